Background: an optimization exercise with open tools, aiming at small area and a short achievable clock period. Do not read the settings as production practice.
At most, simulation tests tie the RTL to the original design; equivalence was not proved.
Runs are listed by start time; runs that overlapped did not see each other's results, and the first one shown may already differ from the original design.
The series may have gaps, and a smaller design here may also do less where the tests do not look.
No functional check of the RTL was part of run 5.

<file path="flow/config.mk">
export PLATFORM = sky130hd
export DESIGN_NAME = awgn_top
export DESIGN_NICKNAME = awgn_top
export VERILOG_FILES = /design/flow/design.v
export SDC_FILE = /design/flow/constraint.sdc
export NUM_CORES = 4
export LEC_CHECK = 0
export CAP_MARGIN = 20
export CORE_MARGIN = 2
export CORE_UTILIZATION = 40
export SLEW_MARGIN = 20
export SYNTH_MEMORY_MAX_BITS = 16384
</file>
<file path="flow/constraint.sdc">
create_clock -name core_clock -period 23.0 [get_ports {clk}]
set_input_delay 4.6000 -clock core_clock [delete_from_list [all_inputs] [get_ports {clk}]]
set_output_delay 4.6000 -clock core_clock [all_outputs]
set_load 0.01 [all_outputs]
</file>
<file path="flow/design.v">
`timescale 1ns / 1ps
`timescale 1ns / 1ps
module lshift1(
input [47:0] a, input s, output reg [47:0] out
    );
integer i;
always @ (*)
begin
if (s==1)
begin
for (i=0;i<47;i=i+1)
     out[i+1]=a[i];
out[0]=1'b0;
end
else 
out=a;
end
endmodule
module lshift2(
input [47:0] a, input s, output reg [47:0] out
    );
integer i;
always @ (*)
begin
if (s==1)
begin
for (i=0;i<46;i=i+1)
     out[i+2]=a[i];
out[1:0]=2'b0;
end
else 
out=a;
end
endmodule
module lshift4(
input [47:0] a, input s, output reg [47:0] out
    );
integer i;
always @ (*)
begin
if (s==1)
begin
for (i=0;i<44;i=i+1)
     out[i+4]=a[i];
out[3:0]=4'b0;
end
else 
out=a;
end
endmodule
module lshift8(
input [47:0] a, input s, output reg [47:0] out
    );
integer i;
always @ (*)
begin
if (s==1)
begin
for (i=0;i<40;i=i+1)
     out[i+8]=a[i];
out[7:0]=8'b0;
end
else 
out=a;
end
endmodule
module lshift16(
input [47:0] a, input s, output reg [47:0] out
    );
integer i;
always @ (*)
begin
if (s==1)
begin
for (i=0;i<32;i=i+1)
     out[i+16]=a[i];
out[15:0]=16'b0;
end
else 
out=a;
end
endmodule
module lshift32(
input [47:0] a, input s, output reg [47:0] out
    );
integer i;
always @ (*)
begin
if (s==1)
begin
for (i=0;i<16;i=i+1)
     out[i+32]=a[i];
out[31:0]=32'b0;
end
else 
out=a;
end
endmodule
module lshift_48(input [47:0] a, input [5:0] s, output [47:0] out);
wire [47:0] o1,o2,o3,o4,o5,o6;
lshift1 s1(a,s[0],o1);
lshift2 s2(o1,s[1],o2);
lshift4 s3(o2,s[2],o3);
lshift8 s4(o3,s[3],o4);
lshift16 s5(o4,s[4],o5);
lshift32 s6(o5,s[5],out);
endmodule
module lzd2(a,p,v);
input [1:0]a;
output reg p,v;
always @ (*)
begin
v= a[0] | a[1];
p= ~a[1] & a[0];
end
endmodule
module lzd4(a,p,v);
input [3:0]a;
output reg [1:0]p;
output reg v;
wire p1,p2,v1,v2;
lzd2 l1 (a[1:0],p1,v1);
lzd2 l2 (a[3:2],p2,v2);
always @ (*)
begin
v = v1 | v2;
p[1]=~v2;
if (v2==1)
p[0]= p2;
else
p[0]= p1;
end
endmodule
module lzd8(a,p,v);
input [7:0]a;
output reg [2:0]p;
output reg v;
wire [1:0] p1,p2;
wire v1,v2;
lzd4 l3 (a[3:0],p1,v1);
lzd4 l4 (a[7:4],p2,v2);
always @ (*)
begin
v = v1 | v2;
p[2]=~v2;
if (v2==0)
begin p[1]= p1[1];
p[0]= p1[0]; end
else
begin p[1]= p2[1];
p[0]= p2[0]; end
end
endmodule
module lzd16(a,p,v);
input [15:0]a;
output reg [3:0]p;
output reg v;
wire [2:0] p1,p2;
wire v1,v2;
lzd8 l5 (a[7:0],p1,v1);
lzd8 l6 (a[15:8],p2,v2);
always @ (*)
begin
v = v1 | v2;
p[3]=~v2;
if (v2==0)
begin p[2] = p1[2];
p[1]= p1[1];
p[0]= p1[0]; end
else
begin p[2] = p2[2];
p[1]= p2[1];
p[0]= p2[0]; end
end
endmodule
module lzd32(a,p,v);
input [31:0]a;
output reg [4:0]p;
output reg v;
wire [3:0] p1,p2;
wire v1,v2;
lzd16 l7 (a[15:0],p1,v1);
lzd16 l8 (a[31:16],p2,v2);
always @ (*)
begin
v = v1 | v2;
p[4]=~v2;
if (v2==0)
begin p[3] = p1[3];
p[2] = p1[2];
p[1]= p1[1];
p[0]= p1[0]; end
else
begin p[3] = p2[3];
p[2] = p2[2];
p[1]= p2[1];
p[0]= p2[0]; end
end
endmodule
module lzd48(a,p,v);
input [47:0]a;
output reg [5:0]p;
output reg v;
wire [4:0] p1,p2;
wire v1,v2;
lzd32 l9 ({a[15:0],16'b0},p1,v1);
lzd32 l10 (a[47:16],p2,v2);
always @ (*)
begin
v = v1 | v2;
p[5]=~v2;
if (v2==0)
begin p[4] = p1[4];
p[3] = p1[3];
p[2] = p1[2];
p[1]= p1[1];
p[0]= p1[0]; end
else
begin p[4] = p2[4];
p[3] = p2[3];
p[2] = p2[2];
p[1]= p2[1];
p[0]= p2[0]; end
end
endmodule
`timescale 1ns / 1ps
module mem_128x52(
    input clk,
    input [51:0] wdata,
    input we,
    input [6:0] addr,
    output [51:0] rdata
    );
reg [51:0]mem[0:127];
reg [51:0] data_out;
initial begin
$readmemb("mem_coeff_log.mem",mem);
end
assign rdata = data_out;
always @ (posedge clk)
begin
   data_out <= mem[addr];
end
endmodule
`timescale 1ns / 1ps
module mem_64x19(
    input clk,
    input [18:0] wdata,
    input we,
    input [5:0] addr,
    output [18:0] rdata
    );
reg [18:0]mem[0:63];
reg [18:0] data_out;
initial begin
$readmemb("mem_coeff_sqrt.mem",mem);
end
assign rdata = data_out;
always @ (posedge clk)
begin
   data_out <= mem[addr];
end
endmodule
`timescale 1ns / 1ps
module mem_128x19(
    input clk,
    input [18:0] wdata,
    input we_0,
    input we_1,
    input [6:0] addr_0,
    input [6:0] addr_1,
    output [18:0] rdata_0,
    output [18:0] rdata_1
    );
reg [18:0]mem[0:127];
reg [18:0] data_out_0,data_out_1;
initial begin
$readmemb("mem_coeff_cos.mem",mem);
end
assign rdata_0 = data_out_0;
assign rdata_1 = data_out_1;
always @ (posedge clk)
begin
   data_out_0 <= mem[addr_0];
   data_out_1 <= mem[addr_1];
end
endmodule
`timescale 1ns / 1ps
module tausworthe(clk,reset,s0,s1,s2,r
    );
input clk, reset;
input [31:0] s0,s1,s2;
output reg[31:0] r;
wire [31:0] b1,b2,b0,d0,d1,d2,w0,w1,w2;
wire [31:0] y0,y1,y2,x0,x1,x2,c0,c1,c2;
wire [31:0] r_temp;
reg [31:0] p2,p1,p0;
reg flag;
assign w0=p0 << 13;
assign y0= w0 ^ p0;
assign b0= y0 >> 19;
assign c0 = p0 & 32'hfffffffe;
assign d0= c0 << 12;
assign w1= p1 << 2;
assign y1= w1 ^ p1;
assign b1= y1 >> 25;
assign c1 = p1 & 32'hfffffff8;
assign d1=c1<<4;
assign w2=p2<<3;
assign y2= w2 ^ p2;
assign b2=y2>>11;
assign c2 = p2 & 32'hfffffff0;
assign d2=c2<<17;
assign r_temp = x0 ^ x1 ^ x2;
assign x0= b0 ^ d0;
assign x1= b1 ^ d1;
assign x2= b2 ^ d2;
always @ (posedge clk)
begin
if (reset) flag<=1'b0;
else begin
if (~flag)
   begin {p2,p1,p0}<={s2,s1,s0};
	flag <=1'b1; end
else
  {p2,p1,p0}<={x2,x1,x0};
end
r<=r_temp;
end
endmodule
`timescale 1ns / 1ps
module taus_wrapper(clk,reset,s0,s1,s2,s3,s4,s5,u0,u1
    );
input clk,reset;
input [31:0] s0,s1,s2,s3,s4,s5;
output [47:0] u0;
output [15:0] u1;
wire [31:0] w0,w1;
tausworthe taus1(clk,reset,s0,s1,s2,w0);
tausworthe taus2(clk,reset,s3,s4,s5,w1);
assign u0= {w0,w1[31:16]};
assign u1=w1[15:0];
endmodule
`timescale 1ns / 1ps
module log_block(clk,u0,e
    );
input clk;
input [47:0] u0;
output reg [30:0] e;
wire [47:0] x_e;
wire [7:0] x_a;
wire [39:0] x_b;
wire [5:0] lzd_op,exp_e;
wire lzd_v;
wire [52:0] m1;
wire [21:0]m4,m5;
wire [22:0]m2;
wire [61:0]m3;
wire [26:0]y_e;
wire [30:0]y_e_add,y_e_sub;
wire [31:0] e_bar,y_e_new,e_temp;
wire [32:0] e_final;
wire [51:0]rdata,wdata;
reg we;
reg [5:0] exp_e_reg;
reg [47:0]x_e_reg;
wire [21:0]c1_log_reg;
wire [29:0]c0_log_reg;
reg [12:0]c2_log_reg;
mem_128x52 mem (
		.clk(clk), 
		.rdata(rdata), 
		.wdata(wdata),
		.we(we), 
		.addr(x_e[46:40])
	);
lzd48 lzd_log1(u0,lzd_op,lzd_v);
assign exp_e= lzd_op + 1'b1;
lshift_48 lshift_log1(u0,lzd_op,x_e);
wire x_comb;
assign x_a = x_e_reg[47:40];
assign x_b = x_e_reg[39:0];
assign x_comb= x_e_reg[46] | x_e_reg[45] | x_e_reg[44] |x_e_reg[43] |x_e_reg[42] |x_e_reg[41] |x_e_reg[40]; 
assign c0_log_reg = x_comb ? rdata[51:22]:30'b000000011001101000110101111001;
assign c1_log_reg = x_comb ?rdata[21:0]: 22'b1110101001101110000100;
assign m1 =  x_b  * c2_log_reg;
assign m2 =  c1_log_reg - m1[52:40];
assign m4 = ~m2[21:0] + 1'b1;
assign m5 = m2[22] ? m2[21:0]: m4;
assign m3 = m5 * x_b;
assign y_e_add= c0_log_reg + m3[61:39];
assign y_e_sub = c0_log_reg - m3[61:39];
assign y_e = m2[22]? y_e_add[30:4]:y_e_sub[30:4];
assign e_bar =  exp_e_reg * 26'b10110001011100100001100000;
assign y_e_new = y_e;
assign e_temp = e_bar - y_e_new;
assign e_final = e_temp <<1;
always @ (posedge clk)
begin
we <=1'b0;
exp_e_reg <=exp_e;
x_e_reg <=x_e;
c2_log_reg <= 13'b0111011110010;
e <= e_final[32:2]  ;
end
endmodule
`timescale 1ns / 1ps
module sqrt(clk,in,out
    );
input clk;
input [30:0] in;
output reg[16:0] out;
wire [5:0]exp_f,exp_fbar,exp_f1;
wire [36:0]x12,x24;
wire [19:0]y12,y24;
wire [45:0]y_ans_temp,y_1;
wire [14:0]y_ans;
wire [4:0] w1;
wire [47:0] x_bar;
wire [30:0]x_fbar,x_fbar_temp,x_f;
wire [18:0] rdata,c0;
wire wdata;
wire v1;
wire [1:0]flag;
reg [11:0]c1_12,c1_24;
reg y_f_final;
reg we;
reg [30:0]in_reg;
reg [30:0]x_f_reg;
reg [5:0]exp_fbar_reg,exp_f_reg;
mem_64x19 mem (
		.clk(clk), 
		.rdata(c0), 
		.wdata(wdata),
		.we(we), 
		.addr(x_f[30:25])
	);
lzd32 lzd_sqrt1({in,1'b0},w1,v1);
assign exp_f = 5'b00101 - w1;
assign exp_f1 = exp_f[5]?(~exp_f + 1'b1) : exp_f;
lshift_48 l_sqrt1({in,17'b0},{1'b0,w1},x_bar);
assign x_fbar = x_bar[47:17];
assign x_f = exp_f[0]?(x_fbar>>1):x_fbar;
assign flag={exp_f[0],exp_f[5]};
assign exp_fbar = (flag==2'b11)?(exp_f1 - 1'b1)>>1 : (flag==2'b10)?(exp_f1 + 1'b1)>>1 :exp_f1 >>1;
assign x24 = c1_24 * x_f_reg[24:0];
assign x12 = c1_12 * x_f_reg[24:0];
assign y24 = x24[36:24] + c0;
assign y12 = x12[36:24] + c0;
assign y_ans = x_f_reg[30]? y24[19:5] : y12[19:5];
assign y_ans_temp = {5'b0,y_ans,26'b0};
assign y_1 = exp_f_reg[5]?(y_ans_temp >>exp_fbar_reg):(y_ans_temp <<exp_fbar_reg);
wire [45:0]y_f,y_f_temp;
wire [5:0]ls_val;
assign y_f_temp = exp_f_reg[5]?{2'b0,y_1[40:0],3'b0}:{y_1[45:0]};
assign ls_val = 6'b000101-exp_fbar_reg;
assign y_f=exp_f_reg[5]?y_f_temp : (y_f_temp << ls_val);
always @ (posedge clk)
begin
in_reg <=in;
we<=1'b0;
c1_24 <=12'b100101010001;
c1_12 <=12'b110100101101;
x_f_reg <=x_f;
exp_f_reg <=exp_f;
exp_fbar_reg <=exp_fbar;
out <=y_f[45:29];
end
endmodule
`timescale 1ns / 1ps
module sincos_block(clk,reset,u1,g0,g1
    );
input clk,reset;
input [15:0] u1;
output reg [15:0] g0,g1;
wire wdata;
reg [1:0]quad;
reg we;
reg [11:0] c1_sincos;
reg [13:0] x_g_a_reg,x_g_b_reg;
reg [19:0]y_g_a_reg,y_g_b_reg;  
reg quad_reg;
reg [15:0]g0_temp1,g1_temp1;  
wire [13:0] x_g_a,x_g_b;
wire [6:0] x_g_a_B,x_g_b_B;
wire [19:0] m1a,m1b,m4a,m4b;
wire [18:0] c0_a,c0_b;
wire [20:0] m2a,m2b;
wire [19:0]y_g_a,y_g_b;
wire [15:0]g0_temp,g1_temp;
wire [18:0] rdata_0,rdata_1;
mem_128x19 mem (
		.clk(clk), 
		.rdata_0(rdata_0), 
		.rdata_1(rdata_1), 
		.wdata(wdata),
		.we_0(we), 
		.we_1(we),
		.addr_0(x_g_a[13:7]),
		.addr_1(x_g_b[13:7])	
	);
assign x_g_a=u1[13:0];
assign x_g_b=14'h3fff-u1[13:0];
assign x_g_a_B = x_g_a_reg[6:0];
assign x_g_b_B = x_g_b_reg[6:0];
assign x_comb_0= x_g_a_reg[13] | x_g_a_reg[12] | x_g_a_reg[11] | |x_g_a_reg[10] |x_g_a_reg[9] |x_g_a_reg[8] | x_g_a_reg[7]; 
assign x_comb_1= x_g_b_reg[13] | x_g_b_reg[12] | x_g_b_reg[11] | |x_g_b_reg[10] |x_g_b_reg[9] |x_g_b_reg[8] | x_g_b_reg[7]; 
assign c0_a = x_comb_0 ? rdata_0: 19'b1001010001001000101;
assign c0_b = x_comb_1 ? rdata_1: 19'b1001010001001000101;
assign m1a = c1_sincos * x_g_a_B;
assign m1b = c1_sincos * x_g_b_B;
assign m2a= {c0_a,1'b0} - {1'b0,m1a};
assign m2b= {c0_b,1'b0} - {1'b0,m1b};
assign m4a = ~m2a[19:0] + 1'b1;
assign m4b = ~m2b[19:0] + 1'b1;
assign y_g_a = m2a[20] ? m2a[19:0] : m4a;
assign y_g_b = m2b[20] ? m2b[19:0] : m4b;
assign g0_temp[15] = (quad==2'b00)?1'b0:(quad==2'b01)?1'b0: (quad==2'b10)?1'b1:(quad==2'b11)?1'b1:1'b0 ;
assign g1_temp[15] = (quad==2'b00)?1'b0:(quad==2'b01)?1'b1: (quad==2'b10)?1'b1:(quad==2'b11)?1'b0:1'b0 ;
assign g0_temp[14:0] = (quad==2'b00)?y_g_b[19:5]:(quad==2'b01)?y_g_a[19:5]: (quad==2'b10)?y_g_b[19:5]:(quad==2'b11)?y_g_a[19:5]: 15'b0 ;
assign g1_temp[14:0] = (quad==2'b00)?y_g_a[19:5]:(quad==2'b01)?y_g_b[19:5]: (quad==2'b10)?y_g_a[19:5]:(quad==2'b11)?y_g_b[19:5]: 15'b0 ;
always @ (posedge clk)
begin
we <=1'b0;
c1_sincos<=12'b100001011001;
quad <= u1[15:14];
quad_reg <=quad;
y_g_a_reg <=y_g_a;
y_g_b_reg <=y_g_b;
x_g_a_reg <=x_g_a;
x_g_b_reg <=x_g_b;
g0_temp1 <=g0_temp;
g1_temp1 <=g1_temp;  
g0<=g0_temp1;
g1<=g1_temp1;
end
endmodule
`timescale 1ns / 1ps
module awgn_top(clk,reset,s0,s1,s2,s3,s4,s5,x0,x1,valid
    );
input clk,reset;
input [31:0] s0,s1,s2,s3,s4,s5;
output [16:0] x0,x1;
output valid;
wire [47:0] u0;
wire [15:0] u1;
wire [30:0]e;
wire [16:0]f;
wire [31:0] y0,y1;
wire [15:0]g0,g1;
taus_wrapper t1 (.clk(clk),
                  .reset(reset),
						.s0(s0),
						.s1(s1),
						.s2(s2),
						.s3(s3),
						.s4(s4),
						.s5(s5),
						.u0(u0),
						.u1(u1));
log_block l1 (.clk(clk),
               .u0(u0),
					 .e(e));
sqrt sq1 (.clk(clk),
                .in(e),
					.out(f));
sincos_block sc1 (.clk(clk),
                  .reset(reset),
						.u1(u1),
						.g0(g0),
						.g1(g1));
assign y0= f * g0[14:0];
assign y1 = f * g1[14:0];
assign x0={g0[15],y0[31:16]};
assign x1={g1[15],y1[31:16]};
reg [2:0] vcnt;
always @ (posedge clk)
begin
if (reset) vcnt <= 3'd0;
else if (vcnt != 3'd6) vcnt <= vcnt + 3'd1;
end
assign valid = (vcnt == 3'd6);
endmodule
</file>
<file path="flow/mem_coeff_cos.mem">
1001010001001000101
1001001100111101100
1001001000110010010
1001000100100111001
1001000000011011111
1000111100010000110
1000111000000101100
1000110011111010011
1000101111101111001
1000101011100100000
1000100111011000110
1000100011001101101
1000011111000010011
1000011010110111010
1000010110101100000
1000010010100000111
1000001110010101101
1000001010001010100
1000000101111111010
1000000001110100001
0111111101101000111
0111111001011101110
0111110101010010100
0111110001000111011
0111101100111100001
0111101000110001000
0111100100100101110
0111100000011010101
0111011100001111011
0111011000000100010
0111010011111001000
0111001111101101111
0111001011100010101
0111000111010111100
0111000011001100010
0110111111000001001
0110111010110101111
0110110110101010110
0110110010011111100
0110101110010100011
0110101010001001001
0110100101111110000
0110100001110010111
0110011101100111101
0110011001011100100
0110010101010001010
0110010001000110001
0110001100111010111
0110001000101111110
0110000100100100100
0110000000011001011
0101111100001110001
0101111000000011000
0101110011110111110
0101101111101100101
0101101011100001011
0101100111010110010
0101100011001011000
0101011110111111111
0101011010110100101
0101010110101001100
0101010010011110010
0101001110010011001
0101001010000111111
0101000101111100110
0101000001110001100
0100111101100110011
0100111001011011001
0100110101010000000
0100110001000100110
0100101100111001101
0100101000101110011
0100100100100011010
0100100000011000000
0100011100001100111
0100011000000001101
0100010011110110100
0100001111101011010
0100001011100000001
0100000111010100111
0100000011001001110
0011111110111110100
0011111010110011011
0011110110101000001
0011110010011101000
0011101110010001110
0011101010000110101
0011100101111011011
0011100001110000010
0011011101100101000
0011011001011001111
0011010101001110101
0011010001000011100
0011001100111000010
0011001000101101001
0011000100100001111
0011000000010110110
0010111100001011100
0010111000000000011
0010110011110101010
0010101111101010000
0010101011011110111
0010100111010011101
0010100011001000100
0010011110111101010
0010011010110010001
0010010110100110111
0010010010011011110
0010001110010000100
0010001010000101011
0010000101111010001
0010000001101111000
0001111101100011110
0001111001011000101
0001110101001101011
0001110001000010010
0001101100110111000
0001101000101011111
0001100100100000101
0001100000010101100
0001011100001010010
0001010111111111001
0001010011110011111
0001001111101000110
0001001011011101100
0001000111010010011
0001000011000111001
0000111110111100000
</file>
<file path="flow/mem_coeff_log.mem">
0000000110011010001101011110011110101001101110000100
0000001101101110001000101110101110100101111110111101
0000010101000000001100011011001110100010001111110110
0000011100010000011000100100001110011110100000101111
0000100011011110101101001001101110011010110001100111
0000101010101011001010001011011110010111000010100000
0000110001110101101111101001101110010011010011011001
0000111000111110011101100100001110001111100100010010
0001000000000101010011111011011110001011110101001011
0001000111001010010010101111001110001000000110000100
0001001110001101011001111110111110000100010110111100
0001010101001110101001101011001110000000100111110101
0001011100001110000001110100001101111100111000101110
0001100011001011100010011001001101111001001001100111
0001101010000111001011011010111101110101011010100000
0001110001000000111100111000101101110001101011011001
0001110111111000110110110011001101101101111100010001
0001111110101110111001001010001101101010001101001010
0010000101100011000011111101011101100110011110000011
0010001100010101010111001101001101100010101110111100
0010010011000101110010111001011101011110111111110101
0010011001110100010111000001101101011011010000101110
0010100000100001000011100110101101010111100001100111
0010100111001011111000100111111101010011110010011111
0010101101110100110110000101111101010000000011011000
0010110100011011111100000000001101001100010100010001
0010111011000001001010010110101101001000100101001010
0011000001100100100001001001101101000100110110000011
0011001000000110000000011001011101000001000110111100
0011001110100101101000000101001100111101010111110100
0011010101000011011000001101011100111001101000101101
0011011011011111010000110001111100110101111001100110
0011100001111001010001110011001100110010001010011111
0011101000010001011011010000111100101110011011011000
0011101110100111101101001010101100101010101100010001
0011110100111100000111100001001100100110111101001001
0011111011001110101010010100001100100011001110000010
0100000001011111010101100011001100011111011110111011
0100000111101110001001001110111100011011101111110100
0100001101111011000101010110111100011000000000101101
0100010100000110001001111011011100010100010001100110
0100011010001111010110111100011100010000100010011110
0100100000010110101100011001101100001100110011010111
0100100110011100001010010011011100001001000100010000
0100101100011111110000101001101100000101010101001001
0100110010100001011111011100001100000001100110000010
0100111000100001010110101011001011111101110110111011
0100111110011111010110010110011011111010000111110011
0101000100011011011110011110011011110110011000101100
0101001010010101101111000010101011110010101001100101
0101010000001110001000000011001011101110111010011110
0101010110000100101001100000011011101011001011010111
0101011011111001010011011001111011100111011100010000
0101100001101100000101101111101011100011101101001000
0101100111011101000000100010001011011111111110000001
0101101101001100000011110000101011011100001110111010
0101110010111001001111011011111011011000011111110011
0101111000100100100011100011101011010100110000101100
0101111110001110000000000111101011010001000001100101
0110000011110101100101001000001011001101010010011101
0110001001011011010010100100111011001001100011010110
0110001110111111001000011110001011000101110100001111
0110010100100001000110110011111011000010000101001000
0110011010000001001101100101111010111110010110000001
0110011111011111011100110100011010111010100110111010
0110100100111011110100011111011010110110110111110010
0110101010010110010100100110101010110011001000101011
0110101111101110111101001010101010101111011001100100
0110110101000101101110001010111010101011101010011101
0110111010011010100111100111011010100111111011010110
0110111111101101101001100000011010100100001100001111
0111000100111110110011110101101010100000011101001000
0111001010001110000110100111101010011100101110000000
0111001111011011100001110110001010011000111110111001
0111010100100111000101100000101010010101001111110010
0111011001110000110001100111111010010001100000101011
0111011110111000100110001011011010001101110001100100
0111100011111110100011001011011010001010000010011101
0111101001000010101000100111111010000110010011010101
0111101110000100110110100000011010000010100100001110
0111110011000101001100110101101001111110110101000111
0111111000000011101011100111011001111011000110000000
0111111101000000010010110101011001110111010110111001
1000000001111011000010011111111001110011100111110010
1000000110110011111010100110111001101111111000101010
1000001011101010111011001010001001101100001001100011
1000010000100000000100001001111001101000011010011100
1000010101010011010101100101111001100100101011010101
1000011010000100101111011110101001100000111100001110
1000011110110100010001110011101001011101001101000111
1000100011100001111100100100111001011001011101111111
1000101000001101101111110010101001010101101110111000
1000101100110111101011011101001001010001111111110001
1000110001011111101111100011101001001110010000101010
1000110110000101111100000110101001001010100001100011
1000111010101010010001000110001001000110110010011100
1000111111001100101110100010001001000011000011010100
1001000011101101010100011010101000111111010100001101
1001001000001100000010101111001000111011100101000110
1001001100101000111001100000011000110111110101111111
1001010001000011111000101110001000110100000110111000
1001010101011101000000010111111000110000010111110001
1001011001110100010000011110011000101100101000101001
1001011110001001101001000001001000101000111001100010
1001100010011101001010000000011000100101001010011011
1001100110101110110011011100001000100001011011010100
1001101010111110100101010100001000011101101100001101
1001101111001100011111101000101000011001111101000110
1001110011011000100010011001111000010110001101111110
1001110111100010101101100110111000010010011110110111
1001111011101011000001010000111000001110101111110000
1001111111110001011101010110111000001011000000101001
1010000011110110000001111001101000000111010001100010
1010000111111000101110111000101000000011100010011011
1010001011111001100100010011110111111111110011010011
1010001111111000100010001011110111111100000100001100
1010010011110101101000100000010111111000010101000101
1010010111110000110111010000110111110100100101111110
1010011011101010001110011110000111110000110110110111
1010011111100001101110000111010111101101000111110000
1010100011010111010110001101010111101001011000101001
1010100111001011000110101111110111100101101001100001
1010101010111100111111101110100111100001111010011010
1010101110101101000001001001110111011110001011010011
1010110010011011001011000001100111011010011100001100
1010110110000111011101010101010111010110101101000101
1010111001110001111000000110000111010010111101111110
1010111101011010011011010010100111001111001110110110
</file>
<file path="flow/mem_coeff_sqrt.mem">
0100110011110111000
0101000001000010010
0101001110001101101
0101011011011000111
0101101000100100010
0101110101101111100
0110000010111010111
0110010000000110001
0110011101010001100
0110101010011100111
0110110111101000001
0111000100110011100
0111010001111110110
0111011111001010001
0111101100010101011
0111111001100000110
1000000110101100000
1000010011110111011
1000100001000010101
1000101110001110000
1000111011011001010
1001001000100100101
1001010101101111111
1001100010111011010
1001110000000110100
1001111101010001111
1010001010011101010
1010010111101000100
1010100100110011111
1010110001111111001
1010111111001010100
1011001100010101110
1011011101100010010
1011100110110110101
1011110000001010111
1011111001011111010
1100000010110011100
1100001100000111111
1100010101011100001
1100011110110000100
1100101000000100110
1100110001011001001
1100111010101101011
1101000100000001110
1101001101010110000
1101010110101010011
1101011111111110101
1101101001010011000
1101110010100111010
1101111011111011101
1110000101010000000
1110001110100100010
1110010111111000101
1110100001001100111
1110101010100001010
1110110011110101100
1110111101001001111
1111000110011110001
1111001111110010100
1111011001000110110
1111100010011011001
1111101011101111011
1111110101000011110
1111111110011000000
</file>
<file path="flow/run.sh">
#!/bin/bash
# synth_recipe.tcl (not shown) runs the flow's synth.tcl, then flattens the netlist and writes it again
# the make line also repeats each setting of config.mk as NAME=value (left out here)
make -C /OpenROAD-flow-scripts/flow DESIGN_CONFIG=/design/flow/config.mk WORK_HOME=/design/flow/orfs CLKGATE_MAP_FILE= SYNTH_SCRIPT=/design/flow/synth_recipe.tcl finish
</file>
==> flow_summary.ini, run 1 <==
[worst_setup_path]
r2r_start = l1.x_e_reg[11]$_SDFF_PP0_
endpoint_kind = flip-flop
crit_path_max_fanout = 8
crit_path_frequent_cell = fa_1
required_ns = 23.62
timing_worst_setup_path_type = reg2reg
arrival_ns = 22.51
cpPeakStageDelay_ns = 0.59
ff2ff_setup_slack_ns = 1.12
reg2regPathDepth = 91
startpoint_type = flip-flop
crit_slowest_cell = fa_1
r2r_end = l1.e[30]$_DFF_P_

[synthesis]
syn_inst = 12800
muxShareOfSynthArea_pct = 4.34
ys_async_sr_fraction_pct = 0
synth-xor-area-share_pct = 4.19
post_synth_fa_ha_maj_area_fraction_pct = 40.9
netlist_area_um2 = 109000
ys_ff_latch = 579
synth_edf_count = 176
yosysSeqAreaShare_pct = 12.2
synth-simple-area-share_pct = 15.0
synth_compound_area_share_pct = 13.5
synth_top_family_by_area = adder cells
synth_ff_type = dfxtp_1
yosys_warnings = 24
synth_cell_type_count = 110
synth_nets = 15600
avgSynthCellArea_um2 = 8.55

[finish]
layout-drive-gt1-share_pct = 5.79
final_cell_mix = inv_1 (2,019), nand2_1 (1,596), fa_1 (1,553)
final_common_cell = inv_1
regArea_um2 = 13400
final_nets = 15400
largest_reg_flops = 52
postLayoutCoreUtil_pct = 43.5
nFillCells = 27000
multi_input_area_um2 = 85800
area_growth_pct = 8.13

[timing]
holdWs_ns = 0.322
worstMarginPinSlew_ns = 1.09
finClkSkew_ns = 0.0423
max_slew_margin_pct = 25.6
fmax_mhz = 45.7
finalMaxSlewViolations = 0
setup_viol = 0
period_share_pct = 95.1
finalHoldViolCount = 0
setup_ws_ns = 1.12
fin_crit_ns = 21.88

[place]
hpwl_mm = 261
gp_congestion = 0.983
io_buffers = 212
dp_slack_ns = -0.272

[routing]
vias = 90300
routedWlPerCell_um = 21.2
wl_mm = 343
ant_nets = 0
drt_iter0_markers = 8546
viasPerCell = 5.57
drc_errors = 0
firstDrtPassIters = 7

[die]
rows = 191
design.core.area_um2 = 271000
start_util_pct = 40.3
num_io_pins = 229
die_height_um = 526
die_w_um = 526
die-area_um2 = 277000

[global_routing]
gr-total-overflow = 0
grt_pass1_wl_mm = 537
grt_pass1_vias = 91200
grt_max_degree = 203
antenna_found_initial = 12
grt_usage_pct = 24.5

[clock_tree]
clk_path_buf_depth = 3
cts_root_buffer = clkbuf_16
cts_tree = built
h-tree-depth = 3
clkSinkCount = 579
path_clk_slew_ns = 0.06
numCtsBuffers = 72
clk-insertion-delay-late_ns = 0.72

[job]
drv_cap = 0

[worst_hold_path]
hold_path_end = sc1.g0[1]$_DFF_P_
hp-class = reg2reg
hold_depth = 0
worstHoldStart = sc1.g0_temp1[1]$_DFF_P_

[status]
outcome = finished clean
-- how the worst max path moves through the flow --
stage | slack (ns) | startpoint | cells past startpoint | to
2_1_floorplan | 2.22 | l1.x_e_reg[11]$_SDFF_PP0_ | 94 | l1.e[30]$_DFF_P_
3_3_place_gp | -0.20 | l1.x_e_reg[13]$_SDFF_PP0_ | 87 | l1.e[28]$_DFF_P_
3_5_place_dp | -0.27 | l1.x_e_reg[13]$_SDFF_PP0_ | 87 | l1.e[28]$_DFF_P_
4_1_cts | 0.06 | l1.x_e_reg[13]$_SDFF_PP0_ | 92 | l1.e[30]$_DFF_P_
5_1_grt | -0.09 | l1.x_e_reg[11]$_SDFF_PP0_ | 89 | l1.e[30]$_DFF_P_
6_report | 1.12 | l1.x_e_reg[11]$_SDFF_PP0_ | 91 | l1.e[30]$_DFF_P_
-- cell type report --
type	instances	area share [%]
inverter	2038	6.49
tap	3570	3.79
antenna	4	0.00848
sequential	579	11.3
timing repair buffer	445	3.54
clock buffer	88	1.67
clock inverter	45	0.485
multi-input combinational	9438	72.7
-- repair_timing --
action                                  4_1_cts  5_1_grt
hold buffers                                  0        0
gates resized for setup                       5       51
pin swaps                                     1       15
endpoints found under the setup margin        4       15
buffers inserted                              1       23
gates cloned                                  0        6
-- synthesized netlist by cell type (206+ instances only) --
| library cell | n | area, um^2 |
|---|---|---|
| a21oi_1 | 604 | 3020 |
| dfxtp_1 | 403 | 8070 |
| nand2_1 | 1597 | 5990 |
| o21ai_0 | 453 | 2270 |
| nand3_1 | 206 | 1030 |
| ha_1 | 1084 | 13600 |
| and2_1 | 444 | 2780 |
| fa_1 | 1553 | 31100 |
| xnor2_1 | 397 | 3480 |
| clkbuf_1 | 520 | 1950 |
| inv_1 | 2020 | 7580 |
| mux2i_1 | 221 | 2210 |
| nor2_1 | 676 | 2540 |
-- worst max-delay path: cells and delay by family, from the launching register on --
| kind | cells | cell delay [ns] |
|---|---|---|
| simple gates | 19 | 3.30 |
| compound gates | 39 | 8.08 |
| xor+xnor | 6 | 1.13 |
| buf+inv | 8 | 0.75 |
| fa+ha+maj | 19 | 8.12 |
| flops | 1 | 0.38 |
-- per-stage QoR --
step | TNS [ns] | area [um^2] | std cells
after global placement | -0.316 | 115000 | 16000
after global routing | -0.164 | 118000 | 16200
after floorplan | 0 | 109000 | 12800
final | 0 | 118000 | 16200
after CTS | 0 | 117000 | 16200
after detailed placement | -0.500 | 115000 | 16000
-- cell families (layout without fill, tap and decap cells) --
family	Yosys count	in the layout
other	0	4
and+or+nand+nor	3586	3586
muxes	421	421
AOI/OAI and AO/OA	2272	2272
xor gates and xnor gates	521	522
buffers and inverters	2746	2616
DFF	579	579
adders and majority gates	2637	2637
-- layer usage --
layer | vias to the layer above | share of wire (%) | global-route usage (%)
met5 | - | 0.021 | 0
met3 | 820 | 7.4 | 3.97
met4 | 10 | 4.2 | 8.70
met1 | 44400 | 43 | 33.6
met2 | 3513 | 45 | 39.2
li1 | 41500 | - | -
Power of run 1 is left out: the tool's default activity adds up to more than one toggle a clock period on the data nets, which glitch-free logic cannot reach.
==> run 2: too many edits to list; what changed since run 1 <==
flow/design.v: 583 -> 7208 lines; modules unchanged: 0
  awgn_taus: new, 58 lines
  awgn_ln1: new, 75 lines
  awgn_ln2: new, 1064 lines, not shown
  awgn_ln3: new, 2952 lines, shown in part
  awgn_sq1: new, 38 lines
  awgn_sq2: new, 856 lines, not shown
  awgn_ang: new, 580 lines, not shown
  awgn_out: new, 1537 lines, not shown
  awgn_top: edited, 45 -> 48 lines
  removed: lshift1, lshift2, lshift4, lshift8, lshift16, lshift32, lshift_48, lzd2, lzd4, lzd8, lzd16, lzd32, lzd48, mem_128x52, mem_64x19, mem_128x19, tausworthe, taus_wrapper, log_block, sqrt, sincos_block
  code outside the modules changed too, not shown
==> module awgn_taus as of run 2 <==
module awgn_taus(clk, reset, s0, s1, s2, s3, s4, s5, u0, u1);
input clk;
input reset;
input [31:0] s0;
input [31:0] s1;
input [31:0] s2;
input [31:0] s3;
input [31:0] s4;
input [31:0] s5;
output [47:0] u0;
output [15:0] u1;
reg rq;
reg [31:1] t1p0;
reg [31:3] t1p1;
reg [31:4] t1p2;
wire [31:0] tv1;
wire [31:0] tv2;
wire [31:0] tv3;
wire [31:0] tx4;
wire [31:0] tx5;
wire [31:0] tx6;
wire [31:0] tu7;
reg [31:1] t2p0;
reg [31:3] t2p1;
reg [31:4] t2p2;
wire [31:0] tv8;
wire [31:0] tv9;
wire [31:0] tv10;
wire [31:0] tx11;
wire [31:0] tx12;
wire [31:0] tx13;
wire [31:0] tu14;
assign tv1 = {t1p0, 1'b0};
assign tv2 = {t1p1, 3'b0};
assign tv3 = {t1p2, 4'b0};
assign tx4 = (((tv1 << 13) ^ tv1) >> 19) ^ (tv1 << 12);
assign tx5 = (((tv2 << 2) ^ tv2) >> 25) ^ (tv2 << 4);
assign tx6 = (((tv3 << 3) ^ tv3) >> 11) ^ (tv3 << 17);
assign tu7 = tx4 ^ tx5 ^ tx6;
assign tv8 = {t2p0, 1'b0};
assign tv9 = {t2p1, 3'b0};
assign tv10 = {t2p2, 4'b0};
assign tx11 = (((tv8 << 13) ^ tv8) >> 19) ^ (tv8 << 12);
assign tx12 = (((tv9 << 2) ^ tv9) >> 25) ^ (tv9 << 4);
assign tx13 = (((tv10 << 3) ^ tv10) >> 11) ^ (tv10 << 17);
assign tu14 = tx11 ^ tx12 ^ tx13;
assign u0 = {tu7, tu14[31:16]};
assign u1 = tu14[15:0];
always @(posedge clk) begin
  rq <= reset;
  t1p0 <= rq ? s0[31:1] : tx4[31:1];
  t1p1 <= rq ? s1[31:3] : tx5[31:3];
  t1p2 <= rq ? s2[31:4] : tx6[31:4];
  t2p0 <= rq ? s3[31:1] : tx11[31:1];
  t2p1 <= rq ? s4[31:3] : tx12[31:3];
  t2p2 <= rq ? s5[31:4] : tx13[31:4];
end
endmodule
==> module awgn_ln1 as of run 2 <==
module awgn_ln1(clk, u0, xe1, ex1);
input clk;
input [47:0] u0;
output [46:0] xe1;
output [5:0] ex1;
reg [5:0] lz;
wire [47:0] xe;
reg [46:0] xe1;
reg [5:0] ex1;
always @(*) begin
  if (u0[47:16] != 32'd0) begin
    lz = 6'd31;
    casez (u0[47:16])
      32'b1???????????????????????????????: lz = 6'd0;
      32'b01??????????????????????????????: lz = 6'd1;
      32'b001?????????????????????????????: lz = 6'd2;
      32'b0001????????????????????????????: lz = 6'd3;
      32'b00001???????????????????????????: lz = 6'd4;
      32'b000001??????????????????????????: lz = 6'd5;
      32'b0000001?????????????????????????: lz = 6'd6;
      32'b00000001????????????????????????: lz = 6'd7;
      32'b000000001???????????????????????: lz = 6'd8;
      32'b0000000001??????????????????????: lz = 6'd9;
      32'b00000000001?????????????????????: lz = 6'd10;
      32'b000000000001????????????????????: lz = 6'd11;
      32'b0000000000001???????????????????: lz = 6'd12;
      32'b00000000000001??????????????????: lz = 6'd13;
      32'b000000000000001?????????????????: lz = 6'd14;
      32'b0000000000000001????????????????: lz = 6'd15;
      32'b00000000000000001???????????????: lz = 6'd16;
      32'b000000000000000001??????????????: lz = 6'd17;
      32'b0000000000000000001?????????????: lz = 6'd18;
      32'b00000000000000000001????????????: lz = 6'd19;
      32'b000000000000000000001???????????: lz = 6'd20;
      32'b0000000000000000000001??????????: lz = 6'd21;
      32'b00000000000000000000001?????????: lz = 6'd22;
      32'b000000000000000000000001????????: lz = 6'd23;
      32'b0000000000000000000000001???????: lz = 6'd24;
      32'b00000000000000000000000001??????: lz = 6'd25;
      32'b000000000000000000000000001?????: lz = 6'd26;
      32'b0000000000000000000000000001????: lz = 6'd27;
      32'b00000000000000000000000000001???: lz = 6'd28;
      32'b000000000000000000000000000001??: lz = 6'd29;
      32'b0000000000000000000000000000001?: lz = 6'd30;
      32'b00000000000000000000000000000001: lz = 6'd31;
      default: lz = 6'd31;
    endcase
  end else if (u0[15:0] != 16'd0) begin
    casez (u0[15:0])
      16'b1???????????????: lz = 6'd32;
      16'b01??????????????: lz = 6'd33;
      16'b001?????????????: lz = 6'd34;
      16'b0001????????????: lz = 6'd35;
      16'b00001???????????: lz = 6'd36;
      16'b000001??????????: lz = 6'd37;
      16'b0000001?????????: lz = 6'd38;
      16'b00000001????????: lz = 6'd39;
      16'b000000001???????: lz = 6'd40;
      16'b0000000001??????: lz = 6'd41;
      16'b00000000001?????: lz = 6'd42;
      16'b000000000001????: lz = 6'd43;
      16'b0000000000001???: lz = 6'd44;
      16'b00000000000001??: lz = 6'd45;
      16'b000000000000001?: lz = 6'd46;
      16'b0000000000000001: lz = 6'd47;
      default: lz = 6'd47;
    endcase
  end else lz = 6'd62;
end
assign xe = u0 << lz;
always @(posedge clk) begin
  xe1 <= xe[46:0];
  ex1 <= lz + 6'd1;
end
endmodule
==> module awgn_ln3 as of run 2, first 143 of 2952 lines <==
module awgn_ln3(clk, m5r, xb2, w2, za, zb);
input clk;
input [21:0] m5r;
input [39:0] xb2;
input [35:0] w2;
output [74:0] za;
output [74:0] zb;
wire bzo403;
wire bzt404;
wire bzn405;
wire bz406;
wire bz407;
wire bz408;
wire bz409;
wire bz410;
wire bz411;
wire bz412;
wire bz413;
wire bz414;
wire bz415;
wire bz416;
wire bz417;
wire bz418;
wire bz419;
wire bz420;
wire bz421;
wire bz422;
wire bz423;
wire bz424;
wire bz425;
wire bz426;
wire bz427;
wire bz428;
wire bz429;
wire bz430;
wire bz431;
wire bz432;
wire bz433;
wire bz434;
wire bz435;
wire bz436;
wire bz437;
wire bz438;
wire bz439;
wire bz440;
wire bz441;
wire bz442;
wire bz443;
wire bz444;
wire bz445;
wire bz446;
wire bznn447;
wire bzo448;
wire bzt449;
wire bzn450;
wire bz451;
wire bz452;
wire bz453;
wire bz454;
wire bz455;
wire bz456;
wire bz457;
wire bz458;
wire bz459;
wire bz460;
wire bz461;
wire bz462;
wire bz463;
wire bz464;
wire bz465;
wire bz466;
wire bz467;
wire bz468;
wire bz469;
wire bz470;
wire bz471;
wire bz472;
wire bz473;
wire bz474;
wire bz475;
wire bz476;
wire bz477;
wire bz478;
wire bz479;
wire bz480;
wire bz481;
wire bz482;
wire bz483;
wire bz484;
wire bz485;
wire bz486;
wire bz487;
wire bz488;
wire bz489;
wire bz490;
wire bz491;
wire bznn492;
wire bzo493;
wire bzt494;
wire bzn495;
wire bz496;
wire bz497;
wire bz498;
wire bz499;
wire bz500;
wire bz501;
wire bz502;
wire bz503;
wire bz504;
wire bz505;
wire bz506;
wire bz507;
wire bz508;
wire bz509;
wire bz510;
wire bz511;
wire bz512;
wire bz513;
wire bz514;
wire bz515;
wire bz516;
wire bz517;
wire bz518;
wire bz519;
wire bz520;
wire bz521;
wire bz522;
wire bz523;
wire bz524;
wire bz525;
wire bz526;
wire bz527;
wire bz528;
wire bz529;
wire bz530;
wire bz531;
wire bz532;
wire bz533;
wire bz534;
wire bz535;
wire bz536;
wire bznn537;
wire bzo538;
==> module awgn_sq1 as of run 2 <==
module awgn_sq1(clk, za, zb, xf4, w14);
input clk;
input [74:0] za;
input [74:0] zb;
output [29:0] xf4;
output [3:0] w14;
wire [74:0] zs;
wire [30:0] e;
reg [3:0] w1;
wire [30:0] un;
reg [29:0] xf4;
reg [3:0] w14;
assign zs = za + zb;
assign e = zs[74:44];
always @(*) begin
  casez (e[30:18])
    13'b1????????????: w1 = 4'd0;
    13'b01???????????: w1 = 4'd1;
    13'b001??????????: w1 = 4'd2;
    13'b0001?????????: w1 = 4'd3;
    13'b00001????????: w1 = 4'd4;
    13'b000001???????: w1 = 4'd5;
    13'b0000001??????: w1 = 4'd6;
    13'b00000001?????: w1 = 4'd7;
    13'b000000001????: w1 = 4'd8;
    13'b0000000001???: w1 = 4'd9;
    13'b00000000001??: w1 = 4'd10;
    13'b000000000001?: w1 = 4'd11;
    13'b0000000000001: w1 = 4'd12;
    default: w1 = 4'd12;
  endcase
end
assign un = e << w1;
always @(posedge clk) begin
  xf4 <= w1[0] ? un[29:0] : un[30:1];
  w14 <= w1;
end
endmodule
==> module awgn_top as of run 2 <==
module awgn_top(clk, reset, s0, s1, s2, s3, s4, s5, x0, x1, valid);
input clk;
input reset;
input [31:0] s0;
input [31:0] s1;
input [31:0] s2;
input [31:0] s3;
input [31:0] s4;
input [31:0] s5;
output [16:0] x0;
output [16:0] x1;
output valid;
wire [47:0] u0;
wire [15:0] u1;
wire [46:0] xe1;
wire [5:0] ex1;
wire [21:0] m5r;
wire [39:0] xb2;
wire [35:0] w2;
wire [74:0] za;
wire [74:0] zb;
wire [29:0] xf4;
wire [3:0] w14;
wire [14:0] fr;
wire pr;
wire [14:0] g0r;
wire [14:0] g1r;
wire sg0;
wire sg1;
wire [16:0] x0r;
wire [16:0] x1r;
reg [2:0] vcnt;
awgn_taus tg(.clk(clk), .reset(reset), .s0(s0), .s1(s1), .s2(s2), .s3(s3), .s4(s4), .s5(s5), .u0(u0), .u1(u1));
awgn_ln1 l1(.clk(clk), .u0(u0), .xe1(xe1), .ex1(ex1));
awgn_ln2 l2(.clk(clk), .xe1(xe1), .ex1(ex1), .m5r(m5r), .xb2(xb2), .w2(w2));
awgn_ln3 l3(.clk(clk), .m5r(m5r), .xb2(xb2), .w2(w2), .za(za), .zb(zb));
awgn_sq1 q1(.clk(clk), .za(za), .zb(zb), .xf4(xf4), .w14(w14));
awgn_sq2 q2(.clk(clk), .xf4(xf4), .w14(w14), .fr(fr), .pr(pr));
awgn_ang an(.clk(clk), .u1(u1), .g0r(g0r), .g1r(g1r), .sg0(sg0), .sg1(sg1));
awgn_out om(.clk(clk), .fr(fr), .pr(pr), .g0r(g0r), .g1r(g1r), .sg0(sg0), .sg1(sg1), .x0r(x0r), .x1r(x1r));
always @(posedge clk) begin
  if (reset) vcnt <= 3'd0;
  else if (vcnt != 3'd7) vcnt <= vcnt + 3'd1;
end
assign valid = (vcnt == 3'd7);
assign x0 = x0r;
assign x1 = x1r;
endmodule
removed: flow/mem_coeff_cos.mem
removed: flow/mem_coeff_log.mem
removed: flow/mem_coeff_sqrt.mem
==> run 2 against run 1 <==
  * Still clean
  * Sequential share of layout area grew 2.5 points
  * Synthesized cell count is 5.9% higher
  * Die area fell by 6.5%
  * Critical endpoint is now l2.romc[15]$_DFF_P_
  * Critical path depth is 65 lower
  * Critical path type unchanged
==> flow_summary.ini, run 2 <==
[place]
dp_slack_ns = 13.88
hpwl_mm = 271
io_buffers = 212
gp_congestion = 0.965

[die]
die_w_um = 509
start_util_pct = 40.2
die_height_um = 509
die-area_um2 = 259000
design.core.area_um2 = 254000
rows = 185
num_io_pins = 229

[synthesis]
synth_nets = 15100
yosys-top-cells-count = nor2_1 (1,311), a21oi_1 (1,298), nand2_1 (1,262), inv_1 (1,090), o21ai_0 (1,029)
netlist_area_um2 = 102000
yosysMostFrequentCell = nor2_1
ys_ff_latch = 742
yosysTopAreaCellShare_pct = 16.1
ys_async_sr_fraction_pct = 0
syn_inst = 13500
synth_cell_type_count = 120
yosys_warnings = 9
yosysSeqAreaShare_pct = 14.6
synth_area_leaders = fa_1 (16%), dfxtp_1 (15%), ha_1 (7.5%)
synth_ff_type = dfxtp_1
synth_top_area_cell = fa_1
synth_edf_count = 0
avgSynthCellArea_um2 = 7.54

[clock_tree]
clkSinkCount = 742
h-tree-depth = 3
cts_tree = built
post_cts_resized = 0
cts-hold-fix-buffers = 0
clk-insertion-delay-late_ns = 0.76
cts_setup_buffers = 0
path_clk_slew_ns = 0.06
clk_path_buf_depth = 3
cts_root_buffer = clkbuf_16
numCtsBuffers = 87

[job]
drv_cap = 0

[finish]
top_register = l3.za
layout-drive-gt1-share_pct = 6.49
final_cell_mix = nor2_1 (1,300), a21oi_1 (1,298), nand2_1 (1,261)
postLayoutCoreUtil_pct = 42.7
final_nets = 14400
area_growth_pct = 6.36
final_common_cell = nor2_1
nFillCells = 26000
largest_reg_flops = 75

[status]
outcome = finished clean

[timing]
finalHoldViolCount = 0
setup_viol = 0
period_share_pct = 42.0
setup_ws_ns = 13.34
finClkSkew_ns = 0.0885
fin_crit_ns = 9.66
fmax_mhz = 104
worstMarginPinSlew_ns = 1.13
rsz0062_at_grt = false
tns_ns = 0
max_slew_margin_pct = 24.5
holdWs_ns = 0.319
finalMaxSlewViolations = 0

[routing]
routedWlPerCell_um = 23.2
drc_errors = 0
drt_iter0_markers = 11900
firstDrtPassIters = 6
viasPerCell = 6.11
vias = 99100
ant_nets = 0
wl_mm = 376

[global_routing]
gr-total-overflow = 0
grt_pass1_wl_mm = 575
grt_pass1_vias = 92500
antenna_found_initial = 18
grt_usage_pct = 28.2
grt_max_degree = 134

[worst_setup_path]
timing_worst_setup_path_type = reg2reg
crit_start = tg.t1p0[14]$_DFF_P_
crit_path_max_fanout = 34
ff2ff_setup_slack_ns = 13.34
r2r_end = l2.romc[15]$_DFF_P_
endpoint_kind = flip-flop
required_ns = 23.54
reg2regPathDepth = 26
arrival_ns = 10.19
r2r_start = tg.t1p0[14]$_DFF_P_
startpoint_type = flip-flop
crit_path_end = l2.romc[15]$_DFF_P_

[worst_hold_path]
hold_depth = 0
hp-class = reg2reg
run 2: routing by layer:
metal  global-route usage [%]  wire length, um  vias to the layer above
met5                        0               92                        -
met4                     10.9            15800                       14
met3                     4.89            33700                      836
met2                     43.2           164000                     5118
met1                     39.3           162000                    47200
li1                         -                -                    45900
run 2: critical path: stages, from the launching register on:
cell       delay, ns
dfxtp_1         0.58
xor3_1          0.53
xnor2_2         0.34
nand3_1         0.18
nor3_1          0.50
nand2_1         0.49
nor3_1          0.57
a21o_1          0.55
buf_4           0.43
inv_6           0.21
mux2i_1         0.44
mux2i_1         0.18
mux2i_1         0.34
nor2_1          0.09
o31a_1          0.29
buf_4           0.25
inv_2           0.07
buf_4           0.44
ha_1            0.47
buf_4           0.38
nor2_1          0.09
buf_4           0.19
nor3_1          0.50
a21oi_1         0.09
o2111ai_1       0.22
a21oi_1         0.06
a31oi_1         0.83
run 2: cell type report:
class                      instances  area, um^2  area share (%)
timing repair buffer             462        4010            3.70
clock buffer                     105        2360            2.17
multi-input combinational      10400       78000            71.9
tap                             3366        4210            3.88
clock inverter                    56         718           0.662
antenna                            8        20.0          0.0185
inverter                        1106        4170            3.84
sequential                       742       15000            13.8
run 2: cell families (layout without fill, tap and decap cells):
logic type,Yosys count,after routing,share of synthesized area [%]
AOI/OAI and AO/OA,4470,4470,27.6
and+or+nand+nor,3433,3433,14.5
buffers and inverters,2402,1729,9.08
adders and majority gates,1548,1548,24.7
DFF,742,742,14.6
muxes,461,461,4.99
xor gates and xnor gates,457,457,4.59
other,1,9,0.00368
run 2: through the flow:
step,cells,instance area (um^2)
after floorplan,13500,102000
after CTS,16200,108000
after detailed placement,16000,105000
after global placement,16000,105000
final,16200,108000
after global routing,16200,108000
run 2: how the worst min path moves through the flow:
stage / from / endpoint
after floorplan: an.ua[0]$_DFF_P_ / an.ub[0]$_DFF_P_
after global placement: an.ua[13]$_DFF_P_ / an.ub[13]$_DFF_P_
after detailed placement: an.ua[10]$_DFF_P_ / an.ub[10]$_DFF_P_
after CTS: an.ub[6]$_DFF_P_ / an.uc[6]$_DFF_P_
after global routing: an.ua[7]$_DFF_P_ / an.ub[7]$_DFF_P_
final: an.ub[6]$_DFF_P_ / an.uc[6]$_DFF_P_
Power of run 2 is left out for the same reason.
## Run 3: large edit since run 2, in outline
flow/design.v: 7208 -> 6554 lines; modules unchanged: 1
  awgn_taus: edited, 58 -> 58 lines
  awgn_ln1: edited, 75 -> 80 lines
  awgn_ln2: edited, 1064 -> 802 lines, not shown
  awgn_sq1: edited, 38 -> 36 lines
  awgn_sq2: edited, 856 -> 25 lines
  awgn_sq3: new, 760 lines, not shown
  awgn_sq4: new, 65 lines
  awgn_ang: edited, 580 -> 272 lines, not shown
  awgn_out: edited, 1537 -> 1443 lines, shown in part
  awgn_top: edited, 48 -> 61 lines
==> module awgn_taus as of run 3 <==
module awgn_taus(clk, reset, s0, s1, s2, s3, s4, s5, u0, u1);
input clk;
input reset;
input [31:0] s0;
input [31:0] s1;
input [31:0] s2;
input [31:0] s3;
input [31:0] s4;
input [31:0] s5;
output [47:0] u0;
output [15:0] u1;
reg rq;
reg [31:1] t1p0;
reg [31:3] t1p1;
reg [31:4] t1p2;
wire [31:0] tv1;
wire [31:0] tv2;
wire [31:0] tv3;
wire [31:0] tx4;
wire [31:0] tx5;
wire [31:0] tx6;
wire [31:0] tu7;
reg [31:0] t2p0;
reg [31:0] t2p1;
reg [31:0] t2p2;
wire [31:0] tv8;
wire [31:0] tv9;
wire [31:0] tv10;
wire [31:0] tx11;
wire [31:0] tx12;
wire [31:0] tx13;
wire [31:0] tu14;
assign tv1 = {t1p0, 1'b0};
assign tv2 = {t1p1, 3'b0};
assign tv3 = {t1p2, 4'b0};
assign tx4 = (((tv1 << 13) ^ tv1) >> 19) ^ (tv1 << 12);
assign tx5 = (((tv2 << 2) ^ tv2) >> 25) ^ (tv2 << 4);
assign tx6 = (((tv3 << 3) ^ tv3) >> 11) ^ (tv3 << 17);
assign tu7 = tx4 ^ tx5 ^ tx6;
assign tv8 = {t2p0[31:1], 1'b0};
assign tv9 = {t2p1[31:3], 3'b0};
assign tv10 = {t2p2[31:4], 4'b0};
assign tx11 = (((tv8 << 13) ^ tv8) >> 19) ^ (tv8 << 12);
assign tx12 = (((tv9 << 2) ^ tv9) >> 25) ^ (tv9 << 4);
assign tx13 = (((tv10 << 3) ^ tv10) >> 11) ^ (tv10 << 17);
assign tu14 = tx11 ^ tx12 ^ tx13;
assign u0 = {tu7, tu14[31:16]};
assign u1 = t2p0[15:0] ^ t2p1[15:0] ^ t2p2[15:0];
always @(posedge clk) begin
  rq <= reset;
  t1p0 <= rq ? s0[31:1] : tx4[31:1];
  t1p1 <= rq ? s1[31:3] : tx5[31:3];
  t1p2 <= rq ? s2[31:4] : tx6[31:4];
  t2p0 <= rq ? s3[31:0] : tx11[31:0];
  t2p1 <= rq ? s4[31:0] : tx12[31:0];
  t2p2 <= rq ? s5[31:0] : tx13[31:0];
end
endmodule
==> module awgn_ln1 as of run 3 <==
module awgn_ln1(clk, u0, xe1, ex1);
input clk;
input [47:0] u0;
output [46:0] xe1;
output [5:0] ex1;
reg [4:0] lzh;
reg [3:0] lzl;
wire hz;
wire lzz;
wire [5:0] lz;
wire [47:0] xe;
reg [46:0] xe1;
reg [5:0] ex1;
always @(*) begin
  casez (u0[47:16])
    32'b1???????????????????????????????: lzh = 5'd0;
    32'b01??????????????????????????????: lzh = 5'd1;
    32'b001?????????????????????????????: lzh = 5'd2;
    32'b0001????????????????????????????: lzh = 5'd3;
    32'b00001???????????????????????????: lzh = 5'd4;
    32'b000001??????????????????????????: lzh = 5'd5;
    32'b0000001?????????????????????????: lzh = 5'd6;
    32'b00000001????????????????????????: lzh = 5'd7;
    32'b000000001???????????????????????: lzh = 5'd8;
    32'b0000000001??????????????????????: lzh = 5'd9;
    32'b00000000001?????????????????????: lzh = 5'd10;
    32'b000000000001????????????????????: lzh = 5'd11;
    32'b0000000000001???????????????????: lzh = 5'd12;
    32'b00000000000001??????????????????: lzh = 5'd13;
    32'b000000000000001?????????????????: lzh = 5'd14;
    32'b0000000000000001????????????????: lzh = 5'd15;
    32'b00000000000000001???????????????: lzh = 5'd16;
    32'b000000000000000001??????????????: lzh = 5'd17;
    32'b0000000000000000001?????????????: lzh = 5'd18;
    32'b00000000000000000001????????????: lzh = 5'd19;
    32'b000000000000000000001???????????: lzh = 5'd20;
    32'b0000000000000000000001??????????: lzh = 5'd21;
    32'b00000000000000000000001?????????: lzh = 5'd22;
    32'b000000000000000000000001????????: lzh = 5'd23;
    32'b0000000000000000000000001???????: lzh = 5'd24;
    32'b00000000000000000000000001??????: lzh = 5'd25;
    32'b000000000000000000000000001?????: lzh = 5'd26;
    32'b0000000000000000000000000001????: lzh = 5'd27;
    32'b00000000000000000000000000001???: lzh = 5'd28;
    32'b000000000000000000000000000001??: lzh = 5'd29;
    32'b0000000000000000000000000000001?: lzh = 5'd30;
    32'b00000000000000000000000000000001: lzh = 5'd31;
    default: lzh = 5'd31;
  endcase
end
always @(*) begin
  casez (u0[15:0])
    16'b1???????????????: lzl = 4'd0;
    16'b01??????????????: lzl = 4'd1;
    16'b001?????????????: lzl = 4'd2;
    16'b0001????????????: lzl = 4'd3;
    16'b00001???????????: lzl = 4'd4;
    16'b000001??????????: lzl = 4'd5;
    16'b0000001?????????: lzl = 4'd6;
    16'b00000001????????: lzl = 4'd7;
    16'b000000001???????: lzl = 4'd8;
    16'b0000000001??????: lzl = 4'd9;
    16'b00000000001?????: lzl = 4'd10;
    16'b000000000001????: lzl = 4'd11;
    16'b0000000000001???: lzl = 4'd12;
    16'b00000000000001??: lzl = 4'd13;
    16'b000000000000001?: lzl = 4'd14;
    16'b0000000000000001: lzl = 4'd15;
    default: lzl = 4'd15;
  endcase
end
assign hz = u0[47:16] == 32'd0;
assign lzz = u0[15:0] == 16'd0;
assign lz = hz ? (lzz ? 6'd62 : {2'b10, lzl}) : {1'b0, lzh};
assign xe = u0 << lz;
always @(posedge clk) begin
  xe1 <= xe[46:0];
  ex1 <= lz + 6'd1;
end
endmodule
==> module awgn_sq1, changes in run 3 <==
@@ -1,14 +1,13 @@
-module awgn_sq1(clk, za, zb, xf4, w14);
+module awgn_sq1(clk, za, zb, e4, w14);
 input clk;
 input [74:0] za;
 input [74:0] zb;
-output [29:0] xf4;
+output [30:0] e4;
 output [3:0] w14;
 wire [74:0] zs;
 wire [30:0] e;
 reg [3:0] w1;
-wire [30:0] un;
-reg [29:0] xf4;
+reg [30:0] e4;
 reg [3:0] w14;
 assign zs = za + zb;
 assign e = zs[74:44];
@@ -30,9 +29,8 @@
     default: w1 = 4'd12;
   endcase
 end
-assign un = e << w1;
 always @(posedge clk) begin
-  xf4 <= w1[0] ? un[29:0] : un[30:1];
+  e4 <= e;
   w14 <= w1;
 end
 endmodule
==> module awgn_sq2 as of run 3 <==
module awgn_sq2(clk, e4, w14, xf5, rs5, w15);
input clk;
input [30:0] e4;
input [3:0] w14;
output [24:0] xf5;
output [18:0] rs5;
output [3:0] w15;
wire [30:0] un;
wire [29:0] xf;
wire [5:0] sadr;
wire [18:0] roms;
localparam [1215:0] roms_T = 1216'hff981fa87bebbdfc4d9f646de7e53c678f7a4fecf59d542ba133f2fc5e3a45c2a037beeee53ada531affd756a9e9ab0d101d9d5af3164e5026c7b098ab870c1fe059cbe5f57815ee6dadbb12b315d5f952b1fcd499fa5e89453aa7d47ce03498bb52adfe4892c76ca8b8e11085613ddc0d607e60cf62addf28ba3f671338dbd05aa73b3a8c64062c175d75be2d12256d8ea71b54109267b8;
reg [24:0] xf5;
reg [18:0] rs5;
reg [3:0] w15;
assign un = e4 << w14;
assign xf = w14[0] ? un[29:0] : un[30:1];
assign sadr = {w14[0], xf[29:25]};
assign roms = roms_T[sadr*19 +: 19];
always @(posedge clk) begin
  xf5 <= xf[24:0];
  rs5 <= roms;
  w15 <= w14;
end
endmodule
==> module awgn_sq4 as of run 3 <==
module awgn_sq4(clk, ya6, w16, bo, bt, bn, pr);
input clk;
input [14:0] ya6;
input [3:0] w16;
output [7:0] bo;
output [7:0] bt;
output [6:0] bn;
output pr;
wire pos;
reg [1:0] fbv;
wire [14:0] f;
wire [16:0] fx;
reg [7:0] bo, bt;
reg [6:0] bn;
reg pr;
assign pos = w16 <= 4'd5;
always @(*) begin
  case (w16)
    4'd0: fbv = 2'd0;
    4'd1: fbv = 2'd0;
    4'd2: fbv = 2'd0;
    4'd3: fbv = 2'd0;
    4'd4: fbv = 2'd0;
    4'd5: fbv = 2'd0;
    4'd6: fbv = 2'd0;
    4'd7: fbv = 2'd1;
    4'd8: fbv = 2'd1;
    4'd9: fbv = 2'd2;
    4'd10: fbv = 2'd2;
    4'd11: fbv = 2'd3;
    4'd12: fbv = 2'd3;
    4'd13: fbv = 2'd0;
    4'd14: fbv = 2'd0;
    4'd15: fbv = 2'd0;
  endcase
end
assign f = pos ? ya6 : (ya6 >> fbv);
assign fx = {1'b0, f, 1'b0};
always @(posedge clk) begin
  bo[0] <= fx[1] ^ fx[0];
  bt[0] <= (fx[2] & ~fx[1] & ~fx[0]) | (~fx[2] & fx[1] & fx[0]);
  bn[0] <= fx[2];
  bo[1] <= fx[3] ^ fx[2];
  bt[1] <= (fx[4] & ~fx[3] & ~fx[2]) | (~fx[4] & fx[3] & fx[2]);
  bn[1] <= fx[4];
  bo[2] <= fx[5] ^ fx[4];
  bt[2] <= (fx[6] & ~fx[5] & ~fx[4]) | (~fx[6] & fx[5] & fx[4]);
  bn[2] <= fx[6];
  bo[3] <= fx[7] ^ fx[6];
  bt[3] <= (fx[8] & ~fx[7] & ~fx[6]) | (~fx[8] & fx[7] & fx[6]);
  bn[3] <= fx[8];
  bo[4] <= fx[9] ^ fx[8];
  bt[4] <= (fx[10] & ~fx[9] & ~fx[8]) | (~fx[10] & fx[9] & fx[8]);
  bn[4] <= fx[10];
  bo[5] <= fx[11] ^ fx[10];
  bt[5] <= (fx[12] & ~fx[11] & ~fx[10]) | (~fx[12] & fx[11] & fx[10]);
  bn[5] <= fx[12];
  bo[6] <= fx[13] ^ fx[12];
  bt[6] <= (fx[14] & ~fx[13] & ~fx[12]) | (~fx[14] & fx[13] & fx[12]);
  bn[6] <= fx[14];
  bo[7] <= fx[15] ^ fx[14];
  bt[7] <= (fx[16] & ~fx[15] & ~fx[14]) | (~fx[16] & fx[15] & fx[14]);
  pr <= pos;
end
endmodule
==> module awgn_out, changes in run 3, first 110 of 2400 lines <==
@@ -1,6 +1,8 @@
-module awgn_out(clk, fr, pr, g0r, g1r, sg0, sg1, x0r, x1r);
+module awgn_out(clk, bo, bt, bn, pr, g0r, g1r, sg0, sg1, x0r, x1r);
 input clk;
-input [14:0] fr;
+input [7:0] bo;
+input [7:0] bt;
+input [6:0] bn;
 input pr;
 input [14:0] g0r;
 input [14:0] g1r;
@@ -8,253 +10,141 @@
 input sg1;
 output [16:0] x0r;
 output [16:0] x1r;
-wire bp0o2243;
-wire bp0t2244;
-wire bp0n2245;
-wire bp02246;
-wire bp02247;
-wire bp02248;
-wire bp02249;
-wire bp02250;
-wire bp02251;
-wire bp02252;
-wire bp02253;
-wire bp02254;
-wire bp02255;
-wire bp02256;
-wire bp02257;
-wire bp02258;
-wire bp02259;
-wire bp02260;
-wire bp02261;
-wire bp0nn2262;
-wire bp0o2263;
-wire bp0t2264;
-wire bp0n2265;
-wire bp02266;
-wire bp02267;
-wire bp02268;
-wire bp02269;
-wire bp02270;
-wire bp02271;
-wire bp02272;
-wire bp02273;
-wire bp02274;
-wire bp02275;
-wire bp02276;
-wire bp02277;
-wire bp02278;
-wire bp02279;
-wire bp02280;
-wire bp02281;
-wire bp0nn2282;
-wire bp0o2283;
-wire bp0t2284;
-wire bp0n2285;
-wire bp02286;
-wire bp02287;
-wire bp02288;
-wire bp02289;
-wire bp02290;
-wire bp02291;
-wire bp02292;
-wire bp02293;
-wire bp02294;
-wire bp02295;
-wire bp02296;
-wire bp02297;
-wire bp02298;
-wire bp02299;
-wire bp02300;
-wire bp02301;
-wire bp0nn2302;
-wire bp0o2303;
-wire bp0t2304;
-wire bp0n2305;
-wire bp02306;
-wire bp02307;
-wire bp02308;
-wire bp02309;
-wire bp02310;
-wire bp02311;
-wire bp02312;
-wire bp02313;
-wire bp02314;
-wire bp02315;
-wire bp02316;
-wire bp02317;
-wire bp02318;
-wire bp02319;
-wire bp02320;
-wire bp02321;
-wire bp0nn2322;
-wire bp0o2323;
-wire bp0t2324;
-wire bp0n2325;
-wire bp02326;
-wire bp02327;
-wire bp02328;
-wire bp02329;
-wire bp02330;
-wire bp02331;
-wire bp02332;
-wire bp02333;
-wire bp02334;
-wire bp02335;
-wire bp02336;
-wire bp02337;
==> module awgn_top as of run 3 <==
module awgn_top(clk, reset, s0, s1, s2, s3, s4, s5, x0, x1, valid);
input clk;
input reset;
input [31:0] s0;
input [31:0] s1;
input [31:0] s2;
input [31:0] s3;
input [31:0] s4;
input [31:0] s5;
output [16:0] x0;
output [16:0] x1;
output valid;
wire [47:0] u0;
wire [15:0] u1;
wire [46:0] xe1;
wire [5:0] ex1;
wire [21:0] m5r;
wire [39:0] xb2;
wire [35:0] w2;
wire [74:0] za;
wire [74:0] zb;
wire [30:0] e4;
wire [3:0] w14;
wire [24:0] xf5;
wire [18:0] rs5;
wire [3:0] w15;
wire [14:0] ya6;
wire [3:0] w16;
wire [7:0] bo;
wire [7:0] bt;
wire [6:0] bn;
wire pr;
wire [14:0] g0r;
wire [14:0] g1r;
wire sg0;
wire sg1;
wire [16:0] x0r;
wire [16:0] x1r;
reg [3:0] vcnt;
reg vr;
awgn_taus tg(.clk(clk), .reset(reset), .s0(s0), .s1(s1), .s2(s2), .s3(s3), .s4(s4), .s5(s5), .u0(u0), .u1(u1));
awgn_ln1 l1(.clk(clk), .u0(u0), .xe1(xe1), .ex1(ex1));
awgn_ln2 l2(.clk(clk), .xe1(xe1), .ex1(ex1), .m5r(m5r), .xb2(xb2), .w2(w2));
awgn_ln3 l3(.clk(clk), .m5r(m5r), .xb2(xb2), .w2(w2), .za(za), .zb(zb));
awgn_sq1 q1(.clk(clk), .za(za), .zb(zb), .e4(e4), .w14(w14));
awgn_sq2 q2(.clk(clk), .e4(e4), .w14(w14), .xf5(xf5), .rs5(rs5), .w15(w15));
awgn_sq3 q3(.clk(clk), .xf5(xf5), .rs5(rs5), .w15(w15), .ya6(ya6), .w16(w16));
awgn_sq4 q4(.clk(clk), .ya6(ya6), .w16(w16), .bo(bo), .bt(bt), .bn(bn), .pr(pr));
awgn_ang an(.clk(clk), .u1(u1), .g0r(g0r), .g1r(g1r), .sg0(sg0), .sg1(sg1));
awgn_out om(.clk(clk), .bo(bo), .bt(bt), .bn(bn), .pr(pr), .g0r(g0r), .g1r(g1r), .sg0(sg0), .sg1(sg1), .x0r(x0r), .x1r(x1r));
always @(posedge clk) begin
  if (reset) vcnt <= 4'd0;
  else if (vcnt != 4'd8) vcnt <= vcnt + 4'd1;
end
assign valid = vr;
assign x0 = x0r;
assign x1 = x1r;
always @(posedge clk) begin
  vr <= ~reset & (vcnt == 4'd8);
end
endmodule
==> run 3 against run 2 <==
  * Still clean
  * Clock skew about the same
  * Via count decreased by 13%
  * Non-clock buffer count decreased by 51
  * Sequential cell count up 33
  * Global-route usage fell by 1.8 points
  * Routed wire length shrank 15%
  * First-iteration DRC count is 27% lower
  * Utilization grew 0.36 points
  * Final cell count is 11% lower
  * Register-to-register slack gained 1.6 ns
  * Count of clock-buffer cells in the layout up 10
  * Largest cell class unchanged
==> flow_summary.ini, run 3 <==
[status]
outcome = finished clean

[finish]
nFillCells = 23000
top_register = l3.za
final_common_cell = nor2_1
layout-drive-gt1-share_pct = 6.27
final_cell_mix = nor2_1 (1,137), nand2_1 (1,104), inv_1 (1,092)
final_nets = 12900
area_growth_pct = 7.27
largest_reg_flops = 75

[routing]
wl_mm = 319
ant_nets = 0
drt_iter0_markers = 8629
drc_errors = 0
routedWlPerCell_um = 22.0
vias = 85800
firstDrtPassIters = 9
viasPerCell = 5.92

[clock_tree]
path_clk_slew_ns = 0.07
h-tree-depth = 3
cts_setup_buffers = 0
clk_path_buf_depth = 3
clk-insertion-delay-late_ns = 0.79
cts_tree = built
post_cts_resized = 0
cts_root_buffer = clkbuf_16
cts-hold-fix-buffers = 0
clkSinkCount = 775
numCtsBuffers = 91

[timing]
rsz0062_at_grt = false
fmax_mhz = 124
finalHoldViolCount = 0
fin_crit_ns = 8.07
tns_ns = 0
finalMaxSlewViolations = 0
setup_viol = 0
worstMarginPinSlew_ns = 1.18
max_slew_margin_pct = 20.7
finClkSkew_ns = 0.0886
period_share_pct = 35.1

[synthesis]
avgSynthCellArea_um2 = 7.81
yosys-top-cells-count = nor2_1 (1,146), nand2_1 (1,104), inv_1 (1,094), a21oi_1 (1,045), o21ai_0 (955)
yosys_warnings = 11
synth_edf_count = 0
synth_area_leaders = fa_1 (18%), dfxtp_1 (17%), ha_1 (6.9%)
ys_ff_latch = 775
synth_ff_type = dfxtp_1
yosysSeqAreaShare_pct = 16.6
netlist_area_um2 = 93300
synth_top_area_cell = fa_1
ys_async_sr_fraction_pct = 0
synth_nets = 13500
yosysTopAreaCellShare_pct = 18.0
yosysMostFrequentCell = nor2_1
synth_cell_type_count = 106
syn_inst = 12000

[global_routing]
met1_usage_pct = 35.8
gr-total-overflow = 0
grt_pass1_wl_mm = 496
antenna_found_initial = 11
grt_pass1_vias = 83300
grt_usage_pct = 26.3
use_met3_pct = 3.35
grt_max_degree = 121
top_usage_layer = met2
use_met2_pct = 42.0

[die]
start_util_pct = 40.2
die_w_um = 487
design.core.area_um2 = 232000
die_height_um = 487
num_io_pins = 229
rows = 177
die-area_um2 = 237000

[worst_setup_path]
required_ns = 23.65
timing_worst_setup_path_type = reg2reg
crit_path_max_fanout = 24
arrival_ns = 8.72
startpoint_type = flip-flop
endpoint_kind = flip-flop

[place]
hpwl_mm = 231
gp_congestion = 0.953
io_buffers = 220

[worst_hold_path]
hp-class = reg2reg

[job]
drv_cap = 0
==> run 3: cells by family after synthesis <==
group	Yosys count	share of synthesized area (%)
flops	775	16.6
compound gates	3557	23.4
mux	435	5.38
fa+ha+maj	1434	25.8
buf+inv	2184	8.88
xor+xnor	670	6.81
other cells	1	0.00402
simple gates	2894	13.1
==> run 3: path summary, 6_finish.rpt <==
path                                    startpoint            endpoint  cells past startpoint  slack [ns]
worst min register to register   an.ub[12]$_DFF_P_   an.uc[12]$_DFF_P_                      0        0.32
worst max-delay path            l1.xe1[41]$_DFF_P_  l2.m5r[19]$_DFF_P_                     22       14.93
worst max register to register  l1.xe1[41]$_DFF_P_  l2.m5r[19]$_DFF_P_                     22       14.93
worst min-delay path             an.ub[12]$_DFF_P_   an.uc[12]$_DFF_P_                      0        0.32
==> run 3: critical path: stages, from the launching register on <==
cell	delay, ns
dfxtp_1	0.30
buf_4	0.38
clkinv_1	0.83
ha_1	0.94
nor2b_1	0.19
buf_4	0.24
a21oi_1	0.16
and2_0	0.46
o311ai_0	0.66
nand2_1	0.12
nand2_1	0.09
o221ai_1	0.19
fa_1	0.61
inv_1	0.05
ha_1	0.22
a2111o_1	0.29
o21ai_0	0.41
o21ai_0	0.35
o41ai_1	0.63
o21ai_0	0.30
nor3b_1	0.23
a31oi_1	0.19
a21oi_1	0.07
==> run 3: stage by stage <==
| step | hold WS, ns | cell area [um^2] | setup slack (ns) | util, % | cells |
|---|---|---|---|---|---|
| 5_1_grt | 0.327 | 100000 | 14.75 | 43.1 | 14500 |
| 4_1_cts | 0.320 | 100000 | 15.21 | 43.1 | 14500 |
| 6_report | 0.320 | 100000 | 14.93 | 43.1 | 14500 |
| 2_1_floorplan | 0.310 | 93300 | 16.92 | - | 12000 |
| 3_3_place_gp | 0.311 | 96900 | 15.24 | 41.7 | 14300 |
| 3_5_place_dp | 0.312 | 96900 | 15.26 | 41.7 | 14300 |
==> run 3: final cells by class <==
cell class	instances	area [um^2]	area share [%]
Tap cell	3043	3810	3.80
Clock buffer	115	2510	2.51
Antenna cell	10	25.0	0.0250
Sequential cell	775	15700	15.6
Multi-Input combinational cell	8991	69600	69.5
Clock inverter	53	703	0.702
Inverter	1105	4150	4.14
Timing Repair Buffer	411	3640	3.63
==> run 3: layer usage <==
| metal | vias to the layer above | routed length [um] |
|---|---|---|
| met5 | - | 48 |
| met4 | 8 | 14700 |
| met3 | 706 | 23900 |
| met2 | 3893 | 144000 |
| met1 | 41500 | 137000 |
| li1 | 39700 | - |
Power of run 3 is left out for the same reason.
==> run 4: changes to the inputs <==
--- a/flow/config.mk
+++ b/flow/config.mk
@@ -7,6 +7,6 @@
 export LEC_CHECK = 0
 export CAP_MARGIN = 20
 export CORE_MARGIN = 2
-export CORE_UTILIZATION = 40
+export CORE_UTILIZATION = 60
 export SLEW_MARGIN = 20
 export SYNTH_MEMORY_MAX_BITS = 16384
==> run 4 against run 3 <==
  * Non-clock buffer count down 19
  * Count of clock-buffer cells in the layout down 3
  * Area after synthesis unchanged
  * Clock skew up 0.0019 ns
  * Final cell count down 7.1%
  * Setup slack better by 0.83 ns
  * Global-route usage up 12 points
  * Maximum frequency up 11%
  * Worst hold slack worse by 0.033 ns
  * Critical path depth unchanged
==> flow_summary.ini, run 4 <==
[synthesis]
avgSynthCellArea_um2 = 7.81
synth_edf_count = 0
ys_ff_latch = 775
syn_inst = 12000
yosysSeqAreaShare_pct = 16.6
yosysTopAreaCellShare_pct = 18.0
yosysMostFrequentCell = nor2_1
yosys-top-cells-count = nor2_1 (1,146), nand2_1 (1,104), inv_1 (1,094), a21oi_1 (1,045), o21ai_0 (955)
synth_area_leaders = fa_1 (18%), dfxtp_1 (17%), ha_1 (6.9%)
synth_ff_type = dfxtp_1
netlist_area_um2 = 93300
synth_top_area_cell = fa_1
yosys_warnings = 11
synth_cell_type_count = 106
ys_async_sr_fraction_pct = 0
synth_nets = 13500

[global_routing]
grt_pass1_vias = 83900
grt_max_degree = 126
antenna_found_initial = 5
grt_usage_pct = 38.2
grt_pass1_wl_mm = 480
gr-total-overflow = 0

[finish]
layoutNonFillerInstCount = 13500
stdcell_area_um2 = 98800
final_cell_mix = nor2_1 (1,136), nand2_1 (1,103), inv_1 (1,091)
final_common_cell = nor2_1
final_nets = 12900
top_register = l3.za
area_growth_pct = 5.87
layout-drive-gt1-share_pct = 6.16
largest_reg_flops = 75
nFillCells = 13300

[timing]
finalMaxSlewViolations = 0
fin_crit_ns = 7.24
holdWs_ns = 0.287
tns_ns = 0
rsz0062_at_grt = false
worstMarginPinSlew_ns = 1.22
period_share_pct = 31.5
max_slew_margin_pct = 18.9
fmax_mhz = 138
finalHoldViolCount = 0
finClkSkew_ns = 0.0905
setup_viol = 0

[die]
die-area_um2 = 159000
start_util_pct = 60.5
die_height_um = 398
rows = 144
num_io_pins = 229
die_w_um = 398
design.core.area_um2 = 154000

[job]
drv_cap = 0

[routing]
viasPerCell = 6.45
drt_iter0_markers = 9783
routedWlPerCell_um = 22.9
firstDrtPassIters = 9
ant_nets = 0
wl_mm = 309
drc_errors = 0
vias = 87000

[worst_setup_path]
cp.depth = 22
r2r_start = l1.xe1[41]$_DFF_P_
cp_num_buf_inv = 3
ff2ff_setup_slack_ns = 15.76
crit_path_frequent_cell = o21ai_0
crit_path_max_fanout = 24
arrival_ns = 7.91
crit_path_end = l2.w2[32]$_DFF_P_
cpPeakStageDelay_ns = 0.81
reg2regPathDepth = 22
crit_start = l1.xe1[41]$_DFF_P_
required_ns = 23.67
path_cells = buf_4 -> clkinv_1 -> buf_4 -> ha_1 -> nand2_1 -> and3_1 -> o21ai_0 -> a41oi_1 -> fa_1 -> ha_1 -> or2_2 -> o31ai_1 -> a211oi_1 -> o311ai_0 -> o21ai_0 -> nor2_1 -> o2111ai_1 -> a31oi_1 -> nor2b_1 -> o21ai_0 -> nor2b_1 -> xnor2_1
r2r_end = l2.w2[32]$_DFF_P_
startpoint_type = flip-flop
crit_slowest_cell = ha_1
cpLargestDelayFamily = compound AO/OA/AOI/OAI gates
timing_worst_setup_path_type = reg2reg
endpoint_kind = flip-flop

[clock_tree]
cts_root_buffer = clkbuf_16
numCtsBuffers = 91
cts_setup_buffers = 0
post_cts_resized = 0
cts_tree = built
cts-hold-fix-buffers = 0
path_clk_slew_ns = 0.06
h-tree-depth = 3
clkSinkCount = 775
clk-insertion-delay-late_ns = 0.81
clk_path_buf_depth = 3

[place]
io_buffers = 220
hpwl_mm = 221
gp_congestion = 1.01
placed_area_um2 = 95500
dp.cells = 13300

[status]
outcome = finished clean

[worst_hold_path]
hold_depth = 0
hp-class = reg2reg
==> run 4: cell counts after synthesis <==
Identical to the previous run, type by type.
==> run 4: logic make-up (layout without fill, tap and decap cells) <==
group                    count (synthesis)  in the layout  share of synthesized area (%)
buffers and inverters                 2184           1668                           8.88
XOR/XNOR                               670            670                           6.81
multiplexers                           435            435                           5.38
flip-flops                             775            775                           16.6
AO/OA/AOI/OAI                         3557           3557                           23.4
other                                    1              3                        0.00402
AND/OR/NAND/NOR                       2894           2894                           13.1
adder cells (fa/ha/maj)               1434           1434                           25.8
==> run 4: area by class of cell <==
class | count | area (um^2) | share of cell area (%)
antenna | 2 | 5.00 | 0.00506
timing repair buffer | 392 | 3510 | 3.55
clock buffer | 112 | 2450 | 2.48
sequential | 775 | 15700 | 15.8
tap | 2044 | 2560 | 2.59
multi-input combinational | 8991 | 69700 | 70.5
clock inverter | 59 | 843 | 0.853
inverter | 1105 | 4150 | 4.20
==> run 4: how the worst min path moves through the flow <==
stage,from,to
floorplan,an.uc[14]$_DFF_P_,an.qd[0]$_DFF_P_
global placement,an.ub[10]$_DFF_P_,an.uc[10]$_DFF_P_
detailed placement,an.ub[13]$_DFF_P_,an.uc[13]$_DFF_P_
CTS,an.uc[14]$_DFF_P_,an.qd[0]$_DFF_P_
global route,an.uc[14]$_DFF_P_,an.qd[0]$_DFF_P_
finish,an.uc[14]$_DFF_P_,an.qd[0]$_DFF_P_
==> run 4: per-stage QoR <==
| stage | utilization (%) | setup WS, ns |
|---|---|---|
| floorplan | - | 16.92 |
| global placement | 61.9 | 16.06 |
| detailed placement | 61.9 | 16.07 |
| CTS | 64.1 | 16.00 |
| global route | 64.1 | 15.35 |
| finish | 64.1 | 15.76 |
==> run 4: metal layers <==
layer | share of wire, % | routed length (um) | global-route usage, %
met2 | 46 | 141000 | 61.9
met4 | 5.4 | 16700 | 18.9
met5 | 0.021 | 66 | 0
met3 | 9.1 | 28200 | 5.96
met1 | 40 | 123000 | 49.6
==> run 4: worst reg2reg max path, stage by stage (launching register included) <==
cell       delay (ns)
dfxtp_1          0.30
buf_4            0.25
clkinv_1         0.09
buf_4            0.31
ha_1             0.82
nand2_1          0.59
and3_1           0.42
o21ai_0          0.54
a41oi_1          0.33
fa_1             0.53
ha_1             0.36
or2_2            0.33
o31ai_1          0.10
a211oi_1         0.15
o311ai_0         0.55
o21ai_0          0.22
nor2_1           0.17
o2111ai_1        0.15
a31oi_1          0.30
nor2b_1          0.08
o21ai_0          0.24
nor2b_1          0.20
xnor2_1          0.12
Power of run 4 is left out for the same reason.
==> run 5: too many edits to list; what changed since run 4 <==
flow/design.v: 6554 -> 6449 lines; modules unchanged: 5
  awgn_ln2: edited, 802 -> 615 lines, not shown
  awgn_ln3: edited, 2952 -> 3033 lines, shown in part
  awgn_sq3: edited, 760 -> 760 lines, not shown
  awgn_ang: edited, 272 -> 272 lines, not shown
  awgn_out: edited, 1443 -> 1443 lines, not shown
  awgn_top: edited, 61 -> 62 lines
==> module awgn_ln3, changes in run 5, first 127 of 3558 lines <==
@@ -1,13 +1,108 @@
-module awgn_ln3(clk, m5r, xb2, w2, za, zb);
+module awgn_ln3(clk, m5r, xb2, eb2, rc2, za, zb);
 input clk;
 input [21:0] m5r;
 input [39:0] xb2;
-input [35:0] w2;
+input [26:0] eb2;
+input [29:0] rc2;
 output [74:0] za;
 output [74:0] zb;
-wire bzo403;
-wire bzt404;
-wire bzn405;
+wire bzo309;
+wire bzt310;
+wire bzn311;
+wire bz312;
+wire bz313;
+wire bz314;
+wire bz315;
+wire bz316;
+wire bz317;
+wire bz318;
+wire bz319;
+wire bz320;
+wire bz321;
+wire bz322;
+wire bz323;
+wire bz324;
+wire bz325;
+wire bz326;
+wire bz327;
+wire bz328;
+wire bz329;
+wire bz330;
+wire bz331;
+wire bz332;
+wire bz333;
+wire bz334;
+wire bz335;
+wire bz336;
+wire bz337;
+wire bz338;
+wire bz339;
+wire bz340;
+wire bz341;
+wire bz342;
+wire bz343;
+wire bz344;
+wire bz345;
+wire bz346;
+wire bz347;
+wire bz348;
+wire bz349;
+wire bz350;
+wire bz351;
+wire bz352;
+wire bznn353;
+wire bzo354;
+wire bzt355;
+wire bzn356;
+wire bz357;
+wire bz358;
+wire bz359;
+wire bz360;
+wire bz361;
+wire bz362;
+wire bz363;
+wire bz364;
+wire bz365;
+wire bz366;
+wire bz367;
+wire bz368;
+wire bz369;
+wire bz370;
+wire bz371;
+wire bz372;
+wire bz373;
+wire bz374;
+wire bz375;
+wire bz376;
+wire bz377;
+wire bz378;
+wire bz379;
+wire bz380;
+wire bz381;
+wire bz382;
+wire bz383;
+wire bz384;
+wire bz385;
+wire bz386;
+wire bz387;
+wire bz388;
+wire bz389;
+wire bz390;
+wire bz391;
+wire bz392;
+wire bz393;
+wire bz394;
+wire bz395;
+wire bz396;
+wire bz397;
+wire bznn398;
+wire bzo399;
+wire bzt400;
+wire bzn401;
+wire bz402;
+wire bz403;
+wire bz404;
+wire bz405;
 wire bz406;
 wire bz407;
 wire bz408;
@@ -45,14 +140,14 @@
 wire bz440;
 wire bz441;
 wire bz442;
-wire bz443;
-wire bz444;
-wire bz445;
-wire bz446;
-wire bznn447;
-wire bzo448;
-wire bzt449;
-wire bzn450;
+wire bznn443;
==> module awgn_top, changes in run 5 <==
@@ -16,7 +16,8 @@
 wire [5:0] ex1;
 wire [21:0] m5r;
 wire [39:0] xb2;
-wire [35:0] w2;
+wire [26:0] eb2;
+wire [29:0] rc2;
 wire [74:0] za;
 wire [74:0] zb;
 wire [30:0] e4;
@@ -40,8 +41,8 @@
 reg vr;
 awgn_taus tg(.clk(clk), .reset(reset), .s0(s0), .s1(s1), .s2(s2), .s3(s3), .s4(s4), .s5(s5), .u0(u0), .u1(u1));
 awgn_ln1 l1(.clk(clk), .u0(u0), .xe1(xe1), .ex1(ex1));
-awgn_ln2 l2(.clk(clk), .xe1(xe1), .ex1(ex1), .m5r(m5r), .xb2(xb2), .w2(w2));
-awgn_ln3 l3(.clk(clk), .m5r(m5r), .xb2(xb2), .w2(w2), .za(za), .zb(zb));
+awgn_ln2 l2(.clk(clk), .xe1(xe1), .ex1(ex1), .m5r(m5r), .xb2(xb2), .eb2(eb2), .rc2(rc2));
+awgn_ln3 l3(.clk(clk), .m5r(m5r), .xb2(xb2), .eb2(eb2), .rc2(rc2), .za(za), .zb(zb));
 awgn_sq1 q1(.clk(clk), .za(za), .zb(zb), .e4(e4), .w14(w14));
 awgn_sq2 q2(.clk(clk), .e4(e4), .w14(w14), .xf5(xf5), .rs5(rs5), .w15(w15));
 awgn_sq3 q3(.clk(clk), .xf5(xf5), .rs5(rs5), .w15(w15), .ya6(ya6), .w16(w16));
removed: flow/run.sh
==> flow/flow/run.sh (new file) <==
#!/bin/bash
# Standard layout (standard synthesis, same SDC), with timing repair asked to keep
# extra setup slack so that the resizer works on paths well below the 23 ns period.
set -euo pipefail
bash standard.sh SETUP_SLACK_MARGIN=16 finish > flow_make.log 2>&1
==> flow/standard.sh (new file) <==
#!/bin/bash
# synth_recipe.tcl (not shown) runs the flow's synth.tcl, then flattens the netlist and writes it again
# the make line also repeats each setting of config.mk as NAME=value (left out here)
make -C /OpenROAD-flow-scripts/flow DESIGN_CONFIG=/design/flow/config.mk WORK_HOME=/design/flow/orfs CLKGATE_MAP_FILE= SYNTH_SCRIPT=/design/flow/synth_recipe.tcl "${@:-finish}"
--- a/flow/config.mk
+++ b/flow/config.mk
@@ -7,6 +7,6 @@
 export LEC_CHECK = 0
 export CAP_MARGIN = 20
 export CORE_MARGIN = 2
-export CORE_UTILIZATION = 60
+export CORE_UTILIZATION = 40
 export SLEW_MARGIN = 20
 export SYNTH_MEMORY_MAX_BITS = 16384
==> run 5 against run 4 <==
  * Still clean on timing, DRC and antenna
  * Register-to-register slack gained 0.65 ns
  * Routed wire length grew 10%
  * Maximum frequency grew 9.9%
  * Via count grew 0.93%
  * Area after synthesis grew 1.2%
  * Critical path depth grew 6
  * First-iteration DRC count grew 2.1%
  * Setup slack gained 0.65 ns
  * Highest routed layer unchanged
==> flow_summary.ini, run 5 <==
[clock_tree]
cts_root_buffer = clkbuf_16
cts_setup_buffers = 0
h-tree-depth = 3
clk_path_buf_depth = 3
cts_tree = built
clk-insertion-delay-late_ns = 0.80
path_clk_slew_ns = 0.08
clkSinkCount = 796
numCtsBuffers = 94

[timing]
max_slew_margin_pct = 21.3
tns_ns = 0
finalMaxSlewViolations = 0
setup_viol = 0
setup_ws_ns = 16.41
period_share_pct = 28.6
worstMarginPinSlew_ns = 1.17
fin_crit_ns = 6.59
finClkSkew_ns = 0.0859
rsz0062_at_grt = true
finalHoldViolCount = 0
fmax_mhz = 152

[worst_setup_path]
startpoint_type = flip-flop
r2r_end = l2.m5r[15]$_DFF_P_
crit_path_max_fanout = 5
arrival_ns = 7.17
r2r_start = l1.xe1[5]$_SDFF_PP0_
crit_slowest_cell = a2111oi_1
required_ns = 23.58
cpPeakStageDelay_ns = 0.63
crit_path_frequent_cell = o21ai_0
reg2regPathDepth = 28
ff2ff_setup_slack_ns = 16.41
endpoint_kind = flip-flop
timing_worst_setup_path_type = reg2reg
crit_start = l1.xe1[5]$_SDFF_PP0_

[die]
die_w_um = 490
num_io_pins = 229
rows = 178
die-area_um2 = 240000
start_util_pct = 40.2
die_height_um = 490
design.core.area_um2 = 235000

[routing]
drc_errors = 0
routedWlPerCell_um = 23.3
ant_nets = 0
wl_mm = 339
vias = 87800
drt_iter0_markers = 9993
viasPerCell = 6.02
firstDrtPassIters = 7

[synthesis]
ys_ff_latch = 796
yosysSeqAreaShare_pct = 16.9
netlist_area_um2 = 94500
synth_nets = 13400
synth_edf_count = 0
yosysMostFrequentCell = inv_1
syn_inst = 11900
yosys_warnings = 11
yosysTopAreaCellShare_pct = 17.4
yosys-top-cells-count = inv_1 (1,086), nand2_1 (1,064), a21oi_1 (1,000), nor2_1 (940), clkbuf_1 (872)
synth_area_leaders = fa_1 (17%), dfxtp_1 (17%), ha_1 (6.8%)
ys_async_sr_fraction_pct = 0
avgSynthCellArea_um2 = 7.94
synth_ff_type = dfxtp_1
synth_top_area_cell = fa_1
synth_cell_type_count = 93

[place]
io_buffers = 220
dp_slack_ns = 15.76
gp_congestion = 0.980
hpwl_mm = 243
placed_area_um2 = 98400

[worst_hold_path]
hp-class = reg2reg
hold_path_end = an.uc[12]$_DFF_P_
worstHoldStart = an.ub[12]$_DFF_P_
hold_depth = 0

[finish]
final_common_cell = inv_1
top_register = l3.za
final_nets = 12900
largest_reg_flops = 75
final_cell_mix = inv_1 (1,085), nand2_1 (1,064), a21oi_1 (999)
stdcell_area_um2 = 102000
area_growth_pct = 7.76
layout-drive-gt1-share_pct = 6.74

[global_routing]
grt_usage_pct = 27.2
grt_max_degree = 123
antenna_found_initial = 18
grt_pass1_vias = 85100
gr-total-overflow = 0
grt_pass1_wl_mm = 518

[job]
drv_cap = 0

[status]
outcome = finished clean
[run 5: cell count changes in the layout (fill, tap and decap cells not counted), sizes merged, moves of 45 or more]
cell	previous run	this run
o311a	41	106
a211oi	152	204
nor2	1146	940
o21ai	978	795
o22ai	190	303
o211ai	241	170
buf	172	217
a21oi	1047	1000
[run 5: how the worst max path moves through the flow]
stage,cells after the start,end,slack (ns)
after floorplan,31,l2.m5r[20]$_DFF_P_,17.01
after global placement,29,l2.m5r[20]$_DFF_P_,15.78
after detailed placement,29,l2.m5r[20]$_DFF_P_,15.76
after CTS,29,l2.m5r[20]$_DFF_P_,16.02
after global routing,28,l2.m5r[15]$_DFF_P_,15.98
final,28,l2.m5r[15]$_DFF_P_,16.41
[run 5: final cells by class]
class	count	area, um^2
diodes	12	30.0
multi-input cells	8901	70400
inverters	1106	4150
fillers	23300	133000
well taps	3150	3940
flip-flops and latches	796	16100
clock inverters	55	716
repair buffers	437	3870
clock buffers	121	2640
[run 5: timing repair]
item                                    4_1_cts  5_1_grt
resized for setup                             4       17
endpoints found under the hold margin         0        0
endpoints found under the setup margin        7       13
pin swaps                                     0        2
hold buffers                                  0        0
[run 5: metrics by stage]
| step | instances | utilization (%) | hold WS (ns) |
|---|---|---|---|
| after detailed placement | 14400 | 41.9 | 0.312 |
| after global routing | 14600 | 43.3 | 0.319 |
| after floorplan | 11900 | - | 0.310 |
| final | 14600 | 43.3 | 0.314 |
| after CTS | 14600 | 43.3 | 0.319 |
| after global placement | 14400 | 41.9 | 0.311 |
[run 5: routing by layer]
metal	global-route usage (%)	routed length, um	vias up
met5	0	108	-
met4	10.1	13400	16
met3	4.65	29700	788
met2	43.3	152000	4319
met1	37.0	144000	42600
li1	-	-	40100
[run 5: cells by family (layout without fill, tap and decap cells)]
group,after synthesis,after routing,synth area share [%]
DFF,796,796,16.9
buffers and inverters,2204,1719,8.78
adders and majority gates,1442,1442,25.4
and+or+nand+nor,2703,2703,12.4
AOI/OAI and AO/OA,3604,3604,24.2
muxes,455,455,5.58
other,1,13,0.00397
xor gates and xnor gates,696,696,6.87
[run 5: worst max-delay path, delay by kind of cell, from the launching register on]
kind,cells,cell delay (ns)
compound gates,14,2.89
xor+xnor,2,0.32
fa+ha+maj,4,1.62
buf+inv,2,0.15
flops,1,0.51
simple gates,6,0.95
Power of run 5 is left out for the same reason.
==> run 6: too many edits to list; what changed since run 5 <==
flow/design.v: 6449 -> 6386 lines; modules unchanged: 3
  awgn_ln2: edited, 615 -> 652 lines
  awgn_ln3: edited, 3033 -> 2848 lines, shown in part
  awgn_sq1: edited, 36 -> 36 lines
  awgn_sq3: edited, 760 -> 760 lines, not shown
  awgn_sq4: edited, 65 -> 41 lines
  awgn_ang: edited, 272 -> 322 lines, not shown
  awgn_out: edited, 1443 -> 1502 lines, not shown
  awgn_top: edited, 62 -> 62 lines
==> module awgn_ln2, changes in run 6 <==
@@ -1,8 +1,9 @@
-module awgn_ln2(clk, xe1, ex1, m5r, xb2, eb2, rc2);
+module awgn_ln2(clk, xe1, ex1, m5s, x32, xb2, eb2, rc2);
 input clk;
 input [46:0] xe1;
 input [5:0] ex1;
-output [21:0] m5r;
+output [32:0] m5s;
+output [41:0] x32;
 output [39:0] xb2;
 output [26:0] eb2;
 output [29:0] rc2;
@@ -267,8 +268,10 @@
 wire s269;
 wire c270;
 wire [51:0] m1s;
-reg [21:0] m5r;
+wire [21:0] m5;
+reg [32:0] m5s;
 reg [39:0] xb2;
+reg [41:0] x32;
 wire s271;
 wire c272;
 wire s273;
@@ -568,6 +571,7 @@
 assign s269 = ~xe1[39];
 assign c270 = xe1[39];
 assign m1s = {c268, c266, c264, c262, c260, c258, c256, c254, c252, c250, c248, c246, c244, c242, c240, c238, c236, c234, c232, c230, c228, c226, c224, c222, c220, c218, c216, c214, c212, c210, c208, c206, c204, c202, c200, c198, c196, c194, c192, c190, c188, c186, c184, c182, c180, c178, c176, 1'b1, xe1[2], xe1[1], xe1[0], 1'b0} + {s269, s267, s265, s263, s261, s259, s257, s255, s253, s251, s249, s247, s245, s243, s241, s239, s237, s235, s233, s231, s229, s227, s225, s223, s221, s219, s217, s215, s213, s211, s209, s207, s205, s203, s201, s199, s197, s195, s193, s191, s189, s187, s185, s183, s181, s179, s177, s175, 1'b0, 1'b0, 1'b0, 1'b0};
+assign m5 = romk + {10'd0, m1s[51:40]};
 assign s271 = ex1[0] ^ ex1[1];
 assign c272 = ex1[0] & ex1[1];
 assign s273 = ex1[1] ^ ex1[2];
@@ -607,9 +611,42 @@
 assign s307 = ex1[3] ^ ex1[5];
 assign c308 = ex1[3] & ex1[5];
 always @(posedge clk) begin
-  m5r <= romk + {10'd0, m1s[51:40]};
+  m5s[0] <= ~m5[1] & m5[0];
+  m5s[1] <= m5[1] & ~m5[0];
+  m5s[2] <= m5[1] & m5[0];
+  m5s[3] <= ~m5[3] & m5[2];
+  m5s[4] <= m5[3] & ~m5[2];
+  m5s[5] <= m5[3] & m5[2];
+  m5s[6] <= ~m5[5] & m5[4];
+  m5s[7] <= m5[5] & ~m5[4];
+  m5s[8] <= m5[5] & m5[4];
+  m5s[9] <= ~m5[7] & m5[6];
+  m5s[10] <= m5[7] & ~m5[6];
+  m5s[11] <= m5[7] & m5[6];
+  m5s[12] <= ~m5[9] & m5[8];
+  m5s[13] <= m5[9] & ~m5[8];
+  m5s[14] <= m5[9] & m5[8];
+  m5s[15] <= ~m5[11] & m5[10];
+  m5s[16] <= m5[11] & ~m5[10];
+  m5s[17] <= m5[11] & m5[10];
+  m5s[18] <= ~m5[13] & m5[12];
+  m5s[19] <= m5[13] & ~m5[12];
+  m5s[20] <= m5[13] & m5[12];
+  m5s[21] <= ~m5[15] & m5[14];
+  m5s[22] <= m5[15] & ~m5[14];
+  m5s[23] <= m5[15] & m5[14];
+  m5s[24] <= ~m5[17] & m5[16];
+  m5s[25] <= m5[17] & ~m5[16];
+  m5s[26] <= m5[17] & m5[16];
+  m5s[27] <= ~m5[19] & m5[18];
+  m5s[28] <= m5[19] & ~m5[18];
+  m5s[29] <= m5[19] & m5[18];
+  m5s[30] <= ~m5[21] & m5[20];
+  m5s[31] <= m5[21] & ~m5[20];
+  m5s[32] <= m5[21] & m5[20];
   xb2 <= xe1[39:0];
-  eb2 <= {1'b0, ex1[5], ex1[4], c306, c304, c302, c300, c298, c296, c294, c292, c290, c288, c286, c284, c282, ex1[4], ex1[0], ex1[2], ex1[1], ex1[0], ex1[4], ex1[3], ex1[2], ex1[1], ex1[0], ex1[0]} + {1'b0, 1'b0, c308, s307, s305, s303, s301, s299, s297, s295, s293, s291, s289, s287, s285, s283, s281, ex1[3], 1'b0, 1'b0, ex1[5], ex1[5], ex1[4], ex1[3], ex1[2], ex1[1], 1'b0};
-  rc2 <= romc;
+  x32 <= {2'b0, xe1[39:0]} + {1'b0, xe1[39:0], 1'b0};
+  eb2 <= ~({1'b0, ex1[5], ex1[4], c306, c304, c302, c300, c298, c296, c294, c292, c290, c288, c286, c284, c282, ex1[4], ex1[0], ex1[2], ex1[1], ex1[0], ex1[4], ex1[3], ex1[2], ex1[1], ex1[0], ex1[0]} + {1'b0, 1'b0, c308, s307, s305, s303, s301, s299, s297, s295, s293, s291, s289, s287, s285, s283, s281, ex1[3], 1'b0, 1'b0, ex1[5], ex1[5], ex1[4], ex1[3], ex1[2], ex1[1], 1'b0});
+  rc2 <= ~romc;
 end
 endmodule
==> module awgn_ln3 as of run 6, first 142 of 2848 lines <==
module awgn_ln3(clk, m5s, xb2, x32, eb2, rc2, za, zb);
input clk;
input [32:0] m5s;
input [39:0] xb2;
input [41:0] x32;
input [26:0] eb2;
input [29:0] rc2;
output [74:0] za;
output [74:0] zb;
wire rp309;
wire rp310;
wire rp311;
wire rp312;
wire rp313;
wire rp314;
wire rp315;
wire rp316;
wire rp317;
wire rp318;
wire rp319;
wire rp320;
wire rp321;
wire rp322;
wire rp323;
wire rp324;
wire rp325;
wire rp326;
wire rp327;
wire rp328;
wire rp329;
wire rp330;
wire rp331;
wire rp332;
wire rp333;
wire rp334;
wire rp335;
wire rp336;
wire rp337;
wire rp338;
wire rp339;
wire rp340;
wire rp341;
wire rp342;
wire rp343;
wire rp344;
wire rp345;
wire rp346;
wire rp347;
wire rp348;
wire rp349;
wire rp350;
wire rp351;
wire rp352;
wire rp353;
wire rp354;
wire rp355;
wire rp356;
wire rp357;
wire rp358;
wire rp359;
wire rp360;
wire rp361;
wire rp362;
wire rp363;
wire rp364;
wire rp365;
wire rp366;
wire rp367;
wire rp368;
wire rp369;
wire rp370;
wire rp371;
wire rp372;
wire rp373;
wire rp374;
wire rp375;
wire rp376;
wire rp377;
wire rp378;
wire rp379;
wire rp380;
wire rp381;
wire rp382;
wire rp383;
wire rp384;
wire rp385;
wire rp386;
wire rp387;
wire rp388;
wire rp389;
wire rp390;
wire rp391;
wire rp392;
wire rp393;
wire rp394;
wire rp395;
wire rp396;
wire rp397;
wire rp398;
wire rp399;
wire rp400;
wire rp401;
wire rp402;
wire rp403;
wire rp404;
wire rp405;
wire rp406;
wire rp407;
wire rp408;
wire rp409;
wire rp410;
wire rp411;
wire rp412;
wire rp413;
wire rp414;
wire rp415;
wire rp416;
wire rp417;
wire rp418;
wire rp419;
wire rp420;
wire rp421;
wire rp422;
wire rp423;
wire rp424;
wire rp425;
wire rp426;
wire rp427;
wire rp428;
wire rp429;
wire rp430;
wire rp431;
wire rp432;
wire rp433;
wire rp434;
wire rp435;
wire rp436;
wire rp437;
wire rp438;
wire rp439;
wire rp440;
wire rp441;
==> module awgn_sq1, changes in run 6 <==
@@ -10,7 +10,7 @@
 reg [30:0] e4;
 reg [3:0] w14;
 assign zs = za + zb;
-assign e = zs[74:44];
+assign e = ~zs[74:44];
 always @(*) begin
   casez (e[30:18])
     13'b1????????????: w1 = 4'd0;
==> module awgn_sq4 as of run 6 <==
module awgn_sq4(clk, ya6, w16, fr, f3r, pr);
input clk;
input [14:0] ya6;
input [3:0] w16;
output [14:0] fr;
output [16:0] f3r;
output pr;
wire pos;
reg [1:0] fbv;
wire [14:0] f;
reg [14:0] fr;
reg [16:0] f3r;
reg pr;
assign pos = w16 <= 4'd5;
always @(*) begin
  case (w16)
    4'd0: fbv = 2'd0;
    4'd1: fbv = 2'd0;
    4'd2: fbv = 2'd0;
    4'd3: fbv = 2'd0;
    4'd4: fbv = 2'd0;
    4'd5: fbv = 2'd0;
    4'd6: fbv = 2'd0;
    4'd7: fbv = 2'd1;
    4'd8: fbv = 2'd1;
    4'd9: fbv = 2'd2;
    4'd10: fbv = 2'd2;
    4'd11: fbv = 2'd3;
    4'd12: fbv = 2'd3;
    4'd13: fbv = 2'd0;
    4'd14: fbv = 2'd0;
    4'd15: fbv = 2'd0;
  endcase
end
assign f = pos ? ya6 : (ya6 >> fbv);
always @(posedge clk) begin
  fr <= f;
  f3r <= {2'b0, f} + {1'b0, f, 1'b0};
  pr <= pos;
end
endmodule
==> module awgn_top as of run 6 <==
module awgn_top(clk, reset, s0, s1, s2, s3, s4, s5, x0, x1, valid);
input clk;
input reset;
input [31:0] s0;
input [31:0] s1;
input [31:0] s2;
input [31:0] s3;
input [31:0] s4;
input [31:0] s5;
output [16:0] x0;
output [16:0] x1;
output valid;
wire [47:0] u0;
wire [15:0] u1;
wire [46:0] xe1;
wire [5:0] ex1;
wire [32:0] m5s;
wire [41:0] x32;
wire [39:0] xb2;
wire [26:0] eb2;
wire [29:0] rc2;
wire [74:0] za;
wire [74:0] zb;
wire [30:0] e4;
wire [3:0] w14;
wire [24:0] xf5;
wire [18:0] rs5;
wire [3:0] w15;
wire [14:0] ya6;
wire [3:0] w16;
wire [14:0] fr;
wire [16:0] f3r;
wire pr;
wire [23:0] g0s;
wire [23:0] g1s;
wire sg0;
wire sg1;
wire [16:0] x0r;
wire [16:0] x1r;
reg [3:0] vcnt;
reg vr;
awgn_taus tg(.clk(clk), .reset(reset), .s0(s0), .s1(s1), .s2(s2), .s3(s3), .s4(s4), .s5(s5), .u0(u0), .u1(u1));
awgn_ln1 l1(.clk(clk), .u0(u0), .xe1(xe1), .ex1(ex1));
awgn_ln2 l2(.clk(clk), .xe1(xe1), .ex1(ex1), .m5s(m5s), .x32(x32), .xb2(xb2), .eb2(eb2), .rc2(rc2));
awgn_ln3 l3(.clk(clk), .m5s(m5s), .xb2(xb2), .x32(x32), .eb2(eb2), .rc2(rc2), .za(za), .zb(zb));
awgn_sq1 q1(.clk(clk), .za(za), .zb(zb), .e4(e4), .w14(w14));
awgn_sq2 q2(.clk(clk), .e4(e4), .w14(w14), .xf5(xf5), .rs5(rs5), .w15(w15));
awgn_sq3 q3(.clk(clk), .xf5(xf5), .rs5(rs5), .w15(w15), .ya6(ya6), .w16(w16));
awgn_sq4 q4(.clk(clk), .ya6(ya6), .w16(w16), .fr(fr), .f3r(f3r), .pr(pr));
awgn_ang an(.clk(clk), .u1(u1), .g0s(g0s), .g1s(g1s), .sg0(sg0), .sg1(sg1));
awgn_out om(.clk(clk), .fr(fr), .f3r(f3r), .pr(pr), .g0s(g0s), .g1s(g1s), .sg0(sg0), .sg1(sg1), .x0r(x0r), .x1r(x1r));
always @(posedge clk) begin
  if (reset) vcnt <= 4'd0;
  else if (vcnt != 4'd8) vcnt <= vcnt + 4'd1;
end
assign valid = vr;
assign x0 = x0r;
assign x1 = x1r;
always @(posedge clk) begin
  vr <= ~reset & (vcnt == 4'd8);
end
endmodule
==> flow/flow/run.sh (replaced) <==
#!/bin/bash
# Standard layout (standard synthesis, same SDC and constraints), with the timing repair
# asked to keep extra setup slack so that it also works on paths well below the 23 ns period.
set -euo pipefail
bash standard.sh SETUP_SLACK_MARGIN=16.5 finish > flow_make.log 2>&1
--- a/flow/config.mk
+++ b/flow/config.mk
@@ -7,6 +7,6 @@
 export LEC_CHECK = 0
 export CAP_MARGIN = 20
 export CORE_MARGIN = 2
-export CORE_UTILIZATION = 40
+export CORE_UTILIZATION = 60
 export SLEW_MARGIN = 20
 export SYNTH_MEMORY_MAX_BITS = 16384
==> run 6 against run 5 <==
  * Still clean on timing, DRC and antenna
  * Die area is 41% lower
  * Routed wire length is 19% lower
  * Clock skew is 0.033 ns lower
  * Worst hold slack better by 0.0098 ns
  * Final cell count is 23% lower
  * Critical path depth is 1 lower
  * Setup slack better by 0.25 ns
  * Synthesized cell count is 20% lower
  * Sequential cell count is 70 higher
  * Critical path type unchanged
  * Largest cell class unchanged
==> flow_summary.ini, run 6 <==
[place]
hpwl_mm = 198
gp_congestion = 1.03
io_buffers = 220
dp.cells = 11000

[finish]
final_cell_mix = inv_1 (1,301), dfxtp_1 (813), fa_1 (771)
largest_reg_flops = 73
layout-drive-gt1-share_pct = 6.89
top_register = l3.zb
final_nets = 10800
layoutNonFillerInstCount = 11200
area_growth_pct = 7.51
final_common_cell = inv_1

[synthesis]
synth_edf_count = 0
yosys_warnings = 11
yosys-top-cells-count = inv_1 (1,302), dfxtp_1 (866), fa_1 (771), nand2_1 (692), a222oi_1 (625)
yosysSeqAreaShare_pct = 20.7
ys_ff_latch = 866
yosysMostFrequentCell = inv_1
synth_top_area_cell = dfxtp_1
avgSynthCellArea_um2 = 8.76
netlist_area_um2 = 83700
synth_nets = 11100
synth_cell_type_count = 95
synth_area_leaders = dfxtp_1 (21%), fa_1 (18%), ha_1 (9.3%)
ys_async_sr_fraction_pct = 0
syn_inst = 9548
yosysTopAreaCellShare_pct = 20.7
synth_ff_type = dfxtp_1

[timing]
finalMaxSlewViolations = 0
finClkSkew_ns = 0.0531
tns_ns = 0
fin_crit_ns = 6.33
finalHoldViolCount = 0
rsz0062_at_grt = true
fmax_mhz = 158
worstMarginPinSlew_ns = 1.13
period_share_pct = 27.5
setup_viol = 0
holdWs_ns = 0.324
max_slew_margin_pct = 24.2

[routing]
drt_iter0_markers = 13700
vias = 74400
top_layer = met5
wl_met1_mm = 108
wl_mm = 274
routedWlPerCell_um = 24.5
firstDrtPassIters = 22
drc_errors = 0
ant_nets = 0
viasPerCell = 6.64
wl_met3_mm = 30.7
wl_met2_mm = 120

[worst_hold_path]
hold_path_end = an.uc[12]$_DFF_P_
worstHoldStart = an.ub[12]$_DFF_P_
hp-class = reg2reg
hold_depth = 0

[job]
drv_cap = 0

[worst_setup_path]
endpoint_kind = flip-flop
startpoint_type = flip-flop
reg2regPathDepth = 27
r2r_start = l1.xe1[41]$_DFF_P_
required_ns = 23.60
timing_worst_setup_path_type = reg2reg
crit_path_max_fanout = 28
arrival_ns = 6.94
cpPeakStageDelay_ns = 0.67
crit_slowest_cell = a211oi_1
ff2ff_setup_slack_ns = 16.67
r2r_end = l2.m5s[31]$_DFF_P_

[clock_tree]
clk_path_buf_depth = 3
h-tree-depth = 3
cts_root_buffer = clkbuf_16
path_clk_slew_ns = 0.06
cts_tree = built
cts-hold-fix-buffers = 0
clkSinkCount = 866
clk-insertion-delay-late_ns = 0.76
numCtsBuffers = 95

[die]
num_io_pins = 229
die-area_um2 = 142000
rows = 137
design.core.area_um2 = 139000
die_w_um = 377
die_height_um = 377
start_util_pct = 60.2

[status]
outcome = finished clean

[global_routing]
grt_pass1_wl_mm = 427
grt_pass1_vias = 73000
antenna_found_initial = 10
gr-total-overflow = 0
grt_max_degree = 98
grt_usage_pct = 38.0
run 6: final cells by class:
cell class                      instances  area [um^2]
Fill cell                           11700        49100
Multi-Input combinational cell       6615        58700
Antenna cell                            5         12.5
Timing Repair Buffer                  349         3180
Tap cell                             1876         2350
Inverter                             1316         4940
Timing Repair inverter                  1         7.51
Clock buffer                          119         2590
Sequential cell                       866        17400
Clock inverter                         60          769
run 6: worst max path at each step:
stage,startpoint,endpoint,slack [ns],cells after the start
global placement,l1.xe1[12]$_SDFF_PP0_,l2.m5s[31]$_DFF_P_,16.22,25
finish,l1.xe1[41]$_DFF_P_,l2.m5s[31]$_DFF_P_,16.67,27
global route,l1.xe1[6]$_SDFF_PP0_,l2.m5s[31]$_DFF_P_,16.37,27
detailed placement,l1.xe1[12]$_SDFF_PP0_,l2.m5s[31]$_DFF_P_,16.09,25
floorplan,l1.xe1[20]$_SDFF_PP0_,l2.m5s[31]$_DFF_P_,17.29,27
CTS,l1.xe1[10]$_SDFF_PP0_,l2.m5s[31]$_DFF_P_,16.43,27
run 6: per-stage QoR:
stage                     setup slack [ns]  util, %  cell area (um^2)
final                                16.67     64.7             90000
after global placement               16.22     62.1             86400
after CTS                            16.43     64.6             89800
after global routing                 16.37     64.7             90000
after floorplan                      17.29        -             83700
after detailed placement             16.09     62.1             86400
run 6: timing repair:
item                                    in CTS  in global routing
endpoints found under the setup margin      25                 46
hold endpoints to repair                     0                  0
cloned                                       1                  0
setup buffers                                1                  7
pin swaps                                    1                 11
gates resized for setup                     23                 48
run 6: metal layers:
layer | GRT usage, % | vias up
met5 | 0.137 | -
met4 | 17.7 | 14
met3 | 8.36 | 960
met2 | 58.7 | 4835
met1 | 50.9 | 35500
li1 | - | 33100
run 6: cells by family (layout without fill, tap and decap cells):
kind of cell / after synthesis / in the layout / share of synthesized area [%]
AOI/OAI and AO/OA: 2516 / 2516 / 21.6
xor gates and xnor gates: 452 / 452 / 5.06
adders and majority gates: 1394 / 1394 / 27.8
buffers and inverters: 2067 / 1845 / 9.34
DFF: 866 / 866 / 20.7
muxes: 386 / 386 / 5.49
other: 1 / 6 / 0.00448
and+or+nand+nor: 1866 / 1866 / 10.1
run 6: critical path: cells and delay by family (launching register included):
kind / cells / cell delay (ns)
AOI/OAI and AO/OA: 13 / 2.46
buffers and inverters: 5 / 1.20
adders and majority gates: 3 / 1.04
and+or+nand+nor: 5 / 0.99
DFF: 1 / 0.31
muxes: 1 / 0.19
Power of run 6 is left out for the same reason.
## Run 7: large edit since run 6, in outline
flow/design.v: 6386 -> 6842 lines; modules unchanged: 3
  awgn_ln1: edited, 80 -> 83 lines
  awgn_ln2: edited, 652 -> 809 lines, not shown
  awgn_ln3: edited, 2848 -> 2853 lines, shown in part
  awgn_sq1: edited, 36 -> 37 lines
  awgn_sq3: edited, 760 -> 760 lines, not shown
  awgn_ang: edited, 322 -> 610 lines, not shown
  awgn_out: edited, 1502 -> 1502 lines, not shown
  awgn_top: edited, 62 -> 64 lines
==> module awgn_ln1, changes in run 7 <==
@@ -1,8 +1,9 @@
-module awgn_ln1(clk, u0, xe1, ex1);
+module awgn_ln1(clk, u0, xe1, ex1, xa1n);
 input clk;
 input [47:0] u0;
 output [46:0] xe1;
 output [5:0] ex1;
+output [6:0] xa1n;
 reg [4:0] lzh;
 reg [3:0] lzl;
 wire hz;
@@ -11,6 +12,7 @@
 wire [47:0] xe;
 reg [46:0] xe1;
 reg [5:0] ex1;
+reg [6:0] xa1n;
 always @(*) begin
   casez (u0[47:16])
     32'b1???????????????????????????????: lzh = 5'd0;
@@ -76,5 +78,6 @@
 always @(posedge clk) begin
   xe1 <= xe[46:0];
   ex1 <= lz + 6'd1;
+  xa1n <= ~xe[46:40];
 end
 endmodule
==> module awgn_ln3, changes in run 7, first 128 of 4930 lines <==
@@ -1,89 +1,13 @@
-module awgn_ln3(clk, m5s, xb2, x32, eb2, rc2, za, zb);
+module awgn_ln3(clk, m5s, xb2, x32, eb2, rc2, za, zb, zc);
 input clk;
 input [32:0] m5s;
 input [39:0] xb2;
 input [41:0] x32;
 input [26:0] eb2;
 input [29:0] rc2;
-output [74:0] za;
-output [74:0] zb;
-wire rp309;
-wire rp310;
-wire rp311;
-wire rp312;
-wire rp313;
-wire rp314;
-wire rp315;
-wire rp316;
-wire rp317;
-wire rp318;
-wire rp319;
-wire rp320;
-wire rp321;
-wire rp322;
-wire rp323;
-wire rp324;
-wire rp325;
-wire rp326;
-wire rp327;
-wire rp328;
-wire rp329;
-wire rp330;
-wire rp331;
-wire rp332;
-wire rp333;
-wire rp334;
-wire rp335;
-wire rp336;
-wire rp337;
-wire rp338;
-wire rp339;
-wire rp340;
-wire rp341;
-wire rp342;
-wire rp343;
-wire rp344;
-wire rp345;
-wire rp346;
-wire rp347;
-wire rp348;
-wire rp349;
-wire rp350;
-wire rp351;
-wire rp352;
-wire rp353;
-wire rp354;
-wire rp355;
-wire rp356;
-wire rp357;
-wire rp358;
-wire rp359;
-wire rp360;
-wire rp361;
-wire rp362;
-wire rp363;
-wire rp364;
-wire rp365;
-wire rp366;
-wire rp367;
-wire rp368;
-wire rp369;
-wire rp370;
-wire rp371;
-wire rp372;
-wire rp373;
-wire rp374;
-wire rp375;
-wire rp376;
-wire rp377;
-wire rp378;
-wire rp379;
-wire rp380;
-wire rp381;
-wire rp382;
-wire rp383;
-wire rp384;
-wire rp385;
+output [30:0] za;
+output [30:0] zb;
+output zc;
 wire rp386;
 wire rp387;
 wire rp388;
@@ -469,2380 +393,2461 @@
 wire rp768;
 wire rp769;
 wire rp770;
-wire s771;
-wire c772;
-wire s773;
-wire c774;
-wire s775;
-wire c776;
-wire s777;
-wire c778;
-wire s779;
-wire c780;
-wire s781;
-wire c782;
-wire s783;
-wire c784;
-wire s785;
-wire c786;
-wire s787;
-wire c788;
-wire s789;
-wire c790;
-wire s791;
-wire c792;
-wire s793;
-wire c794;
-wire s795;
-wire c796;
-wire s797;
-wire c798;
-wire s799;
-wire c800;
==> module awgn_sq1, changes in run 7 <==
@@ -1,16 +1,17 @@
-module awgn_sq1(clk, za, zb, e4, w14);
+module awgn_sq1(clk, za, zb, zc, e4, w14);
 input clk;
-input [74:0] za;
-input [74:0] zb;
+input [30:0] za;
+input [30:0] zb;
+input zc;
 output [30:0] e4;
 output [3:0] w14;
-wire [74:0] zs;
+wire [30:0] zs;
 wire [30:0] e;
 reg [3:0] w1;
 reg [30:0] e4;
 reg [3:0] w14;
-assign zs = za + zb;
-assign e = ~zs[74:44];
+assign zs = za + zb + {30'd0, zc};
+assign e = ~zs;
 always @(*) begin
   casez (e[30:18])
     13'b1????????????: w1 = 4'd0;
==> module awgn_top as of run 7 <==
module awgn_top(clk, reset, s0, s1, s2, s3, s4, s5, x0, x1, valid);
input clk;
input reset;
input [31:0] s0;
input [31:0] s1;
input [31:0] s2;
input [31:0] s3;
input [31:0] s4;
input [31:0] s5;
output [16:0] x0;
output [16:0] x1;
output valid;
wire [47:0] u0;
wire [15:0] u1;
wire [46:0] xe1;
wire [5:0] ex1;
wire [6:0] xa1n;
wire [32:0] m5s;
wire [41:0] x32;
wire [39:0] xb2;
wire [26:0] eb2;
wire [29:0] rc2;
wire [30:0] za;
wire [30:0] zb;
wire zc;
wire [30:0] e4;
wire [3:0] w14;
wire [24:0] xf5;
wire [18:0] rs5;
wire [3:0] w15;
wire [14:0] ya6;
wire [3:0] w16;
wire [14:0] fr;
wire [16:0] f3r;
wire pr;
wire [23:0] g0s;
wire [23:0] g1s;
wire sg0;
wire sg1;
wire [16:0] x0r;
wire [16:0] x1r;
reg [3:0] vcnt;
reg vr;
awgn_taus tg(.clk(clk), .reset(reset), .s0(s0), .s1(s1), .s2(s2), .s3(s3), .s4(s4), .s5(s5), .u0(u0), .u1(u1));
awgn_ln1 l1(.clk(clk), .u0(u0), .xe1(xe1), .ex1(ex1), .xa1n(xa1n));
awgn_ln2 l2(.clk(clk), .xe1(xe1), .ex1(ex1), .xa1n(xa1n), .m5s(m5s), .x32(x32), .xb2(xb2), .eb2(eb2), .rc2(rc2));
awgn_ln3 l3(.clk(clk), .m5s(m5s), .xb2(xb2), .x32(x32), .eb2(eb2), .rc2(rc2), .za(za), .zb(zb), .zc(zc));
awgn_sq1 q1(.clk(clk), .za(za), .zb(zb), .zc(zc), .e4(e4), .w14(w14));
awgn_sq2 q2(.clk(clk), .e4(e4), .w14(w14), .xf5(xf5), .rs5(rs5), .w15(w15));
awgn_sq3 q3(.clk(clk), .xf5(xf5), .rs5(rs5), .w15(w15), .ya6(ya6), .w16(w16));
awgn_sq4 q4(.clk(clk), .ya6(ya6), .w16(w16), .fr(fr), .f3r(f3r), .pr(pr));
awgn_ang an(.clk(clk), .u1(u1), .g0s(g0s), .g1s(g1s), .sg0(sg0), .sg1(sg1));
awgn_out om(.clk(clk), .fr(fr), .f3r(f3r), .pr(pr), .g0s(g0s), .g1s(g1s), .sg0(sg0), .sg1(sg1), .x0r(x0r), .x1r(x1r));
always @(posedge clk) begin
  if (reset) vcnt <= 4'd0;
  else if (vcnt != 4'd8) vcnt <= vcnt + 4'd1;
end
assign valid = vr;
assign x0 = x0r;
assign x1 = x1r;
always @(posedge clk) begin
  vr <= ~reset & (vcnt == 4'd8);
end
endmodule
==> flow/flow/run.sh (replaced) <==
#!/bin/bash
# Standard layout (standard synthesis, same SDC and constraints), with the timing repair
# asked to keep extra setup slack so that it also works on paths well below the 23 ns period.
set -euo pipefail
bash standard.sh SETUP_SLACK_MARGIN=16.8 finish > flow_make.log 2>&1
==> run 7 against run 6 <==
  * Largest cell class unchanged
  * Register-to-register slack better by 0.33 ns
  * Sequential cell count down 75
  * Utilization up 0.23 points
  * Count of clock-buffer cells in the layout down 6
  * Setup slack better by 0.19 ns
==> flow_summary.ini, run 7 <==
[status]
outcome = finished clean

[global_routing]
gr-total-overflow = 0
grt_usage_pct = 35.3
grt_max_degree = 89
grt_pass1_vias = 69000
antenna_found_initial = 10
grt_pass1_wl_mm = 385

[worst_hold_path]
hold_depth = 0
worstHoldStart = an.ub[11]$_DFF_P_
hp-class = reg2reg

[clock_tree]
numCtsBuffers = 88
clk-insertion-delay-late_ns = 0.76
h-tree-depth = 3
cts_root_buffer = clkbuf_16
clk_path_buf_depth = 3
cts_tree = built
cts-hold-fix-buffers = 0
clkSinkCount = 791
path_clk_slew_ns = 0.06

[worst_setup_path]
r2r_start = tg.t1p2[12]$_DFF_P_
startpoint_type = flip-flop
cp.depth = 1
crit_start = om.x1r[12]$_DFF_P_
reg2regPathDepth = 14
timing_worst_setup_path_type = reg2out
path_cells = clkdlybuf4s50_1
arrival_ns = 1.54
endpoint_kind = output port
cp_num_buf_inv = 1
crit_path_max_fanout = 1
crit_slowest_cell = clkdlybuf4s50_1
cpPeakStageDelay_ns = 0.52
required_ns = 18.40
cpLargestDelayFamily = buffers and inverters

[synthesis]
avgSynthCellArea_um2 = 8.96
ys_ff_latch = 791
netlist_area_um2 = 80600
yosys-top-cells-count = inv_1 (1,591), fa_1 (837), dfxtp_1 (791), ha_1 (623), a222oi_1 (622)
synth_top_area_cell = fa_1
yosysSeqAreaShare_pct = 19.6
yosysTopAreaCellShare_pct = 20.8
yosys_warnings = 11
synth_nets = 10700
synth_cell_type_count = 96
synth_edf_count = 0
synth_ff_type = dfxtp_1
syn_inst = 9000
yosysMostFrequentCell = inv_1
synth_area_leaders = fa_1 (21%), dfxtp_1 (20%), ha_1 (9.7%)
ys_async_sr_fraction_pct = 0

[place]
io_buffers = 220
placed_area_um2 = 83400
gp_congestion = 0.971
hpwl_mm = 180

[timing]
worstMarginPinSlew_ns = 1.08
fmax_mhz = 163
period_share_pct = 26.7
setup_viol = 0
fin_crit_ns = 6.14
tns_ns = 0
holdWs_ns = 0.325
max_slew_margin_pct = 28.0
finClkSkew_ns = 0.0716
rsz0062_at_grt = false
finalMaxSlewViolations = 0
finalHoldViolCount = 0

[die]
num_io_pins = 229
die_w_um = 371
design.core.area_um2 = 133000
rows = 134
start_util_pct = 60.4
die_height_um = 371
die-area_um2 = 137000

[routing]
routedWlPerCell_um = 23.1
vias = 68800
drt_iter0_markers = 12100
drc_errors = 0
firstDrtPassIters = 23
wl_mm = 246
ant_nets = 0
viasPerCell = 6.47

[finish]
final_nets = 10400
top_register = l1.xe1
area_growth_pct = 7.47
layout-drive-gt1-share_pct = 6.70
final_cell_mix = inv_1 (1,586), fa_1 (837), dfxtp_1 (760)
largest_reg_flops = 47
nFillCells = 11200
multi_input_area_um2 = 56400
final_common_cell = inv_1
stdcell_area_um2 = 86700
regArea_um2 = 15900

[job]
drv_cap = 0
[run 7: cell count changes in the layout (fill, tap and decap cells not counted), moves of 23 or more]
| cell | before | now |
|---|---|---|
| inv_1 | 1301 | 1586 |
| a21oi_1 | 536 | 394 |
| nand2_1 | 691 | 558 |
| nor2_1 | 544 | 421 |
| o21ai_0 | 488 | 388 |
| fa_1 | 771 | 837 |
| dfxtp_1 | 813 | 760 |
| xnor2_1 | 316 | 270 |
| a211oi_1 | 93 | 54 |
| o22ai_1 | 63 | 28 |
| a31oi_1 | 97 | 68 |
| clkdlybuf4s50_1 | 220 | 196 |
| dlygate4sd2_1 | 0 | 23 |
[run 7: layout make-up]
type / count / share of cell area, %
Tap cell: 1768 / 2.55
Clock inverter: 47 / 0.739
Antenna cell: 10 / 0.0289
Multi-Input combinational cell: 5964 / 65.1
Timing Repair inverter: 1 / 0.00577
Clock buffer: 113 / 2.80
Inverter: 1602 / 6.96
Sequential cell: 791 / 18.3
Timing Repair Buffer: 335 / 3.52
[run 7: per-stage QoR]
| stage | utilization [%] | cells | setup WS, ns |
|---|---|---|---|
| floorplan | - | 9000 | 17.57 |
| global placement | 62.5 | 10500 | 16.57 |
| detailed placement | 62.5 | 10500 | 16.50 |
| CTS | 64.8 | 10600 | 16.80 |
| global route | 64.9 | 10600 | 16.80 |
| finish | 64.9 | 10600 | 16.86 |
[run 7: cell families after synthesis]
group                    Yosys count  synth area share [%]
adder cells (fa/ha/maj)         1460                  30.4
buffers and inverters           2245                  10.6
multiplexers                     402                  5.87
AND/OR/NAND/NOR                 1565                  8.85
other                              2               0.00931
XOR/XNOR                         415                  5.09
flip-flops                       791                  19.6
AO/OA/AOI/OAI                   2120                  19.5
[run 7: worst paths after layout]
check	to	slack, ns
setup / recovery	x1[12]	16.86
hold / removal	an.uc[11]$_DFF_P_	0.33
setup reg to reg	l1.xa1n[3]$_DFF_P_	17.00
hold reg to reg	an.uc[11]$_DFF_P_	0.33
[run 7: per-layer routing]
| metal | GRT usage (%) | share of wire, % | vias to the layer above |
|---|---|---|---|
| met5 | 0.0699 | 0.0041 | - |
| met3 | 6.94 | 10 | 871 |
| met4 | 16.0 | 4.8 | 2 |
| met2 | 56.5 | 45 | 4148 |
| li1 | - | - | 30800 |
| met1 | 46.2 | 40 | 32900 |
[run 7: timing repair]
action / CTS / global route
setup buffers: 1 / 4
resized for setup: 38 / 30
pin swaps: 0 / 0
setup endpoints to repair: 31 / 25
cloned: 0 / 1
endpoints found under the hold margin: 0 / 0
Power of run 7 is left out for the same reason.
--- run 8: outline of the changes from run 7 ---
flow/design.v: 6842 -> 6837 lines; modules unchanged: 3
  awgn_ln2: edited, 809 -> 733 lines
  awgn_ln3: edited, 2853 -> 2949 lines, shown in part
  awgn_sq1: edited, 37 -> 39 lines
  awgn_sq3: edited, 760 -> 764 lines, not shown
  awgn_ang: edited, 610 -> 608 lines, not shown
  awgn_out: edited, 1502 -> 1502 lines, not shown
  awgn_top: edited, 64 -> 60 lines
  removed: awgn_sq2
==> module awgn_ln2, changes in run 8 <==
@@ -1,4 +1,4 @@
-module awgn_ln2(clk, xe1, ex1, xa1n, m5s, x32, xb2, eb2, rc2);
+module awgn_ln2(clk, xe1, ex1, xa1n, m5s, x32, xb2, ex2n, rc2);
 input clk;
 input [46:0] xe1;
 input [5:0] ex1;
@@ -6,7 +6,7 @@
 output [32:0] m5s;
 output [41:0] x32;
 output [39:0] xb2;
-output [26:0] eb2;
+output [5:0] ex2n;
 output [29:0] rc2;
 wire [4:0] rkr;
 localparam [639:0] rkr_T = 640'had294a52939ce739ce5294a528c6318c610842107bdef7bdce739ce6b5ad6b58c6318c5ad6b5ad6a5294a525294a5284210841ce739ce6318c6314a5294a42108420c6318c6310842108210842100000;
@@ -351,45 +351,7 @@
 reg [32:0] m5s;
 reg [39:0] xb2;
 reg [41:0] x32;
-wire s348;
-wire c349;
-wire s350;
-wire c351;
-wire s352;
-wire c353;
-wire s354;
-wire c355;
-wire s356;
-wire c357;
-wire s358;
-wire c359;
-wire s360;
-wire c361;
-wire s362;
-wire c363;
-wire s364;
-wire c365;
-wire s366;
-wire c367;
-wire s368;
-wire c369;
-wire s370;
-wire c371;
-wire s372;
-wire c373;
-wire s374;
-wire c375;
-wire s376;
-wire c377;
-wire s378;
-wire c379;
-wire s380;
-wire c381;
-wire s382;
-wire c383;
-wire s384;
-wire c385;
-reg [26:0] eb2;
+reg [5:0] ex2n;
 reg [29:0] rc2;
 assign rkr = rkr_T[xe1[46:40]*5 +: 5];
 assign xa2 = ~xa1n;
@@ -729,44 +691,6 @@
 assign c347 = xe1[43];
 assign m1s = {1'b0, xe1[46], xe1[45], xe1[44], c345, c343, c341, 1'b1, na18, c337, c335, c333, c331, c329, c327, c325, c323, c321, c319, c317, c315, c313, c311, c309, c307, c305, c303, c301, c299, c297, c295, c293, c291, c289, c287, c285, c283, c281, c279, c277, c275, c273, c271, c269, c267, c265, c263, c261, c259, c257, c255, c253, c251, c249, c247, c245, c243, 1'b1, xe1[2], xe1[1], xe1[0], 1'b0} + {1'b0, 1'b0, 1'b0, c347, s346, s344, s342, s340, c339, s338, s336, s334, s332, s330, s328, s326, s324, s322, s320, s318, s316, s314, s312, s310, s308, s306, s304, s302, s300, s298, s296, s294, s292, s290, s288, s286, s284, s282, s280, s278, s276, s274, s272, s270, s268, s266, s264, s262, s260, s258, s256, s254, s252, s250, s248, s246, s244, s242, 1'b0, 1'b0, 1'b0, 1'b0};
 assign m5 = m1s[61:40];
-assign s348 = ex1[0] ^ ex1[1];
-assign c349 = ex1[0] & ex1[1];
-assign s350 = ex1[1] ^ ex1[2];
-assign c351 = ex1[1] & ex1[2];
-assign s352 = ex1[0] ^ ex1[2] ^ ex1[3];
-assign c353 = (ex1[0] & ex1[2]) | (ex1[3] & (ex1[0] ^ ex1[2]));
-assign s354 = ex1[1] ^ ex1[3] ^ ex1[4];
-assign c355 = (ex1[1] & ex1[3]) | (ex1[4] & (ex1[1] ^ ex1[3]));
-assign s356 = ex1[2] ^ ex1[4];
-assign c357 = ex1[2] & ex1[4];
-assign s358 = ex1[0] ^ ex1[1];
-assign c359 = ex1[0] & ex1[1];
-assign s360 = ex1[2] ^ ex1[5] ^ s348;
-assign c361 = (ex1[2] & ex1[5]) | (s348 & (ex1[2] ^ ex1[5]));
-assign s362 = ex1[3] ^ c349 ^ s350;
-assign c363 = (ex1[3] & c349) | (s350 & (ex1[3] ^ c349));
-assign s364 = ex1[4] ^ c351 ^ s352;
-assign c365 = (ex1[4] & c351) | (s352 & (ex1[4] ^ c351));
-assign s366 = ex1[5] ^ c353 ^ s354;
-assign c367 = (ex1[5] & c353) | (s354 & (ex1[5] ^ c353));
-assign s368 = ex1[5] ^ c355 ^ s356;
-assign c369 = (ex1[5] & c355) | (s356 & (ex1[5] ^ c355));
-assign s370 = ex1[3] ^ ex1[5] ^ c357;
-assign c371 = (ex1[3] & ex1[5]) | (c357 & (ex1[3] ^ ex1[5]));
-assign s372 = ex1[0] ^ ex1[4];
-assign c373 = ex1[0] & ex1[4];
-assign s374 = ex1[0] ^ ex1[1] ^ ex1[5];
-assign c375 = (ex1[0] & ex1[1]) | (ex1[5] & (ex1[0] ^ ex1[1]));
-assign s376 = ex1[1] ^ ex1[2];
-assign c377 = ex1[1] & ex1[2];
-assign s378 = ex1[0] ^ ex1[2] ^ ex1[3];
-assign c379 = (ex1[0] & ex1[2]) | (ex1[3] & (ex1[0] ^ ex1[2]));
-assign s380 = ex1[1] ^ ex1[3] ^ ex1[4];
-assign c381 = (ex1[1] & ex1[3]) | (ex1[4] & (ex1[1] ^ ex1[3]));
-assign s382 = ex1[2] ^ ex1[4] ^ ex1[5];
-assign c383 = (ex1[2] & ex1[4]) | (ex1[5] & (ex1[2] ^ ex1[4]));
-assign s384 = ex1[3] ^ ex1[5];
-assign c385 = ex1[3] & ex1[5];
 always @(posedge clk) begin
   m5s[0] <= ~m5[1] & m5[0];
   m5s[1] <= m5[1] & ~m5[0];
@@ -803,7 +727,7 @@
   m5s[32] <= m5[21] & m5[20];
   xb2 <= xe1[39:0];
   x32 <= {2'b0, xe1[39:0]} + {1'b0, xe1[39:0], 1'b0};
-  eb2 <= ~({1'b0, ex1[5], ex1[4], c383, c381, c379, c377, c375, c373, c371, c369, c367, c365, c363, c361, c359, ex1[4], ex1[0], ex1[2], ex1[1], ex1[0], ex1[4], ex1[3], ex1[2], ex1[1], ex1[0], ex1[0]} + {1'b0, 1'b0, c385, s384, s382, s380, s378, s376, s374, s372, s370, s368, s366, s364, s362, s360, s358, ex1[3], 1'b0, 1'b0, ex1[5], ex1[5], ex1[4], ex1[3], ex1[2], ex1[1], 1'b0});
+  ex2n <= ~ex1;
   rc2 <= ~romc;
 end
 endmodule
==> module awgn_ln3, changes in run 8, first 129 of 3043 lines <==
@@ -1,13 +1,51 @@
-module awgn_ln3(clk, m5s, xb2, x32, eb2, rc2, za, zb, zc);
+module awgn_ln3(clk, m5s, xb2, x32, ex2n, rc2, za, zb, zc);
 input clk;
 input [32:0] m5s;
 input [39:0] xb2;
 input [41:0] x32;
-input [26:0] eb2;
+input [5:0] ex2n;
 input [29:0] rc2;
 output [30:0] za;
 output [30:0] zb;
 output zc;
+wire rp348;
+wire rp349;
+wire rp350;
+wire rp351;
+wire rp352;
+wire rp353;
+wire rp354;
+wire rp355;
+wire rp356;
+wire rp357;
+wire rp358;
+wire rp359;
+wire rp360;
+wire rp361;
+wire rp362;
+wire rp363;
+wire rp364;
+wire rp365;
+wire rp366;
+wire rp367;
+wire rp368;
+wire rp369;
+wire rp370;
+wire rp371;
+wire rp372;
+wire rp373;
+wire rp374;
+wire rp375;
+wire rp376;
+wire rp377;
+wire rp378;
+wire rp379;
+wire rp380;
+wire rp381;
+wire rp382;
+wire rp383;
+wire rp384;
+wire rp385;
 wire rp386;
 wire rp387;
 wire rp388;
@@ -432,44 +470,44 @@
 wire rp807;
 wire rp808;
 wire rp809;
-wire rp810;
-wire rp811;
-wire rp812;
-wire rp813;
-wire rp814;
-wire rp815;
-wire rp816;
-wire rp817;
-wire rp818;
-wire rp819;
-wire rp820;
-wire rp821;
-wire rp822;
-wire rp823;
-wire rp824;
-wire rp825;
-wire rp826;
-wire rp827;
-wire rp828;
-wire rp829;
-wire rp830;
-wire rp831;
-wire rp832;
-wire rp833;
-wire rp834;
-wire rp835;
-wire rp836;
-wire rp837;
-wire rp838;
-wire rp839;
-wire rp840;
-wire rp841;
-wire rp842;
-wire rp843;
-wire rp844;
-wire rp845;
-wire rp846;
-wire rp847;
+wire s810;
+wire c811;
+wire s812;
+wire c813;
+wire s814;
+wire c815;
+wire s816;
+wire c817;
+wire s818;
+wire c819;
+wire s820;
+wire c821;
+wire s822;
+wire c823;
+wire s824;
+wire c825;
+wire s826;
+wire c827;
+wire s828;
+wire c829;
+wire s830;
+wire c831;
+wire s832;
+wire c833;
+wire s834;
+wire c835;
+wire s836;
+wire c837;
+wire s838;
+wire c839;
+wire s840;
+wire c841;
+wire s842;
==> module awgn_sq1 as of run 8 <==
module awgn_sq1(clk, za, zb, zc, xf5, w15);
input clk;
input [30:0] za;
input [30:0] zb;
input zc;
output [29:0] xf5;
output [3:0] w15;
wire [30:0] zs;
wire [30:0] e;
reg [3:0] w1;
wire [30:0] un;
reg [29:0] xf5;
reg [3:0] w15;
assign zs = za + zb + {30'd0, zc};
assign e = ~zs;
always @(*) begin
  casez (e[30:18])
    13'b1????????????: w1 = 4'd0;
    13'b01???????????: w1 = 4'd1;
    13'b001??????????: w1 = 4'd2;
    13'b0001?????????: w1 = 4'd3;
    13'b00001????????: w1 = 4'd4;
    13'b000001???????: w1 = 4'd5;
    13'b0000001??????: w1 = 4'd6;
    13'b00000001?????: w1 = 4'd7;
    13'b000000001????: w1 = 4'd8;
    13'b0000000001???: w1 = 4'd9;
    13'b00000000001??: w1 = 4'd10;
    13'b000000000001?: w1 = 4'd11;
    13'b0000000000001: w1 = 4'd12;
    default: w1 = 4'd12;
  endcase
end
assign un = e << w1;
always @(posedge clk) begin
  xf5 <= w1[0] ? un[29:0] : un[30:1];
  w15 <= w1;
end
endmodule
==> module awgn_top as of run 8 <==
module awgn_top(clk, reset, s0, s1, s2, s3, s4, s5, x0, x1, valid);
input clk;
input reset;
input [31:0] s0;
input [31:0] s1;
input [31:0] s2;
input [31:0] s3;
input [31:0] s4;
input [31:0] s5;
output [16:0] x0;
output [16:0] x1;
output valid;
wire [47:0] u0;
wire [15:0] u1;
wire [46:0] xe1;
wire [5:0] ex1;
wire [6:0] xa1n;
wire [32:0] m5s;
wire [41:0] x32;
wire [39:0] xb2;
wire [5:0] ex2n;
wire [29:0] rc2;
wire [30:0] za;
wire [30:0] zb;
wire zc;
wire [29:0] xf5;
wire [3:0] w15;
wire [14:0] ya6;
wire [3:0] w16;
wire [14:0] fr;
wire [16:0] f3r;
wire pr;
wire [23:0] g0s;
wire [23:0] g1s;
wire sg0;
wire sg1;
wire [16:0] x0r;
wire [16:0] x1r;
reg [3:0] vcnt;
reg vr;
awgn_taus tg(.clk(clk), .reset(reset), .s0(s0), .s1(s1), .s2(s2), .s3(s3), .s4(s4), .s5(s5), .u0(u0), .u1(u1));
awgn_ln1 l1(.clk(clk), .u0(u0), .xe1(xe1), .ex1(ex1), .xa1n(xa1n));
awgn_ln2 l2(.clk(clk), .xe1(xe1), .ex1(ex1), .xa1n(xa1n), .m5s(m5s), .x32(x32), .xb2(xb2), .ex2n(ex2n), .rc2(rc2));
awgn_ln3 l3(.clk(clk), .m5s(m5s), .xb2(xb2), .x32(x32), .ex2n(ex2n), .rc2(rc2), .za(za), .zb(zb), .zc(zc));
awgn_sq1 q1(.clk(clk), .za(za), .zb(zb), .zc(zc), .xf5(xf5), .w15(w15));
awgn_sq3 q3(.clk(clk), .xf5(xf5), .w15(w15), .ya6(ya6), .w16(w16));
awgn_sq4 q4(.clk(clk), .ya6(ya6), .w16(w16), .fr(fr), .f3r(f3r), .pr(pr));
awgn_ang an(.clk(clk), .u1(u1), .g0s(g0s), .g1s(g1s), .sg0(sg0), .sg1(sg1));
awgn_out om(.clk(clk), .fr(fr), .f3r(f3r), .pr(pr), .g0s(g0s), .g1s(g1s), .sg0(sg0), .sg1(sg1), .x0r(x0r), .x1r(x1r));
always @(posedge clk) begin
  if (reset) vcnt <= 4'd0;
  else if (vcnt != 4'd7) vcnt <= vcnt + 4'd1;
end
assign valid = vr;
assign x0 = x0r;
assign x1 = x1r;
always @(posedge clk) begin
  vr <= ~reset & (vcnt == 4'd7);
end
endmodule
==> flow/flow/run.sh (replaced) <==
#!/bin/bash
# Standard layout (standard synthesis, same SDC and constraints). The timing repair is asked to
# keep extra setup slack, so that it also works on paths well below the 23 ns period, and the
# port buffers are buf_2 cells.
set -euo pipefail
bash standard.sh SETUP_SLACK_MARGIN=17.2 "BUFFER_PORTS_ARGS=-buffer_cell sky130_fd_sc_hd__buf_2" finish > flow_make.log 2>&1
--- a/flow/config.mk
+++ b/flow/config.mk
@@ -7,6 +7,6 @@
 export LEC_CHECK = 0
 export CAP_MARGIN = 20
 export CORE_MARGIN = 2
-export CORE_UTILIZATION = 60
+export CORE_UTILIZATION = 55
 export SLEW_MARGIN = 20
 export SYNTH_MEMORY_MAX_BITS = 16384
==> run 8 against run 7 <==
  * Design area is 1.6% lower
  * Non-clock buffer count is 88 higher
  * Final cell count is 0.57% higher
  * First-iteration DRC count is 6.6% lower
  * Register-to-register slack better by 0.17 ns
  * Critical path type is now reg2reg
==> flow_summary.ini, run 8 <==
[status]
outcome = finished clean

[global_routing]
grt_usage_pct = 35.2
antenna_found_initial = 13
use_met3_pct = 6.62
grt_pass1_vias = 69700
grt_max_degree = 107
top_usage_layer = met2
met1_usage_pct = 45.0
use_met2_pct = 57.6
gr-total-overflow = 0
grt_pass1_wl_mm = 404

[routing]
wl_mm = 259
drt_iter0_markers = 11300
vias = 68800
drc_errors = 0
ant_nets = 0
viasPerCell = 6.44
firstDrtPassIters = 22
routedWlPerCell_um = 24.2

[synthesis]
netlist_area_um2 = 78000
synth_edf_count = 0
yosysTopAreaCellShare_pct = 22.0
synth_top_family_by_area = adder cells
synth_compound_area_share_pct = 20.7
ys_ff_latch = 704
synth_cell_type_count = 95
ys_async_sr_fraction_pct = 0
muxShareOfSynthArea_pct = 4.96
yosys_warnings = 10
synth_ff_type = dfxtp_1
avgSynthCellArea_um2 = 8.80
synth-simple-area-share_pct = 8.71
syn_inst = 8863
synth-xor-area-share_pct = 5.28
yosysMostFrequentCell = inv_1
yosys-top-cells-count = inv_1 (1,552), fa_1 (856), dfxtp_1 (704), a222oi_1 (624), ha_1 (592)
yosysSeqAreaShare_pct = 18.1
post_synth_fa_ha_maj_area_fraction_pct = 31.5
synth_area_leaders = fa_1 (22%), dfxtp_1 (18%), ha_1 (9.5%)
synth_nets = 10500
synth_top_area_cell = fa_1

[clock_tree]
cts_root_buffer = clkbuf_16
cts_tree = built
path_clk_slew_ns = 0.06
clk_path_buf_depth = 3
clkSinkCount = 704
numCtsBuffers = 83
h-tree-depth = 3
cts-hold-fix-buffers = 0
clk-insertion-delay-late_ns = 0.72

[timing]
finalHoldViolCount = 0
worstMarginPinSlew_ns = 1.27
fin_crit_ns = 5.83
period_share_pct = 25.3
setup_viol = 0
rsz0062_at_grt = true
finalMaxSlewViolations = 0
max_slew_margin_pct = 14.9
tns_ns = 0
finClkSkew_ns = 0.0387
fmax_mhz = 172

[die]
die-area_um2 = 145000
rows = 138
num_io_pins = 229
start_util_pct = 55.2
die_w_um = 381
die_height_um = 381
design.core.area_um2 = 141000

[worst_setup_path]
path_cells = buf_12 -> a222oi_1 -> inv_1 -> fa_1 -> inv_1 -> fa_1 -> fa_1 -> fa_1 -> fa_1 -> ha_1 -> o21ai_1 -> nand2b_1 -> a21oi_2 -> nor2b_1 -> o21ai_1 -> nand2b_1 -> a21oi_4 -> o311ai_4 -> a31o_4 -> o211ai_1 -> a221oi_2 -> a211o_1
arrival_ns = 6.41
startpoint_type = flip-flop
cp_num_buf_inv = 3
cpLargestDelayFamily = adder cells
r2r_start = l2.m5s[0]$_DFF_P_
required_ns = 23.58
cpPeakStageDelay_ns = 0.60
crit_path_max_fanout = 14
crit_path_frequent_cell = fa_1
timing_worst_setup_path_type = reg2reg
endpoint_kind = flip-flop
crit_slowest_cell = fa_1
crit_start = l2.m5s[0]$_DFF_P_
ff2ff_setup_slack_ns = 17.17

[finish]
largest_reg_flops = 47
nFillCells = 12600
final_nets = 10400
area_growth_pct = 9.30
top_register = l1.xe1
final_cell_mix = inv_1 (1,542), fa_1 (843), a222oi_1 (624)
regArea_um2 = 14300
layout-drive-gt1-share_pct = 12.0
multi_input_area_um2 = 56200
final_common_cell = inv_1

[place]
gp_congestion = 0.985
hpwl_mm = 181
io_buffers = 220

[job]
drv_cap = 0

[worst_hold_path]
worstHoldStart = an.sg0$_DFF_P_
hp-class = reg2reg
run 8: final timing paths:
kind                                           end  cells after the start
worst max-delay path                 l3.zc$_DFF_P_                     22
worst min-delay path            om.x0r[16]$_DFF_P_                      0
worst max register to register       l3.zc$_DFF_P_                     22
worst min register to register  om.x0r[16]$_DFF_P_                      0
run 8: final cells by class:
class / count / area share (%)
multi-input combinational: 5939 / 65.9
timing repair inverter: 2 / 0.0191
clock inverter: 50 / 0.808
antenna: 13 / 0.0381
clock buffer: 105 / 2.75
timing repair buffer: 423 / 3.92
inverter: 1566 / 6.99
sequential: 704 / 16.8
tap: 1890 / 2.77
run 8: cell families (layout without fill, tap and decap cells):
group | Yosys count | after routing
simple gates | 1511 | 1512
fa+ha+maj | 1449 | 1449
flops | 704 | 704
other cells | 1 | 14
xor+xnor | 427 | 427
mux | 343 | 343
compound gates | 2206 | 2207
buf+inv | 2222 | 2146
run 8: what timing repair did:
action / CTS / global route
gates resized for setup: 205 / 166
endpoints found under the setup margin: 139 / 105
cloned: 17 / 4
endpoints found under the hold margin: 0 / 0
pin swaps: 31 / 53
buffers inserted: 25 / 29
run 8: per-stage QoR:
stage / instances / worst slack (ns) / util [%] / hold WS [ns] / area (um^2)
2_1_floorplan: 8863 / 17.21 / - / 0.310 / 78000
3_3_place_gp: 10400 / 16.05 / 56.7 / 0.310 / 80000
3_5_place_dp: 10400 / 16.02 / 56.7 / 0.312 / 80000
4_1_cts: 10600 / 17.10 / 59.8 / 0.325 / 84400
5_1_grt: 10700 / 16.92 / 60.4 / 0.328 / 85300
6_report: 10700 / 17.17 / 60.4 / 0.325 / 85300
run 8: metal layers:
metal,vias up,share of wire [%]
li1,30600,-
met4,0,5.3
met2,3983,46
met3,916,9.6
met1,33400,39
met5,-,0
Power of run 8 is left out for the same reason.
==> run 9: too many edits to list; what changed since run 8 <==
flow/design.v: 6837 -> 6350 lines; modules unchanged: 3
  awgn_ln2: edited, 733 -> 733 lines
  awgn_ln3: edited, 2949 -> 2681 lines, shown in part
  awgn_sq1: edited, 39 -> 42 lines
  awgn_sq3: edited, 764 -> 765 lines, not shown
  awgn_ang: edited, 608 -> 608 lines, not shown
  awgn_out: edited, 1502 -> 1278 lines, not shown
  awgn_top: edited, 60 -> 61 lines
==> module awgn_ln2, changes in run 9 <==
@@ -727,7 +727,7 @@
   m5s[32] <= m5[21] & m5[20];
   xb2 <= xe1[39:0];
   x32 <= {2'b0, xe1[39:0]} + {1'b0, xe1[39:0], 1'b0};
-  ex2n <= ~ex1;
-  rc2 <= ~romc;
+  ex2n <= ex1;
+  rc2 <= romc;
 end
 endmodule
==> module awgn_ln3 as of run 9, first 142 of 2681 lines <==
module awgn_ln3(clk, m5s, xb2, x32, ex2n, rc2, za, zb, zc);
input clk;
input [32:0] m5s;
input [39:0] xb2;
input [41:0] x32;
input [5:0] ex2n;
input [29:0] rc2;
output [30:0] za;
output [30:0] zb;
output zc;
wire rp348;
wire rp349;
wire rp350;
wire rp351;
wire rp352;
wire rp353;
wire rp354;
wire rp355;
wire rp356;
wire rp357;
wire rp358;
wire rp359;
wire rp360;
wire rp361;
wire rp362;
wire rp363;
wire rp364;
wire rp365;
wire rp366;
wire rp367;
wire rp368;
wire rp369;
wire rp370;
wire rp371;
wire rp372;
wire rp373;
wire rp374;
wire rp375;
wire rp376;
wire rp377;
wire rp378;
wire rp379;
wire rp380;
wire rp381;
wire rp382;
wire rp383;
wire rp384;
wire rp385;
wire rp386;
wire rp387;
wire rp388;
wire rp389;
wire rp390;
wire rp391;
wire rp392;
wire rp393;
wire rp394;
wire rp395;
wire rp396;
wire rp397;
wire rp398;
wire rp399;
wire rp400;
wire rp401;
wire rp402;
wire rp403;
wire rp404;
wire rp405;
wire rp406;
wire rp407;
wire rp408;
wire rp409;
wire rp410;
wire rp411;
wire rp412;
wire rp413;
wire rp414;
wire rp415;
wire rp416;
wire rp417;
wire rp418;
wire rp419;
wire rp420;
wire rp421;
wire rp422;
wire rp423;
wire rp424;
wire rp425;
wire rp426;
wire rp427;
wire rp428;
wire rp429;
wire rp430;
wire rp431;
wire rp432;
wire rp433;
wire rp434;
wire rp435;
wire rp436;
wire rp437;
wire rp438;
wire rp439;
wire rp440;
wire rp441;
wire rp442;
wire rp443;
wire rp444;
wire rp445;
wire rp446;
wire rp447;
wire rp448;
wire rp449;
wire rp450;
wire rp451;
wire rp452;
wire rp453;
wire rp454;
wire rp455;
wire rp456;
wire rp457;
wire rp458;
wire rp459;
wire rp460;
wire rp461;
wire rp462;
wire rp463;
wire rp464;
wire rp465;
wire rp466;
wire rp467;
wire rp468;
wire rp469;
wire rp470;
wire rp471;
wire rp472;
wire rp473;
wire rp474;
wire rp475;
wire rp476;
wire rp477;
wire rp478;
wire rp479;
==> module awgn_sq1, changes in run 9 <==
@@ -1,18 +1,20 @@
-module awgn_sq1(clk, za, zb, zc, xf5, w15);
+module awgn_sq1(clk, za, zb, zc, xf5, w15, oddn5);
 input clk;
 input [30:0] za;
 input [30:0] zb;
 input zc;
 output [29:0] xf5;
 output [3:0] w15;
+output oddn5;
 wire [30:0] zs;
 wire [30:0] e;
 reg [3:0] w1;
 wire [30:0] un;
 reg [29:0] xf5;
 reg [3:0] w15;
+reg oddn5;
 assign zs = za + zb + {30'd0, zc};
-assign e = ~zs;
+assign e = zs;
 always @(*) begin
   casez (e[30:18])
     13'b1????????????: w1 = 4'd0;
@@ -35,5 +37,6 @@
 always @(posedge clk) begin
   xf5 <= w1[0] ? un[29:0] : un[30:1];
   w15 <= w1;
+  oddn5 <= ~w1[0];
 end
 endmodule
==> module awgn_top, changes in run 9 <==
@@ -25,6 +25,7 @@
 wire zc;
 wire [29:0] xf5;
 wire [3:0] w15;
+wire oddn5;
 wire [14:0] ya6;
 wire [3:0] w16;
 wire [14:0] fr;
@@ -42,8 +43,8 @@
 awgn_ln1 l1(.clk(clk), .u0(u0), .xe1(xe1), .ex1(ex1), .xa1n(xa1n));
 awgn_ln2 l2(.clk(clk), .xe1(xe1), .ex1(ex1), .xa1n(xa1n), .m5s(m5s), .x32(x32), .xb2(xb2), .ex2n(ex2n), .rc2(rc2));
 awgn_ln3 l3(.clk(clk), .m5s(m5s), .xb2(xb2), .x32(x32), .ex2n(ex2n), .rc2(rc2), .za(za), .zb(zb), .zc(zc));
-awgn_sq1 q1(.clk(clk), .za(za), .zb(zb), .zc(zc), .xf5(xf5), .w15(w15));
-awgn_sq3 q3(.clk(clk), .xf5(xf5), .w15(w15), .ya6(ya6), .w16(w16));
+awgn_sq1 q1(.clk(clk), .za(za), .zb(zb), .zc(zc), .xf5(xf5), .w15(w15), .oddn5(oddn5));
+awgn_sq3 q3(.clk(clk), .xf5(xf5), .w15(w15), .oddn5(oddn5), .ya6(ya6), .w16(w16));
 awgn_sq4 q4(.clk(clk), .ya6(ya6), .w16(w16), .fr(fr), .f3r(f3r), .pr(pr));
 awgn_ang an(.clk(clk), .u1(u1), .g0s(g0s), .g1s(g1s), .sg0(sg0), .sg1(sg1));
 awgn_out om(.clk(clk), .fr(fr), .f3r(f3r), .pr(pr), .g0s(g0s), .g1s(g1s), .sg0(sg0), .sg1(sg1), .x0r(x0r), .x1r(x1r));
==> run 9 against run 8 <==
  * Still clean
  * Worst hold slack worse by 0.0021 ns
  * Die area down 2.1%
  * Critical path depth up 1
  * Sequential cell count up 1
  * Maximum frequency about the same
  * Design area down 3.1%
  * First-iteration DRC count up 4.0%
  * Utilization down 0.34 points
  * Register-to-register slack about the same
  * Global-route usage down 0.89 points
==> flow_summary.ini, run 9 <==
[synthesis]
ys_async_sr_fraction_pct = 0
synth_top_area_cell = fa_1
synth_edf_count = 0
netlist_area_um2 = 76300
synth_cell_type_count = 100
avgSynthCellArea_um2 = 8.82
synth_area_leaders = fa_1 (22%), dfxtp_1 (18%), a222oi_1 (8.2%)
syn_inst = 8660
yosysTopAreaCellShare_pct = 22.1
yosys_warnings = 10
synth_nets = 10200
yosysMostFrequentCell = inv_1
yosysSeqAreaShare_pct = 18.5
yosys-top-cells-count = inv_1 (1,458), fa_1 (843), dfxtp_1 (705), a222oi_1 (624), clkbuf_1 (569)
synth_ff_type = dfxtp_1
ys_ff_latch = 705

[clock_tree]
clk-insertion-delay-late_ns = 0.73
path_clk_slew_ns = 0.06
numCtsBuffers = 81
cts_root_buffer = clkbuf_16
clkSinkCount = 705
h-tree-depth = 3
cts-hold-fix-buffers = 0
clk_path_buf_depth = 3
cts_tree = built

[worst_setup_path]
path_cells = clkinvlp_4 -> buf_12 -> nor2_4 -> a21oi_4 -> fa_2 -> fa_1 -> fa_2 -> fa_1 -> inv_1 -> ha_1 -> o21a_1 -> o21ai_0 -> nand2b_1 -> a21o_1 -> nand3_4 -> a2111oi_4 -> buf_6 -> o21ai_4 -> a2111oi_4 -> o31ai_4 -> or3_4 -> buf_6 -> xor2_1
arrival_ns = 6.41
cp.depth = 23
reg2regPathDepth = 23
crit_slowest_cell = fa_1
timing_worst_setup_path_type = reg2reg
cpLargestDelayFamily = adder cells
required_ns = 23.57
r2r_start = q1.w15[0]$_DFF_P_
crit_start = q1.w15[0]$_DFF_P_
cpPeakStageDelay_ns = 0.57
crit_path_end = q3.ya6[11]$_DFF_P_
crit_path_max_fanout = 6
endpoint_kind = flip-flop
r2r_end = q3.ya6[11]$_DFF_P_
startpoint_type = flip-flop
ff2ff_setup_slack_ns = 17.17
cp_num_buf_inv = 5

[global_routing]
grt_pass1_wl_mm = 384
antenna_found_initial = 8
grt_usage_pct = 34.3
grt_max_degree = 223
grt_pass1_vias = 66600
gr-total-overflow = 0

[die]
die_height_um = 377
design.core.area_um2 = 138000
num_io_pins = 229
start_util_pct = 55.5
die-area_um2 = 142000
rows = 136
die_w_um = 377

[routing]
routedWlPerCell_um = 23.9
firstDrtPassIters = 22
wl_mm = 247
drc_errors = 0
viasPerCell = 6.41
vias = 66300
ant_nets = 0
drt_iter0_markers = 11800

[finish]
nFillCells = 12200
top_register = l1.xe1
largest_reg_flops = 47
final_common_cell = inv_1
final_nets = 9997
final_cell_mix = inv_1 (1,444), fa_1 (827), dfxtp_1 (636)
layout-drive-gt1-share_pct = 11.6
area_growth_pct = 8.25

[timing]
worstMarginPinSlew_ns = 1.08
setup_viol = 0
finClkSkew_ns = 0.0514
fin_crit_ns = 5.83
finalHoldViolCount = 0
max_slew_margin_pct = 28.2
fmax_mhz = 171
setup_ws_ns = 17.17
tns_ns = 0
period_share_pct = 25.4
finalMaxSlewViolations = 0
rsz0062_at_grt = true

[job]
drv_cap = 0

[place]
io_buffers = 220
hpwl_mm = 177
gp_congestion = 0.970
dp_slack_ns = 15.83

[worst_hold_path]
hp-class = reg2reg

[status]
outcome = finished clean
==> run 9: how the worst min path moves through the flow <==
stage                    endpoint  slack, ns               from  cells after the start
3_5_place_dp     an.ub[7]$_DFF_P_       0.31   an.ua[7]$_DFF_P_                      0
5_1_grt          an.qd[1]$_DFF_P_       0.33  an.ub[15]$_DFF_P_                      0
6_report        an.ub[12]$_DFF_P_       0.32  an.ua[12]$_DFF_P_                      0
2_1_floorplan    an.qd[0]$_DFF_P_       0.31  an.ub[14]$_DFF_P_                      0
3_3_place_gp   l2.ex2n[3]$_DFF_P_       0.31  l1.ex1[3]$_DFF_P_                      0
4_1_cts         an.ub[12]$_DFF_P_       0.32  an.ua[12]$_DFF_P_                      0
==> run 9: timing repair <==
item | CTS | global route
resized for setup | 122 | 150
buffers inserted | 14 | 19
setup endpoints to repair | 97 | 82
hold endpoints to repair | 0 | 0
pin swaps | 34 | 41
cloned | 7 | 10
==> run 9: per-layer routing <==
metal	wire, um	vias up	GRT usage, %
met5	43	-	0
met4	11000	6	13.8
met3	23500	735	6.52
met2	113000	3772	55.7
met1	99100	32100	45.1
li1	-	29700	-
==> run 9: layout make-up <==
cell class / instances / area (um^2) / share of cell area [%]
inverters: 1470 / 5560 / 6.72
clock inverters: 48 / 621 / 0.751
well taps: 1794 / 2240 / 2.72
clock buffers: 103 / 2240 / 2.71
diodes: 3 / 7.51 / 0.00908
multi-input cells: 5820 / 54800 / 66.3
repair buffers: 394 / 2900 / 3.51
flip-flops and latches: 705 / 14300 / 17.3
repair inverters: 2 / 10.0 / 0.0121
==> run 9: kinds of logic after synthesis <==
group	after synthesis	share of synthesized area, %
compound gates	2135	20.6
other cells	1	0.00491
buf+inv	2136	10.6
fa+ha+maj	1331	30.1
flops	705	18.5
simple gates	1566	9.36
xor+xnor	418	5.33
mux	368	5.52
==> run 9: per-stage QoR <==
stage / hold slack [ns] / utilization [%] / instances / cell area, um^2
2_1_floorplan: 0.310 / - / 8660 / 76400
3_5_place_dp: 0.312 / 56.8 / 10100 / 78200
3_3_place_gp: 0.310 / 56.8 / 10100 / 78200
5_1_grt: 0.325 / 60.0 / 10300 / 82600
6_report: 0.323 / 60.0 / 10300 / 82600
4_1_cts: 0.322 / 59.4 / 10300 / 81700
Power of run 9 is left out for the same reason.
==> run 10: changes to the inputs <==
==> flow/flow/run.sh (replaced) <==
#!/bin/bash
# Standard layout (standard synthesis, same SDC and constraints). The timing repair is asked to
# keep extra setup slack, so that it also works on paths well below the 23 ns period, and the
# port buffers are buf_2 cells.
set -euo pipefail
bash standard.sh SETUP_SLACK_MARGIN=17.5 "BUFFER_PORTS_ARGS=-buffer_cell sky130_fd_sc_hd__buf_2" finish > flow_make.log 2>&1
--- a/flow/config.mk
+++ b/flow/config.mk
@@ -8,5 +8,7 @@
 export CAP_MARGIN = 20
 export CORE_MARGIN = 2
 export CORE_UTILIZATION = 55
+export CTS_CLUSTER_DIAMETER = 150
+export CTS_CLUSTER_SIZE = 20
 export SLEW_MARGIN = 20
 export SYNTH_MEMORY_MAX_BITS = 16384
==> run 10 against run 9 <==
  * Maximum frequency down 0.89%
  * Register-to-register slack worse by 0.05 ns
  * Non-clock buffer count up 58
  * Area after synthesis unchanged
  * Critical endpoint is now l3.zc$_DFF_P_
  * Sequential cell count unchanged
  * Clock skew down 0.025 ns
  * Critical path depth up 2
  * Still clean
  * Sequential share of layout area up 0.24 points
  * Highest routed layer unchanged
  * Synthesized cell count unchanged
  * Worst hold slack worse by 0.00095 ns
==> flow_summary.ini, run 10 <==
[synthesis]
ys_ff_latch = 705
synth_cell_type_count = 100
netlist_area_um2 = 76300
yosys-top-cells-count = inv_1 (1,458), fa_1 (843), dfxtp_1 (705), a222oi_1 (624), clkbuf_1 (569)
yosysMostFrequentCell = inv_1
synth_ff_type = dfxtp_1
synth_area_leaders = fa_1 (22%), dfxtp_1 (18%), a222oi_1 (8.2%)
yosysTopAreaCellShare_pct = 22.1
synth_top_area_cell = fa_1
yosys_warnings = 10
ys_async_sr_fraction_pct = 0
syn_inst = 8660
avgSynthCellArea_um2 = 8.82
synth_edf_count = 0
yosysSeqAreaShare_pct = 18.5
synth_nets = 10200

[worst_setup_path]
timing_worst_setup_path_type = reg2reg
startpoint_type = flip-flop
crit_path_max_fanout = 40
arrival_ns = 6.38
endpoint_kind = flip-flop
required_ns = 23.50

[finish]
area_growth_pct = 7.21
final_cell_mix = inv_1 (1,437), fa_1 (825), a222oi_1 (624)
final_common_cell = inv_1
layoutNonFillerInstCount = 10300
layout-drive-gt1-share_pct = 12.2
top_register = l1.xe1
stdcell_area_um2 = 81900
largest_reg_flops = 47
final_nets = 10000

[die]
die-area_um2 = 142000
start_util_pct = 55.5
rows = 136
die_height_um = 377
design.core.area_um2 = 138000
num_io_pins = 229
die_w_um = 377

[timing]
tns_ns = 0
fmax_mhz = 170
max_slew_margin_pct = 28.7
finalHoldViolCount = 0
fin_crit_ns = 5.88
finClkSkew_ns = 0.0262
setup_viol = 0
worstMarginPinSlew_ns = 1.06
rsz0062_at_grt = true
finalMaxSlewViolations = 0
period_share_pct = 25.6

[routing]
drc_errors = 0
vias = 65800
wl_mm = 246
ant_nets = 0
drt_iter0_markers = 11700
viasPerCell = 6.39
routedWlPerCell_um = 23.9
firstDrtPassIters = 19

[clock_tree]
numCtsBuffers = 41
clk-insertion-delay-late_ns = 0.66
h-tree-depth = 2
cts-hold-fix-buffers = 0
cts_tree = built
path_clk_slew_ns = 0.08
cts_root_buffer = clkbuf_16
clkSinkCount = 705
clk_path_buf_depth = 3

[global_routing]
grt_pass1_vias = 66300
antenna_found_initial = 6
gr-total-overflow = 0
grt_pass1_wl_mm = 383
grt_max_degree = 99
grt_usage_pct = 34.2

[job]
drv_cap = 0

[worst_hold_path]
hp-class = reg2reg

[place]
hpwl_mm = 176
placed_area_um2 = 78200
gp_congestion = 0.987
io_buffers = 220
dp.cells = 10100

[status]
outcome = finished clean
run 10: cell counts after synthesis:
No cell type changed its count.
run 10: area by class of cell:
class / count / area (um^2)
timing repair buffer: 452 / 3420
timing repair inverter: 5 / 42.5
tap: 1794 / 2240
clock buffer: 43 / 1030
multi-input combinational: 5819 / 55100
antenna: 5 / 12.5
sequential: 705 / 14300
fill: 12300 / 55800
clock inverter: 6 / 83.8
inverter: 1470 / 5610
run 10: path summary, 6_finish.rpt:
kind                                   startpoint                 to  slack [ns]  cells past startpoint
worst max-delay path            l2.m5s[2]$_DFF_P_      l3.zc$_DFF_P_       17.12                     25
worst min-delay path            an.ua[10]$_DFF_P_  an.ub[10]$_DFF_P_        0.32                      0
worst max register to register  l2.m5s[2]$_DFF_P_      l3.zc$_DFF_P_       17.12                     25
worst min register to register  an.ua[10]$_DFF_P_  an.ub[10]$_DFF_P_        0.32                      0
run 10: critical path, cell delays in order (launching register included):
cell,delay [ns]
dfxtp_1,0.32
buf_8,0.18
a222oi_1,0.51
inv_1,0.13
fa_1,0.57
inv_1,0.07
fa_1,0.50
fa_2,0.37
fa_2,0.53
inv_1,0.05
fa_1,0.40
ha_1,0.21
a21oi_2,0.11
nor2b_1,0.05
o21ai_1,0.14
nand2b_1,0.07
a21oi_1,0.15
nor2b_1,0.07
o21ai_1,0.11
nand2b_1,0.08
a21oi_2,0.17
o21ai_1,0.08
a21o_1,0.19
a21o_4,0.23
a2111oi_4,0.27
a21oi_4,0.14
run 10: kinds of logic after synthesis:
logic type               after synthesis  synth area share [%]
AO/OA/AOI/OAI                       2135                  20.6
XOR/XNOR                             418                  5.33
adder cells (fa/ha/maj)             1331                  30.1
buffers and inverters               2136                  10.6
flip-flops                           705                  18.5
multiplexers                         368                  5.52
other                                  1               0.00491
AND/OR/NAND/NOR                     1566                  9.36
run 10: what timing repair did:
action,4_1_cts,5_1_grt
buffers inserted,34,60
setup endpoints to repair,172,158
resized for setup,224,175
pin swaps,56,65
cloned,10,4
run 10: stage by stage:
stage	util, %	hold WS (ns)	setup slack (ns)
floorplan	-	0.310	17.50
global placement	56.8	0.311	16.16
detailed placement	56.8	0.312	16.09
CTS	58.6	0.324	17.21
global route	59.5	0.322	16.92
finish	59.5	0.322	17.12
run 10: per-layer routing:
metal / GRT usage, % / up-vias / part of all wire [%]
met4: 12.7 / 4 / 4.4
li1: - / 29700 / -
met5: 0 / - / 0.0089
met1: 45.1 / 31800 / 40
met3: 6.24 / 722 / 9.3
met2: 56.0 / 3591 / 46
Power of run 10 is left out for the same reason.
==> run 11: changes to the inputs <==
==> flow/flow/run.sh (replaced) <==
#!/bin/bash
# Standard layout (standard synthesis, same SDC and constraints). The timing repair is asked to
# keep extra setup slack, so that it also works on paths well below the 23 ns period, and the
# port buffers are buf_2 cells.
set -euo pipefail
bash standard.sh SETUP_SLACK_MARGIN=17.3 "BUFFER_PORTS_ARGS=-buffer_cell sky130_fd_sc_hd__buf_2" finish > flow_make.log 2>&1
--- a/flow/config.mk
+++ b/flow/config.mk
@@ -7,8 +7,6 @@
 export LEC_CHECK = 0
 export CAP_MARGIN = 20
 export CORE_MARGIN = 2
-export CORE_UTILIZATION = 55
-export CTS_CLUSTER_DIAMETER = 150
-export CTS_CLUSTER_SIZE = 20
+export CORE_UTILIZATION = 60
 export SLEW_MARGIN = 20
 export SYNTH_MEMORY_MAX_BITS = 16384
==> run 11 against run 10 <==
  * Still clean on timing, DRC and antenna
  * Final cell count is 1.0% lower
  * Maximum frequency is 2.1% higher
  * Via count is 2.0% higher
  * Utilization is 6.1 points higher
  * Design area is 0.78% higher
==> flow_summary.ini, run 11 <==
[finish]
layoutNonFillerInstCount = 10200
final_nets = 9996
nFillCells = 10600
largest_reg_flops = 47
stdcell_area_um2 = 82500
postLayoutCoreUtil_pct = 65.5
layout-drive-gt1-share_pct = 11.6
area_growth_pct = 8.05
top_register = l1.xe1
final_cell_mix = inv_1 (1,446), fa_1 (830), a222oi_1 (624)
final_common_cell = inv_1

[clock_tree]
h-tree-depth = 3
cts-hold-fix-buffers = 0
clk_path_buf_depth = 3
cts_root_buffer = clkbuf_16
clkSinkCount = 705
clk-insertion-delay-late_ns = 0.70
cts_tree = built
path_clk_slew_ns = 0.06
numCtsBuffers = 79

[timing]
finalHoldViolCount = 0
worstMarginPinSlew_ns = 1.03
fin_crit_ns = 5.76
tns_ns = 0
setup_viol = 0
fmax_mhz = 174
finClkSkew_ns = 0.0385
finalMaxSlewViolations = 0
rsz0062_at_grt = true
period_share_pct = 25.1
max_slew_margin_pct = 31.2

[synthesis]
yosys_warnings = 10
yosys-top-cells-count = inv_1 (1,458), fa_1 (843), dfxtp_1 (705), a222oi_1 (624), clkbuf_1 (569)
synth_edf_count = 0
avgSynthCellArea_um2 = 8.82
yosysTopAreaCellShare_pct = 22.1
synth_cell_type_count = 100
yosysMostFrequentCell = inv_1
synth-xor-area-share_pct = 5.33
synth_top_family_by_area = adder cells
synth-simple-area-share_pct = 9.36
post_synth_fa_ha_maj_area_fraction_pct = 30.1
synth_nets = 10200
yosysSeqAreaShare_pct = 18.5
muxShareOfSynthArea_pct = 5.52
synth_ff_type = dfxtp_1
ys_ff_latch = 705
netlist_area_um2 = 76300
synth_compound_area_share_pct = 20.6
ys_async_sr_fraction_pct = 0
synth_top_area_cell = fa_1
syn_inst = 8660
synth_area_leaders = fa_1 (22%), dfxtp_1 (18%), a222oi_1 (8.2%)

[routing]
vias = 67100
drt_iter0_markers = 12900
drc_errors = 0
ant_nets = 0
wl_mm = 244
routedWlPerCell_um = 23.9
firstDrtPassIters = 22
viasPerCell = 6.59

[worst_setup_path]
required_ns = 23.54
crit_slowest_cell = fa_1
timing_worst_setup_path_type = reg2reg
crit_path_max_fanout = 19
crit_path_frequent_cell = inv_1
endpoint_kind = flip-flop
startpoint_type = flip-flop
cpPeakStageDelay_ns = 0.52
arrival_ns = 6.30

[die]
die_w_um = 361
rows = 130
design.core.area_um2 = 126000
num_io_pins = 229
die-area_um2 = 130000
die_height_um = 361
start_util_pct = 60.6

[worst_hold_path]
hp-class = reg2reg

[global_routing]
grt_pass1_wl_mm = 379
gr-total-overflow = 0
grt_pass1_vias = 67100
antenna_found_initial = 11
grt_max_degree = 105
grt_usage_pct = 36.6

[place]
io_buffers = 220
placed_area_um2 = 78000
hpwl_mm = 174
dp.cells = 9986
gp_congestion = 1.01

[status]
outcome = finished clean

[job]
drv_cap = 0
## run 11: final timing paths
check | start | to | slack, ns | cells after the start
setup reg to reg | l2.m5s[0]$_DFF_P_ | l3.zc$_DFF_P_ | 17.24 | 26
hold reg to reg | an.ua[12]$_DFF_P_ | an.ub[12]$_DFF_P_ | 0.32 | 0
setup / recovery | l2.m5s[0]$_DFF_P_ | l3.zc$_DFF_P_ | 17.24 | 26
hold / removal | an.ua[12]$_DFF_P_ | an.ub[12]$_DFF_P_ | 0.32 | 0
## run 11: final cells by class
type | instances | area (um^2) | area share [%]
Timing Repair inverter | 2 | 12.5 | 0.0152
Clock inverter | 33 | 455 | 0.552
Clock buffer | 109 | 2270 | 2.75
Tap cell | 1650 | 2060 | 2.50
Antenna cell | 9 | 22.5 | 0.0273
Timing Repair Buffer | 395 | 2970 | 3.60
Inverter | 1470 | 5560 | 6.73
Multi-Input combinational cell | 5820 | 54900 | 66.5
Sequential cell | 705 | 14300 | 17.3
## run 11: layer usage
metal	global-route usage (%)	part of all wire, %	vias up
met5	0	0	-
met3	8.04	11	939
met2	58.2	45	4318
met1	47.2	38	32200
met4	17.9	5.7	0
li1	-	-	29700
## run 11: cells by family after synthesis
| kind of cell | Yosys count |
|---|---|
| simple gates | 1566 |
| flops | 705 |
| fa+ha+maj | 1331 |
| buf+inv | 2136 |
| other cells | 1 |
| mux | 368 |
| xor+xnor | 418 |
| compound gates | 2135 |
## run 11: worst max-delay path: cells and delay by family, from the launching register on
kind,cells,cell delay (ns)
buf+inv,6,0.49
simple gates,4,0.33
fa+ha+maj,6,2.55
compound gates,10,1.86
flops,1,0.37
## run 11: per-stage QoR
stage | hold slack [ns] | setup slack [ns]
global route | 0.327 | 16.95
CTS | 0.325 | 17.22
detailed placement | 0.312 | 16.07
global placement | 0.310 | 16.20
finish | 0.324 | 17.24
floorplan | 0.310 | 17.30
## run 11: repair_timing
item | in CTS | in global routing
setup endpoints to repair | 154 | 135
gates resized for setup | 139 | 163
pin swaps | 22 | 45
setup buffers | 10 | 29
gates cloned | 9 | 8
endpoints found under the hold margin | 0 | 0
Power of run 11 is left out for the same reason.
==> run 12: changes to the inputs <==
--- a/flow/config.mk
+++ b/flow/config.mk
@@ -7,6 +7,8 @@
 export LEC_CHECK = 0
 export CAP_MARGIN = 20
 export CORE_MARGIN = 2
-export CORE_UTILIZATION = 60
+export CORE_UTILIZATION = 55
+export CTS_CLUSTER_DIAMETER = 150
+export CTS_CLUSTER_SIZE = 20
 export SLEW_MARGIN = 20
 export SYNTH_MEMORY_MAX_BITS = 16384
==> run 12 against run 11 <==
  * Design area fell by 1.8%
  * Sequential cell count did not move
  * Area after synthesis did not move
  * Sequential share of layout area rose by 0.34 points
  * Critical path depth fell by 25
  * Register-to-register slack improved by 0.03 ns
  * Setup slack got worse by 0.0047 ns
  * Count of clock-buffer cells in the layout fell by 66
  * Routed wire length rose by 1.4%
  * Critical path type is now reg2out
  * Largest cell class unchanged
==> flow_summary.ini, run 12 <==
[routing]
drt_iter0_markers = 11700
viasPerCell = 6.45
vias = 66100
firstDrtPassIters = 23
drc_errors = 0
ant_nets = 0
routedWlPerCell_um = 24.1
wl_mm = 247

[synthesis]
synth_cell_type_count = 100
muxShareOfSynthArea_pct = 5.52
synth_area_leaders = fa_1 (22%), dfxtp_1 (18%), a222oi_1 (8.2%)
yosys-top-cells-count = inv_1 (1,458), fa_1 (843), dfxtp_1 (705), a222oi_1 (624), clkbuf_1 (569)
post_synth_fa_ha_maj_area_fraction_pct = 30.1
synth_edf_count = 0
synth-xor-area-share_pct = 5.33
synth_compound_area_share_pct = 20.6
avgSynthCellArea_um2 = 8.82
ys_async_sr_fraction_pct = 0
synth-simple-area-share_pct = 9.36
synth_ff_type = dfxtp_1
netlist_area_um2 = 76300
synth_nets = 10200
synth_top_family_by_area = adder cells
synth_top_area_cell = fa_1
yosysMostFrequentCell = inv_1
syn_inst = 8660
yosysSeqAreaShare_pct = 18.5
yosysTopAreaCellShare_pct = 22.1
ys_ff_latch = 705
yosys_warnings = 10

[clock_tree]
cts_tree = built
path_clk_slew_ns = 0.09
cts-hold-fix-buffers = 0
clk_path_buf_depth = 3
numCtsBuffers = 41
h-tree-depth = 2
cts_root_buffer = clkbuf_16
clkSinkCount = 705
clk-insertion-delay-late_ns = 0.68

[timing]
rsz0062_at_grt = true
max_slew_margin_pct = 26.0
setup_viol = 0
worstMarginPinSlew_ns = 1.10
fin_crit_ns = 5.77
finalMaxSlewViolations = 0
finalHoldViolCount = 0
finClkSkew_ns = 0.0485
fmax_mhz = 173
period_share_pct = 25.1
tns_ns = 0

[finish]
regArea_um2 = 14300
largest_reg_flops = 47
final_common_cell = inv_1
top_register = l1.xe1
area_growth_pct = 6.06
final_nets = 9957
final_cell_mix = inv_1 (1,444), fa_1 (827), a222oi_1 (624)
stdcell_area_um2 = 81000
layout-drive-gt1-share_pct = 10.9
postLayoutCoreUtil_pct = 58.8
nFillCells = 12500
layoutNonFillerInstCount = 10200
multi_input_area_um2 = 54800

[global_routing]
grt_pass1_vias = 66000
antenna_found_initial = 9
grt_usage_pct = 34.2
grt_max_degree = 93
grt_pass1_wl_mm = 384
gr-total-overflow = 0

[worst_setup_path]
crit_path_max_fanout = 1
cp_num_buf_inv = 1
arrival_ns = 1.17
path_cells = buf_6
startpoint_type = flip-flop
cpLargestDelayFamily = flip-flops
timing_worst_setup_path_type = reg2out
required_ns = 18.40
endpoint_kind = output port
crit_slowest_cell = dfxtp_4
cpPeakStageDelay_ns = 0.37

[place]
placed_area_um2 = 78200
io_buffers = 220
gp_congestion = 0.997
dp.cells = 10100
hpwl_mm = 176

[die]
design.core.area_um2 = 138000
die_height_um = 377
num_io_pins = 229
die-area_um2 = 142000
die_w_um = 377
rows = 136
start_util_pct = 55.5

[worst_hold_path]
hp-class = reg2reg

[job]
drv_cap = 0

[status]
outcome = finished clean
==> run 12: cell counts after synthesis <==
No cell type changed its count.
==> run 12: through the flow <==
| stage | worst slack [ns] | hold slack [ns] |
|---|---|---|
| after floorplan | 17.30 | 0.310 |
| after global placement | 15.91 | 0.310 |
| after detailed placement | 15.92 | 0.312 |
| after CTS | 17.21 | 0.326 |
| after global routing | 16.99 | 0.336 |
| final | 17.23 | 0.328 |
==> run 12: per-layer routing <==
metal | track usage, % | up-vias | wire length (um)
met1 | 45.4 | 31900 | 99100
met2 | 55.5 | 3829 | 113000
met3 | 5.81 | 737 | 23500
met5 | 0 | - | 10
met4 | 13.9 | 2 | 11600
li1 | - | 29600 | -
==> run 12: what timing repair did <==
action / 4_1_cts / 5_1_grt
gates resized for setup: 164 / 147
pin swaps: 31 / 38
setup buffers: 16 / 22
cloned: 6 / 8
hold endpoints to repair: 0 / 0
endpoints found under the setup margin: 143 / 132
==> run 12: kinds of logic (layout without fill, tap and decap cells) <==
| logic type | after synthesis | count (layout) |
|---|---|---|
| other | 1 | 7 |
| and+or+nand+nor | 1566 | 1566 |
| xor gates and xnor gates | 418 | 418 |
| adders and majority gates | 1331 | 1331 |
| DFF | 705 | 705 |
| AOI/OAI and AO/OA | 2135 | 2136 |
| buffers and inverters | 2136 | 1914 |
| muxes | 368 | 368 |
==> run 12: area by class of cell <==
cell class                      count  area share, %
Clock inverter                      5         0.0989
Tap cell                         1794           2.77
Sequential cell                   705           17.7
Inverter                         1470           6.86
Clock buffer                       43           1.30
Timing Repair Buffer              393           3.60
Antenna cell                        6         0.0185
Multi-Input combinational cell   5820           67.7
Timing Repair inverter              3         0.0185
==> run 12: path summary, 6_finish.rpt <==
check / startpoint / to / slack, ns / cells after the start
max: om.x1r[16]$_DFF_P_ / x1[16] / 17.23 / 1
min: an.ua[8]$_DFF_P_ / an.ub[8]$_DFF_P_ / 0.33 / 0
max reg2reg: l2.m5s[0]$_DFF_P_ / l3.zc$_DFF_P_ / 17.27 / 25
min reg2reg: an.ua[8]$_DFF_P_ / an.ub[8]$_DFF_P_ / 0.33 / 0
Power of run 12 is left out for the same reason.

## what the ideal ports hide
Ports are ideal in the flow. The routed layouts listed here were re-timed in OpenROAD.
Step 1 assumes that a clkbuf_16 drives the clock port and a buf_2 every other input.
Step 2, shift: input delay + t, output delay - t, t = (earliest + latest rising clock arrival at the registers) / 2. This alone moves slack from input paths to output paths.
Slacks: ideal ports / drivers / drivers and shift; pairs: ideal ports / drivers.
| run | shift t [ns] | slack for setup (ns) | worst register clock-pin slew, ns |
|---|---|---|---|
| run 1 | 0.792 | 1.117 / 1.117 / 1.117 | 0.08 / 0.08 |
| run 2 | 0.834 | 13.343 / 13.343 / 13.343 | 0.07 / 0.07 |
| run 3 | 0.844 | 14.929 / 14.929 / 14.929 | 0.07 / 0.07 |
| run 4 | 0.853 | 15.761 / 15.761 / 15.761 | 0.10 / 0.10 |
| run 5 | 0.843 | 16.413 / 16.413 / 16.413 | 0.08 / 0.08 |
| run 6 | 0.808 | 16.666 / 16.666 / 16.666 | 0.07 / 0.07 |
| run 7 | 0.785 | 16.858 / 16.781 / 16.999 | 0.07 / 0.07 |
| run 8 | 0.774 | 17.170 / 17.170 / 17.170 | 0.08 / 0.08 |
| run 9 | 0.785 | 17.169 / 17.169 / 17.169 | 0.07 / 0.07 |
| run 10 | 0.717 | 17.117 / 17.117 / 17.117 | 0.09 / 0.09 |
| run 11 | 0.758 | 17.238 / 17.200 / 17.238 | 0.07 / 0.07 |
| run 12 | 0.728 | 17.233 / 17.160 / 17.270 | 0.09 / 0.09 |
After both steps every run listed still meets setup and hold.
